What follows belongs to an exercise in optimizing a design on an open flow for small area, a short achievable clock period and few clock cycles; a production flow would make more cautious choices. Where RTL was checked, it was by simulation tests only, not by an equivalence proof against the original. Runs are listed by start time; runs that overlapped did not see each other's results, and the first one shown may already differ from the original design. Not every run is shown, and edits may drop behaviour that the tests do not exercise. No functional check of the RTL was part of run 1.

## flow/run.sh

```bash
#!/bin/bash
# synth_recipe.tcl (not shown) runs the flow's synth.tcl, then flattens the netlist and writes it again
# the make line also repeats each setting of config.mk as NAME=value (left out here)
make -C /OpenROAD-flow-scripts/flow DESIGN_CONFIG=/design/flow/config.mk WORK_HOME=/design/flow/orfs CLKGATE_MAP_FILE= SYNTH_SCRIPT=/design/flow/synth_recipe.tcl finish
```

## flow/config.mk

```make
export PLATFORM = sky130hd
export DESIGN_NAME = RV32ICore
export DESIGN_NICKNAME = RV32ICore
export VERILOG_FILES = /design/flow/design.v
export SDC_FILE = /design/flow/constraint.sdc
export NUM_CORES = 8
export LEC_CHECK = 0
export CAP_MARGIN = 20
export CORE_MARGIN = 2
export CORE_UTILIZATION = 40
export SLEW_MARGIN = 20
```

## flow/constraint.sdc

```tcl
create_clock -name core_clock -period 12.0 [get_ports {CPU_CLK}]
set_input_delay 2.4000 -clock core_clock [delete_from_list [all_inputs] [get_ports {CPU_CLK}]]
set_output_delay 2.4000 -clock core_clock [all_outputs]
set_load 0.01 [all_outputs]
```

## flow/design.v

```verilog
`timescale 1ns / 1ps
module RV32ICore(
    input wire CPU_CLK,
    input wire CPU_RST,
    output wire [31:0] CPU_InstMem_A,        
    input wire [31:0] CPU_InstMem_RD,        
    output wire [31:0] CPU_DataMem_A,        
    output wire [3:0] CPU_DataMem_WE,        
    output wire [31:0] CPU_DataMem_WD,       
    input wire [31:0] CPU_DataMem_RD         
    );
    wire clk = CPU_CLK;
    wire rst = CPU_RST;
    localparam NB = 4;                       
    wire        redir_e;                     
    wire [31:0] redir_e_pc;
    wire        redir_d;                     
    wire [31:0] redir_d_pc;
    wire        stall_d;                     
    reg         e_v, e_rw, e_ld, e_st, e_br, e_jal, e_jalr, e_csr, e_ptk;
    reg  [4:0]  e_rd;
    reg  [2:0]  e_f3;
    reg  [31:0] a_e, r2_e, imm_e, alt_e;
    reg         e_fa_m, e_fa_w, e_fa_w2, e_fb_m, e_fb_w, e_fb_w2;
    reg         e_bimm, e_sub, e_sl, e_sra;
    reg         e_r_sum, e_r_slt, e_r_sltu, e_r_xor, e_r_or, e_r_and, e_r_sh, e_r_b, e_r_link, e_r_csr;
    reg  [1:0]  e_ring;
    reg  [NB-1:0] e_hit;
    reg  [7:0]  e_tag;
    reg         m_rw, m_ld;
    reg  [4:0]  m_rd;
    reg  [2:0]  m_f3;
    reg  [31:0] m_res, m_wd;
    reg  [3:0]  m_we;
    reg         w_rw, w_ld;
    reg  [4:0]  w_rd;
    reg  [2:0]  w_f3;
    reg  [31:0] w_res;
    reg         w2_rw;
    reg  [4:0]  w2_rd;
    reg  [31:0] wb2;
    reg  [NB-1:0]    btb_v;
    reg  [8*NB-1:0]  btb_tag;
    reg  [12*NB-1:0] btb_off;
    reg  [2*NB-1:0]  btb_ctr;
    reg  [1:0]       btb_ptr;
    reg  [31:0] pc_f1;
    reg  [NB-1:0] hit_f1;
    reg  [11:0] off_f1;
    reg         pt_f1;
    integer i;
    always @(*) begin
        off_f1 = 12'd0;
        pt_f1 = 1'b0;
        for (i = 0; i < NB; i = i + 1) begin
            hit_f1[i] = btb_v[i] && (btb_tag[8*i +: 8] == pc_f1[9:2]);
            if (hit_f1[i]) off_f1 = off_f1 | btb_off[12*i +: 12];
            if (hit_f1[i] && btb_ctr[2*i+1]) pt_f1 = 1'b1;
        end
    end
    wire [31:0] pc_f1_inc = pc_f1 + 32'd4;
    wire [31:0] pc_f1_tgt = pc_f1 + {{19{off_f1[11]}}, off_f1, 1'b0};
    always @(posedge clk or posedge rst) begin
        if (rst)
            pc_f1 <= 32'd0;
        else if (redir_e)
            pc_f1 <= redir_e_pc;
        else if (redir_d)
            pc_f1 <= redir_d_pc;
        else if (!stall_d)
            pc_f1 <= pt_f1 ? pc_f1_tgt : pc_f1_inc;
    end
    assign CPU_InstMem_A = pc_f1;
    reg         v_f2, skv, pt_f2;
    reg  [31:0] pc_f2, skid;
    reg  [11:0] poff_f2;
    reg  [NB-1:0] hit_f2;
    always @(posedge clk or posedge rst) begin
        if (rst) begin
            v_f2 <= 1'b0;
            skv <= 1'b0;
        end else if (redir_e || redir_d) begin
            v_f2 <= 1'b0;
            skv <= 1'b0;
        end else if (!stall_d) begin
            v_f2 <= 1'b1;
            skv <= 1'b0;
        end else
            skv <= 1'b1;
    end
    always @(posedge clk) begin
        if (!stall_d) begin
            pc_f2 <= pc_f1;
            pt_f2 <= pt_f1;
            poff_f2 <= off_f1;
            hit_f2 <= hit_f1;
        end
        if (!skv)
            skid <= CPU_InstMem_RD;
    end
    wire [31:0] inst_f2 = skv ? skid : CPU_InstMem_RD;
    reg         v_d, pt_d;
    reg  [31:0] ir, pc_d;
    reg  [11:0] poff_d;
    reg  [NB-1:0] hit_d;
    always @(posedge clk or posedge rst) begin
        if (rst)
            v_d <= 1'b0;
        else if (redir_e || redir_d)
            v_d <= 1'b0;
        else if (!stall_d)
            v_d <= v_f2;
    end
    always @(posedge clk) begin
        if (!stall_d) begin
            ir <= inst_f2;
            pc_d <= pc_f2;
            pt_d <= pt_f2;
            poff_d <= poff_f2;
            hit_d <= hit_f2;
        end
    end
    wire [6:0] opc = ir[6:0];
    wire [2:0] f3  = ir[14:12];
    wire [4:0] rs1 = ir[19:15];
    wire [4:0] rs2 = ir[24:20];
    wire [4:0] rd  = ir[11:7];
    wire is_lui   = opc == 7'b0110111;
    wire is_auipc = opc == 7'b0010111;
    wire is_jal   = opc == 7'b1101111;
    wire is_jalr  = opc == 7'b1100111;
    wire is_br    = opc == 7'b1100011 && (f3[2] || !f3[1]);
    wire is_ld    = opc == 7'b0000011;
    wire is_st    = opc == 7'b0100011;
    wire is_opi   = opc == 7'b0010011;
    wire is_op    = opc == 7'b0110011;
    wire is_csr   = opc == 7'b1110011 && f3[1:0] != 2'b00;
    wire [31:0] immI = {{20{ir[31]}}, ir[31:20]};
    wire [31:0] immS = {{20{ir[31]}}, ir[31:25], ir[11:7]};
    wire [31:0] immB = {{20{ir[31]}}, ir[7], ir[30:25], ir[11:8], 1'b0};
    wire [31:0] immU = {ir[31:12], 12'b0};
    wire [31:0] immJ = {{12{ir[31]}}, ir[19:12], ir[20], ir[30:21], 1'b0};
    wire [31:0] tgt = pc_d + (is_jal ? immJ : (is_auipc ? immU : immB));
    wire [31:0] pc4 = pc_d + 32'd4;
    wire jfit  = (&immJ[20:12]) || !(|immJ[20:12]);
    wire vhit  = (|hit_d) && ((is_br && poff_d == immB[12:1]) || (is_jal && jfit && poff_d == immJ[12:1]));
    wire ptk   = is_jal || (is_br && (vhit ? pt_d : immB[31]));
    wire redir_d_raw = v_d && (ptk ? !(pt_d && vhit) : pt_d);
    assign redir_d = redir_d_raw && !stall_d && !redir_e;
    assign redir_d_pc = ptk ? tgt : pc4;
    wire has_rd = is_lui || is_auipc || is_jal || is_jalr || is_ld || is_opi || is_op || is_csr;
    wire use1 = !(is_lui || is_auipc || is_jal || (is_csr && f3[2]));
    wire use2 = is_br || is_st || is_op;
    wire haz_e = e_ld && ((use1 && rs1 == e_rd) || (use2 && rs2 == e_rd));
    wire haz_m = m_ld && ((use1 && rs1 == m_rd) || (use2 && rs2 == m_rd));
    reg  [4:0] csr_pos;
    reg  [5:0] csr_clr;
    wire csr_ready = csr_clr[5];
    wire csr_wait = is_csr && !(csr_ready && (csr_pos + 5'd1) == ir[24:20]);
    assign stall_d = v_d && (haz_e || haz_m || csr_wait);
    wire fa_m  = use1 && e_rw && e_rd == rs1;
    wire fa_w  = use1 && m_rw && m_rd == rs1;
    wire fa_w2 = use1 && w_rw && w_rd == rs1;
    wire fb_m  = use2 && e_rw && e_rd == rs2;
    wire fb_w  = use2 && m_rw && m_rd == rs2;
    wire fb_w2 = use2 && w_rw && w_rd == rs2;
    reg  [32*32-1:32] rf;
    reg  [31:1]      rfv;
    reg  [31:0] rf_r1, rf_r2;
    integer k;
    always @(*) begin
        rf_r1 = 32'd0;
        rf_r2 = 32'd0;
        for (k = 1; k < 32; k = k + 1) begin
            if (rfv[k] && rs1 == k) rf_r1 = rf_r1 | rf[32*k +: 32];
            if (rfv[k] && rs2 == k) rf_r2 = rf_r2 | rf[32*k +: 32];
        end
    end
    wire [31:0] r1 = (w2_rw && w2_rd == rs1) ? wb2 : rf_r1;
    wire [31:0] r2 = (w2_rw && w2_rd == rs2) ? wb2 : rf_r2;
    genvar g;
    generate
        for (g = 1; g < 32; g = g + 1) begin : rfw
            always @(posedge clk)
                if (w2_rw && w2_rd == g) rf[32*g +: 32] <= wb2;
            always @(posedge clk or posedge rst)
                if (rst) rfv[g] <= 1'b0;
                else if (w2_rw && w2_rd == g) rfv[g] <= 1'b1;
        end
    endgenerate
    wire alu_rr = is_op;
    wire alu_ri = is_opi;
    wire alu = alu_rr || alu_ri;
    wire f7b = ir[30];
    wire d_sub  = (alu_rr && f3 == 3'b000 && f7b) || (alu && (f3 == 3'b010 || f3 == 3'b011)) || is_br;
    wire d_sl   = alu && f3 == 3'b001;
    wire d_sra  = alu && f3 == 3'b101 && f7b;
    wire go_e = v_d && !stall_d && !redir_e;
    always @(posedge clk or posedge rst) begin
        if (rst) begin
            e_v <= 1'b0; e_rw <= 1'b0; e_ld <= 1'b0; e_st <= 1'b0; e_br <= 1'b0;
            e_jal <= 1'b0; e_jalr <= 1'b0; e_csr <= 1'b0;
        end else begin
            e_v    <= go_e;
            e_rw   <= go_e && has_rd && rd != 5'd0;
            e_ld   <= go_e && is_ld && rd != 5'd0;
            e_st   <= go_e && is_st;
            e_br   <= go_e && is_br;
            e_jal  <= go_e && is_jal;
            e_jalr <= go_e && is_jalr;
            e_csr  <= go_e && is_csr;
        end
    end
    always @(posedge clk) begin
        e_rd   <= rd;
        e_f3   <= f3;
        e_ptk  <= ptk;
        a_e    <= (is_csr && f3[2]) ? {27'd0, rs1} : r1;
        r2_e   <= r2;
        imm_e  <= is_lui ? immU : is_auipc ? tgt : is_st ? immS : is_br ? immB : is_jal ? immJ : immI;
        alt_e  <= (is_br && !ptk) ? tgt : pc4;
        e_fa_m <= fa_m;
        e_fa_w <= !fa_m && fa_w;
        e_fa_w2 <= !fa_m && !fa_w && fa_w2;
        e_fb_m <= fb_m;
        e_fb_w <= !fb_m && fb_w;
        e_fb_w2 <= !fb_m && !fb_w && fb_w2;
        e_bimm <= !(is_op || is_br);
        e_sub  <= d_sub;
        e_sl   <= d_sl;
        e_sra  <= d_sra;
        e_r_sum  <= is_ld || is_st || (alu && f3 == 3'b000);
        e_r_slt  <= alu && f3 == 3'b010;
        e_r_sltu <= alu && f3 == 3'b011;
        e_r_xor  <= alu && f3 == 3'b100;
        e_r_or   <= alu && f3 == 3'b110;
        e_r_and  <= alu && f3 == 3'b111;
        e_r_sh   <= alu && (f3 == 3'b001 || f3 == 3'b101);
        e_r_b    <= is_lui || is_auipc;
        e_r_link <= is_jal || is_jalr;
        e_r_csr  <= is_csr;
        e_ring <= ir[26:25];
        e_hit  <= vhit ? hit_d : {NB{1'b0}};
        e_tag  <= pc_d[9:2];
    end
    wire [31:0] A  = e_fa_m ? m_res : e_fa_w ? w_res : e_fa_w2 ? wb2 : a_e;
    wire [31:0] R2 = e_fb_m ? m_res : e_fb_w ? w_res : e_fb_w2 ? wb2 : r2_e;
    wire [31:0] B  = e_bimm ? imm_e : R2;
    wire [32:0] sum33 = {1'b0, A} + {1'b0, B ^ {32{e_sub}}} + {32'd0, e_sub};
    wire [31:0] sum = sum33[31:0];
    wire ltu = !sum33[32];
    wire lts = (A[31] ^ B[31]) ? A[31] : sum[31];
    wire eq  = A == R2;
    function [31:0] rev32(input [31:0] x);
        integer j;
        for (j = 0; j < 32; j = j + 1) rev32[j] = x[31-j];
    endfunction
    wire [31:0] sh_in = e_sl ? rev32(A) : A;
    wire signed [32:0] sh_x = {e_sra & sh_in[31], sh_in};
    wire [32:0] sh_r = sh_x >>> B[4:0];
    wire [31:0] sh_out = e_sl ? rev32(sh_r[31:0]) : sh_r[31:0];
    reg  [32*32-1:0] ring0, ring1, ring2, ring3;
    wire [31:0] head0 = ring0[31:0];
    wire [31:0] head1 = ring1[31:0];
    wire [31:0] head2 = ring2[31:0];
    wire [31:0] head3 = ring3[31:0];
    wire [31:0] csr_old = e_ring[1] ? (e_ring[0] ? head3 : head2) : (e_ring[0] ? head1 : head0);
    wire [31:0] csr_new = (e_f3[1:0] == 2'b01) ? A : (e_f3[1:0] == 2'b10) ? (csr_old | A) : (csr_old & ~A);
    wire csr_w = e_csr;
    wire [31:0] tail0 = (csr_w && e_ring == 2'd0) ? csr_new : (csr_ready ? head0 : 32'd0);
    wire [31:0] tail1 = (csr_w && e_ring == 2'd1) ? csr_new : (csr_ready ? head1 : 32'd0);
    wire [31:0] tail2 = (csr_w && e_ring == 2'd2) ? csr_new : (csr_ready ? head2 : 32'd0);
    wire [31:0] tail3 = (csr_w && e_ring == 2'd3) ? csr_new : (csr_ready ? head3 : 32'd0);
    always @(posedge clk) begin
        ring0 <= {tail0, ring0[32*32-1:32]};
        ring1 <= {tail1, ring1[32*32-1:32]};
        ring2 <= {tail2, ring2[32*32-1:32]};
        ring3 <= {tail3, ring3[32*32-1:32]};
    end
    always @(posedge clk or posedge rst) begin
        if (rst) begin
            csr_pos <= 5'd0;
            csr_clr <= 6'd0;
        end else begin
            csr_pos <= csr_pos + 5'd1;
            if (!csr_clr[5]) csr_clr <= csr_clr + 6'd1;
        end
    end
    wire [31:0] res = ({32{e_r_sum}}  & sum)
                    | ({32{e_r_slt}}  & {31'd0, lts})
                    | ({32{e_r_sltu}} & {31'd0, ltu})
                    | ({32{e_r_xor}}  & (A ^ B))
                    | ({32{e_r_or}}   & (A | B))
                    | ({32{e_r_and}}  & (A & B))
                    | ({32{e_r_sh}}   & sh_out)
                    | ({32{e_r_b}}    & imm_e)
                    | ({32{e_r_link}} & alt_e)
                    | ({32{e_r_csr}}  & csr_old);
    wire cond  = e_f3[2] ? (e_f3[1] ? ltu : lts) : eq;
    wire taken = cond ^ e_f3[0];
    assign redir_e = (e_br && (taken != e_ptk)) || e_jalr;
    assign redir_e_pc = e_jalr ? {sum[31:1], 1'b0} : alt_e;
    wire jfit_e = (&imm_e[20:12]) || !(|imm_e[20:12]);
    wire alloc = !(|e_hit) && ((e_br && taken) || (e_jal && jfit_e));
    genvar b;
    generate
        for (b = 0; b < NB; b = b + 1) begin : btbu
            always @(posedge clk or posedge rst) begin
                if (rst)
                    btb_v[b] <= 1'b0;
                else if (alloc && btb_ptr == b)
                    btb_v[b] <= 1'b1;
            end
            always @(posedge clk) begin
                if (alloc && btb_ptr == b) begin
                    btb_tag[8*b +: 8] <= e_tag;
                    btb_off[12*b +: 12] <= imm_e[12:1];
                    btb_ctr[2*b +: 2] <= e_jal ? 2'd3 : 2'd2;
                end else if (e_br && e_hit[b]) begin
                    if (taken && btb_ctr[2*b +: 2] != 2'd3)
                        btb_ctr[2*b +: 2] <= btb_ctr[2*b +: 2] + 2'd1;
                    else if (!taken && btb_ctr[2*b +: 2] != 2'd0)
                        btb_ctr[2*b +: 2] <= btb_ctr[2*b +: 2] - 2'd1;
                end
            end
        end
    endgenerate
    always @(posedge clk or posedge rst) begin
        if (rst)
            btb_ptr <= 2'd0;
        else if (alloc)
            btb_ptr <= btb_ptr + 2'd1;
    end
    wire [3:0] st_mask = (e_f3[1:0] == 2'b00) ? 4'b0001 : (e_f3[1:0] == 2'b01) ? 4'b0011 :
                         (e_f3[1:0] == 2'b10) ? 4'b1111 : 4'b0000;
    always @(posedge clk or posedge rst) begin
        if (rst) begin
            m_rw <= 1'b0; m_ld <= 1'b0; m_we <= 4'd0;
        end else begin
            m_rw <= e_rw;
            m_ld <= e_ld;
            m_we <= (e_st && !e_f3[2]) ? (st_mask << sum[1:0]) : 4'd0;
        end
    end
    always @(posedge clk) begin
        m_rd  <= e_rd;
        m_f3  <= e_f3;
        m_res <= res;
        m_wd  <= e_f3[1] ? R2 : e_f3[0] ? {2{R2[15:0]}} : {4{R2[7:0]}};
    end
    assign CPU_DataMem_A  = m_res;
    assign CPU_DataMem_WE = m_we;
    assign CPU_DataMem_WD = m_wd;
    wire [31:0] rdata = CPU_DataMem_RD;
    wire [7:0]  ld_b = w_res[1] ? (w_res[0] ? rdata[31:24] : rdata[23:16]) : (w_res[0] ? rdata[15:8] : rdata[7:0]);
    wire [15:0] ld_h = w_res[1] ? rdata[31:16] : rdata[15:0];
    wire [31:0] ldv  = w_f3[1] ? rdata :
                       w_f3[0] ? {{16{!w_f3[2] && ld_h[15]}}, ld_h} :
                                 {{24{!w_f3[2] && ld_b[7]}}, ld_b};
    always @(posedge clk or posedge rst) begin
        if (rst) begin
            w_rw <= 1'b0; w_ld <= 1'b0; w2_rw <= 1'b0;
        end else begin
            w_rw <= m_rw;
            w_ld <= m_ld;
            w2_rw <= w_rw;
        end
    end
    always @(posedge clk) begin
        w_rd  <= m_rd;
        w_f3  <= m_f3;
        w_res <= m_res;
        w2_rd <= w_rd;
        wb2   <= w_ld ? ldv : w_res;
    end
endmodule
```

==> flow_metrics.env, run 1 <==
export IMPL_grt_pass1_vias=94900
export IMPL_cpPeakStageDelay_ns=0.75
export IMPL_overflow=0
export IMPL_vias_per_cell=5.56
export IMPL_min_from="ring0[888]"
export IMPL_die_area_um2=414000
export IMPL_wl_per_cell_um=29.3
export IMPL_avgSynthCellArea_um2=14.7
export IMPL_fmax_ghz=0.121
export IMPL_syn_nets=11400
export IMPL_reg2reg_to="btb_ctr[0]"
export IMPL_drtIter0Drc=15400
export IMPL_async_flop_share_pct=1.72
export IMPL_vias=97200
export IMPL_netlist_area_um2=164000
export IMPL_gp_congestion=0.983
export IMPL_ant_nets=0
export IMPL_crit_required_ns=12.75
export IMPL_die_x_um=644
export IMPL_fin_ws_ns=3.71
export IMPL_critical_path_top_delay_family="compound AO/OA/AOI/OAI gates"
export IMPL_routed_wl_um=513000
export IMPL_arrival_ns=9.04
export IMPL_portBuffers=165
export IMPL_finalSetupViolCount=0
export IMPL_grt_usage_pct=23.9
export IMPL_r2r_start="e_fb_w"
export IMPL_slew_violations=0
export IMPL_crit_path_end="btb_ctr[0]"
export IMPL_cts_buffers=544
export IMPL_synth_largest_area_cell="dfxtp_1"
export IMPL_grt_pass1_wl_um=713000
export IMPL_ys_types=96
export IMPL_cts_tree="yes"
export IMPL_fill_cells=35100
export IMPL_dr_pass1_iters=12
export IMPL_cts_sinks=5757
export IMPL_synthTopCellsByArea="dfxtp_1 (54%), edfxtp_1 (22%), a22oi_1 (2.2%)"
export IMPL_synthDominantCellAreaShare_pct=54.4
export IMPL_crit_path_end_kind="flip-flop"
export IMPL_status="timing/DRC/antenna clean"
export IMPL_cp_num_buf_inv=5
export IMPL_rsz0062_at_grt="no"
export IMPL_pin_count=166
export IMPL_htreeDepth=6
export IMPL_yosysSeqAreaShare_pct=78.1
export IMPL_cts_root_buf="clkbuf_16"
export IMPL_crit_path_frequent_cell="buf_4"
export IMPL_cp_depth=22
export IMPL_pre_cts_ws_ns=3.81
export IMPL_design_core_area_um2=407000
export IMPL_path_class="reg2reg"
export IMPL_final_core_util_pct=46.9
export IMPL_tns_ns=0
export IMPL_drv_cap=0
export IMPL_path_max_fanout=32
export IMPL_hp_class="reg2reg"
export IMPL_crit_start="e_fb_w"
export IMPL_clk_pin_slew_ns=0.06
export IMPL_worstPathCellList="buf_4, clkinv_1, mux2i_1, o21ai_0, mux2i_4, buf_4, xnor2_1, ha_1, nor2b_1, o31ai_1, a21oi_1, a221o_1, a211o_1, a21oi_1, nand4b_1, a31oi_4, xnor2_1, buf_4, o22ai_1, nand3_1, inv_1, mux2i_1"
export IMPL_cpMaxStageDelayCell="inv_1"
export IMPL_syn2layout_area_growth_pct=16.6
export IMPL_cts_setup_buffers=0
export IMPL_timing_slew_headroom_pct=16.3
export IMPL_synth_edf_count=1210
export IMPL_post_route_period_util_pct=69.1
export IMPL_synthFlopType="dfxtp_1"
export IMPL_worstMarginPinSlew_ns=1.24
export IMPL_drive_above_1_share_pct=12.0
export IMPL_rows=234
export IMPL_dpl_hpwl_um=313000
export IMPL_nets=11800
export IMPL_clk_path_buf_depth=4
export IMPL_drc=0
export IMPL_synth_most_common_cell="dfxtp_1"
export IMPL_period_needed_ns=8.29
export IMPL_synth_ff_latch_count=5757
export IMPL_start_kind="flip-flop"
export IMPL_hold_viol=0
export IMPL_r2r_cells=22
export IMPL_start_util_pct=40.2
export IMPL_antenna_found_initial=37
export IMPL_rrSetupSlack_ns=3.71
export IMPL_grt_max_degree=68
export IMPL_die_h_um=644
export IMPL_cts_resized=0
export IMPL_synthTopCellsByCount="dfxtp_1 (4448), edfxtp_1 (1210), a22oi_1 (484)"
export IMPL_ctsHoldBuffers=0
export IMPL_finClkSkew_ns=0.132
export IMPL_yosysWarnings=1
export IMPL_clk_latency_ns=1.07
export IMPL_synth_cells=11200
==> cells by family (layout without fill, tap and decap cells) <==
logic type	after synthesis	count (layout)	synth area share, %
flip-flops	5757	5757	78.1
AO/OA/AOI/OAI	2173	2173	9.62
AND/OR/NAND/NOR	1707	1707	5.03
buffers and inverters	700	1565	1.65
multiplexers	330	330	2.52
XOR/XNOR	329	329	1.78
adder cells (fa/ha/maj)	169	169	1.31
other	0	20	0
==> stage by stage <==
step	instances	hold WS [ns]	instance area, um2
2_1_floorplan	11200	0.310	164000
3_3_place_gp	16500	0.310	173000
3_5_place_dp	16500	0.312	173000
4_1_cts	17500	0.276	191000
5_1_grt	17500	0.271	191000
6_report	17500	0.285	191000
==> final cells by class <==
class,instances,area (um2),share of cell area [%]
sequential,5757,128000,67.0
multi-input combinational,4708,33800,17.7
clock buffer,777,15700,8.22
tap,5428,6790,3.56
timing repair buffer,441,3740,1.96
clock inverter,198,2380,1.25
inverter,149,562,0.294
antenna,20,50.0,0.0262
==> layout by cell type, fill, tap and decap left out, drive strengths merged, types with 91 or more instances in the layout <==
cell and instances:
edfxtp 1210, nand2 398, buf 276, clkbuf 777, and3 97, mux2 91
ha 166, dfrtp 99, nand4 140, clkdlybuf4s50 165, a221oi 268, a22oi 484
clkinv 117, inv 180, xnor2 228, nor2 399, nor3 121, a22o 238
xor2 101, o21ai 349, mux2i 182, nand3 318, a21oi 295, dfxtp 4448
==> routing by layer <==
layer / up-vias / wire length [um] / global-route usage (%)
li1: 41300 / - / -
met1: 47200 / 200000 / 30.8
met2: 6680 / 215000 / 35.3
met3: 2047 / 59200 / 7.29
met4: 30 / 37900 / 14.6
met5: - / 249 / 0.0578
==> worst reg2reg max path: cells and delay by family (launching register included) <==
family / cells / cell delay (ns)
DFF: 1 / 0.30
buffers and inverters: 5 / 2.36
adders and majority gates: 1 / 0.36
muxes: 3 / 0.96
and+or+nand+nor: 3 / 0.62
xor gates and xnor gates: 2 / 0.39
AOI/OAI and AO/OA: 8 / 2.99
==> registers in the layout (all words and copies together) (netlist names), 48 cells and up <==
register	count
ring0	1024
ring1	1024
ring2	1024
btb_off	48
ring3	1024
rf	992
==> worst min path at each step <==
stage / endpoint / slack (ns) / cells past startpoint
after floorplan: ring0[0] / 0.31 / 0
after global placement: ring2[100] / 0.31 / 0
after detailed placement: ring0[238] / 0.31 / 0
after CTS: ring3[464] / 0.28 / 0
after global routing: ring3[464] / 0.27 / 0
final: ring0[856] / 0.29 / 0
Power of run 1 is not shown: the default activity estimate is doubtful for this run.
==> inputs of run 2 (changes only) <==
==> flow/design.v (replaced) <==
`timescale 1ns / 1ps
module RV32ICore(
    input wire CPU_CLK,
    input wire CPU_RST,
    output wire [31:0] CPU_InstMem_A,        
    input wire [31:0] CPU_InstMem_RD,        
    output wire [31:0] CPU_DataMem_A,        
    output wire [3:0] CPU_DataMem_WE,        
    output wire [31:0] CPU_DataMem_WD,       
    input wire [31:0] CPU_DataMem_RD         
    );
    wire clk = CPU_CLK;
    wire rst = CPU_RST;
    localparam NB = 6;                       
    wire        redir_e;                     
    wire [31:0] redir_e_pc;
    wire        redir_d;                     
    wire [31:0] redir_d_pc;
    wire        stall_d;                     
    wire        kill_d, kill_e;
    wire        q_mis;                       
    reg         q_mis2;                      
    reg  [31:0] q_tgt;                       
    reg         e_rw, e_ld, e_st, e_br, e_jal, e_jalr, e_csr, e_ptk;
    reg  [4:0]  e_rd;
    reg  [2:0]  e_f3;
    reg  [31:0] a_e, r2_e, imm_e, pc_e;
    reg         e_fa_m, e_fa_w, e_fa_l, e_fa_r, e_fb_m, e_fb_w, e_fb_l, e_fb_r;
    reg         e_bimm, e_sub, e_sl, e_sra;
    reg         e_r_sum, e_r_slt, e_r_sltu, e_r_xor, e_r_or, e_r_and, e_r_sh, e_r_b, e_r_link, e_r_csr;
    reg  [1:0]  e_ring;
    reg  [NB-1:0] e_hit;
    reg  [7:0]  e_tag;
    reg         m_rw, m_ld, m_lw;
    reg  [4:0]  m_rd;
    reg  [2:0]  m_f3;
    reg  [31:0] m_res, m_addr, m_wd;
    reg  [3:0]  m_we;
    reg         w_rw, w_ld;
    reg  [4:0]  w_rd;
    reg  [2:0]  w_f3;
    reg  [31:0] w_res;
    wire [31:0] rdata = CPU_DataMem_RD;
    wire [7:0]  ld_b = w_res[1] ? (w_res[0] ? rdata[31:24] : rdata[23:16]) : (w_res[0] ? rdata[15:8] : rdata[7:0]);
    wire [15:0] ld_h = w_res[1] ? rdata[31:16] : rdata[15:0];
    wire [31:0] ldv  = w_f3[1] ? rdata :
                       w_f3[0] ? {{16{!w_f3[2] && ld_h[15]}}, ld_h} :
                                 {{24{!w_f3[2] && ld_b[7]}}, ld_b};
    wire [31:0] w_data = w_ld ? ldv : w_res;
    reg  [NB-1:0]    btb_v;
    reg  [8*NB-1:0]  btb_tag;
    reg  [12*NB-1:0] btb_off;
    reg  [2*NB-1:0]  btb_ctr;
    reg  [2:0]       btb_ptr;
    reg  [31:0] pc_f;
    reg  [NB-1:0] hit_f;
    reg  [11:0] off_f;
    reg         pt_f;
    integer i;
    always @(*) begin
        off_f = 12'd0;
        pt_f = 1'b0;
        for (i = 0; i < NB; i = i + 1) begin
            hit_f[i] = btb_v[i] && (btb_tag[8*i +: 8] == pc_f[9:2]);
            if (hit_f[i]) off_f = off_f | btb_off[12*i +: 12];
            if (hit_f[i] && btb_ctr[2*i+1]) pt_f = 1'b1;
        end
    end
    wire [31:0] pc_f_inc = pc_f + 32'd4;
    reg  [13:0] tlo;
    reg  [13:0] lo_i;
    integer n;
    always @(*) begin
        tlo = 14'd0;
        for (n = 0; n < NB; n = n + 1) begin
            lo_i = {1'b0, pc_f[13:1]} + {1'b0, btb_off[12*n+11], btb_off[12*n +: 12]};
            tlo = tlo | ({14{hit_f[n]}} & lo_i);
        end
    end
    wire [17:0] thi_p = pc_f[31:14] + 18'd1;
    wire [17:0] thi_m = pc_f[31:14] - 18'd1;
    wire hi_p = tlo[13] && !off_f[11];
    wire hi_m = !tlo[13] && off_f[11];
    wire [17:0] thi = ({18{hi_p}} & thi_p) | ({18{hi_m}} & thi_m) | ({18{!hi_p && !hi_m}} & pc_f[31:14]);
    wire [31:0] pc_f_tgt = {thi, tlo[12:0], pc_f[0]};
    wire sel_d = redir_d;
    wire sel_h = !redir_d && stall_d;
    wire sel_t = !redir_d && !stall_d && pt_f;
    wire sel_i = !redir_d && !stall_d && !pt_f;
    wire [31:0] pc_f_nr = ({32{sel_d}} & redir_d_pc) | ({32{sel_h}} & pc_f)
                        | ({32{sel_t}} & pc_f_tgt) | ({32{sel_i}} & pc_f_inc);
    wire [31:0] pc_f_next = ({32{q_mis}} & q_tgt) | ({32{!q_mis && redir_e}} & redir_e_pc)
                          | ({32{!q_mis && !redir_e}} & pc_f_nr);
    always @(posedge clk) begin
        if (rst)
            pc_f <= 32'd0;
        else
            pc_f <= pc_f_next;
    end
    assign CPU_InstMem_A = pc_f;
    reg         v_d, hold_v, pt_d;
    reg  [31:0] ir_hold, pc_d;
    reg  [11:0] poff_d;
    reg  [NB-1:0] hit_d;
    always @(posedge clk or posedge rst) begin
        if (rst) begin
            v_d <= 1'b0;
            hold_v <= 1'b0;
        end else begin
            if (!stall_d) v_d <= 1'b1;
            hold_v <= stall_d;
        end
    end
    wire vd = v_d && !kill_d;
    wire [31:0] ir = hold_v ? ir_hold : CPU_InstMem_RD;
    always @(posedge clk) begin
        ir_hold <= ir;
        if (!stall_d) begin
            pc_d <= pc_f;
            pt_d <= pt_f;
            poff_d <= off_f;
            hit_d <= hit_f;
        end
    end
    wire [6:0] opc = ir[6:0];
    wire [2:0] f3  = ir[14:12];
    wire [4:0] rs1 = ir[19:15];
    wire [4:0] rs2 = ir[24:20];
    wire [4:0] rd  = ir[11:7];
    wire is_lui   = opc == 7'b0110111;
    wire is_auipc = opc == 7'b0010111;
    wire is_jal   = opc == 7'b1101111;
    wire is_jalr  = opc == 7'b1100111;
    wire is_br    = opc == 7'b1100011 && (f3[2] || !f3[1]);
    wire is_ld    = opc == 7'b0000011;
    wire is_st    = opc == 7'b0100011;
    wire is_opi   = opc == 7'b0010011;
    wire is_op    = opc == 7'b0110011;
    wire is_csr   = opc == 7'b1110011 && f3[1:0] != 2'b00;
    wire [31:0] immI = {{20{ir[31]}}, ir[31:20]};
    wire [31:0] immS = {{20{ir[31]}}, ir[31:25], ir[11:7]};
    wire [31:0] immB = {{20{ir[31]}}, ir[7], ir[30:25], ir[11:8], 1'b0};
    wire [31:0] immU = {ir[31:12], 12'b0};
    wire [31:0] immJ = {{12{ir[31]}}, ir[19:12], ir[20], ir[30:21], 1'b0};
    wire [31:0] pc4 = pc_d + 32'd4;
    wire jfit  = (&immJ[20:12]) || !(|immJ[20:12]);
    wire vhit  = (|hit_d) && ((is_br && poff_d == immB[12:1]) || (is_jal && jfit && poff_d == immJ[12:1]));
    wire ptk   = pt_d && vhit;
    assign redir_d = vd && !stall_d && pt_d && !vhit;
    assign redir_d_pc = pc4;
    wire has_rd = is_lui || is_auipc || is_jal || is_jalr || is_ld || is_opi || is_op || is_csr;
    wire use1 = !(is_lui || is_auipc || is_jal || (is_csr && f3[2]));
    wire use2 = is_br || is_st || is_op;
    wire haz_e = e_ld && ((use1 && rs1 == e_rd) || (use2 && rs2 == e_rd));
    wire lw_fast = is_br || ((is_op || is_opi) && f3[2] && (f3[1] || !f3[0]));
    wire haz_m = m_ld && !(m_lw && lw_fast) && ((use1 && rs1 == m_rd) || (use2 && rs2 == m_rd));
    reg  [4:0] csr_pos;
    reg  [5:0] csr_clr;
    wire csr_ready = csr_clr[5];
    wire csr_wait = is_csr && !(csr_ready && (csr_pos + 5'd1) == ir[24:20]);
    assign stall_d = vd && (haz_e || haz_m || csr_wait);
    wire fa_m = use1 && e_rw && e_rd == rs1;
    wire fa_x = use1 && m_rw && m_rd == rs1;
    wire fb_m = use2 && e_rw && e_rd == rs2;
    wire fb_x = use2 && m_rw && m_rd == rs2;
    reg  [32*32-1:32] rf;
    reg  [31:1]      rfv;
    reg  [31:0] rf_r1, rf_r2;
    integer k;
    always @(*) begin
        rf_r1 = 32'd0;
        rf_r2 = 32'd0;
        for (k = 1; k < 32; k = k + 1) begin
            if (rfv[k] && rs1 == k) rf_r1 = rf_r1 | rf[32*k +: 32];
            if (rfv[k] && rs2 == k) rf_r2 = rf_r2 | rf[32*k +: 32];
        end
    end
    wire [31:0] r1 = (w_rw && w_rd == rs1) ? w_data : rf_r1;
    wire [31:0] r2 = (w_rw && w_rd == rs2) ? w_data : rf_r2;
    genvar g;
    generate
        for (g = 1; g < 32; g = g + 1) begin : rfw
            always @(posedge clk)
                if (w_rw && w_rd == g) rf[32*g +: 32] <= w_data;
            always @(posedge clk or posedge rst)
                if (rst) rfv[g] <= 1'b0;
                else if (w_rw && w_rd == g) rfv[g] <= 1'b1;
        end
    endgenerate
    wire alu_rr = is_op;
    wire alu = is_op || is_opi;
    wire f7b = ir[30];
    wire d_sub  = (alu_rr && f3 == 3'b000 && f7b) || (alu && (f3 == 3'b010 || f3 == 3'b011));
    wire d_sl   = alu && f3 == 3'b001;
    wire d_sra  = alu && f3 == 3'b101 && f7b;
    wire go_e = vd && !stall_d;
    always @(posedge clk or posedge rst) begin
        if (rst) begin
            e_rw <= 1'b0; e_ld <= 1'b0; e_st <= 1'b0; e_br <= 1'b0;
            e_jal <= 1'b0; e_jalr <= 1'b0; e_csr <= 1'b0;
        end else begin
            e_rw   <= go_e && has_rd && rd != 5'd0;
            e_ld   <= go_e && is_ld && rd != 5'd0;
            e_st   <= go_e && is_st;
            e_br   <= go_e && is_br;
            e_jal  <= go_e && is_jal;
            e_jalr <= go_e && is_jalr;
            e_csr  <= go_e && is_csr;
        end
    end
    always @(posedge clk) begin
        e_rd   <= rd;
        e_f3   <= f3;
        e_ptk  <= ptk;
        a_e    <= (is_csr && f3[2]) ? {27'd0, rs1} : is_auipc ? pc_d : r1;
        pc_e   <= pc_d;
        r2_e   <= r2;
        imm_e  <= is_lui || is_auipc ? immU : is_st ? immS : is_br ? immB : is_jal ? immJ : immI;
        e_fa_m <= fa_m;
        e_fa_w <= !fa_m && fa_x && !m_ld;
        e_fa_l <= !fa_m && fa_x && m_ld;
        e_fa_r <= !fa_m && !fa_x;
        e_fb_m <= fb_m;
        e_fb_w <= !fb_m && fb_x && !m_ld;
        e_fb_l <= !fb_m && fb_x && m_ld;
        e_fb_r <= !fb_m && !fb_x;
        e_bimm <= !(is_op || is_br);
        e_sub  <= d_sub;
        e_sl   <= d_sl;
        e_sra  <= d_sra;
        e_r_sum  <= is_ld || is_st || is_auipc || (alu && f3 == 3'b000);
        e_r_slt  <= alu && f3 == 3'b010;
        e_r_sltu <= alu && f3 == 3'b011;
        e_r_xor  <= alu && f3 == 3'b100;
        e_r_or   <= alu && f3 == 3'b110;
        e_r_and  <= alu && f3 == 3'b111;
        e_r_sh   <= alu && (f3 == 3'b001 || f3 == 3'b101);
        e_r_b    <= is_lui;
        e_r_link <= is_jal || is_jalr;
        e_r_csr  <= is_csr;
        e_ring <= ir[26:25];
        e_hit  <= vhit ? hit_d : {NB{1'b0}};
        e_tag  <= pc_d[9:2];
    end
    wire e_br_v   = e_br && !kill_e;
    wire e_jal_v  = e_jal && !kill_e;
    wire e_jalr_v = e_jalr && !kill_e;
    wire e_st_v   = e_st && !kill_e;
    wire e_csr_v  = e_csr && !kill_e;
    wire [31:0] A  = ({32{e_fa_m}} & m_res) | ({32{e_fa_w}} & w_res) | ({32{e_fa_r}} & a_e);
    wire [31:0] R2 = ({32{e_fb_m}} & m_res) | ({32{e_fb_w}} & w_res) | ({32{e_fb_r}} & r2_e);
    wire [31:0] B  = e_bimm ? imm_e : R2;
    wire [31:0] Af = A | ({32{e_fa_l}} & rdata);
    wire [31:0] R2f = R2 | ({32{e_fb_l}} & rdata);
    wire [31:0] Bf = e_bimm ? imm_e : R2f;
    wire [32:0] sum33 = {1'b0, A ^ {32{e_sub}}} + {1'b0, B};
    wire [31:0] sum = sum33[31:0] ^ {32{e_sub}};
    wire ltu = sum33[32];
    wire lts = (A[31] ^ B[31]) ? A[31] : sum[31];
    wire eq  = Af == R2f;
    wire lt_lo = Af[30:0] < R2f[30:0];
    wire lt  = (Af[31] != R2f[31]) ? (e_f3[1] ? R2f[31] : Af[31]) : lt_lo;
    function [31:0] rev32(input [31:0] x);
        integer j;
        for (j = 0; j < 32; j = j + 1) rev32[j] = x[31-j];
    endfunction
    wire [31:0] sh_in = e_sl ? rev32(A) : A;
    wire signed [32:0] sh_x = {e_sra & sh_in[31], sh_in};
    wire [32:0] sh_r = sh_x >>> B[4:0];
    wire [31:0] sh_out = e_sl ? rev32(sh_r[31:0]) : sh_r[31:0];
    reg  [32*32-1:0] ring0, ring1, ring2, ring3;
    wire [31:0] head0 = ring0[31:0];
    wire [31:0] head1 = ring1[31:0];
    wire [31:0] head2 = ring2[31:0];
    wire [31:0] head3 = ring3[31:0];
    wire [31:0] csr_old = e_ring[1] ? (e_ring[0] ? head3 : head2) : (e_ring[0] ? head1 : head0);
    wire [31:0] csr_new = (e_f3[1:0] == 2'b01) ? A : (e_f3[1:0] == 2'b10) ? (csr_old | A) : (csr_old & ~A);
    wire csr_w = e_csr_v;
    wire [31:0] tail0 = (csr_w && e_ring == 2'd0) ? csr_new : (csr_ready ? head0 : 32'd0);
    wire [31:0] tail1 = (csr_w && e_ring == 2'd1) ? csr_new : (csr_ready ? head1 : 32'd0);
    wire [31:0] tail2 = (csr_w && e_ring == 2'd2) ? csr_new : (csr_ready ? head2 : 32'd0);
    wire [31:0] tail3 = (csr_w && e_ring == 2'd3) ? csr_new : (csr_ready ? head3 : 32'd0);
    always @(posedge clk) begin
        ring0 <= {tail0, ring0[32*32-1:32]};
        ring1 <= {tail1, ring1[32*32-1:32]};
        ring2 <= {tail2, ring2[32*32-1:32]};
        ring3 <= {tail3, ring3[32*32-1:32]};
    end
    always @(posedge clk or posedge rst) begin
        if (rst) begin
            csr_pos <= 5'd0;
            csr_clr <= 6'd0;
        end else begin
            csr_pos <= csr_pos + 5'd1;
            if (!csr_clr[5]) csr_clr <= csr_clr + 6'd1;
        end
    end
    wire [31:0] pc4_e;
    wire [31:0] res = ({32{e_r_sum}}  & sum)
                    | ({32{e_r_slt}}  & {31'd0, lts})
                    | ({32{e_r_sltu}} & {31'd0, ltu})
                    | ({32{e_r_xor}}  & (Af ^ Bf))
                    | ({32{e_r_or}}   & (Af | Bf))
                    | ({32{e_r_and}}  & (Af & Bf))
                    | ({32{e_r_sh}}   & sh_out)
                    | ({32{e_r_b}}    & imm_e)
                    | ({32{e_r_link}} & pc4_e)
                    | ({32{e_r_csr}}  & csr_old);
    wire [31:0] tgt_e = pc_e + imm_e;
    assign pc4_e = pc_e + 32'd4;
    wire cond  = e_f3[2] ? lt : eq;
    wire taken = cond ^ e_f3[0];
    assign redir_e = (e_jal_v && !e_ptk) || e_jalr_v;
    assign redir_e_pc = ({32{e_jalr}} & {sum[31:1], 1'b0}) | ({32{!e_jalr}} & tgt_e);
    always @(posedge clk or posedge rst) begin
        if (rst)
            q_mis2 <= 1'b0;
        else
            q_mis2 <= q_mis;
    end
    always @(posedge clk)
        q_tgt <= e_ptk ? pc4_e : tgt_e;
    reg  q_br, q_jal, q_jalr, q_ptk, q_taken, q_rd;
    always @(posedge clk or posedge rst) begin
        if (rst) begin
            q_br <= 1'b0; q_jal <= 1'b0; q_jalr <= 1'b0; q_rd <= 1'b0;
        end else begin
            q_br <= e_br_v;
            q_jal <= e_jal_v;
            q_jalr <= e_jalr_v;
            q_rd <= redir_d;
        end
    end
    always @(posedge clk) begin
        q_ptk <= e_ptk;
        q_taken <= taken;
    end
    assign q_mis = q_br && (q_taken != q_ptk);
    assign kill_e = q_mis || (q_jal && !q_ptk) || q_jalr;
    assign kill_d = kill_e || q_mis2 || q_rd;
    wire jfit_e = (&imm_e[20:12]) || !(|imm_e[20:12]);
    reg  u_br, u_jalfit, u_jal;
    wire u_taken = q_taken;
    reg  [NB-1:0] u_hit;
    reg  [7:0]  u_tag;
    reg  [11:0] u_off;
    always @(posedge clk or posedge rst) begin
        if (rst) begin
            u_br <= 1'b0;
            u_jalfit <= 1'b0;
        end else begin
            u_br <= e_br_v;
            u_jalfit <= e_jal_v && jfit_e;
        end
    end
    always @(posedge clk) begin
        u_jal <= e_jal;
        u_hit <= e_hit;
        u_tag <= e_tag;
        u_off <= imm_e[12:1];
    end
    wire u_alloc = !(|u_hit) && ((u_br && u_taken) || u_jalfit);
    genvar b;
    generate
        for (b = 0; b < NB; b = b + 1) begin : btbu
            always @(posedge clk or posedge rst) begin
                if (rst)
                    btb_v[b] <= 1'b0;
                else if (u_alloc && btb_ptr == b)
                    btb_v[b] <= 1'b1;
            end
            always @(posedge clk) begin
                if (u_alloc && btb_ptr == b) begin
                    btb_tag[8*b +: 8] <= u_tag;
                    btb_off[12*b +: 12] <= u_off;
                    btb_ctr[2*b +: 2] <= u_jal ? 2'd3 : 2'd2;
                end else if (u_br && u_hit[b]) begin
                    if (u_taken && btb_ctr[2*b +: 2] != 2'd3)
                        btb_ctr[2*b +: 2] <= btb_ctr[2*b +: 2] + 2'd1;
                    else if (!u_taken && btb_ctr[2*b +: 2] != 2'd0)
                        btb_ctr[2*b +: 2] <= btb_ctr[2*b +: 2] - 2'd1;
                end
            end
        end
    endgenerate
    always @(posedge clk or posedge rst) begin
        if (rst)
            btb_ptr <= 3'd0;
        else if (u_alloc)
            btb_ptr <= (btb_ptr == 3'd5) ? 3'd0 : btb_ptr + 3'd1;
    end
    wire [3:0] st_mask = (e_f3[1:0] == 2'b00) ? 4'b0001 : (e_f3[1:0] == 2'b01) ? 4'b0011 :
                         (e_f3[1:0] == 2'b10) ? 4'b1111 : 4'b0000;
    always @(posedge clk or posedge rst) begin
        if (rst) begin
            m_rw <= 1'b0; m_ld <= 1'b0;
        end else begin
            m_rw <= e_rw && !kill_e;
            m_ld <= e_ld && !kill_e;
        end
    end
    always @(posedge clk) begin
        m_we  <= (e_st_v && !e_f3[2]) ? (st_mask << sum[1:0]) : 4'd0;
        m_lw  <= e_f3 == 3'b010;
        m_rd  <= e_rd;
        m_f3  <= e_f3;
        m_res <= res;
        if (e_ld || e_st) m_addr <= sum;
        m_wd  <= e_f3[1] ? R2 : e_f3[0] ? {2{R2[15:0]}} : {4{R2[7:0]}};
    end
    assign CPU_DataMem_A  = m_addr;
    assign CPU_DataMem_WE = m_we;
    assign CPU_DataMem_WD = m_wd;
    always @(posedge clk or posedge rst) begin
        if (rst) begin
            w_rw <= 1'b0; w_ld <= 1'b0;
        end else begin
            w_rw <= m_rw;
            w_ld <= m_ld;
        end
    end
    always @(posedge clk) begin
        w_rd  <= m_rd;
        w_f3  <= m_f3;
        w_res <= m_res;
    end
endmodule
==> flow/flow/run.sh (new file) <==
#!/bin/bash
set -euo pipefail
bash standard.sh \
  SETUP_SLACK_MARGIN=8 \
  "BUFFER_PORTS_ARGS=-buffer_cell sky130_fd_sc_hd__buf_4" \
  "CTS_ARGS=-sink_clustering_enable -repair_clock_nets -sink_clustering_size 24 -sink_clustering_max_diameter 80 -dont_use_dummy_load" \
  finish > orfs_make.log 2>&1
==> flow/standard.sh (new file) <==
#!/bin/bash
# synth_recipe.tcl (not shown) runs the flow's synth.tcl, then flattens the netlist and writes it again
# the make line also repeats each setting of config.mk as NAME=value (left out here)
make -C /OpenROAD-flow-scripts/flow DESIGN_CONFIG=/design/flow/config.mk WORK_HOME=/design/flow/orfs CLKGATE_MAP_FILE= SYNTH_SCRIPT=/design/flow/synth_recipe.tcl "${@:-finish}"
removed: flow/run.sh
==> run 2 against run 1 <==
Still clean. Synthesized cell count rose by 5.2%. Die area rose by 2.1%. Maximum frequency rose by 74%. Worst hold slack got worse by 0.019 ns. Clock skew fell by 0.0077 ns. Non-clock buffer count rose by 495. Register-to-register slack improved by 3.7 ns. Critical path type is now in2reg. Largest cell class unchanged.
==> flow_metrics.env, run 2 <==
export IMPL_crit_required_ns=12.88
export IMPL_die_area_um2=423000
export IMPL_finalSetupViolCount=0
export IMPL_ant_nets=0
export IMPL_drv_cap=0
export IMPL_yosysSeqAreaShare_pct=76.5
export IMPL_worstMarginPinSlew_ns=1.33
export IMPL_grtUsageMet2_pct=34.6
export IMPL_grt_max_degree=81
export IMPL_rsz0062_at_grt="yes"
export IMPL_drtIter0Drc=19600
export IMPL_clk_latency_ns=0.96
export IMPL_die_h_um=651
export IMPL_synthDominantCellAreaShare_pct=53.8
export IMPL_synthTopCellsByCount="dfxtp_1 (4494), edfxtp_1 (1207), a22oi_1 (534)"
export IMPL_avgSynthCellArea_um2=14.2
export IMPL_worstPathCellList="buf_8, or4_4, a222oi_1, a32o_2, nand4_1, a22o_4, o41a_4, nor2_4, nand2_4, or3_1, a31o_1, a21oi_1"
export IMPL_synth_edf_count=1207
export IMPL_final_core_util_pct=46.8
export IMPL_mostFrequentLayoutCell="dfxtp_1"
export IMPL_dpl_cell_count=17100
export IMPL_yosysWarnings=1
export IMPL_ctsHoldBuffers=0
export IMPL_design_core_area_um2=416000
export IMPL_cpPeakStageDelay_ns=0.54
export IMPL_async_flop_share_pct=1.21
export IMPL_tns_ns=0
export IMPL_synth_most_common_cell="dfxtp_1"
export IMPL_vias_per_cell=5.86
export IMPL_hold_viol=0
export IMPL_routed_wl_um=570000
export IMPL_layout_common_cells="dfxtp_1 (4440), edfxtp_1 (1207), buf_4 (622), nand2_1 (510), a22oi_1 (496)"
export IMPL_status="timing/DRC/antenna clean"
export IMPL_hp_class="reg2reg"
export IMPL_overflow=0
export IMPL_crit_path_end_kind="flip-flop"
export IMPL_wl_per_cell_um=31.6
export IMPL_timing_slew_headroom_pct=11.1
export IMPL_synth_cells=11700
export IMPL_grt_pass1_vias=95200
export IMPL_syn2layout_area_growth_pct=16.5
export IMPL_htreeDepth=5
export IMPL_cts_buffers=296
export IMPL_cts_sinks=5771
export IMPL_dr_pass1_iters=14
export IMPL_fmax_ghz=0.210
export IMPL_netlist_area_um2=167000
export IMPL_vias=106000
export IMPL_rows=237
export IMPL_period_needed_ns=4.77
export IMPL_start_kind="primary input"
export IMPL_clk_path_buf_depth=4
export IMPL_path_max_fanout=7
export IMPL_post_route_period_util_pct=39.8
export IMPL_fill_cells=36100
export IMPL_synth_largest_area_cell="dfxtp_1"
export IMPL_slew_violations=0
export IMPL_dpl_hpwl_um=342000
export IMPL_antenna_found_initial=88
export IMPL_nets=12800
export IMPL_busiest_layer="met2"
export IMPL_drc=0
export IMPL_synthFlopType="dfxtp_1"
export IMPL_multi_input_area_um2=40900
export IMPL_cts_root_buf="clkbuf_16"
export IMPL_gp_congestion=1.01
export IMPL_finClkSkew_ns=0.125
export IMPL_pin_count=166
export IMPL_synthTopCellsByArea="dfxtp_1 (54%), edfxtp_1 (22%), a22oi_1 (2.4%)"
export IMPL_die_x_um=651
export IMPL_instances_no_fill=18000
export IMPL_path_class="in2reg"
export IMPL_portBuffers=165
export IMPL_drive_above_1_share_pct=17.4
export IMPL_regArea_um2=128000
export IMPL_arrival_ns=5.65
export IMPL_ys_types=101
export IMPL_cpMaxStageDelayCell="or4_4"
export IMPL_grt_pass1_wl_um=753000
export IMPL_syn_nets=12100
export IMPL_globalRouteMet1Util_pct=32.7
export IMPL_synth_ff_latch_count=5771
export IMPL_start_util_pct=40.2
export IMPL_cts_tree="yes"
export IMPL_met3_usage_pct=8.93
export IMPL_clk_pin_slew_ns=0.09
export IMPL_grt_usage_pct=25.1
run 2: cell types whose count changed after synthesis, moves of 55 or more:
cell and delta:
a21oi_1 +67, a221oi_1 +76, nand2_1 +130, ha_1 +83
mux2i_1 -127, inv_1 +55, mux2_2 -59
run 2: through the flow:
step	area (um2)	setup slack, ns	hold slack, ns
after floorplan	170000	6.72	0.310
after global placement	177000	5.00	0.310
after detailed placement	177000	5.10	0.312
after CTS	190000	7.35	0.259
after global routing	195000	7.22	0.266
final	195000	7.23	0.266
run 2: routing by layer:
layer | share of wire (%) | vias to the layer above
li1 | - | 43800
met1 | 37 | 50900
met2 | 39 | 8449
met3 | 14 | 2539
met4 | 9.2 | 57
met5 | 0.10 | -
run 2: worst max-delay path: cells and delay by family:
| family | cells | cell delay, ns |
|---|---|---|
| buffers and inverters | 1 | 0.10 |
| and+or+nand+nor | 5 | 1.48 |
| AOI/OAI and AO/OA | 6 | 1.65 |
run 2: final timing paths:
| path | startpoint | endpoint | slack (ns) | cells past startpoint |
|---|---|---|---|---|
| max in group asynchronous | CPU_RST | btb_ptr[1] | 8.74 | 3 |
| worst min-delay path | ring3[49] | ring3[17] | 0.27 | 0 |
| worst max-delay path | CPU_InstMem_RD[19] | pc_f[16] | 7.23 | 12 |
| worst min register to register | ring3[49] | ring3[17] | 0.27 | 0 |
| min in group asynchronous | CPU_RST | q_rd | 1.79 | 2 |
| worst max register to register | hold_v | pc_f[16] | 7.45 | 12 |
run 2: kinds of logic after synthesis:
group                    synth area share, %
AND/OR/NAND/NOR                         5.63
AO/OA/AOI/OAI                           10.8
XOR/XNOR                                1.91
multiplexers                            1.39
flip-flops                              76.5
buffers and inverters                   1.78
adder cells (fa/ha/maj)                 1.96
other                                0.00224
run 2: final cells by class:
type | count | share of cell area (%)
Antenna cell | 105 | 0.135
Clock buffer | 296 | 3.80
Inverter | 203 | 0.435
Multi-Input combinational cell | 5221 | 21.0
Sequential cell | 5771 | 65.8
Tap cell | 5497 | 3.53
Timing Repair Buffer | 936 | 5.31
Timing Repair inverter | 8 | 0.0302
run 2: what timing repair did:
| item | CTS | global route |
|---|---|---|
| endpoints found under the hold margin | 0 | 0 |
| setup buffers | 197 | 227 |
| pin swaps | 142 | 249 |
| cloned | 38 | 22 |
| endpoints found under the setup margin | 430 | 277 |
| resized for setup | 690 | 442 |
Testbench counts for the RTL of run 2, summed over its fixed seeds: cycles 712,832.
Power of run 2 is not shown: the default activity estimate is doubtful for this run.
==> inputs of run 3 (changes only) <==
--- a/flow/design.v
+++ b/flow/design.v
@@ -16,4 +16,2 @@
     wire [31:0] redir_e_pc;
-    wire        redir_d;                     
-    wire [31:0] redir_d_pc;
     wire        stall_d;                     
@@ -21,5 +19,4 @@
     wire        q_mis;                       
-    reg         q_mis2;                      
     reg  [31:0] q_tgt;                       
-    reg         e_rw, e_ld, e_st, e_br, e_jal, e_jalr, e_csr, e_ptk;
+    reg         e_rw, e_ld, e_st, e_br, e_jal, e_jalr, e_csr, e_bad, e_ptk;
     reg  [4:0]  e_rd;
@@ -30,3 +27,3 @@
     reg         e_r_sum, e_r_slt, e_r_sltu, e_r_xor, e_r_or, e_r_and, e_r_sh, e_r_b, e_r_link, e_r_csr;
-    reg  [1:0]  e_ring;
+    reg         e_ring;
     reg  [NB-1:0] e_hit;
@@ -85,7 +82,17 @@
     wire [31:0] pc_f_tgt = {thi, tlo[12:0], pc_f[0]};
-    wire sel_d = redir_d;
-    wire sel_h = !redir_d && stall_d;
-    wire sel_t = !redir_d && !stall_d && pt_f;
-    wire sel_i = !redir_d && !stall_d && !pt_f;
-    wire [31:0] pc_f_nr = ({32{sel_d}} & redir_d_pc) | ({32{sel_h}} & pc_f)
+    reg  [31:0] a_pc;
+    reg         a_pt;
+    reg  [11:0] a_off;
+    reg  [NB-1:0] a_hit;
+    reg         f_held1, f_held2, f_redir1;
+    wire        a_v = !f_held2 && !f_redir1;
+    reg         hold_v, sk_v;                
+    wire        clear = q_mis || redir_e;    
+    wire        replay = !clear && hold_v && sk_v && a_v;
+    wire        f_hold = !clear && !replay && hold_v;
+    wire sel_r = !clear && replay;
+    wire sel_h = f_hold;
+    wire sel_t = !clear && !replay && !hold_v && pt_f;
+    wire sel_i = !clear && !replay && !hold_v && !pt_f;
+    wire [31:0] pc_f_nr = ({32{sel_r}} & a_pc) | ({32{sel_h}} & pc_f)
                         | ({32{sel_t}} & pc_f_tgt) | ({32{sel_i}} & pc_f_inc);
@@ -98,26 +105,53 @@
             pc_f <= pc_f_next;
+        a_pc <= pc_f;
+        a_pt <= pt_f;
+        a_off <= off_f;
+        a_hit <= hit_f;
+    end
+    always @(posedge clk or posedge rst) begin
+        if (rst) begin
+            f_held1 <= 1'b0;
+            f_held2 <= 1'b0;
+            f_redir1 <= 1'b1;
+        end else begin
+            f_held1 <= f_hold;
+            f_held2 <= f_held1;
+            f_redir1 <= clear || replay;
+        end
     end
     assign CPU_InstMem_A = pc_f;
-    reg         v_d, hold_v, pt_d;
-    reg  [31:0] ir_hold, pc_d;
-    reg  [11:0] poff_d;
-    reg  [NB-1:0] hit_d;
+    reg  [31:0] ir_hold, dh_pc, sk_ir, sk_pc;
+    reg         dh_pt, sk_pt;
+    reg  [11:0] dh_off, sk_off;
+    reg  [NB-1:0] dh_hit, sk_hit;
+    wire [31:0] ir     = hold_v ? ir_hold : sk_v ? sk_ir : CPU_InstMem_RD;
+    wire [31:0] pc_d   = hold_v ? dh_pc   : sk_v ? sk_pc   : a_pc;
+    wire        pt_d   = hold_v ? dh_pt   : sk_v ? sk_pt   : a_pt;
+    wire [11:0] poff_d = hold_v ? dh_off  : sk_v ? sk_off  : a_off;
+    wire [NB-1:0] hit_d = hold_v ? dh_hit : sk_v ? sk_hit  : a_hit;
+    wire vd = (hold_v || sk_v || a_v) && !kill_d;
     always @(posedge clk or posedge rst) begin
         if (rst) begin
-            v_d <= 1'b0;
             hold_v <= 1'b0;
+            sk_v <= 1'b0;
         end else begin
-            if (!stall_d) v_d <= 1'b1;
-            hold_v <= stall_d;
+            hold_v <= !clear && stall_d;
+            if (clear)
+                sk_v <= 1'b0;
+            else if (hold_v || sk_v)
+                sk_v <= (hold_v && sk_v) || a_v;
         end
     end
-    wire vd = v_d && !kill_d;
-    wire [31:0] ir = hold_v ? ir_hold : CPU_InstMem_RD;
     always @(posedge clk) begin
         ir_hold <= ir;
-        if (!stall_d) begin
-            pc_d <= pc_f;
-            pt_d <= pt_f;
-            poff_d <= off_f;
-            hit_d <= hit_f;
+        dh_pc <= pc_d;
+        dh_pt <= pt_d;
+        dh_off <= poff_d;
+        dh_hit <= hit_d;
+        if (!(hold_v && sk_v)) begin
+            sk_ir <= CPU_InstMem_RD;
+            sk_pc <= a_pc;
+            sk_pt <= a_pt;
+            sk_off <= a_off;
+            sk_hit <= a_hit;
         end
@@ -148,4 +182,3 @@
     wire ptk   = pt_d && vhit;
-    assign redir_d = vd && !stall_d && pt_d && !vhit;
-    assign redir_d_pc = pc4;
+    wire bad   = pt_d && !vhit && !is_jal;
     wire has_rd = is_lui || is_auipc || is_jal || is_jalr || is_ld || is_opi || is_op || is_csr;
@@ -156,6 +189,6 @@
     wire haz_m = m_ld && !(m_lw && lw_fast) && ((use1 && rs1 == m_rd) || (use2 && rs2 == m_rd));
-    reg  [4:0] csr_pos;
-    reg  [5:0] csr_clr;
-    wire csr_ready = csr_clr[5];
-    wire csr_wait = is_csr && !(csr_ready && (csr_pos + 5'd1) == ir[24:20]);
+    reg  [5:0] csr_pos;
+    reg  [6:0] csr_clr;
+    wire csr_ready = csr_clr[6];
+    wire csr_wait = is_csr && !(csr_ready && (csr_pos + 6'd1) == ir[25:20]);
     assign stall_d = vd && (haz_e || haz_m || csr_wait);
@@ -199,3 +232,3 @@
             e_rw <= 1'b0; e_ld <= 1'b0; e_st <= 1'b0; e_br <= 1'b0;
-            e_jal <= 1'b0; e_jalr <= 1'b0; e_csr <= 1'b0;
+            e_jal <= 1'b0; e_jalr <= 1'b0; e_csr <= 1'b0; e_bad <= 1'b0;
         end else begin
@@ -208,2 +241,3 @@
             e_csr  <= go_e && is_csr;
+            e_bad  <= go_e && bad;
         end
@@ -240,3 +274,3 @@
         e_r_csr  <= is_csr;
-        e_ring <= ir[26:25];
+        e_ring <= ir[26];
         e_hit  <= vhit ? hit_d : {NB{1'b0}};
@@ -270,19 +304,13 @@
     wire [31:0] sh_out = e_sl ? rev32(sh_r[31:0]) : sh_r[31:0];
-    reg  [32*32-1:0] ring0, ring1, ring2, ring3;
+    reg  [64*32-1:0] ring0, ring1;
     wire [31:0] head0 = ring0[31:0];
     wire [31:0] head1 = ring1[31:0];
-    wire [31:0] head2 = ring2[31:0];
-    wire [31:0] head3 = ring3[31:0];
-    wire [31:0] csr_old = e_ring[1] ? (e_ring[0] ? head3 : head2) : (e_ring[0] ? head1 : head0);
+    wire [31:0] csr_old = e_ring ? head1 : head0;
     wire [31:0] csr_new = (e_f3[1:0] == 2'b01) ? A : (e_f3[1:0] == 2'b10) ? (csr_old | A) : (csr_old & ~A);
     wire csr_w = e_csr_v;
-    wire [31:0] tail0 = (csr_w && e_ring == 2'd0) ? csr_new : (csr_ready ? head0 : 32'd0);
-    wire [31:0] tail1 = (csr_w && e_ring == 2'd1) ? csr_new : (csr_ready ? head1 : 32'd0);
-    wire [31:0] tail2 = (csr_w && e_ring == 2'd2) ? csr_new : (csr_ready ? head2 : 32'd0);
-    wire [31:0] tail3 = (csr_w && e_ring == 2'd3) ? csr_new : (csr_ready ? head3 : 32'd0);
+    wire [31:0] tail0 = (csr_w && !e_ring) ? csr_new : (csr_ready ? head0 : 32'd0);
+    wire [31:0] tail1 = (csr_w && e_ring) ? csr_new : (csr_ready ? head1 : 32'd0);
     always @(posedge clk) begin
-        ring0 <= {tail0, ring0[32*32-1:32]};
-        ring1 <= {tail1, ring1[32*32-1:32]};
-        ring2 <= {tail2, ring2[32*32-1:32]};
-        ring3 <= {tail3, ring3[32*32-1:32]};
+        ring0 <= {tail0, ring0[64*32-1:32]};
+        ring1 <= {tail1, ring1[64*32-1:32]};
     end
@@ -290,7 +318,7 @@
         if (rst) begin
-            csr_pos <= 5'd0;
-            csr_clr <= 6'd0;
+            csr_pos <= 6'd0;
+            csr_clr <= 7'd0;
         end else begin
-            csr_pos <= csr_pos + 5'd1;
-            if (!csr_clr[5]) csr_clr <= csr_clr + 6'd1;
+            csr_pos <= csr_pos + 6'd1;
+            if (!csr_clr[6]) csr_clr <= csr_clr + 7'd1;
         end
@@ -312,16 +340,12 @@
     wire taken = cond ^ e_f3[0];
-    assign redir_e = (e_jal_v && !e_ptk) || e_jalr_v;
-    assign redir_e_pc = ({32{e_jalr}} & {sum[31:1], 1'b0}) | ({32{!e_jalr}} & tgt_e);
-    always @(posedge clk or posedge rst) begin
-        if (rst)
-            q_mis2 <= 1'b0;
-        else
-            q_mis2 <= q_mis;
-    end
+    wire e_bad_v = e_bad && !kill_e;
+    assign redir_e = (e_jal_v && !e_ptk) || e_jalr_v || e_bad_v;
+    assign redir_e_pc = ({32{e_jalr}} & {sum[31:1], 1'b0}) | ({32{!e_jalr && e_jal}} & tgt_e)
+                      | ({32{!e_jalr && !e_jal}} & pc4_e);
     always @(posedge clk)
         q_tgt <= e_ptk ? pc4_e : tgt_e;
-    reg  q_br, q_jal, q_jalr, q_ptk, q_taken, q_rd;
+    reg  q_br, q_jal, q_jalr, q_bad, q_ptk, q_taken;
     always @(posedge clk or posedge rst) begin
         if (rst) begin
-            q_br <= 1'b0; q_jal <= 1'b0; q_jalr <= 1'b0; q_rd <= 1'b0;
+            q_br <= 1'b0; q_jal <= 1'b0; q_jalr <= 1'b0; q_bad <= 1'b0;
         end else begin
@@ -330,3 +354,3 @@
             q_jalr <= e_jalr_v;
-            q_rd <= redir_d;
+            q_bad <= e_bad_v;
         end
@@ -338,4 +362,4 @@
     assign q_mis = q_br && (q_taken != q_ptk);
-    assign kill_e = q_mis || (q_jal && !q_ptk) || q_jalr;
-    assign kill_d = kill_e || q_mis2 || q_rd;
+    assign kill_e = q_mis || (q_jal && !q_ptk) || q_jalr || q_bad;
+    assign kill_d = q_mis;
     wire jfit_e = (&imm_e[20:12]) || !(|imm_e[20:12]);
==> run 3 against run 2 <==
Register-to-register slack improved by 0.21 ns. First-iteration DRC count decreased by 5.4%. Die area up 1.7%. Utilization fell by 0.78 points. Final area about the same. Synthesized cell count is 1.7% higher. Critical path depth rose by 7. Sequential share of layout area is 1.3 points higher. Routed wire length decreased by 0.87%. Highest routed layer unchanged.
==> flow_metrics.env, run 3 <==
export IMPL_synthTopCellsByArea="dfxtp_1 (54%), edfxtp_1 (22%), a22oi_1 (2.3%)"
export IMPL_synthDominantCellAreaShare_pct=53.7
export IMPL_yosysSeqAreaShare_pct=76.7
export IMPL_synth_cells=11900
export IMPL_cts_sinks=5878
export IMPL_grt_pass1_vias=96600
export IMPL_r2r_cells=19
export IMPL_slew_violations=0
export IMPL_die_h_um=656
export IMPL_tns_ns=0
export IMPL_layout_common_cells="dfxtp_1 (4510), edfxtp_1 (1239), nand2_1 (555), buf_4 (542), a22oi_1 (504)"
export IMPL_post_route_period_util_pct=36.2
export IMPL_drive_above_1_share_pct=14.9
export IMPL_routed_wl_um=565000
export IMPL_crit_required_ns=12.87
export IMPL_ys_types=92
export IMPL_path_max_fanout=8
export IMPL_grt_max_degree=68
export IMPL_rsz0062_at_grt="yes"
export IMPL_mostFrequentLayoutCell="dfxtp_1"
export IMPL_worstPathCellList="buf_6, ha_4, a21o_1, a21o_1, a211oi_4, nor3_4, o31ai_2, a21boi_1, o21a_1, o21a_1, or4_4, ha_4, clkinvlp_4, buf_6, buf_4, o22ai_2, o211ai_1, a41oi_2, a221o_1"
export IMPL_r2r_start="pc_f[2]"
export IMPL_start_kind="flip-flop"
export IMPL_hp_class="reg2reg"
export IMPL_dr_pass1_iters=21
export IMPL_vias_per_cell=5.83
export IMPL_grt_usage_pct=24.7
export IMPL_worstMarginPinSlew_ns=1.36
export IMPL_start_util_pct=40.2
export IMPL_die_area_um2=430000
export IMPL_hold_viol=0
export IMPL_clk_path_buf_depth=4
export IMPL_cp_depth=19
export IMPL_syn_nets=12300
export IMPL_htreeDepth=5
export IMPL_finClkSkew_ns=0.164
export IMPL_rows=239
export IMPL_overflow=0
export IMPL_syn2layout_area_growth_pct=14.6
export IMPL_dpl_hpwl_um=328000
export IMPL_synthFlopType="dfxtp_1"
export IMPL_avgSynthCellArea_um2=14.2
export IMPL_status="timing/DRC/antenna clean"
export IMPL_period_needed_ns=4.34
export IMPL_yosysWarnings=1
export IMPL_ctsHoldBuffers=0
export IMPL_netlist_area_um2=170000
export IMPL_design_core_area_um2=423000
export IMPL_synth_ff_latch_count=5878
export IMPL_die_x_um=656
export IMPL_crit_path_end_kind="flip-flop"
export IMPL_timing_slew_headroom_pct=8.65
export IMPL_hold_end="ring1[440]"
export IMPL_finalSetupViolCount=0
export IMPL_gp_congestion=1.02
export IMPL_arrival_ns=5.21
export IMPL_critical_path_top_delay_family="compound AO/OA/AOI/OAI gates"
export IMPL_cp_num_buf_inv=4
export IMPL_nets=12800
export IMPL_cpMaxStageDelayCell="or4_4"
export IMPL_drtIter0Drc=18600
export IMPL_portBuffers=165
export IMPL_holdPathStages=0
export IMPL_min_from="ring1[472]"
export IMPL_fmax_ghz=0.230
export IMPL_synth_edf_count=1239
export IMPL_grt_pass1_wl_um=760000
export IMPL_synthTopCellsByCount="dfxtp_1 (4564), edfxtp_1 (1239), nand2_1 (573)"
export IMPL_cts_buffers=298
export IMPL_drv_cap=0
export IMPL_cpPeakStageDelay_ns=0.53
export IMPL_reg_top3="ring0 (2048), ring1 (2048), rf (992)"
export IMPL_drc=0
export IMPL_clk_latency_ns=1.06
export IMPL_cts_tree="yes"
export IMPL_ant_nets=0
export IMPL_pin_count=166
export IMPL_reg2reg_to="pc_f[30]"
export IMPL_path_class="reg2reg"
export IMPL_synth_largest_area_cell="dfxtp_1"
export IMPL_clk_pin_slew_ns=0.10
export IMPL_antenna_found_initial=61
export IMPL_synth_most_common_cell="dfxtp_1"
export IMPL_cts_root_buf="clkbuf_16"
export IMPL_wl_per_cell_um=31.0
export IMPL_vias=106000
export IMPL_async_flop_share_pct=1.28
export IMPL_rrSetupSlack_ns=7.66
run 3: cell types whose count changed in the layout (fill, tap and decap cells not counted), moves of 58 or more:
cell      previous run  this run
a221oi_1           130       188
a221oi_2           204       120
buf_4              622       542
dfxtp_1           4440      4510
mux2i_1             50       172
nand3_1            323       240
run 3: per-stage QoR:
step,hold slack (ns),std cells,util (%),setup WS (ns),area [um2]
floorplan,0.310,11900,-,7.48,172000
global placement,0.310,17400,42.4,5.58,180000
detailed placement,0.312,17400,42.4,5.45,180000
CTS,0.213,17900,45.2,7.59,191000
global route,0.204,18200,46.0,7.51,195000
finish,0.214,18200,46.0,7.66,195000
run 3: logic make-up after synthesis:
| kind of cell | share of synthesized area (%) |
|---|---|
| flops | 76.7 |
| compound gates | 10.8 |
| simple gates | 5.46 |
| buf+inv | 1.82 |
| xor+xnor | 1.68 |
| fa+ha+maj | 1.92 |
| mux | 1.63 |
run 3: worst max path at each step:
stage	from	to	slack, ns
2_1_floorplan	CPU_RST	pc_f[19]	7.48
3_3_place_gp	CPU_InstMem_RD[18]	a_e[0]	5.58
3_5_place_dp	CPU_InstMem_RD[18]	a_e[0]	5.45
4_1_cts	pc_f[2]	pc_f[23]	7.59
5_1_grt	pc_f[2]	pc_f[22]	7.51
6_report	pc_f[2]	pc_f[30]	7.66
run 3: layout make-up:
class	count	area (um2)
fill	37200	229000
sequential	5878	131000
multi-input combinational	5287	40100
timing repair buffer	801	8480
clock buffer	298	7460
tap	5663	7090
inverter	208	945
antenna	57	143
timing repair inverter	6	47.5
run 3: layer usage:
metal / up-vias / share of wire [%] / global-route usage [%] / wire length (um)
met5: - / 0.16 / 0.477 / 905
li1: 44200 / - / - / -
met3: 2677 / 14 / 9.99 / 78200
met2: 8115 / 39 / 34.0 / 218000
met4: 52 / 8.6 / 16.0 / 48500
met1: 51100 / 39 / 32.1 / 219000
run 3: repair_timing:
item,in CTS,in global routing
cloned,27,21
gates resized for setup,505,333
endpoints found under the setup margin,401,201
pin swaps,96,162
hold endpoints to repair,0,0
setup buffers,171,181
Testbench counts for the RTL of run 3, summed over its fixed seeds: cycles 712,832.
Power of run 3 is not shown: the default activity estimate is doubtful for this run.
==> inputs of run 4 (changes only) <==
--- a/flow/design.v
+++ b/flow/design.v
@@ -25,3 +25,4 @@
     reg         e_fa_m, e_fa_w, e_fa_l, e_fa_r, e_fb_m, e_fb_w, e_fb_l, e_fb_r;
-    reg         e_bimm, e_sub, e_sl, e_sra;
+    reg         e_gb_m, e_gb_w, e_gb_l, e_gb_r, e_gb_i;    
+    reg         e_sub, e_sl, e_sra;
     reg         e_r_sum, e_r_slt, e_r_sltu, e_r_xor, e_r_or, e_r_and, e_r_sh, e_r_b, e_r_link, e_r_csr;
@@ -40,11 +41,18 @@
     wire [31:0] rdata = CPU_DataMem_RD;
-    wire [7:0]  ld_b = w_res[1] ? (w_res[0] ? rdata[31:24] : rdata[23:16]) : (w_res[0] ? rdata[15:8] : rdata[7:0]);
-    wire [15:0] ld_h = w_res[1] ? rdata[31:16] : rdata[15:0];
-    wire [31:0] ldv  = w_f3[1] ? rdata :
-                       w_f3[0] ? {{16{!w_f3[2] && ld_h[15]}}, ld_h} :
-                                 {{24{!w_f3[2] && ld_b[7]}}, ld_b};
-    wire [31:0] w_data = w_ld ? ldv : w_res;
+    reg         w_snl, w_sw, w_sb0, w_sb1, w_sb2, w_sb3, w_sh0, w_sh2, w_sbx, w_shx, w_ss;
+    wire sign = w_ss && ((w_sb0 && rdata[7]) || ((w_sb1 || w_sh0) && rdata[15]) || (w_sb2 && rdata[23]) ||
+                         ((w_sb3 || w_sh2) && rdata[31]));
+    wire [31:0] w_data;
+    assign w_data[7:0]   = ({8{w_snl}} & w_res[7:0]) | ({8{w_sw || w_sb0 || w_sh0}} & rdata[7:0])
+                         | ({8{w_sb1}} & rdata[15:8]) | ({8{w_sb2 || w_sh2}} & rdata[23:16])
+                         | ({8{w_sb3}} & rdata[31:24]);
+    assign w_data[15:8]  = ({8{w_snl}} & w_res[15:8]) | ({8{w_sw || w_sh0}} & rdata[15:8])
+                         | ({8{w_sh2}} & rdata[31:24]) | ({8{w_sbx && sign}});
+    assign w_data[31:16] = ({16{w_snl}} & w_res[31:16]) | ({16{w_sw}} & rdata[31:16])
+                         | ({16{(w_sbx || w_shx) && sign}});
     reg  [NB-1:0]    btb_v;
     reg  [8*NB-1:0]  btb_tag;
-    reg  [12*NB-1:0] btb_off;
+    reg  [11*NB-1:0] btb_off;                
+    reg  [9*NB-1:0]  btb_tlo;                
+    reg  [2*NB-1:0]  btb_dh;                 
     reg  [2*NB-1:0]  btb_ctr;
@@ -53,3 +61,5 @@
     reg  [NB-1:0] hit_f;
-    reg  [11:0] off_f;
+    reg  [10:0] off_f;
+    reg  [8:0]  tlo_f;
+    reg  [1:0]  dh_f;
     reg         pt_f;
@@ -57,3 +67,5 @@
     always @(*) begin
-        off_f = 12'd0;
+        off_f = 11'd0;
+        tlo_f = 9'd0;
+        dh_f = 2'd0;
         pt_f = 1'b0;
@@ -61,3 +73,5 @@
             hit_f[i] = btb_v[i] && (btb_tag[8*i +: 8] == pc_f[9:2]);
-            if (hit_f[i]) off_f = off_f | btb_off[12*i +: 12];
+            off_f = off_f | ({11{hit_f[i]}} & btb_off[11*i +: 11]);
+            tlo_f = tlo_f | ({9{hit_f[i]}} & btb_tlo[9*i +: 9]);
+            dh_f = dh_f | ({2{hit_f[i]}} & btb_dh[2*i +: 2]);
             if (hit_f[i] && btb_ctr[2*i+1]) pt_f = 1'b1;
@@ -66,21 +80,9 @@
     wire [31:0] pc_f_inc = pc_f + 32'd4;
-    reg  [13:0] tlo;
-    reg  [13:0] lo_i;
-    integer n;
-    always @(*) begin
-        tlo = 14'd0;
-        for (n = 0; n < NB; n = n + 1) begin
-            lo_i = {1'b0, pc_f[13:1]} + {1'b0, btb_off[12*n+11], btb_off[12*n +: 12]};
-            tlo = tlo | ({14{hit_f[n]}} & lo_i);
-        end
-    end
-    wire [17:0] thi_p = pc_f[31:14] + 18'd1;
-    wire [17:0] thi_m = pc_f[31:14] - 18'd1;
-    wire hi_p = tlo[13] && !off_f[11];
-    wire hi_m = !tlo[13] && off_f[11];
-    wire [17:0] thi = ({18{hi_p}} & thi_p) | ({18{hi_m}} & thi_m) | ({18{!hi_p && !hi_m}} & pc_f[31:14]);
-    wire [31:0] pc_f_tgt = {thi, tlo[12:0], pc_f[0]};
+    wire [21:0] thi_p = pc_f[31:10] + 22'd1;
+    wire [21:0] thi_m = pc_f[31:10] - 22'd1;
+    wire [21:0] thi = ({22{dh_f[0]}} & thi_p) | ({22{dh_f[1]}} & thi_m) | ({22{!dh_f[0] && !dh_f[1]}} & pc_f[31:10]);
+    wire [31:0] pc_f_tgt = {thi, tlo_f, pc_f[0]};
     reg  [31:0] a_pc;
     reg         a_pt;
-    reg  [11:0] a_off;
+    reg  [10:0] a_off;
     reg  [NB-1:0] a_hit;
@@ -124,3 +126,3 @@
     reg         dh_pt, sk_pt;
-    reg  [11:0] dh_off, sk_off;
+    reg  [10:0] dh_off, sk_off;
     reg  [NB-1:0] dh_hit, sk_hit;
@@ -129,3 +131,3 @@
     wire        pt_d   = hold_v ? dh_pt   : sk_v ? sk_pt   : a_pt;
-    wire [11:0] poff_d = hold_v ? dh_off  : sk_v ? sk_off  : a_off;
+    wire [10:0] poff_d = hold_v ? dh_off  : sk_v ? sk_off  : a_off;
     wire [NB-1:0] hit_d = hold_v ? dh_hit : sk_v ? sk_hit  : a_hit;
@@ -179,4 +181,5 @@
     wire [31:0] pc4 = pc_d + 32'd4;
-    wire jfit  = (&immJ[20:12]) || !(|immJ[20:12]);
-    wire vhit  = (|hit_d) && ((is_br && poff_d == immB[12:1]) || (is_jal && jfit && poff_d == immJ[12:1]));
+    wire jfit  = (&immJ[20:11]) || !(|immJ[20:11]);
+    wire bfit  = immB[12] == immB[11];
+    wire vhit  = (|hit_d) && ((is_br && bfit && poff_d == immB[11:1]) || (is_jal && jfit && poff_d == immJ[11:1]));
     wire ptk   = pt_d && vhit;
@@ -200,14 +203,12 @@
     reg  [31:1]      rfv;
-    reg  [31:0] rf_r1, rf_r2;
+    reg  [31:0] r1, r2;
     integer k;
     always @(*) begin
-        rf_r1 = 32'd0;
-        rf_r2 = 32'd0;
+        r1 = ({32{w_rw && w_rd == rs1}} & w_data);
+        r2 = ({32{w_rw && w_rd == rs2}} & w_data);
         for (k = 1; k < 32; k = k + 1) begin
-            if (rfv[k] && rs1 == k) rf_r1 = rf_r1 | rf[32*k +: 32];
-            if (rfv[k] && rs2 == k) rf_r2 = rf_r2 | rf[32*k +: 32];
+            if (rfv[k] && !(w_rw && w_rd == k) && rs1 == k) r1 = r1 | rf[32*k +: 32];
+            if (rfv[k] && !(w_rw && w_rd == k) && rs2 == k) r2 = r2 | rf[32*k +: 32];
         end
     end
-    wire [31:0] r1 = (w_rw && w_rd == rs1) ? w_data : rf_r1;
-    wire [31:0] r2 = (w_rw && w_rd == rs2) ? w_data : rf_r2;
     genvar g;
@@ -229,2 +230,3 @@
     wire go_e = vd && !stall_d;
+    wire bimm = !(is_op || is_br);
     always @(posedge clk or posedge rst) begin
@@ -260,3 +262,7 @@
         e_fb_r <= !fb_m && !fb_x;
-        e_bimm <= !(is_op || is_br);
+        e_gb_m <= !bimm && fb_m;
+        e_gb_w <= !bimm && !fb_m && fb_x && !m_ld;
+        e_gb_l <= !bimm && !fb_m && fb_x && m_ld;
+        e_gb_r <= !bimm && !fb_m && !fb_x;
+        e_gb_i <= bimm;
         e_sub  <= d_sub;
@@ -285,6 +291,6 @@
     wire [31:0] R2 = ({32{e_fb_m}} & m_res) | ({32{e_fb_w}} & w_res) | ({32{e_fb_r}} & r2_e);
-    wire [31:0] B  = e_bimm ? imm_e : R2;
+    wire [31:0] B  = ({32{e_gb_m}} & m_res) | ({32{e_gb_w}} & w_res) | ({32{e_gb_r}} & r2_e) | ({32{e_gb_i}} & imm_e);
     wire [31:0] Af = A | ({32{e_fa_l}} & rdata);
     wire [31:0] R2f = R2 | ({32{e_fb_l}} & rdata);
-    wire [31:0] Bf = e_bimm ? imm_e : R2f;
+    wire [31:0] Bf = B | ({32{e_gb_l}} & rdata);
     wire [32:0] sum33 = {1'b0, A ^ {32{e_sub}}} + {1'b0, B};
@@ -364,4 +370,5 @@
     assign kill_d = q_mis;
-    wire jfit_e = (&imm_e[20:12]) || !(|imm_e[20:12]);
-    reg  u_br, u_jalfit, u_jal;
+    wire fit_e = (&imm_e[20:11]) || !(|imm_e[20:11]);
+    wire hi_ne = tgt_e[31:10] != pc_e[31:10];
+    reg  u_br, u_brfit, u_jalfit, u_jal;
     wire u_taken = q_taken;
@@ -369,3 +376,5 @@
     reg  [7:0]  u_tag;
-    reg  [11:0] u_off;
+    reg  [10:0] u_off;
+    reg  [8:0]  u_tlo;
+    reg  [1:0]  u_dh;
     always @(posedge clk or posedge rst) begin
@@ -373,2 +382,3 @@
             u_br <= 1'b0;
+            u_brfit <= 1'b0;
             u_jalfit <= 1'b0;
@@ -376,3 +386,4 @@
             u_br <= e_br_v;
-            u_jalfit <= e_jal_v && jfit_e;
+            u_brfit <= e_br_v && fit_e;
+            u_jalfit <= e_jal_v && fit_e;
         end
@@ -383,5 +394,7 @@
         u_tag <= e_tag;
-        u_off <= imm_e[12:1];
+        u_off <= imm_e[11:1];
+        u_tlo <= tgt_e[9:1];
+        u_dh  <= {hi_ne && imm_e[31], hi_ne && !imm_e[31]};
     end
-    wire u_alloc = !(|u_hit) && ((u_br && u_taken) || u_jalfit);
+    wire u_alloc = !(|u_hit) && ((u_brfit && u_taken) || u_jalfit);
     genvar b;
@@ -398,3 +411,5 @@
                     btb_tag[8*b +: 8] <= u_tag;
-                    btb_off[12*b +: 12] <= u_off;
+                    btb_off[11*b +: 11] <= u_off;
+                    btb_tlo[9*b +: 9] <= u_tlo;
+                    btb_dh[2*b +: 2] <= u_dh;
                     btb_ctr[2*b +: 2] <= u_jal ? 2'd3 : 2'd2;
@@ -431,3 +446,3 @@
         m_res <= res;
-        if (e_ld || e_st) m_addr <= sum;
+        m_addr <= sum;
         m_wd  <= e_f3[1] ? R2 : e_f3[0] ? {2{R2[15:0]}} : {4{R2[7:0]}};
@@ -448,2 +463,13 @@
         w_f3  <= m_f3;
+        w_snl <= !m_ld;
+        w_sw  <= m_ld && m_f3[1];
+        w_sb0 <= m_ld && m_f3[1:0] == 2'b00 && m_res[1:0] == 2'd0;
+        w_sb1 <= m_ld && m_f3[1:0] == 2'b00 && m_res[1:0] == 2'd1;
+        w_sb2 <= m_ld && m_f3[1:0] == 2'b00 && m_res[1:0] == 2'd2;
+        w_sb3 <= m_ld && m_f3[1:0] == 2'b00 && m_res[1:0] == 2'd3;
+        w_sh0 <= m_ld && m_f3[1:0] == 2'b01 && !m_res[1];
+        w_sh2 <= m_ld && m_f3[1:0] == 2'b01 && m_res[1];
+        w_sbx <= m_ld && m_f3[1:0] == 2'b00;
+        w_shx <= m_ld && m_f3[1:0] == 2'b01;
+        w_ss  <= !m_f3[2];
         w_res <= m_res;
==> run 4 against run 3 <==
Sequential share of layout area rose by 0.33 points. Setup slack improved by 0.16 ns. Via count fell by 1.8%. Non-clock buffer count rose by 175. Die area fell by 0.88%. Clock-buffer cell count rose by 12. Register-to-register slack improved by 0.16 ns. First-iteration DRC count fell by 4.2%. Cell count fell by 2.2%. Clock skew fell by 0.030 ns. Synthesized area fell by 0.89%.
==> flow_metrics.env, run 4 <==
export IMPL_antenna_found_initial=69
export IMPL_synth_ff_latch_count=5957
export IMPL_start_kind="flip-flop"
export IMPL_vias=104000
export IMPL_path_class="reg2reg"
export IMPL_htreeDepth=5
export IMPL_finalSetupViolCount=0
export IMPL_status="timing/DRC/antenna clean"
export IMPL_routed_wl_um=606000
export IMPL_synthTopCellsByCount="dfxtp_1 (4616), edfxtp_1 (1266), nand2_1 (561)"
export IMPL_rsz0062_at_grt="yes"
export IMPL_die_h_um=653
export IMPL_yosysWarnings=1
export IMPL_reg2reg_to="pc_f[26]"
export IMPL_syn2layout_area_growth_pct=16.7
export IMPL_grt_pass1_wl_um=805000
export IMPL_tns_ns=0
export IMPL_drc=0
export IMPL_syn_nets=11700
export IMPL_rrSetupSlack_ns=7.81
export IMPL_path_max_fanout=8
export IMPL_r2r_start="e_fa_m"
export IMPL_synthTopCellsByArea="dfxtp_1 (55%), edfxtp_1 (23%), a221oi_1 (1.9%)"
export IMPL_synth_most_common_cell="dfxtp_1"
export IMPL_portBuffers=165
export IMPL_avgSynthCellArea_um2=14.7
export IMPL_cts_tree="yes"
export IMPL_drive_above_1_share_pct=17.6
export IMPL_r2r_cells=19
export IMPL_die_area_um2=427000
export IMPL_nets=12500
export IMPL_synth_edf_count=1266
export IMPL_cts_root_buf="clkbuf_16"
export IMPL_crit_required_ns=12.87
export IMPL_met3_length_um=74000
export IMPL_crit_start="e_fa_m"
export IMPL_fill_cells=36200
export IMPL_synth_cells=11500
export IMPL_drv_cap=0
export IMPL_pin_count=166
export IMPL_timing_slew_headroom_pct=4.58
export IMPL_grt_usage_pct=27.0
export IMPL_synth_largest_area_cell="dfxtp_1"
export IMPL_start_util_pct=40.1
export IMPL_overflow=0
export IMPL_period_needed_ns=4.19
export IMPL_reg_top3="ring0 (2048), ring1 (2048), rf (992)"
export IMPL_hold_viol=0
export IMPL_synthFlopType="dfxtp_1"
export IMPL_wl_met2_um=246000
export IMPL_wl_per_cell_um=34.0
export IMPL_rows=238
export IMPL_ys_types=86
export IMPL_fmax_ghz=0.239
export IMPL_finClkSkew_ns=0.133
export IMPL_design_core_area_um2=420000
export IMPL_grt_max_degree=75
export IMPL_cts_buffers=310
export IMPL_clk_latency_ns=1.04
export IMPL_async_flop_share_pct=1.26
export IMPL_mostFrequentLayoutCell="dfxtp_1"
export IMPL_worstMarginPinSlew_ns=1.42
export IMPL_post_route_period_util_pct=34.9
export IMPL_clk_path_buf_depth=4
export IMPL_dr_pass1_iters=20
export IMPL_yosysSeqAreaShare_pct=78.5
export IMPL_netlist_area_um2=169000
export IMPL_slew_violations=0
export IMPL_crit_path_end_kind="flip-flop"
export IMPL_die_x_um=653
export IMPL_ant_nets=0
export IMPL_drt_met1_wl_um=236000
export IMPL_drtIter0Drc=17800
export IMPL_grt_pass1_vias=97600
export IMPL_layout_common_cells="dfxtp_1 (4543), edfxtp_1 (1266), buf_4 (698), nand2_1 (524), a22oi_1 (361)"
export IMPL_ctsHoldBuffers=0
export IMPL_vias_per_cell=5.85
export IMPL_hp_class="reg2reg"
export IMPL_dr_max_layer_used="met5"
export IMPL_synthDominantCellAreaShare_pct=54.8
export IMPL_clk_pin_slew_ns=0.09
export IMPL_cts_sinks=5957
export IMPL_gp_congestion=1.02
export IMPL_crit_path_end="pc_f[26]"
export IMPL_dpl_hpwl_um=366000
export IMPL_arrival_ns=5.05
==> run 4: metal layers <==
metal	global-route usage (%)	vias up
li1	-	43100
met2	38.7	7603
met5	0.0566	-
met3	8.82	2338
met1	35.2	51100
met4	16.9	18
==> run 4: area by class of cell <==
class                           count  area (um2)  area share [%]
Inverter                          173         802           0.408
Clock buffer                      310        7760            3.94
Tap cell                         5520        6910            3.51
Timing Repair inverter              2        10.0         0.00509
Multi-Input combinational cell   4796       38100            19.4
Antenna cell                       67         168          0.0853
Sequential cell                  5957      132000            67.4
Timing Repair Buffer              976       10500            5.32
==> run 4: logic make-up (layout without fill, tap and decap cells) <==
logic type                 count (synthesis)  after routing  synth area share (%)
DFF                                     5957           5957                  78.5
AOI/OAI and AO/OA                       2365           2365                  10.5
and+or+nand+nor                         1730           1732                  4.94
buffers and inverters                    709           1461                  1.64
xor gates and xnor gates                 287            287                  1.55
muxes                                    242            242                  1.61
adders and majority gates                170            170                  1.27
other                                      0             67                     0
==> run 4: worst min path at each step <==
stage,from,endpoint,cells after the start
floorplan,ring0[32],ring0[0],0
global placement,ring1[368],ring1[336],0
detailed placement,ring0[1304],ring0[1272],0
CTS,ring1[1305],ring1[1273],0
global route,ring1[1305],ring1[1273],0
finish,ring0[59],ring0[27],0
==> run 4: critical path, stage by stage (launching register included) <==
cell and delay, ns:
dfxtp_4 0.42, buf_8 0.18, a222oi_1 0.34, buf_4 0.22
xnor2_2 0.11, ha_2 0.22, fa_2 0.24, a21oi_4 0.08
o21ai_4 0.27, a21o_4 0.21, a31oi_4 0.10, o31a_1 0.26
buf_6 0.14, buf_12 0.12, o31ai_4 0.29, buf_4 0.18
a21oi_4 0.08, xnor2_4 0.34, nand2_1 0.10, a41oi_1 0.16
==> run 4: timing repair <==
item	in CTS	in global routing
setup endpoints to repair	380	136
gates cloned	19	24
gates resized for setup	529	308
pin swaps	97	184
setup buffers	204	226
==> run 4: stage by stage <==
stage          setup slack (ns)  cells  area (um2)  hold slack [ns]  utilization, %
2_1_floorplan              7.72  11500      172000            0.310               -
3_3_place_gp               5.10  16900      180000            0.309            42.8
3_5_place_dp               5.42  17000      180000            0.312            42.9
4_1_cts                    7.86  17500      192000            0.279            45.8
5_1_grt                    7.73  17700      197000            0.284            46.8
6_report                   7.81  17800      197000            0.266            46.8
Testbench counts for the RTL of run 4, summed over its fixed seeds: cycles 712,832.
Power of run 4 is not shown: the default activity estimate is doubtful for this run.
==> inputs of run 5 (changes only) <==
--- a/flow/design.v
+++ b/flow/design.v
@@ -18,2 +18,3 @@
     wire        kill_d, kill_e;
+    reg         q_br, q_jal, q_jalr, q_bad, q_ptk, q_taken;    
     wire        q_mis;                       
@@ -91,3 +92,4 @@
     reg         hold_v, sk_v;                
-    wire        clear = q_mis || redir_e;    
+    wire        q_red = q_mis || q_jalr;     
+    wire        clear = q_red || redir_e;    
     wire        replay = !clear && hold_v && sk_v && a_v;
@@ -100,4 +102,4 @@
                         | ({32{sel_t}} & pc_f_tgt) | ({32{sel_i}} & pc_f_inc);
-    wire [31:0] pc_f_next = ({32{q_mis}} & q_tgt) | ({32{!q_mis && redir_e}} & redir_e_pc)
-                          | ({32{!q_mis && !redir_e}} & pc_f_nr);
+    wire [31:0] pc_f_next = ({32{q_red}} & q_tgt) | ({32{!q_red && redir_e}} & redir_e_pc)
+                          | ({32{!q_red && !redir_e}} & pc_f_nr);
     always @(posedge clk) begin
@@ -347,8 +349,6 @@
     wire e_bad_v = e_bad && !kill_e;
-    assign redir_e = (e_jal_v && !e_ptk) || e_jalr_v || e_bad_v;
-    assign redir_e_pc = ({32{e_jalr}} & {sum[31:1], 1'b0}) | ({32{!e_jalr && e_jal}} & tgt_e)
-                      | ({32{!e_jalr && !e_jal}} & pc4_e);
+    assign redir_e = (e_jal_v && !e_ptk) || e_bad_v;
+    assign redir_e_pc = ({32{e_jal}} & tgt_e) | ({32{!e_jal}} & pc4_e);
     always @(posedge clk)
-        q_tgt <= e_ptk ? pc4_e : tgt_e;
-    reg  q_br, q_jal, q_jalr, q_bad, q_ptk, q_taken;
+        q_tgt <= e_jalr ? {sum[31:1], 1'b0} : e_ptk ? pc4_e : tgt_e;
     always @(posedge clk or posedge rst) begin
@@ -369,3 +369,3 @@
     assign kill_e = q_mis || (q_jal && !q_ptk) || q_jalr || q_bad;
-    assign kill_d = q_mis;
+    assign kill_d = q_red;
     wire fit_e = (&imm_e[20:11]) || !(|imm_e[20:11]);
==> run 5 against run 4 <==
Utilization is 0.45 points lower. Cell count hardly changed. Critical path depth stayed put. Non-clock buffer count is 134 lower. Via count is 0.50% lower. Sequential cell count stayed put. Largest cell class unchanged.
==> flow_metrics.env, run 5 <==
export IMPL_arrival_ns=5.19
export IMPL_avgSynthCellArea_um2=14.7
export IMPL_drc=0
export IMPL_min_from="ring1[1624]"
export IMPL_routed_wl_um=565000
export IMPL_hp_class="reg2reg"
export IMPL_worstMarginPinSlew_ns=1.37
export IMPL_syn_nets=11700
export IMPL_r2r_start="e_fa_m"
export IMPL_holdWs_ns=0.227
export IMPL_dpl_hpwl_um=333000
export IMPL_overflow=0
export IMPL_tns_ns=0
export IMPL_reg2reg_to="m_res[26]"
export IMPL_finalSetupViolCount=0
export IMPL_wl_per_cell_um=31.8
export IMPL_holdPathStages=0
export IMPL_synthTopCellsByCount="dfxtp_1 (4616), edfxtp_1 (1266), nand2_1 (566)"
export IMPL_cts_root_buf="clkbuf_16"
export IMPL_rows=238
export IMPL_portBuffers=165
export IMPL_busiest_layer="met2"
export IMPL_period_needed_ns=4.37
export IMPL_reg_top3="ring0 (2048), ring1 (2048), rf (992)"
export IMPL_worstPathCellList="buf_12, a222oi_1, buf_4, xnor2_4, ha_4, fa_2, a21o_1, a21o_1, a2111o_1, a31oi_4, o221ai_4, buf_12, a211oi_4, o31a_1, buf_6, o31ai_4, xnor2_2, buf_4, a221o_1"
export IMPL_layout_common_cells="dfxtp_1 (4537), edfxtp_1 (1266), buf_4 (593), nand2_1 (540), a22oi_1 (345)"
export IMPL_drv_cap=0
export IMPL_clk_latency_ns=1.01
export IMPL_cts_tree="yes"
export IMPL_crit_required_ns=12.83
export IMPL_synthFlopType="dfxtp_1"
export IMPL_async_flop_share_pct=1.26
export IMPL_grt_pass1_vias=94400
export IMPL_die_area_um2=427000
export IMPL_path_class="reg2reg"
export IMPL_finClkSkew_ns=0.125
export IMPL_drtIter0Drc=19100
export IMPL_rrSetupSlack_ns=7.63
export IMPL_synth_edf_count=1266
export IMPL_fmax_ghz=0.229
export IMPL_globalRouteMet1Util_pct=32.7
export IMPL_syn2layout_area_growth_pct=15.5
export IMPL_vias=104000
export IMPL_htreeDepth=5
export IMPL_nets=12400
export IMPL_hold_viol=0
export IMPL_pin_count=166
export IMPL_grt_pass1_wl_um=761000
export IMPL_synth_largest_area_cell="dfxtp_1"
export IMPL_start_util_pct=40.2
export IMPL_gp_congestion=1.02
export IMPL_antenna_found_initial=49
export IMPL_vias_per_cell=5.83
export IMPL_clk_path_buf_depth=4
export IMPL_crit_path_end_kind="flip-flop"
export IMPL_cts_buffers=309
export IMPL_met3_usage_pct=9.44
export IMPL_r2r_cells=19
export IMPL_cpMaxStageDelayCell="a2111o_1"
export IMPL_synth_cells=11500
export IMPL_post_route_period_util_pct=36.4
export IMPL_ctsHoldBuffers=0
export IMPL_timing_slew_headroom_pct=8.05
export IMPL_status="timing/DRC/antenna clean"
export IMPL_grt_usage_pct=25.3
export IMPL_grtUsageMet2_pct=35.0
export IMPL_grt_max_degree=83
export IMPL_ys_types=88
export IMPL_ant_nets=0
export IMPL_yosysWarnings=1
export IMPL_hold_end="ring1[1592]"
export IMPL_design_core_area_um2=420000
export IMPL_slew_violations=0
export IMPL_synth_most_common_cell="dfxtp_1"
export IMPL_synthDominantCellAreaShare_pct=54.8
export IMPL_mostFrequentLayoutCell="dfxtp_1"
export IMPL_synth_ff_latch_count=5957
export IMPL_die_h_um=654
export IMPL_cts_sinks=5957
export IMPL_final_core_util_pct=46.4
export IMPL_start_kind="flip-flop"
export IMPL_cpPeakStageDelay_ns=0.41
export IMPL_clk_pin_slew_ns=0.10
export IMPL_drive_above_1_share_pct=16.2
export IMPL_rsz0062_at_grt="yes"
export IMPL_yosysSeqAreaShare_pct=78.4
export IMPL_netlist_area_um2=169000
export IMPL_path_max_fanout=4
export IMPL_synthTopCellsByArea="dfxtp_1 (55%), edfxtp_1 (23%), a221oi_1 (2.0%)"
export IMPL_die_x_um=654
export IMPL_dr_pass1_iters=17
[run 5: area by class of cell]
type | instances | area (um2)
Inverter | 156 | 651
Antenna cell | 27 | 67.6
Sequential cell | 5957 | 133000
Fill cell | 36500 | 225000
Timing Repair Buffer | 842 | 8730
Multi-Input combinational cell | 4856 | 38200
Tap cell | 5640 | 7060
Clock buffer | 309 | 7730
Timing Repair inverter | 3 | 15.0
[run 5: how the worst max path moves through the flow]
stage	startpoint	end	slack, ns
final	e_fa_m	m_res[26]	7.63
after detailed placement	CPU_InstMem_RD[19]	a_e[12]	5.56
after global routing	e_fa_m	m_res[26]	7.58
after floorplan	CPU_InstMem_RD[3]	e_ld	7.42
after CTS	e_fa_m	m_res[26]	7.55
after global placement	CPU_InstMem_RD[18]	e_bad	5.47
[run 5: critical path, delay by kind of cell (launching register included)]
family	cells	cell delay (ns)
flops	1	0.40
compound gates	10	2.23
fa+ha+maj	2	0.56
buf+inv	5	0.79
xor+xnor	2	0.23
[run 5: cell families (layout without fill, tap and decap cells)]
kind of cell | Yosys count | after routing | share of synthesized area [%]
DFF | 5957 | 5957 | 78.4
AOI/OAI and AO/OA | 2404 | 2404 | 10.7
and+or+nand+nor | 1732 | 1733 | 4.93
buffers and inverters | 686 | 1310 | 1.58
xor gates and xnor gates | 291 | 291 | 1.52
muxes | 257 | 257 | 1.62
adders and majority gates | 171 | 171 | 1.28
other | 0 | 27 | 0
[run 5: metal layers]
layer	vias up	wire length, um
met1	50100	216000
met3	2632	76100
li1	42900	-
met5	-	243
met4	32	53700
met2	7915	219000
[run 5: what timing repair did]
| action | CTS | global route |
|---|---|---|
| setup endpoints to repair | 346 | 145 |
| resized for setup | 571 | 332 |
| gates cloned | 19 | 10 |
| setup buffers | 218 | 126 |
| pin swaps | 115 | 201 |
[run 5: through the flow]
stage	worst slack, ns	cell area (um2)	std cells
after floorplan	7.42	171000	11500
after global placement	5.47	179000	17100
after detailed placement	5.56	180000	17100
after CTS	7.55	192000	17600
after global routing	7.58	195000	17800
final	7.63	195000	17800
Testbench counts for the RTL of run 5, summed over its fixed seeds: cycles 715,574.
Power of run 5 is not shown: the default activity estimate is doubtful for this run.
==> inputs of run 6 (changes only) <==
--- a/flow/design.v
+++ b/flow/design.v
@@ -55,3 +55,2 @@
     reg  [8*NB-1:0]  btb_tag;
-    reg  [11*NB-1:0] btb_off;                
     reg  [9*NB-1:0]  btb_tlo;                
@@ -62,3 +61,2 @@
     reg  [NB-1:0] hit_f;
-    reg  [10:0] off_f;
     reg  [8:0]  tlo_f;
@@ -68,3 +66,2 @@
     always @(*) begin
-        off_f = 11'd0;
         tlo_f = 9'd0;
@@ -74,3 +71,2 @@
             hit_f[i] = btb_v[i] && (btb_tag[8*i +: 8] == pc_f[9:2]);
-            off_f = off_f | ({11{hit_f[i]}} & btb_off[11*i +: 11]);
             tlo_f = tlo_f | ({9{hit_f[i]}} & btb_tlo[9*i +: 9]);
@@ -111,3 +107,3 @@
         a_pt <= pt_f;
-        a_off <= off_f;
+        a_off <= {dh_f, tlo_f};
         a_hit <= hit_f;
@@ -183,5 +179,19 @@
     wire [31:0] pc4 = pc_d + 32'd4;
-    wire jfit  = (&immJ[20:11]) || !(|immJ[20:11]);
-    wire bfit  = immB[12] == immB[11];
-    wire vhit  = (|hit_d) && ((is_br && bfit && poff_d == immB[11:1]) || (is_jal && jfit && poff_d == immJ[11:1]));
+    wire [9:0]  lo_b = {1'b0, pc_d[9:1]} + {1'b0, immB[9:1]};
+    wire [9:0]  lo_j = {1'b0, pc_d[9:1]} + {1'b0, immJ[9:1]};
+    function step_ok(input [21:0] hi, input c, input [1:0] dh);
+        reg z, o, p1, m2;
+        begin
+            z  = hi == 22'd0;
+            o  = &hi;
+            p1 = hi == 22'd1;
+            m2 = hi == 22'h3ffffe;
+            step_ok = (dh == 2'b00 && ((z && !c) || (o && c))) ||
+                      (dh == 2'b01 && ((z && c) || (p1 && !c))) ||
+                      (dh == 2'b10 && ((o && !c) || (m2 && c)));
+        end
+    endfunction
+    wire ok_b = lo_b[8:0] == poff_d[8:0] && step_ok(immB[31:10], lo_b[9], poff_d[10:9]);
+    wire ok_j = lo_j[8:0] == poff_d[8:0] && step_ok(immJ[31:10], lo_j[9], poff_d[10:9]);
+    wire vhit  = (|hit_d) && ((is_br && ok_b) || (is_jal && ok_j));
     wire ptk   = pt_d && vhit;
@@ -370,3 +380,3 @@
     assign kill_d = q_red;
-    wire fit_e = (&imm_e[20:11]) || !(|imm_e[20:11]);
+    wire fit_e = (&imm_e[20:10]) || !(|imm_e[20:10]);
     wire hi_ne = tgt_e[31:10] != pc_e[31:10];
@@ -376,3 +386,2 @@
     reg  [7:0]  u_tag;
-    reg  [10:0] u_off;
     reg  [8:0]  u_tlo;
@@ -394,3 +403,2 @@
         u_tag <= e_tag;
-        u_off <= imm_e[11:1];
         u_tlo <= tgt_e[9:1];
@@ -411,3 +419,2 @@
                     btb_tag[8*b +: 8] <= u_tag;
-                    btb_off[11*b +: 11] <= u_off;
                     btb_tlo[9*b +: 9] <= u_tlo;
==> run 6 against run 5 <==
Worst hold slack gained 0.023 ns. Still clean. Register-to-register slack about the same. Via count rose by 2.2%.
==> flow_metrics.env, run 6 <==
export IMPL_drive_above_1_share_pct=17.7
export IMPL_cts_tree="yes"
export IMPL_instances_no_fill=17800
export IMPL_finClkSkew_ns=0.133
export IMPL_status="timing/DRC/antenna clean"
export IMPL_start_kind="primary input"
export IMPL_dr_pass1_iters=15
export IMPL_clk_pin_slew_ns=0.10
export IMPL_finalSetupViolCount=0
export IMPL_synth_edf_count=1200
export IMPL_vias_per_cell=5.94
export IMPL_path_class="in2reg"
export IMPL_timing_slew_headroom_pct=7.40
export IMPL_r2r_start="e_fa_m"
export IMPL_wl_per_cell_um=33.6
export IMPL_clk_path_buf_depth=4
export IMPL_overflow=0
export IMPL_crit_required_ns=12.92
export IMPL_post_route_period_util_pct=37.8
export IMPL_dpl_hpwl_um=348000
export IMPL_drv_cap=0
export IMPL_worstMarginPinSlew_ns=1.38
export IMPL_ctsHoldBuffers=0
export IMPL_start_util_pct=40.2
export IMPL_synth_largest_area_cell="dfxtp_1"
export IMPL_nets=12500
export IMPL_cts_root_buf="clkbuf_16"
export IMPL_crit_path_end_kind="flip-flop"
export IMPL_gp_congestion=1.04
export IMPL_period_needed_ns=4.54
export IMPL_grt_max_degree=61
export IMPL_grt_pass1_vias=94200
export IMPL_async_flop_share_pct=1.28
export IMPL_grt_pass1_wl_um=776000
export IMPL_syn_nets=11800
export IMPL_routed_wl_um=600000
export IMPL_netlist_area_um2=168000
export IMPL_synthTopCellsByCount="dfxtp_1 (4605), edfxtp_1 (1200), nand2_1 (595)"
export IMPL_portBuffers=165
export IMPL_synthDominantCellAreaShare_pct=55.0
export IMPL_rrSetupSlack_ns=7.64
export IMPL_dpl_cell_count=16900
export IMPL_ys_types=113
export IMPL_synth_ff_latch_count=5880
export IMPL_reg2reg_to="m_res[28]"
export IMPL_grt_usage_pct=26.3
export IMPL_die_x_um=651
export IMPL_slew_violations=0
export IMPL_synthFlopType="dfxtp_1"
export IMPL_layout_common_cells="dfxtp_1 (4524), edfxtp_1 (1200), buf_4 (681), nand2_1 (554), a22oi_1 (350)"
export IMPL_fill_cells=36200
export IMPL_fmax_ghz=0.220
export IMPL_final_core_util_pct=46.7
export IMPL_cts_buffers=300
export IMPL_yosysSeqAreaShare_pct=77.7
export IMPL_design_core_area_um2=417000
export IMPL_synthTopCellsByArea="dfxtp_1 (55%), edfxtp_1 (22%), a221oi_1 (1.8%)"
export IMPL_cts_sinks=5880
export IMPL_rsz0062_at_grt="yes"
export IMPL_drc=0
export IMPL_hold_end="ring1[1223]"
export IMPL_clk_latency_ns=1.00
export IMPL_cpMaxStageDelayCell="xnor2_2"
export IMPL_worstPathCellList="buf_6, mux2i_4, o21a_4, clkinv_8, buf_4, xnor2_2, and3_4, nand2_1, nand4_1, nor3_1, nor2_1"
export IMPL_synth_most_common_cell="dfxtp_1"
export IMPL_pre_cts_ws_ns=5.44
export IMPL_die_h_um=651
export IMPL_drtIter0Drc=20300
export IMPL_hp_class="reg2reg"
export IMPL_cp_num_buf_inv=3
export IMPL_die_area_um2=424000
export IMPL_antenna_found_initial=114
export IMPL_avgSynthCellArea_um2=14.6
export IMPL_yosysWarnings=1
export IMPL_critical_path_top_delay_family="simple AND/OR/NAND/NOR gates"
export IMPL_holdPathStages=0
export IMPL_min_from="ring1[1255]"
export IMPL_fin_ws_ns=7.46
export IMPL_mostFrequentLayoutCell="dfxtp_1"
export IMPL_tns_ns=0
export IMPL_r2r_cells=13
export IMPL_htreeDepth=5
export IMPL_synth_cells=11500
export IMPL_pin_count=166
export IMPL_cpPeakStageDelay_ns=0.92
export IMPL_arrival_ns=5.46
export IMPL_syn2layout_area_growth_pct=16.3
export IMPL_ant_nets=0
export IMPL_vias=106000
export IMPL_rows=237
export IMPL_hold_viol=0
export IMPL_path_max_fanout=17
export IMPL_reg_top3="ring0 (2048), ring1 (2048), rf (992)"
## run 6: cell types whose count changed after synthesis, sizes merged, moves of 21 or more
cell / change
buf: +116
clkbuf: -105
edfxtp: -66
mux2i: -43
nand2: +30
a221oi: -28
mux4: +24
inv: +21
## run 6: metrics by stage
stage / cell area [um2] / hold WS [ns]
after floorplan: 169000 / 0.310
after global placement: 177000 / 0.310
after detailed placement: 177000 / 0.312
after CTS: 190000 / 0.246
after global routing: 195000 / 0.252
final: 195000 / 0.249
## run 6: timing repair
item | in CTS | in global routing
pin swaps | 112 | 191
gates resized for setup | 531 | 477
setup endpoints to repair | 250 | 162
setup buffers | 216 | 233
gates cloned | 18 | 36
## run 6: cells by family after synthesis
logic type | share of synthesized area, %
DFF | 77.7
AOI/OAI and AO/OA | 10.6
and+or+nand+nor | 5.25
buffers and inverters | 1.79
xor gates and xnor gates | 1.63
muxes | 1.68
adders and majority gates | 1.42
## run 6: worst max-delay path by stage
stage	startpoint	end	slack [ns]	cells after the start
after CTS	CPU_InstMem_RD[8]	e_bad	7.73	14
final	CPU_InstMem_RD[18]	a_e[21]	7.46	11
after global routing	sk_v	e_bad	7.52	16
after global placement	CPU_InstMem_RD[16]	e_bad	5.12	12
after detailed placement	CPU_InstMem_RD[16]	a_e[4]	5.44	11
after floorplan	CPU_InstMem_RD[27]	e_bad	7.20	15
## run 6: worst register-to-register path, stage by stage, from the launching register on
cell and delay, ns:
dfxtp_4 0.41, buf_16 0.17, buf_4 0.15, a222oi_1 0.35
buf_4 0.24, xnor2_1 0.09, ha_2 0.51, xor2_4 0.30
a21oi_2 0.08, a31oi_4 0.19, a2bb2oi_4 0.37, nand4_1 0.58
a221oi_4 0.49, nand3_4 0.25
## run 6: area by class of cell
class / instances / area (um2) / share of cell area (%)
timing repair buffer: 942 / 9960 / 5.11
sequential: 5880 / 130000 / 66.9
timing repair inverter: 1 / 5.00 / 0.00257
multi-input combinational: 4910 / 39000 / 20.0
antenna: 130 / 325 / 0.167
clock buffer: 300 / 7510 / 3.85
inverter: 179 / 782 / 0.402
tap: 5497 / 6880 / 3.53
## run 6: layer usage
layer / vias up / routed length (um) / global-route usage, % / part of all wire, %
li1: 43200 / - / - / -
met1: 50800 / 218000 / 33.0 / 36
met2: 8925 / 226000 / 35.2 / 38
met3: 3029 / 89200 / 10.7 / 15
met4: 46 / 65800 / 21.4 / 11
met5: - / 957 / 0.407 / 0.16
Testbench counts for the RTL of run 6, summed over its fixed seeds: cycles 715,574.
Power of run 6 is not shown: the default activity estimate is doubtful for this run.
==> inputs of run 7 (changes only) <==
--- a/flow/design.v
+++ b/flow/design.v
@@ -83,3 +83,3 @@
     reg         a_pt;
-    reg  [10:0] a_off;
+    reg  [11:0] a_off;
     reg  [NB-1:0] a_hit;
@@ -107,3 +107,3 @@
         a_pt <= pt_f;
-        a_off <= {dh_f, tlo_f};
+        a_off <= {tlo_f < pc_f[9:1], dh_f, tlo_f - pc_f[9:1]};
         a_hit <= hit_f;
@@ -124,3 +124,3 @@
     reg         dh_pt, sk_pt;
-    reg  [10:0] dh_off, sk_off;
+    reg  [11:0] dh_off, sk_off;
     reg  [NB-1:0] dh_hit, sk_hit;
@@ -129,3 +129,3 @@
     wire        pt_d   = hold_v ? dh_pt   : sk_v ? sk_pt   : a_pt;
-    wire [10:0] poff_d = hold_v ? dh_off  : sk_v ? sk_off  : a_off;
+    wire [11:0] poff_d = hold_v ? dh_off  : sk_v ? sk_off  : a_off;
     wire [NB-1:0] hit_d = hold_v ? dh_hit : sk_v ? sk_hit  : a_hit;
@@ -179,4 +179,2 @@
     wire [31:0] pc4 = pc_d + 32'd4;
-    wire [9:0]  lo_b = {1'b0, pc_d[9:1]} + {1'b0, immB[9:1]};
-    wire [9:0]  lo_j = {1'b0, pc_d[9:1]} + {1'b0, immJ[9:1]};
     function step_ok(input [21:0] hi, input c, input [1:0] dh);
@@ -193,4 +191,4 @@
     endfunction
-    wire ok_b = lo_b[8:0] == poff_d[8:0] && step_ok(immB[31:10], lo_b[9], poff_d[10:9]);
-    wire ok_j = lo_j[8:0] == poff_d[8:0] && step_ok(immJ[31:10], lo_j[9], poff_d[10:9]);
+    wire ok_b = immB[9:1] == poff_d[8:0] && step_ok(immB[31:10], poff_d[11], poff_d[10:9]);
+    wire ok_j = immJ[9:1] == poff_d[8:0] && step_ok(immJ[31:10], poff_d[11], poff_d[10:9]);
     wire vhit  = (|hit_d) && ((is_br && ok_b) || (is_jal && ok_j));
==> run 7 against run 6 <==
Still clean. Die area down 0.42%. Global-route usage up 4.1 points. Via count is 1.4% higher. Clock-buffer cell count grew 9. Synthesized area fell by 0.42%. Register-to-register slack worse by 0.07 ns. Critical path depth is 1 higher. Cell count increased by 0.58%. Sequential cell count grew 3. Final area increased by 2.6%. Largest cell class unchanged.
==> flow_metrics.env, run 7 <==
export IMPL_fill_cells=35400
export IMPL_ant_nets=0
export IMPL_die_area_um2=422000
export IMPL_dpl_hpwl_um=393000
export IMPL_fmax_ghz=0.211
export IMPL_synthFlopType="dfxtp_1"
export IMPL_gp_congestion=0.997
export IMPL_overflow=0
export IMPL_synth_most_common_cell="dfxtp_1"
export IMPL_layout_common_cells="dfxtp_1 (4531), edfxtp_1 (1201), buf_4 (788), nand2_1 (504), a22o_1 (374)"
export IMPL_rsz0062_at_grt="yes"
export IMPL_grt_pass1_vias=99500
export IMPL_drive_above_1_share_pct=20.6
export IMPL_design_core_area_um2=416000
export IMPL_mostFrequentLayoutCell="dfxtp_1"
export IMPL_dr_pass1_iters=17
export IMPL_regArea_um2=130000
export IMPL_cts_root_buf="clkbuf_16"
export IMPL_slew_violations=0
export IMPL_start_util_pct=40.1
export IMPL_syn_nets=11600
export IMPL_start_kind="primary input"
export IMPL_status="timing/DRC/antenna clean"
export IMPL_synthTopCellsByCount="dfxtp_1 (4607), edfxtp_1 (1201), nand2_1 (534)"
export IMPL_worstMarginPinSlew_ns=1.37
export IMPL_tns_ns=0
export IMPL_syn2layout_area_growth_pct=19.7
export IMPL_vias_per_cell=5.99
export IMPL_portBuffers=165
export IMPL_async_flop_share_pct=1.27
export IMPL_grt_pass1_wl_um=879000
export IMPL_arrival_ns=5.58
export IMPL_synth_ff_latch_count=5883
export IMPL_grt_usage_pct=30.4
export IMPL_hold_viol=0
export IMPL_yosysSeqAreaShare_pct=78.0
export IMPL_reg_top3="ring0 (2048), ring1 (2048), rf (992)"
export IMPL_die_h_um=650
export IMPL_die_x_um=650
export IMPL_synthDominantCellAreaShare_pct=55.3
export IMPL_multi_input_area_um2=39300
export IMPL_avgSynthCellArea_um2=14.7
export IMPL_fin_area_um2=200000
export IMPL_synthTopCellsByArea="dfxtp_1 (55%), edfxtp_1 (22%), a221oi_1 (2.1%)"
export IMPL_htreeDepth=5
export IMPL_finClkSkew_ns=0.189
export IMPL_path_max_fanout=8
export IMPL_cts_sinks=5883
export IMPL_drv_cap=0
export IMPL_crit_required_ns=12.84
export IMPL_pin_count=166
export IMPL_synth_edf_count=1201
export IMPL_cts_tree="yes"
export IMPL_drtIter0Drc=18700
export IMPL_finalSetupViolCount=0
export IMPL_clk_latency_ns=1.06
export IMPL_rows=237
export IMPL_clk_path_buf_depth=4
export IMPL_path_class="in2reg"
export IMPL_ys_types=99
export IMPL_yosysWarnings=1
export IMPL_hp_class="reg2reg"
export IMPL_clk_pin_slew_ns=0.09
export IMPL_routed_wl_um=671000
export IMPL_synth_cells=11300
export IMPL_netlist_area_um2=167000
export IMPL_period_needed_ns=4.74
export IMPL_vias=107000
export IMPL_grt_max_degree=67
export IMPL_post_route_period_util_pct=39.5
export IMPL_crit_path_end_kind="flip-flop"
export IMPL_nets=12600
export IMPL_placed_area_um2=178000
export IMPL_wl_per_cell_um=37.4
export IMPL_antenna_found_initial=86
export IMPL_timing_slew_headroom_pct=8.07
export IMPL_drc=0
export IMPL_synth_largest_area_cell="dfxtp_1"
export IMPL_cts_buffers=309
## run 7: changes by cell type after synthesis, moves of 26 or more
cell       previous run  this run
a2111oi_0             4        30
nand2_1             595       534
clkbuf_1            334       372
a22o_1              330       376
nor2_1              319       279
a21oi_1             254       207
a221o_1              35        87
nand4_1             218       176
o21ai_0             358       331
a221oi_1            350       402
a22oi_1             366       311
buf_2               143        86
a222oi_1            157       122
## run 7: cell type report
class | count | share of cell area (%)
well taps | 5497 | 3.44
clock buffers | 309 | 3.87
flip-flops and latches | 5883 | 65.3
inverters | 166 | 0.379
diodes | 63 | 0.0789
repair inverters | 3 | 0.00877
multi-input cells | 4765 | 19.6
repair buffers | 1257 | 7.30
## run 7: metrics by stage
| step | hold slack [ns] | util [%] | cells | worst slack (ns) |
|---|---|---|---|---|
| after global placement | 0.310 | 42.6 | 16800 | 5.01 |
| after detailed placement | 0.312 | 42.7 | 16800 | 5.37 |
| after CTS | 0.262 | 47.0 | 17600 | 7.65 |
| after global routing | 0.265 | 48.0 | 17900 | 7.35 |
| final | 0.262 | 48.0 | 17900 | 7.26 |
| after floorplan | 0.310 | - | 11300 | 7.53 |
## run 7: final timing paths
path	from	end	slack, ns	cells past startpoint
max in group asynchronous	CPU_RST	rfv[26]	8.69	3
worst max register to register	a_e[1]	m_res[0]	7.57	14
min in group asynchronous	CPU_RST	btb_v[2]	1.79	2
worst min-delay path	ring1[930]	ring1[898]	0.26	0
worst min register to register	ring1[930]	ring1[898]	0.26	0
worst max-delay path	CPU_InstMem_RD[20]	e_bad	7.26	12
## run 7: cells by family (layout without fill, tap and decap cells)
| group | after synthesis | after routing | synth area share (%) |
|---|---|---|---|
| DFF | 5883 | 5883 | 78.0 |
| AOI/OAI and AO/OA | 2357 | 2357 | 10.7 |
| and+or+nand+nor | 1667 | 1678 | 4.90 |
| buffers and inverters | 682 | 1735 | 1.66 |
| xor gates and xnor gates | 294 | 294 | 1.58 |
| muxes | 256 | 256 | 1.75 |
| adders and majority gates | 180 | 180 | 1.36 |
| other | 0 | 63 | 0 |
## run 7: worst max-delay path, stage by stage
cell	delay [ns]
buf_8	0.08
mux2i_4	0.06
o21a_4	0.30
inv_12	0.10
nand4_1	0.78
nor4_4	0.74
buf_6	0.24
nand3_2	0.07
o31ai_1	0.07
nand3_1	0.17
a21o_4	0.34
and3_4	0.18
## run 7: routing by layer
| metal | track usage (%) | wire [um] | up-vias |
|---|---|---|---|
| met5 | 1.18 | 699 | - |
| met4 | 21.0 | 62500 | 42 |
| met3 | 11.0 | 82400 | 2828 |
| met2 | 42.4 | 267000 | 8376 |
| met1 | 38.9 | 259000 | 52900 |
| li1 | - | - | 43300 |
## run 7: what timing repair did
action                                  in CTS  in global routing
setup buffers                              462                220
pin swaps                                  255                256
hold buffers                                 0                  0
gates cloned                                62                 15
endpoints found under the setup margin     269                168
gates resized for setup                    922                343
Testbench counts for the RTL of run 7, summed over its fixed seeds: cycles 715,574.
Power of run 7 is not shown: the default activity estimate is doubtful for this run.
==> inputs of run 8 (changes only) <==
--- a/flow/design.v
+++ b/flow/design.v
@@ -305,3 +305,5 @@
     wire [31:0] Bf = B | ({32{e_gb_l}} & rdata);
-    wire [32:0] sum33 = {1'b0, A ^ {32{e_sub}}} + {1'b0, B};
+    wire [31:0] SX = {32{e_sub}};
+    wire [31:0] Ax = ({32{e_fa_m}} & (m_res ^ SX)) | ({32{e_fa_w}} & (w_res ^ SX)) | ({32{e_fa_r}} & (a_e ^ SX));
+    wire [32:0] sum33 = {1'b0, Ax} + {1'b0, B};
     wire [31:0] sum = sum33[31:0] ^ {32{e_sub}};
==> run 8 against run 7 <==
Utilization shrank 1.4 points. Final area down 2.6%. Via count is 1.4% lower. Routed wire length down 15%. Critical path depth is 5 higher. Sequential share of layout area rose by 1.7 points. Worst hold slack improved by 0.00092 ns. Critical endpoint is now m_res[21]. Highest routed layer unchanged.
==> flow_metrics.env, run 8 <==
export IMPL_ys_types=107
export IMPL_final_core_util_pct=46.7
export IMPL_hold_end="ring1[1883]"
export IMPL_async_flop_share_pct=1.27
export IMPL_cts_sinks=5883
export IMPL_tns_ns=0
export IMPL_path_class="reg2reg"
export IMPL_synthFlopType="dfxtp_1"
export IMPL_yosysSeqAreaShare_pct=77.5
export IMPL_status="timing/DRC/antenna clean"
export IMPL_die_h_um=652
export IMPL_period_needed_ns=4.63
export IMPL_cts_buffers=306
export IMPL_fin_area_um2=195000
export IMPL_r2r_start="a_e[6]"
export IMPL_rows=237
export IMPL_reg2reg_to="m_res[21]"
export IMPL_dr_pass1_iters=22
export IMPL_drtIter0Drc=19700
export IMPL_r2r_cells=17
export IMPL_rsz0062_at_grt="yes"
export IMPL_min_from="ring1[1915]"
export IMPL_vias=106000
export IMPL_crit_path_frequent_cell="buf_6"
export IMPL_grt_usage_pct=25.5
export IMPL_hold_viol=0
export IMPL_antenna_found_initial=58
export IMPL_synth_top_family_by_area="compound AO/OA/AOI/OAI gates"
export IMPL_grt_pass1_vias=95700
export IMPL_die_x_um=652
export IMPL_wl_per_cell_um=31.9
export IMPL_reg_top3="ring0 (2048), ring1 (2048), rf (992)"
export IMPL_post_route_period_util_pct=38.6
export IMPL_synth_mux_area_share_pct=1.84
export IMPL_crit_path_end_kind="flip-flop"
export IMPL_worstMarginPinSlew_ns=1.29
export IMPL_arrival_ns=5.38
export IMPL_design_core_area_um2=417000
export IMPL_mostFrequentLayoutCell="dfxtp_1"
export IMPL_routed_wl_um=568000
export IMPL_yosys_area_share_simple_pct=4.98
export IMPL_drv_cap=0
export IMPL_placed_area_um2=178000
export IMPL_start_kind="flip-flop"
export IMPL_vias_per_cell=5.95
export IMPL_drive_above_1_share_pct=17.0
export IMPL_slew_violations=0
export IMPL_cpPeakStageDelay_ns=0.82
export IMPL_timing_slew_headroom_pct=13.7
export IMPL_synthAdderAreaFrac_pct=1.35
export IMPL_overflow=0
export IMPL_yosysWarnings=1
export IMPL_netlist_area_um2=168000
export IMPL_portBuffers=165
export IMPL_ant_nets=0
export IMPL_instances_no_fill=17800
export IMPL_fmax_ghz=0.216
export IMPL_syn_nets=11800
export IMPL_cts_root_buf="clkbuf_16"
export IMPL_syn2layout_area_growth_pct=15.9
export IMPL_drc=0
export IMPL_path_max_fanout=5
export IMPL_clk_pin_slew_ns=0.11
export IMPL_clk_path_buf_depth=4
export IMPL_holdPathStages=0
export IMPL_finClkSkew_ns=0.131
export IMPL_layout_common_cells="dfxtp_1 (4525), edfxtp_1 (1201), buf_4 (606), nand2_1 (490), a22o_1 (414)"
export IMPL_synth_edf_count=1201
export IMPL_synth_largest_area_cell="dfxtp_1"
export IMPL_avgSynthCellArea_um2=14.5
export IMPL_dpl_hpwl_um=336000
export IMPL_synthTopCellsByArea="dfxtp_1 (55%), edfxtp_1 (21%), a221oi_1 (2.3%)"
export IMPL_pin_count=166
export IMPL_htreeDepth=5
export IMPL_dpl_cell_count=17000
export IMPL_start_util_pct=40.2
export IMPL_synth_cells=11500
export IMPL_finalSetupViolCount=0
export IMPL_cts_tree="yes"
export IMPL_synth_ff_latch_count=5883
export IMPL_synth_compound_area_share_pct=10.9
export IMPL_gp_congestion=1.03
export IMPL_cpMaxStageDelayCell="a222oi_1"
export IMPL_synthTopCellsByCount="dfxtp_1 (4607), edfxtp_1 (1201), nand2_1 (515)"
export IMPL_nets=12500
export IMPL_clk_latency_ns=0.98
export IMPL_synthDominantCellAreaShare_pct=54.9
export IMPL_grt_pass1_wl_um=766000
export IMPL_synth_most_common_cell="dfxtp_1"
export IMPL_hp_class="reg2reg"
export IMPL_rrSetupSlack_ns=7.37
export IMPL_synthXorXnorAreaFrac_pct=1.42
export IMPL_worstPathCellList="inv_2, a222oi_1, mux2i_1, ha_2, and4_1, a211oi_2, o21ai_4, a311oi_4, buf_6, buf_4, buf_6, a2111oi_4, o21ai_1, nand2b_1, or3_1, a31o_2, o211ai_1"
export IMPL_die_area_um2=425000
export IMPL_crit_required_ns=12.75
export IMPL_grt_max_degree=70
## run 8: critical path, delay by kind of cell, from the launching register on
| kind | cells | cell delay [ns] |
|---|---|---|
| simple gates | 3 | 0.65 |
| mux | 1 | 0.23 |
| flops | 1 | 0.50 |
| fa+ha+maj | 1 | 0.38 |
| buf+inv | 4 | 0.43 |
| compound gates | 8 | 2.22 |
## run 8: final cells by class
class	instances	area [um2]
well taps	5497	6880
clock buffers	306	7660
diodes	57	143
repair inverters	2	10.0
flip-flops and latches	5883	130000
multi-input cells	4858	38700
repair buffers	910	9740
inverters	286	1150
fillers	35900	223000
## run 8: repair_timing
item                       in CTS  in global routing
setup buffers                 305                114
pin swaps                     189                185
hold buffers                    0                  0
setup endpoints to repair     278                172
cloned                         22                  8
resized for setup             701                348
## run 8: worst max path at each step
stage,start,endpoint,cells past startpoint
2_1_floorplan,CPU_InstMem_RD[17],a_e[21],13
3_3_place_gp,CPU_InstMem_RD[2],e_rw,11
3_5_place_dp,CPU_InstMem_RD[6],a_e[0],13
4_1_cts,w_rw,a_e[3],10
5_1_grt,e_fa_w,q_tgt[31],16
6_report,a_e[6],m_res[21],17
## run 8: through the flow
stage               setup WS [ns]  hold WS, ns
CTS                          7.65        0.230
global route                 7.34        0.246
floorplan                    7.64        0.310
global placement             5.60        0.310
finish                       7.37        0.263
detailed placement           5.64        0.312
## run 8: logic make-up after synthesis
group                    count (synthesis)
AND/OR/NAND/NOR                       1714
XOR/XNOR                               269
multiplexers                           289
adder cells (fa/ha/maj)                180
AO/OA/AOI/OAI                         2402
flip-flops                            5883
buffers and inverters                  808
## run 8: per-layer routing
layer	GRT usage [%]	routed length [um]	up-vias
li1	-	-	43300
met1	32.9	214000	50800
met2	34.1	214000	8844
met3	10.6	82900	2941
met4	18.5	55800	41
met5	0.521	626	-
Testbench counts for the RTL of run 8, summed over its fixed seeds: cycles 715,574.
Power of run 8 is not shown: the default activity estimate is doubtful for this run.
==> inputs of run 9 (changes only) <==
--- a/flow/config.mk
+++ b/flow/config.mk
@@ -7,2 +7,3 @@
 export LEC_CHECK = 0
+export ABC_AREA = 1
 export CAP_MARGIN = 20
==> run 9 against run 8 <==
Largest cell class unchanged. Global-route usage grew 4.5 points. First-iteration DRC count shrank 7.9%. Clock skew grew 0.060 ns.
==> flow_metrics.env, run 9 <==
export IMPL_status="timing/DRC/antenna clean"
export IMPL_synthDominantCellAreaShare_pct=52.5
export IMPL_synth_top_family_by_area="simple AND/OR/NAND/NOR gates"
export IMPL_finClkSkew_ns=0.191
export IMPL_wl_per_cell_um=31.5
export IMPL_path_class="in2reg"
export IMPL_grt_usage_pct=30.0
export IMPL_crit_required_ns=12.95
export IMPL_gp_congestion=1.06
export IMPL_drc=0
export IMPL_avgSynthCellArea_um2=11.3
export IMPL_synth_ff_latch_count=5883
export IMPL_yosysWarnings=1
export IMPL_antenna_found_initial=115
export IMPL_post_route_period_util_pct=34.4
export IMPL_ys_types=74
export IMPL_mostFrequentLayoutCell="dfxtp_1"
export IMPL_synthTopCellsByArea="dfxtp_1 (53%), edfxtp_1 (21%), nand2_1 (6.0%)"
export IMPL_syn_nets=15700
export IMPL_dpl_hpwl_um=435000
export IMPL_slew_violations=0
export IMPL_crit_path_end_kind="flip-flop"
export IMPL_cts_root_buf="clkbuf_16"
export IMPL_vias_per_cell=5.47
export IMPL_synth_edf_count=1201
export IMPL_ant_nets=0
export IMPL_grt_max_degree=66
export IMPL_reg_top3="ring0 (2048), ring1 (2048), rf (992)"
export IMPL_clk_path_buf_depth=4
export IMPL_nets=16300
export IMPL_drive_above_1_share_pct=10.1
export IMPL_netlist_area_um2=176000
export IMPL_timing_slew_headroom_pct=12.8
export IMPL_cts_buffers=314
export IMPL_portBuffers=165
export IMPL_hp_class="reg2reg"
export IMPL_cts_sinks=5883
export IMPL_die_h_um=667
export IMPL_pin_count=166
export IMPL_holdWs_ns=0.176
export IMPL_synthXorXnorAreaFrac_pct=0.962
export IMPL_arrival_ns=5.08
export IMPL_yosys_area_share_simple_pct=12.1
export IMPL_clk_latency_ns=1.06
export IMPL_grt_pass1_wl_um=914000
export IMPL_start_kind="primary input"
export IMPL_rsz0062_at_grt="yes"
export IMPL_synth_mux_area_share_pct=0.0876
export IMPL_start_util_pct=40.1
export IMPL_clk_pin_slew_ns=0.11
export IMPL_vias=120000
export IMPL_synth_cells=15500
export IMPL_htreeDepth=5
export IMPL_routed_wl_um=690000
export IMPL_synth_most_common_cell="dfxtp_1"
export IMPL_synth_compound_area_share_pct=6.77
export IMPL_die_area_um2=444000
export IMPL_layout_common_cells="dfxtp_1 (4524), nand2_1 (2714), inv_1 (1515), edfxtp_1 (1201), nor2_1 (1060)"
export IMPL_drv_cap=0
export IMPL_grt_pass1_vias=108000
export IMPL_worstMarginPinSlew_ns=1.31
export IMPL_cts_tree="yes"
export IMPL_synth_largest_area_cell="dfxtp_1"
export IMPL_design_core_area_um2=438000
export IMPL_overflow=0
export IMPL_syn2layout_area_growth_pct=13.5
export IMPL_async_flop_share_pct=1.27
export IMPL_rows=243
export IMPL_placed_area_um2=185000
export IMPL_finalSetupViolCount=0
export IMPL_synthFlopType="dfxtp_1"
export IMPL_yosysSeqAreaShare_pct=74.1
export IMPL_period_needed_ns=4.13
export IMPL_fmax_ghz=0.242
export IMPL_drtIter0Drc=18100
export IMPL_hold_viol=0
export IMPL_tns_ns=0
export IMPL_path_max_fanout=13
export IMPL_die_x_um=667
export IMPL_synthAdderAreaFrac_pct=1.30
export IMPL_fin_area_um2=199000
export IMPL_dr_pass1_iters=12
export IMPL_fill_cells=40400
export IMPL_synthTopCellsByCount="dfxtp_1 (4607), nand2_1 (2797), inv_1 (1591)"
[run 9: changes by cell type in the layout (fill, tap and decap cells not counted), sizes merged, moves of 149 or more]
| cell | change |
|---|---|
| o22ai | +522 |
| a21oi | +238 |
| buf | -196 |
| nand3 | +566 |
| a221oi | -429 |
| mux2i | -186 |
| xnor2 | -155 |
| inv | +1292 |
| nor2 | +801 |
| a22o | -401 |
| o21ai | +277 |
| a22oi | -193 |
| a222oi | -149 |
| nand2 | +2307 |
[run 9: layout make-up]
class                           instances  area, um2  area share (%)
Clock buffer                          314       7860            3.94
Antenna cell                           94        235           0.118
Timing Repair inverter                  3       17.5         0.00879
Multi-Input combinational cell       7521      39400            19.8
Tap cell                             5757       7200            3.61
Inverter                             1641       6550            3.29
Timing Repair Buffer                  723       7750            3.89
Sequential cell                      5883     130000            65.4
[run 9: worst paths after layout]
path,slack [ns],cells after the start,endpoint,from
hold reg to reg,0.18,0,ring0[256],ring0[288]
max in group asynchronous,9.33,3,rfv[24],CPU_RST
setup reg to reg,7.93,13,m_addr[12],e_fa_r
setup / recovery,7.87,13,r2_e[8],CPU_InstMem_RD[20]
hold / removal,0.18,0,ring0[256],ring0[288]
min in group asynchronous,1.50,2,f_held2,CPU_RST
[run 9: critical path, stage by stage]
cell and delay [ns]:
buf_4 0.11, nand2_1 0.07, nand3_2 0.17, o21ai_4 0.11
buf_6 0.23, nand2_2 0.17, nor2_2 0.59, nand2_4 0.54
o22ai_1 0.32, nor2_1 0.10, nand2_1 0.08, nor2_1 0.04
nand4_1 0.08
[run 9: metal layers]
metal  vias to the layer above  part of all wire, %  GRT usage [%]
met5                         -                0.058          0.250
met4                        45                   10           22.7
met3                      2654                   12           9.29
met2                      8319                   40           42.4
met1                     57200                   38           38.4
li1                      51700                    -              -
[run 9: what timing repair did]
| item | CTS | global route |
|---|---|---|
| gates cloned | 24 | 13 |
| hold endpoints to repair | 0 | 0 |
| buffers inserted | 175 | 95 |
| hold buffers | 0 | 0 |
| resized for setup | 567 | 246 |
| pin swaps | 26 | 41 |
| endpoints found under the setup margin | 280 | 173 |
[run 9: logic make-up (layout without fill, tap and decap cells)]
kind of cell    after synthesis  after routing
simple gates               5114           5122
other cells                   0             94
buf+inv                    2106           2681
flops                      5883           5883
mux                          15             15
compound gates             2018           2019
fa+ha+maj                   180            180
xor+xnor                    185            185
[run 9: through the flow]
stage	cells	util (%)	setup slack, ns
floorplan	15500	-	7.99
global placement	21200	42.2	4.99
detailed placement	21200	42.2	4.98
CTS	21700	45.0	7.85
global route	21900	45.5	7.89
finish	21900	45.6	7.87
Power of run 9 is not shown: the default activity estimate is doubtful for this run.
==> inputs of run 10 (changes only) <==
--- a/flow/design.v
+++ b/flow/design.v
@@ -20,2 +20,7 @@
     wire        q_mis;                       
+    wire        ql_mis;                      
+    reg  [31:0] ql_tgt;                      
+    reg         e_lbr;                       
+    reg         e_lla, e_llb;                
+    reg  [31:0] m_ltgt;                      
     reg  [31:0] q_tgt;                       
@@ -88,3 +93,3 @@
     reg         hold_v, sk_v;                
-    wire        q_red = q_mis || q_jalr;     
+    wire        q_red = ql_mis || q_mis || q_jalr;   
     wire        clear = q_red || redir_e;    
@@ -98,3 +103,4 @@
                         | ({32{sel_t}} & pc_f_tgt) | ({32{sel_i}} & pc_f_inc);
-    wire [31:0] pc_f_next = ({32{q_red}} & q_tgt) | ({32{!q_red && redir_e}} & redir_e_pc)
+    wire [31:0] pc_f_next = ({32{ql_mis}} & ql_tgt) | ({32{!ql_mis && q_red}} & q_tgt)
+                          | ({32{!q_red && redir_e}} & redir_e_pc)
                           | ({32{!q_red && !redir_e}} & pc_f_nr);
@@ -206,3 +212,6 @@
     wire csr_wait = is_csr && !(csr_ready && (csr_pos + 6'd1) == ir[25:20]);
-    assign stall_d = vd && (haz_e || haz_m || csr_wait);
+    wire late = is_br && e_ld && e_f3 == 3'b010;
+    wire after_late = e_lbr && (is_st || is_csr);
+    assign stall_d = vd && ((haz_e && !late) || haz_m || csr_wait || after_late);
+    wire lbr_d = late && haz_e;
     wire fa_m = use1 && e_rw && e_rd == rs1;
@@ -244,3 +253,3 @@
             e_rw <= 1'b0; e_ld <= 1'b0; e_st <= 1'b0; e_br <= 1'b0;
-            e_jal <= 1'b0; e_jalr <= 1'b0; e_csr <= 1'b0; e_bad <= 1'b0;
+            e_jal <= 1'b0; e_jalr <= 1'b0; e_csr <= 1'b0; e_bad <= 1'b0; e_lbr <= 1'b0;
         end else begin
@@ -249,3 +258,4 @@
             e_st   <= go_e && is_st;
-            e_br   <= go_e && is_br;
+            e_br   <= go_e && is_br && !lbr_d;
+            e_lbr  <= go_e && lbr_d;
             e_jal  <= go_e && is_jal;
@@ -291,2 +301,4 @@
         e_ring <= ir[26];
+        e_lla  <= rs1 == e_rd;
+        e_llb  <= rs2 == e_rd;
         e_hit  <= vhit ? hit_d : {NB{1'b0}};
@@ -378,4 +390,40 @@
     assign q_mis = q_br && (q_taken != q_ptk);
-    assign kill_e = q_mis || (q_jal && !q_ptk) || q_jalr || q_bad;
+    assign kill_e = ql_mis || q_mis || (q_jal && !q_ptk) || q_jalr || q_bad;
     assign kill_d = q_red;
+    reg         m_lbr, m_lla, m_llb, m_lptk;
+    reg  [2:0]  m_lf3;
+    reg  [31:0] m_lop;
+    always @(posedge clk or posedge rst) begin
+        if (rst)
+            m_lbr <= 1'b0;
+        else
+            m_lbr <= e_lbr && !kill_e;
+    end
+    always @(posedge clk) begin
+        m_lla  <= e_lla;
+        m_llb  <= e_llb;
+        m_lptk <= e_ptk;
+        m_lf3  <= e_f3;
+        m_lop  <= e_lla ? R2 : A;
+        m_ltgt <= e_ptk ? pc4_e : tgt_e;
+    end
+    wire [31:0] la_op = m_lla ? rdata : m_lop;
+    wire [31:0] lb_op = m_llb ? rdata : m_lop;
+    wire l_eq = la_op == lb_op;
+    wire l_lt_lo = la_op[30:0] < lb_op[30:0];
+    wire l_lt = (la_op[31] != lb_op[31]) ? (m_lf3[1] ? lb_op[31] : la_op[31]) : l_lt_lo;
+    wire l_taken = (m_lf3[2] ? l_lt : l_eq) ^ m_lf3[0];
+    reg  ql_br, ql_taken, ql_ptk;
+    always @(posedge clk or posedge rst) begin
+        if (rst)
+            ql_br <= 1'b0;
+        else
+            ql_br <= m_lbr && !ql_mis;
+    end
+    always @(posedge clk) begin
+        ql_taken <= l_taken;
+        ql_ptk <= m_lptk;
+        if (m_lbr) ql_tgt <= m_ltgt;
+    end
+    assign ql_mis = ql_br && (ql_taken != ql_ptk);
     wire fit_e = (&imm_e[20:10]) || !(|imm_e[20:10]);
@@ -463,4 +511,4 @@
         end else begin
-            w_rw <= m_rw;
-            w_ld <= m_ld;
+            w_rw <= m_rw && !ql_mis;
+            w_ld <= m_ld && !ql_mis;
         end
==> run 10 against run 9 <==
Synthesized area rose by 2.6%. Sequential cell count is 105 higher. Clock-buffer cell count increased by 7. Utilization decreased by 0.37 points. Critical path depth fell by 5. Critical endpoint is now ring0[2047].
==> flow_metrics.env, run 10 <==
export IMPL_overflow=0
export IMPL_dpl_hpwl_um=481000
export IMPL_synth_ff_latch_count=5988
export IMPL_yosysWarnings=1
export IMPL_path_class="reg2reg"
export IMPL_fill_cells=41900
export IMPL_drt_met1_wl_um=292000
export IMPL_worstMarginPinSlew_ns=1.38
export IMPL_ys_types=69
export IMPL_routed_wl_um=734000
export IMPL_synth_edf_count=1233
export IMPL_finClkSkew_ns=0.173
export IMPL_met3_length_um=86200
export IMPL_gp_congestion=1.06
export IMPL_syn2layout_area_growth_pct=12.5
export IMPL_drc=0
export IMPL_fin_ws_ns=7.77
export IMPL_tns_ns=0
export IMPL_reg_top3="ring0 (2048), ring1 (2048), rf (992)"
export IMPL_async_flop_share_pct=1.30
export IMPL_hp_class="reg2reg"
export IMPL_timing_slew_headroom_pct=7.85
export IMPL_crit_required_ns=12.70
export IMPL_grt_pass1_wl_um=967000
export IMPL_drive_above_1_share_pct=9.57
export IMPL_vias=124000
export IMPL_dr_pass1_iters=7
export IMPL_clk_path_buf_depth=4
export IMPL_start_util_pct=40.2
export IMPL_yosysSeqAreaShare_pct=73.6
export IMPL_synthTopCellsByCount="dfxtp_1 (4677), nand2_1 (2956), inv_1 (1605)"
export IMPL_die_area_um2=456000
export IMPL_synthTopCellsByArea="dfxtp_1 (52%), edfxtp_1 (21%), nand2_1 (6.2%)"
export IMPL_synth_cells=16100
export IMPL_slew_violations=0
export IMPL_cts_root_buf="clkbuf_16"
export IMPL_holdPathStages=0
export IMPL_antenna_found_initial=126
export IMPL_ant_nets=0
export IMPL_clk_pin_slew_ns=0.09
export IMPL_dpl_cell_count=22000
export IMPL_synthDominantCellAreaShare_pct=51.9
export IMPL_instances_no_fill=22600
export IMPL_multi_input_area_um2=41200
export IMPL_status="timing/DRC/antenna clean"
export IMPL_netlist_area_um2=180000
export IMPL_wl_per_cell_um=32.5
export IMPL_vias_per_cell=5.48
export IMPL_design_core_area_um2=449000
export IMPL_htreeDepth=5
export IMPL_grt_pass1_vias=112000
export IMPL_die_h_um=675
export IMPL_syn_nets=16300
export IMPL_drv_cap=0
export IMPL_hold_viol=0
export IMPL_synth_most_common_cell="dfxtp_1"
export IMPL_finalSetupViolCount=0
export IMPL_path_max_fanout=32
export IMPL_nets=16800
export IMPL_cts_buffers=321
export IMPL_die_x_um=675
export IMPL_fmax_ghz=0.236
export IMPL_cts_tree="yes"
export IMPL_start_kind="flip-flop"
export IMPL_arrival_ns=4.93
export IMPL_cts_sinks=5988
export IMPL_r2r_cells=8
export IMPL_wl_met2_um=289000
export IMPL_grt_usage_pct=31.1
export IMPL_pin_count=166
export IMPL_dr_max_layer_used="met5"
export IMPL_pre_cts_ws_ns=5.31
export IMPL_period_needed_ns=4.23
export IMPL_regArea_um2=133000
export IMPL_synthFlopType="dfxtp_1"
export IMPL_layout_common_cells="dfxtp_1 (4592), nand2_1 (2885), inv_1 (1528), edfxtp_1 (1233), nor2_1 (1157)"
export IMPL_rows=246
export IMPL_crit_path_end_kind="flip-flop"
export IMPL_rsz0062_at_grt="yes"
export IMPL_synth_largest_area_cell="dfxtp_1"
export IMPL_avgSynthCellArea_um2=11.2
export IMPL_drtIter0Drc=18600
export IMPL_grt_max_degree=77
export IMPL_post_route_period_util_pct=35.3
export IMPL_portBuffers=165
export IMPL_clk_latency_ns=1.02
export IMPL_mostFrequentLayoutCell="dfxtp_1"
-- run 10: repair_timing --
| action | in CTS | in global routing |
|---|---|---|
| pin swaps | 33 | 26 |
| setup buffers | 131 | 47 |
| gates resized for setup | 515 | 243 |
| hold buffers | 0 | 0 |
| setup endpoints to repair | 292 | 159 |
| cloned | 9 | 9 |
-- run 10: final timing paths --
| kind | startpoint | endpoint | slack, ns |
|---|---|---|---|
| worst max-delay path | ir_hold[12] | ring0[2047] | 7.77 |
| worst min-delay path | ring1[1160] | ring1[1128] | 0.23 |
| worst max register to register | ir_hold[12] | ring0[2047] | 7.77 |
| worst min register to register | ring1[1160] | ring1[1128] | 0.23 |
| max in group asynchronous | CPU_RST | rfv[9] | 9.34 |
| min in group asynchronous | CPU_RST | f_held2 | 1.55 |
-- run 10: through the flow --
stage | hold slack, ns | utilization, % | instance area, um2
3_5_place_dp | 0.312 | 42.2 | 189000
3_3_place_gp | 0.309 | 42.2 | 189000
6_report | 0.226 | 45.2 | 203000
2_1_floorplan | 0.310 | - | 180000
4_1_cts | 0.227 | 44.8 | 201000
5_1_grt | 0.216 | 45.2 | 203000
-- run 10: worst max-delay path: stages (launching register included) --
cell	delay [ns]
dfxtp_1	0.45
buf_4	0.36
clkinvlp_4	0.64
ha_1	0.63
inv_1	0.27
nand2_2	0.07
buf_6	0.26
a21oi_1	0.88
o21ai_1	0.36
-- run 10: routing by layer --
layer  up-vias  GRT usage (%)
met5         -          0.500
met4        48           22.9
met3      2187           8.80
met2      8067           43.1
met1     60300           41.3
li1      53400              -
-- run 10: kinds of logic (layout without fill, tap and decap cells) --
| kind of cell | after synthesis | in the layout | synth area share (%) |
|---|---|---|---|
| other cells | 0 | 112 | 0 |
| flops | 5988 | 5988 | 73.6 |
| buf+inv | 2156 | 2640 | 4.68 |
| simple gates | 5408 | 5412 | 12.4 |
| compound gates | 2116 | 2116 | 6.92 |
| mux | 12 | 12 | 0.0666 |
| xor+xnor | 175 | 175 | 0.866 |
| fa+ha+maj | 211 | 211 | 1.48 |
-- run 10: cell type report --
class	instances	area share, %
antenna	112	0.138
multi-input combinational	7926	20.3
timing repair buffer	649	3.16
tap	5952	3.67
inverter	1668	3.27
clock buffer	321	3.96
timing repair inverter	2	0.00493
sequential	5988	65.5
Testbench counts for the RTL of run 10, summed over its fixed seeds: cycles 690,001.
Power of run 10 is not shown: the default activity estimate is doubtful for this run.
==> inputs of run 11 (changes only) <==
--- a/flow/design.v
+++ b/flow/design.v
@@ -21,3 +21,2 @@
     wire        ql_mis;                      
-    reg  [31:0] ql_tgt;                      
     reg         e_lbr;                       
@@ -103,3 +102,3 @@
                         | ({32{sel_t}} & pc_f_tgt) | ({32{sel_i}} & pc_f_inc);
-    wire [31:0] pc_f_next = ({32{ql_mis}} & ql_tgt) | ({32{!ql_mis && q_red}} & q_tgt)
+    wire [31:0] pc_f_next = ({32{ql_mis}} & m_ltgt) | ({32{!ql_mis && q_red}} & q_tgt)
                           | ({32{!q_red && redir_e}} & redir_e_pc)
@@ -407,3 +406,3 @@
         m_lop  <= e_lla ? R2 : A;
-        m_ltgt <= e_ptk ? pc4_e : tgt_e;
+        if (e_lbr) m_ltgt <= e_ptk ? pc4_e : tgt_e;
     end
@@ -425,3 +424,2 @@
         ql_ptk <= m_lptk;
-        if (m_lbr) ql_tgt <= m_ltgt;
     end
==> run 11 against run 10 <==
Register-to-register slack better by 0.15 ns. Still clean. Sequential cell count is 32 lower. Sequential share of layout area is 0.13 points lower. Via count is 0.28% lower. Clock skew is 0.052 ns lower. Critical path depth is 2 higher. Routed wire length is 4.4% lower. Global-route usage is 1.4 points lower. First-iteration DRC count is 4.2% higher. Synthesized area is 0.36% lower. Worst hold slack better by 0.030 ns.
==> flow_metrics.env, run 11 <==
export IMPL_grt_pass1_wl_um=931000
export IMPL_avgSynthCellArea_um2=11.2
export IMPL_period_needed_ns=4.30
export IMPL_netlist_area_um2=180000
export IMPL_yosys_area_share_simple_pct=12.5
export IMPL_path_class="in2reg"
export IMPL_ant_nets=0
export IMPL_cts_tree="yes"
export IMPL_syn_nets=16300
export IMPL_synthTopCellsByArea="dfxtp_1 (52%), edfxtp_1 (21%), nand2_1 (6.2%)"
export IMPL_hold_viol=0
export IMPL_syn2layout_area_growth_pct=12.6
export IMPL_timing_slew_headroom_pct=4.67
export IMPL_synth_compound_area_share_pct=6.95
export IMPL_critical_path_top_delay_family="simple AND/OR/NAND/NOR gates"
export IMPL_mostFrequentLayoutCell="dfxtp_1"
export IMPL_rsz0062_at_grt="yes"
export IMPL_clk_latency_ns=1.02
export IMPL_worstPathCellList="buf_4, nand2_1, nand3_1, o21ai_4, buf_4, a221oi_4, nand3_4, nor2_1, nor2_1, nand3_1"
export IMPL_grt_max_degree=76
export IMPL_start_util_pct=40.1
export IMPL_design_core_area_um2=448000
export IMPL_cpMaxStageDelayCell="nand3_4"
export IMPL_cpPeakStageDelay_ns=0.78
export IMPL_instances_no_fill=22600
export IMPL_finalSetupViolCount=0
export IMPL_slew_violations=0
export IMPL_crit_required_ns=12.93
export IMPL_dr_pass1_iters=10
export IMPL_die_h_um=674
export IMPL_synth_cells=16000
export IMPL_overflow=0
export IMPL_htreeDepth=5
export IMPL_synthAdderAreaFrac_pct=1.48
export IMPL_nets=16800
export IMPL_fmax_ghz=0.232
export IMPL_yosysWarnings=1
export IMPL_synthDominantCellAreaShare_pct=51.8
export IMPL_dpl_hpwl_um=462000
export IMPL_cts_root_buf="clkbuf_16"
export IMPL_synth_top_family_by_area="simple AND/OR/NAND/NOR gates"
export IMPL_routed_wl_um=702000
export IMPL_r2r_start="a_e[28]"
export IMPL_post_route_period_util_pct=35.9
export IMPL_dpl_cell_count=21900
export IMPL_grt_pass1_vias=111000
export IMPL_gp_congestion=1.09
export IMPL_cp_depth=10
export IMPL_wl_per_cell_um=31.0
export IMPL_vias_per_cell=5.46
export IMPL_drv_cap=0
export IMPL_antenna_found_initial=98
export IMPL_synth_most_common_cell="dfxtp_1"
export IMPL_path_max_fanout=28
export IMPL_crit_path_end_kind="flip-flop"
export IMPL_drtIter0Drc=19400
export IMPL_synth_edf_count=1233
export IMPL_drc=0
export IMPL_worstMarginPinSlew_ns=1.43
export IMPL_r2r_cells=15
export IMPL_min_from="ring0[350]"
export IMPL_holdPathStages=0
export IMPL_clk_path_buf_depth=4
export IMPL_reg_top3="ring0 (2048), ring1 (2048), rf (992)"
export IMPL_rows=246
export IMPL_drive_above_1_share_pct=9.60
export IMPL_finClkSkew_ns=0.121
export IMPL_pin_count=166
export IMPL_hp_class="reg2reg"
export IMPL_status="timing/DRC/antenna clean"
export IMPL_layout_common_cells="dfxtp_1 (4564), nand2_1 (2883), inv_1 (1525), edfxtp_1 (1233), nor2_1 (1164)"
export IMPL_arrival_ns=5.23
export IMPL_tns_ns=0
export IMPL_cts_sinks=5956
export IMPL_synth_ff_latch_count=5956
export IMPL_portBuffers=165
export IMPL_vias=124000
export IMPL_synth_mux_area_share_pct=0.0669
export IMPL_holdWs_ns=0.256
export IMPL_async_flop_share_pct=1.31
export IMPL_cp_num_buf_inv=2
export IMPL_cts_buffers=315
export IMPL_ys_types=69
export IMPL_grt_usage_pct=29.8
export IMPL_yosysSeqAreaShare_pct=73.5
export IMPL_crit_start="CPU_InstMem_RD[20]"
export IMPL_die_x_um=674
export IMPL_clk_pin_slew_ns=0.09
export IMPL_synthFlopType="dfxtp_1"
export IMPL_synth_largest_area_cell="dfxtp_1"
export IMPL_synthTopCellsByCount="dfxtp_1 (4645), nand2_1 (2956), inv_1 (1605)"
export IMPL_start_kind="primary input"
export IMPL_synthXorXnorAreaFrac_pct=0.869
export IMPL_die_area_um2=454000
[run 11: cell count changes in the layout (fill, tap and decap cells not counted), sizes merged]
cell / delta
nand2: -1
dfxtp: -32
inv: -17
clkbuf: -2
o21ai: +1
clkinv: +12
diode: +14
bufbuf: -3
buf: +36
nand3: +1
clkinvlp: +6
[run 11: repair_timing]
item / 4_1_cts / 5_1_grt
endpoints found under the setup margin: 317 / 183
hold endpoints to repair: 0 / 0
resized for setup: 458 / 254
pin swaps: 24 / 31
hold buffers: 0 / 0
gates cloned: 7 / 16
setup buffers: 118 / 103
[run 11: metal layers]
layer	up-vias	global-route usage (%)	part of all wire, %
met2	8607	40.6	39
met3	2437	10.5	13
met1	59200	38.5	39
met5	-	0.0531	0.074
met4	40	22.5	9.2
li1	53400	-	-
[run 11: logic make-up after synthesis]
kind of cell,Yosys count
compound gates,2116
xor+xnor,175
fa+ha+maj,211
buf+inv,2156
flops,5956
mux,12
simple gates,5408
[run 11: final cells by class]
cell class,count,area (um2)
flip-flops and latches,5956,132000
clock buffers,315,7880
diodes,126,315
repair buffers,686,6650
fillers,41800,246000
repair inverters,3,15.0
multi-input cells,7927,41200
inverters,1668,6620
well taps,5952,7450
[run 11: through the flow]
stage / area [um2] / setup slack (ns) / util, %
after detailed placement: 189000 / 5.64 / 42.1
after floorplan: 180000 / 7.87 / -
final: 202000 / 7.70 / 45.1
after global routing: 202000 / 7.82 / 45.1
after global placement: 189000 / 5.59 / 42.1
after CTS: 200000 / 7.83 / 44.5
[run 11: path summary, 6_finish.rpt]
path	slack [ns]	end
min in group asynchronous	1.51	btb_v[5]
max	7.70	r2_e[2]
min	0.26	ring0[318]
max reg2reg	7.92	m_res[0]
min reg2reg	0.26	ring0[318]
max in group asynchronous	9.28	rfv[10]
Testbench counts for the RTL of run 11, summed over its fixed seeds: cycles 690,001.
Power of run 11 is not shown: the default activity estimate is doubtful for this run.
==> inputs of run 12 (changes only) <==
--- a/flow/design.v
+++ b/flow/design.v
@@ -21,2 +21,3 @@
     wire        ql_mis;                      
+    reg  [31:0] ql_tgt;                      
     reg         e_lbr;                       
@@ -102,3 +103,3 @@
                         | ({32{sel_t}} & pc_f_tgt) | ({32{sel_i}} & pc_f_inc);
-    wire [31:0] pc_f_next = ({32{ql_mis}} & m_ltgt) | ({32{!ql_mis && q_red}} & q_tgt)
+    wire [31:0] pc_f_next = ({32{ql_mis}} & ql_tgt) | ({32{!ql_mis && q_red}} & q_tgt)
                           | ({32{!q_red && redir_e}} & redir_e_pc)
@@ -406,3 +407,3 @@
         m_lop  <= e_lla ? R2 : A;
-        if (e_lbr) m_ltgt <= e_ptk ? pc4_e : tgt_e;
+        m_ltgt <= e_ptk ? pc4_e : tgt_e;
     end
@@ -424,2 +425,3 @@
         ql_ptk <= m_lptk;
+        if (m_lbr) ql_tgt <= m_ltgt;
     end
--- a/flow/config.mk
+++ b/flow/config.mk
@@ -8,5 +8,5 @@
 export ABC_AREA = 1
-export CAP_MARGIN = 20
+export CAP_MARGIN = 40
 export CORE_MARGIN = 2
 export CORE_UTILIZATION = 40
-export SLEW_MARGIN = 20
+export SLEW_MARGIN = 40
==> run 12 against run 11 <==
Via count is essentially flat. Maximum frequency grew 3.4%. Clock-buffer cell count grew 6. Worst hold slack gained 0.016 ns. Critical path type is now reg2reg. Routed wire length grew 4.4%. Clock skew shrank 0.0086 ns. Synthesized area grew 0.36%. Final area grew 0.36%. First-iteration DRC count shrank 9.9%.
==> flow_metrics.env, run 12 <==
export IMPL_fmax_ghz=0.240
export IMPL_die_x_um=675
export IMPL_crit_path_end="q_taken"
export IMPL_finClkSkew_ns=0.113
export IMPL_vias=124000
export IMPL_ys_types=69
export IMPL_rsz0062_at_grt="yes"
export IMPL_synth_cells=16100
export IMPL_layout_common_cells="dfxtp_1 (4593), nand2_1 (2883), inv_1 (1525), edfxtp_1 (1233), nor2_1 (1153)"
export IMPL_cts_tree="yes"
export IMPL_ant_nets=0
export IMPL_cts_root_buf="clkbuf_16"
export IMPL_design_core_area_um2=449000
export IMPL_ctsHoldBuffers=0
export IMPL_multi_input_area_um2=41200
export IMPL_die_area_um2=456000
export IMPL_start_util_pct=40.2
export IMPL_dr_pass1_iters=7
export IMPL_path_class="reg2reg"
export IMPL_yosysSeqAreaShare_pct=73.6
export IMPL_grt_pass1_vias=112000
export IMPL_yosysWarnings=1
export IMPL_synthTopCellsByCount="dfxtp_1 (4677), nand2_1 (2956), inv_1 (1605)"
export IMPL_timing_slew_headroom_pct=33.1
export IMPL_clk_path_buf_depth=4
export IMPL_worstMarginPinSlew_ns=1.00
export IMPL_r2r_cells=17
export IMPL_rrSetupSlack_ns=7.84
export IMPL_synth_most_common_cell="dfxtp_1"
export IMPL_dpl_hpwl_um=481000
export IMPL_vias_per_cell=5.46
export IMPL_synth_ff_latch_count=5988
export IMPL_drtIter0Drc=17500
export IMPL_hold_viol=0
export IMPL_reg_top3="ring0 (2048), ring1 (2048), rf (992)"
export IMPL_syn2layout_area_growth_pct=12.6
export IMPL_start_kind="flip-flop"
export IMPL_cts_buffers=321
export IMPL_tns_ns=0
export IMPL_crit_start="e_fb_w"
export IMPL_synth_largest_area_cell="dfxtp_1"
export IMPL_finalSetupViolCount=0
export IMPL_r2r_start="e_fb_w"
export IMPL_slew_violations=0
export IMPL_drive_above_1_share_pct=9.71
export IMPL_status="timing/DRC/antenna clean"
export IMPL_clk_latency_ns=0.99
export IMPL_crit_path_end_kind="flip-flop"
export IMPL_pin_count=166
export IMPL_drc=0
export IMPL_synth_edf_count=1233
export IMPL_synthTopCellsByArea="dfxtp_1 (52%), edfxtp_1 (21%), nand2_1 (6.2%)"
export IMPL_hp_class="reg2reg"
export IMPL_synthFlopType="dfxtp_1"
export IMPL_async_flop_share_pct=1.30
export IMPL_grt_max_degree=77
export IMPL_holdWs_ns=0.272
export IMPL_regArea_um2=133000
export IMPL_nets=16900
export IMPL_synthDominantCellAreaShare_pct=51.9
export IMPL_avgSynthCellArea_um2=11.2
export IMPL_grt_usage_pct=30.9
export IMPL_portBuffers=165
export IMPL_rows=246
export IMPL_die_h_um=675
export IMPL_gp_congestion=1.06
export IMPL_wl_per_cell_um=32.4
export IMPL_syn_nets=16300
export IMPL_grt_pass1_wl_um=962000
export IMPL_antenna_found_initial=117
export IMPL_netlist_area_um2=180000
export IMPL_mostFrequentLayoutCell="dfxtp_1"
export IMPL_htreeDepth=5
export IMPL_clk_pin_slew_ns=0.10
export IMPL_overflow=0
export IMPL_reg2reg_to="q_taken"
export IMPL_post_route_period_util_pct=34.7
export IMPL_crit_required_ns=12.84
export IMPL_period_needed_ns=4.16
export IMPL_routed_wl_um=733000
export IMPL_path_max_fanout=32
export IMPL_final_core_util_pct=45.2
export IMPL_arrival_ns=5.00
export IMPL_drv_cap=0
export IMPL_cts_sinks=5988
export IMPL_fill_cells=41900
## run 12: cell types whose count changed in the layout (fill, tap and decap cells not counted), moves of 9 or more
| cell | delta |
|---|---|
| a32oi_4 | -9 |
| nor2_1 | -11 |
| clkinv_2 | -10 |
| dfxtp_4 | +11 |
| clkinvlp_4 | -15 |
| inv_2 | +21 |
| dfxtp_1 | +29 |
| buf_6 | +20 |
| inv_6 | +9 |
| buf_4 | -41 |
| nand3_2 | +9 |
## run 12: repair_timing
action / in CTS / in global routing
pin swaps: 25 / 26
buffers inserted: 116 / 75
gates cloned: 5 / 11
resized for setup: 460 / 221
setup endpoints to repair: 232 / 132
## run 12: worst max-delay path, stage by stage, from the launching register on
cell and delay, ns:
dfxtp_2 0.32, buf_4 0.30, nand2_1 0.16, nand3_1 0.73, inv_1 0.49, o21ai_0 0.31, ha_1 0.29, o21ai_1 0.14
nand4_1 0.09, o211ai_1 0.12, nand3b_1 0.10, nand2_1 0.12, nand2_1 0.08, nand2_1 0.08, nand2_1 0.08, nand2_1 0.10
nand2_2 0.10, xor2_4 0.37
## run 12: kinds of logic (layout without fill, tap and decap cells)
logic type	Yosys count	count (layout)	synth area share, %
flip-flops	5988	5988	73.6
AND/OR/NAND/NOR	5408	5411	12.4
buffers and inverters	2156	2658	4.68
AO/OA/AOI/OAI	2116	2116	6.92
adder cells (fa/ha/maj)	211	211	1.48
XOR/XNOR	175	175	0.866
multiplexers	12	12	0.0666
other	0	131	0
## run 12: through the flow
step                setup slack [ns]  area [um2]  cells
floorplan                       7.87      180000  16100
global placement                4.89      189000  22000
detailed placement              5.73      190000  22000
CTS                             7.89      201000  22400
global route                    7.86      203000  22600
finish                          7.84      203000  22700
## run 12: area by class of cell
type	instances	share of cell area (%)
timing repair inverter	2	0.00678
timing repair buffer	667	3.21
tap	5952	3.67
clock buffer	321	3.96
inverter	1668	3.28
sequential	5988	65.4
antenna	131	0.161
multi-input combinational	7925	20.3
## run 12: metal layers
layer	global-route usage, %	wire length [um]
met5	0.0319	366
met4	23.1	66400
met3	8.56	86300
met2	42.8	288000
met1	41.1	292000
## run 12: worst min path at each step
| stage | start | end | slack (ns) | cells after the start |
|---|---|---|---|---|
| floorplan | e_llb | m_llb | 0.31 | 0 |
| global placement | ring1[1393] | ring1[1361] | 0.31 | 0 |
| detailed placement | ring0[1512] | ring0[1480] | 0.31 | 0 |
| CTS | ring1[705] | ring1[673] | 0.27 | 0 |
| global route | ring1[481] | ring1[449] | 0.27 | 0 |
| finish | ring1[641] | ring1[609] | 0.27 | 0 |
Testbench counts for the RTL of run 12, summed over its fixed seeds: cycles 690,001.
Power of run 12 is not shown: the default activity estimate is doubtful for this run.

-- static timing again, ports no longer ideal --
No port has a modelled driver above. Below, the same layouts with a new extraction and two added sets of constraints.
Step 1 sets driving cells, clkbuf_16 on the clock port and buf_2 on the other inputs (assumed; they add their load-dependent delay and slew).
Step 2 adds t to the input delays and takes it off the output delays; t is the mean of the earliest and latest rising clock arrival at the registers after step 1. Input paths then give back, and output paths get back, about the clock's delay inside the block.
Three values: no drivers, after step 1, after step 2; two values: the first two.
run	t, ns	setup slack, ns	hold slack, ns
run 1	1.108	3.712 / 3.712 / 3.712	0.285 / 0.285 / 0.285
run 2	1.025	7.230 / 7.285 / 6.260	0.266 / 0.266 / 0.266
run 3	1.066	7.658 / 7.658 / 6.780	0.214 / 0.214 / 0.214
run 4	1.078	7.814 / 7.814 / 6.818	0.266 / 0.266 / 0.266
run 5	1.071	7.634 / 7.634 / 6.672	0.227 / 0.227 / 0.227
run 6	1.041	7.460 / 7.522 / 6.481	0.249 / 0.249 / 0.249
run 7	1.059	7.263 / 7.227 / 6.168	0.262 / 0.262 / 0.262
run 8	1.039	7.369 / 7.369 / 6.450	0.263 / 0.263 / 0.263
run 9	1.053	7.869 / 7.787 / 6.734	0.176 / 0.176 / 0.176
run 10	1.048	7.769 / 7.669 / 6.621	0.226 / 0.226 / 0.226
run 11	1.069	7.698 / 7.615 / 6.546	0.256 / 0.256 / 0.256
run 12	1.064	7.840 / 7.742 / 6.677	0.272 / 0.272 / 0.272
After both steps setup and hold are still met in every run listed. For run 12, which loses most, drivers alone change the setup slack by -0.098 ns; drivers and shift together by -1.163 ns.
